Background: an optimization exercise with open tools, aiming at small area. Do not read the settings as production practice.
RTL that was checked went through simulation tests only; none was proved equivalent to the original.
Runs are listed by start time; runs that overlapped did not see each other's results, and the first one shown may already differ from the original design.
Not every run is shown, and edits may drop behaviour that the tests do not exercise.
The RTL of runs 2 to 4 was laid out without a check of its function.

`flow/config.mk`:
```
export PLATFORM = sky130hd
export DESIGN_NAME = top_module
export DESIGN_NICKNAME = top_module
export VERILOG_FILES = /design/flow/design.v
export SDC_FILE = /design/flow/constraint.sdc
export NUM_CORES = 4
export LEC_CHECK = 0
export CAP_MARGIN = 20
export CORE_MARGIN = 2
export CORE_UTILIZATION = 40
export SLEW_MARGIN = 20
```
`flow/constraint.sdc`:
```
create_clock -name core_clock -period 10.0 [get_ports {clk}]
set_input_delay 2.0000 -clock core_clock [delete_from_list [all_inputs] [get_ports {clk}]]
set_output_delay 2.0000 -clock core_clock [all_outputs]
set_load 0.01 [all_outputs]
```
`flow/design.v`:
```
`timescale 1ns / 1ps
module clk_divider(
	input clk_in,
	input rst,
	output reg divided_clk,
	output tick
    );
parameter toggle_value = 24;  
reg [24:0] cnt; 
assign tick = (cnt==toggle_value) && !divided_clk;
always@(posedge clk_in)
begin
	if (rst) begin
		cnt <= 0;
		divided_clk <= 0;
	end
	else begin
		if (cnt==toggle_value) begin
			cnt <= 0;
			divided_clk <= ~divided_clk;
		end
		else begin
			cnt <= cnt +1;
			divided_clk <= divided_clk;		
		end
	end
end
endmodule
`timescale 1ns / 1ps
module debouncer(
	input 		clk,
	input 		en,  
	input 		rst,
	input 		noisy_in,  
	output reg 	clean_out  
    );
reg noisy_in_reg;
reg clean_out_tmp1;  
reg clean_out_tmp2;  
always@(posedge clk)
begin
	if (rst==1'b1) begin
		noisy_in_reg <= 0;
		clean_out_tmp1 <= 0;
		clean_out_tmp2 <= 0;
		clean_out <= 0;
	end
	else if (en) begin
		noisy_in_reg <= noisy_in; 
		clean_out_tmp1 <= noisy_in_reg;
		clean_out_tmp2 <= clean_out_tmp1;
		clean_out <= ~clean_out_tmp2 & clean_out_tmp1;  
	end
end
endmodule
`timescale 1ns / 1ps
module ssd(clk,reset,a,b,c,d,e,f,g,p,
		a_out,b_out,c_out,d_out,e_out,f_out,g_out,p_out,
		an
          );
input clk, reset; 
input [7:0] a,b,c,d,e,f,g,p;
output reg a_out,b_out,c_out,d_out,e_out,f_out,g_out,p_out;
output reg [7:0] an;
reg [3:0] state; 
reg [19:0] counter; 
parameter scan_count = 20'd999;  
always @ (posedge clk) begin  
	if(reset) begin	 
		state <= 0;  
		counter <= 0;
	end 
	else begin  
		if(counter == scan_count) begin	  
			if (state == 4'b1000) 
				state <= 1;
			else
				state <= state + 1;
			counter <= 0;
		end
		else
			counter <= counter + 1;  
	end
end
always@(posedge clk)
begin
	if(reset) 
	begin
		an[7:0] <= 8'b11111111;
		a_out <= 1;
		b_out  <= 1;
		c_out  <= 1;
		d_out  <= 1;
		e_out  <= 1;
		f_out  <= 1;
		g_out  <= 1;
		p_out  <= 1;
	end
	else if(state == 4'b0001) 
	begin
		an[7:0] <= 8'b11111110;
		a_out  <= a[0];
		b_out  <= b[0];
		c_out  <= c[0];
		d_out  <= d[0];
		e_out  <= e[0];
		f_out  <= f[0];
		g_out  <= g[0];
		p_out  <= p[0];
	end
	else if(state == 4'b0010) 
	begin
		an[7:0] <= 8'b11111101;
		a_out  <= a[1];
		b_out  <= b[1];
		c_out  <= c[1];
		d_out  <= d[1];
		e_out  <= e[1];
		f_out  <= f[1];
		g_out  <= g[1];
		p_out  <= p[1];
	end
	else if(state == 4'b0011) 
	begin
		an[7:0] <= 8'b11111011;
		a_out  <= a[2];
		b_out  <= b[2];
		c_out  <= c[2];
		d_out  <= d[2];
		e_out  <= e[2];
		f_out  <= f[2];
		g_out  <= g[2];
		p_out  <= p[2];
	end
	else if(state == 4'b0100)	
	begin
		an[7:0] <= 8'b11110111;
		a_out  <= a[3];
		b_out  <= b[3];
		c_out  <= c[3];
		d_out  <= d[3];
		e_out  <= e[3];
		f_out  <= f[3];
		g_out  <= g[3];
		p_out  <= p[3];
	end
	else if(state == 4'b0101)	
	begin
		an[7:0] <= 8'b11101111;
		a_out  <= a[4];
		b_out  <= b[4];
		c_out  <= c[4];
		d_out  <= d[4];
		e_out  <= e[4];
		f_out  <= f[4];
		g_out  <= g[4];
		p_out  <= p[4];
	end
	else if(state == 4'b0110)	
	begin
		an[7:0] <= 8'b11011111;
		a_out  <= a[5];
		b_out  <= b[5];
		c_out  <= c[5];
		d_out  <= d[5];
		e_out  <= e[5];
		f_out  <= f[5];
		g_out  <= g[5];
		p_out  <= p[5];
	end
	else if(state == 4'b0111)	
	begin
		an[7:0] <= 8'b10111111;
		a_out  <= a[6];
		b_out  <= b[6];
		c_out  <= c[6];
		d_out  <= d[6];
		e_out  <= e[6];
		f_out  <= f[6];
		g_out  <= g[6];
		p_out  <= p[6];
	end
	else if(state == 4'b1000)	
	begin
		an[7:0] <= 8'b01111111;
		a_out  <= a[7];
		b_out  <= b[7];
		c_out  <= c[7];
		d_out  <= d[7];
		e_out  <= e[7];
		f_out  <= f[7];
		g_out  <= g[7];
		p_out  <= p[7];
	end
	else  
	begin
		an[7:0] <= 8'b11111111;
		a_out  <= 1;
		b_out  <= 1;
		c_out  <= 1;
		d_out  <= 1;
		e_out  <= 1;
		f_out  <= 1;
		g_out  <= 1;
		p_out  <= 1;
	end
end
endmodule
`timescale 1ns / 1ps
module elevator(
input clk, en, rst,
floor_0_p,
floor_1_p,
floor_2_p,
floor_3_p,
floor_4_p,
direction_1,
direction_2,
direction_3,
floor_0_d,
floor_1_d,
floor_2_d,
floor_3_d,
floor_4_d,
output led_inside_0,
led_inside_1,
led_inside_2,
led_inside_3,
led_inside_4,
led_outside_0,
led_outside_1,
led_outside_2,
led_outside_3,
led_outside_4,
led_busy,
output reg [7:0] a,b,c,d,e,f,g,p
);
    reg Cleared;
    reg Pathway,PathwayAnalyzed,ConcurrentP;
    reg kat0,kat1,kat2,kat3,kat4;
    reg [2:0] kat;
    reg [4:0]inreg;
    assign led_inside_0 =inreg[0]; 
    assign led_inside_1 =inreg[1]; 
    assign led_inside_2 =inreg[2]; 
    assign led_inside_3 =inreg[3]; 
    assign led_inside_4 =inreg[4]; 
    reg [9:0] decelerate;
    reg [2:0] pressed,sevenD,somewhere_in_M,Last_Point;
    reg [4:0]oreg;
    assign led_busy = ~Cleared;
    assign led_outside_0 = oreg[0]; 
    assign led_outside_1 = oreg[1]; 
    assign led_outside_2 = oreg[2]; 
    assign led_outside_3 = oreg[3]; 
    assign led_outside_4 = oreg[4]; 
    always @ (posedge clk)
        begin
            if(rst==0)
                begin
                    kat0<=0;
                    kat1<=0;
                    kat2<=0;
                    kat3<=0;
                    kat4<=0;
                    inreg<=0;
                    oreg<=0;
                    p<=8'b11111111;
                    a<=8'b11110110;
                    b<=8'b11001110;
                    c<=8'b11001110;
                    d<=8'b11101010;
                    e<=8'b11100010;
                    f<=8'b11110010;
                    g<=8'b00100101;
                    ConcurrentP<=0;
                    sevenD<=7;
                    kat<=0;
                    PathwayAnalyzed<=0;
                    decelerate<=1;
                    pressed<=7;
                    Cleared<=1;
                    Pathway<=0;
                    somewhere_in_M<=7;
                    Last_Point<=7;
                end
            else if(en)
                begin
                    kat0<=floor_0_d;
                    kat1<=floor_1_d;
                    kat2<=floor_2_d;
                    kat3<=floor_3_d;
                    kat4<=floor_4_d;
					p<=8'b11111111;
					a[7]<=1;
					b[7]<=1;
					c[7]<=1;
					d[7]<=1;
					e[7]<=1;
					f[7]<=1;
					g[7]<=0;
					a[6]<=1;
					b[6]<=1;
					c[6]<=1;
					d[6]<=1;
					e[6]<=1;
					f[6]<=1;
					g[6]<=0;
					if(Cleared)
					   begin
                            a[5]<=1;
                            b[5]<=0;
                            c[5]<=0;
                            d[5]<=1;
                            e[5]<=1;
                            f[5]<=1;
                            g[5]<=1;					   
					   end
					else if(Pathway)
					   begin
                            a[5]<=1;
                            b[5]<=0;
                            c[5]<=0;
                            d[5]<=0;
                            e[5]<=0;
                            f[5]<=1;
                            g[5]<=0;					   
					   end	
					else
					   begin
                            a[5]<=1;
							b[5]<=0;
							c[5]<=0;
							d[5]<=0;
							e[5]<=0;
							f[5]<=0;
							g[5]<=1;					   
					   end						   
					 if(Cleared)
					   begin
                            a[4]<=1;
							b[4]<=0;
							c[4]<=0;
							d[4]<=0;
							e[4]<=0;
							f[4]<=1;
							g[4]<=0;					   
					   end							
					 else if(Pathway)
					   begin
                            a[4]<=0;
							b[4]<=0;
							c[4]<=0;
							d[4]<=0;
							e[4]<=0;
							f[4]<=0;
							g[4]<=1;					   
					   end									
				    else 
					   begin
                            a[4]<=0;
							b[4]<=0;
							c[4]<=1;
							d[4]<=1;
							e[4]<=0;
							f[4]<=0;
							g[4]<=0;					   
					   end
					a[3]<=0;
					b[3]<=1;
					c[3]<=1;
					d[3]<=1;
					e[3]<=0;
					f[3]<=0;
					g[3]<=0;
					a[2]<=1;
					b[2]<=1;
					c[2]<=1;
					d[2]<=0;
					e[2]<=0;
					f[2]<=0;
					g[2]<=1;					
					a[1]<=1;
					b[1]<=1;
					c[1]<=1;
					d[1]<=1;
					e[1]<=1;
					f[1]<=1;
					g[1]<=0;					
					if(kat==0)
					   begin
							a[0]<=0;
							b[0]<=0;
							c[0]<=0;
							d[0]<=0;
							e[0]<=0;
							f[0]<=0;
							g[0]<=1;						   
					   end
					else if(kat==1)
					   begin
                            a[0]<=1;
							b[0]<=0;
							c[0]<=0;
							d[0]<=1;
							e[0]<=1;
							f[0]<=1;
							g[0]<=1;						   
					   end
					else if(kat==2)
					   begin
                            a[0]<=0;
							b[0]<=0;
							c[0]<=1;
							d[0]<=0;
							e[0]<=0;
							f[0]<=1;
							g[0]<=0;						   
					   end
					else if(kat==3)
					   begin
                            a[0]<=0;
							b[0]<=0;
							c[0]<=0;
							d[0]<=0;
							e[0]<=1;
							f[0]<=1;
							g[0]<=0;						   
					   end
					else
					   begin
                            a[0]<=1;
							b[0]<=1;
							c[0]<=0;
							d[0]<=1;
							e[0]<=1;
							f[0]<=0;
							g[0]<=0;						   
					   end					   					   					   					   
                    if(floor_0_p)
                        begin
                            pressed<=0;
							PathwayAnalyzed<=0;
                        end
                    else if(floor_1_p)
                        begin
                            pressed<=1;
							PathwayAnalyzed<=direction_1;
                        end                
                    else if(floor_2_p)
                        begin
                            pressed<=2;
							PathwayAnalyzed<=direction_2;
                        end
                    else if(floor_3_p)
                        begin
                            pressed<=3;
							PathwayAnalyzed<=direction_3;
                        end 
                    else if(floor_4_p)
                        begin
                            pressed<=4;
							PathwayAnalyzed<=1;
                        end    
                    if(floor_0_d==1 && kat0==0 ) 
                        begin
                            sevenD<=0;
							ConcurrentP<=1;
                        end 
                    else if(floor_1_d==1 && kat1==0 ) 
                        begin
                            sevenD<=1;
							ConcurrentP<=1;
                        end
                    else if(floor_2_d==1 && kat2==0 ) 
                        begin
                            sevenD<=2;
							ConcurrentP<=1;
                        end
                    else if(floor_3_d==1 && kat3==0 ) 
                        begin
                            sevenD<=3;
							ConcurrentP<=1;
                        end
                    else if(floor_4_d==1 && kat4==0 ) 
                        begin
                            sevenD<=4;
							ConcurrentP<=1;
                        end                                                                        
                    case(kat)
                        3'd0:
                            begin                  
                                if(decelerate<250)
                                    begin
                                        decelerate<=decelerate+1;
                                    end
                                else
                                    begin
                                        pressed<=7;
										decelerate<=1;
										ConcurrentP<=0;
										somewhere_in_M<=7;
										if(pressed!=7 && pressed!=0)
                                            begin
                                                oreg[pressed]<=1;
												Cleared<=0;
												Last_Point<=pressed;   
												kat<=kat+1;
												Pathway<=0;
                                            end     
                                        else if(ConcurrentP && sevenD!=0)
                                            begin
                                                inreg[sevenD]<=1;
												Cleared<=0;
												Last_Point<=sevenD;  
												kat<=kat+1;
												Pathway<=0;
                                            end
										else
										  begin
										      inreg[0]<=0;
											Cleared<=1;
											oreg[0]<=0;
                                          end
                                    end
                            end
                        3'd1:
                            begin
                                if(decelerate<250)
                                    begin
                                        decelerate<=decelerate+1;
                                    end
                                else
                                    begin       
                                        ConcurrentP<=0;
										pressed<=7;
										decelerate<=1;
                                        if(Last_Point==1 && Cleared==0)    
                                            begin
												Cleared<=1;
												inreg[1]<=0;
												oreg[1]<=0;
												Last_Point<=7;
                                            end
                                        else if(somewhere_in_M==1 && Cleared==0)    
                                            begin
                                                somewhere_in_M<=7;
												inreg[1]<=0;
												oreg[1]<=0;
                                            end											
                                        else 
											begin
												if(Cleared==0)
													begin
														if(Pathway==0)
															kat<=kat+1;
														else
															kat<=kat-1;
													end
												if(pressed!=7 &&  pressed!=1)
													begin
														if(Cleared==1)
															begin
															    oreg[pressed]<=1;
																somewhere_in_M<=7;
																Last_Point<=pressed;
																Cleared<=0;
																if(pressed>1)
																	Pathway<=0;
																else
																	Pathway<=1;
															end
														else if(Pathway==0)
															begin
																if(pressed<2)
																    begin
																    end
																else if(pressed<Last_Point && PathwayAnalyzed ==Pathway)
																	begin
																	   oreg[pressed]<=1;
																		somewhere_in_M<=pressed;
																	end
															end
														else
															begin
															end                                                    
													end
												else if(ConcurrentP && sevenD!=1)
													begin
														if(Cleared==1)
															begin
															    inreg[sevenD]<=1;
																somewhere_in_M<=7;
																Last_Point<=sevenD;
																Cleared<=0;
																if(sevenD>1)
																	Pathway<=0;
																else
																	Pathway<=1;
															end													
														else if(Pathway==0)
															begin
																if(sevenD<2)
																    begin
																    end
																else if(sevenD<Last_Point)
																    begin
																	   inreg[sevenD]<=1;
																	   somewhere_in_M<=sevenD;
																	end
															end
														else
															begin
															end
													end
											end
                                    end
                            end
                        3'd2:
                            begin
                                if(decelerate<250)
                                    begin
                                        decelerate<=decelerate+1;
                                    end
                                else
                                    begin   
                                        ConcurrentP<=0;
										pressed<=7;    
										decelerate<=1;
                                        if(Last_Point==2 && Cleared==0)    
                                            begin
                                                inreg[2]<=0;
												Cleared<=1;
												oreg[2]<=0;
												Last_Point<=7;
                                            end
                                        else if(somewhere_in_M==2 && Cleared==0)    
                                            begin
                                                inreg[2]<=0;
												oreg[2]<=0;
												somewhere_in_M<=7;
                                            end											
                                        else 
											begin
												if(Cleared==0)
													begin
														if(Pathway==0)
															kat<=kat+1;
														else
															kat<=kat-1;
													end
												if(pressed!=7 &&  pressed!=2)
													begin
														if(Cleared==1)
															begin
															    oreg[pressed]<=1;
																somewhere_in_M<=7;
																Last_Point<=pressed;
																Cleared<=0;
																if(pressed>2)
																	Pathway<=0;
																else
																	Pathway<=1;
															end
														else if(Pathway==0)
															begin
																if(pressed<3)
																    begin
																    end
																else if(pressed<Last_Point && PathwayAnalyzed ==Pathway) 
																	begin
																	    oreg[pressed]<=1;
																		somewhere_in_M<=pressed;
																	end
															end
														else
															begin
																if(pressed>=2) 
																    begin
																    end
																else if(pressed>Last_Point && PathwayAnalyzed ==Pathway)
																	begin
																	   oreg[pressed]<=1;
																		somewhere_in_M<=pressed;
																	end
															end                                                    
													end
												else if(ConcurrentP && sevenD!=2)
													begin
														if(Cleared==1)
															begin
															    inreg[sevenD]<=1;
																somewhere_in_M<=7;
																Last_Point<=sevenD;
																Cleared<=0;
																if(sevenD>2)
																	Pathway<=0;
																else
																	Pathway<=1;
															end													
														else if(Pathway==0) 
															begin
																if(sevenD<3)
																    begin
																    end
																else if(sevenD<Last_Point)
																    begin
																	   inreg[sevenD]<=1;
																	   somewhere_in_M<=sevenD;
															         end		
															end
														else
															begin
																if(sevenD>=2) 
																    begin
																    end
																else if(sevenD>Last_Point)
																	begin
																		somewhere_in_M<=sevenD;
																		inreg[sevenD]<=1;
																	end
															end
													end
											end
                                    end
                            end				
                        3'd3:
                            begin
                                if(decelerate<250)
                                    begin
                                        decelerate<=decelerate+1;
                                    end
                                else
                                    begin  
                                        ConcurrentP<=0; 
                                        pressed<=7;   
										decelerate<=1;
                                        if(Last_Point==3 && Cleared==0)    
                                            begin
												Cleared<=1;
												inreg[3]<=0;
												oreg[3]<=0;
												Last_Point<=7;
                                            end
                                        else if(somewhere_in_M==3 && Cleared==0)    
                                            begin
                                                inreg[3]<=0;
                                                oreg[3]<=0;
                                                somewhere_in_M<=7;
                                            end											
                                        else 
											begin
												if(Cleared==0)
													begin
														if(Pathway==0)
															kat<=kat+1;
														else
															kat<=kat-1;
													end
												if(pressed!=7 &&  pressed!=3)
													begin
														if(Cleared==1)
															begin
															    oreg[pressed]<=1;
																somewhere_in_M<=7;
																Last_Point<=pressed;
																Cleared<=0;
																if(pressed>3)
																	Pathway<=0;
																else
																	Pathway<=1;
															end
														else if(Pathway==0)
															begin
															end
														else
															begin
																if(pressed>=3)
																    begin
																    end
																else if(pressed>Last_Point && PathwayAnalyzed ==Pathway)
																	begin
																	    oreg[pressed]<=1;
																		somewhere_in_M<=pressed;
																	end
															end                                                    
													end
												else if(ConcurrentP && sevenD!=3)
													begin
														if(Cleared==1)
															begin
															    inreg[sevenD]<=1;
																somewhere_in_M<=7;
																Last_Point<=sevenD;
																Cleared<=0;
																if(sevenD>3)
																	Pathway<=0;
																else
																	Pathway<=1;
															end													
														else if(Pathway==0)
															begin
															end
														else
															begin
																if(sevenD>=3)
																    begin
																    end
																else if(sevenD>Last_Point)
																	begin
																	   inreg[sevenD]<=1;
																		somewhere_in_M<=sevenD;
																	end
															end
													end
											end
                                    end
                            end				
                        3'd4:
                            begin
                                if(decelerate<250)
                                    begin
                                        decelerate<=decelerate+1;
                                    end
                                else
                                    begin   
                                        ConcurrentP<=0; 
                                        pressed<=7;   
										decelerate<=1;
                                        if(Last_Point==4 && Cleared==0)    
                                            begin
                                                Last_Point<=7;
												Cleared<=1;
												inreg[4]<=0;
												oreg[4]<=0;
                                            end
                                        else if(somewhere_in_M==3 && Cleared==0)    
                                            begin
                                                inreg[4]<=0;
                                                oreg[4]<=0;
                                                somewhere_in_M<=7;
                                            end											
                                        else 
											begin
												if(Cleared==0)
													begin
														kat<=kat-1;
													end
												if(pressed!=7 &&  pressed!=4)
													begin
														if(Cleared==1)
															begin
															    oreg[pressed]<=1;
																somewhere_in_M<=7;
																Last_Point<=pressed;
																Cleared<=0;
																Pathway<=1;
															end
														else if(Pathway==0)
															begin
															end
														else
															begin
																if(pressed>Last_Point && PathwayAnalyzed ==Pathway)
																	begin
																	    oreg[pressed]<=1;
																		somewhere_in_M<=pressed;
																	end
															end                                                    
													end
												else if(ConcurrentP && sevenD!=4)
													begin
														if(Cleared==1)
															begin
															   inreg[sevenD]<=1;
																somewhere_in_M<=7;
																Last_Point<=sevenD;
																Cleared<=0;
																Pathway<=1;
															end													
														else if(Pathway==0)
															begin
															end
														else
															begin
																if(sevenD>Last_Point)
																	begin
																		somewhere_in_M<=sevenD;
																		inreg[sevenD]<=1;
																	end
															end
													end
											end
                                    end
                            end				
                endcase
                end
        end
endmodule
`timescale 1ns / 1ps
module top_module(
    input clk,
    rst,
    floor_0_p,
    floor_1_p,
    floor_2_p,
    floor_3_p,
    floor_4_p,
    direction_1,
    direction_2,
    direction_3,
    floor_0_d,
    floor_1_d,
    floor_2_d,
    floor_3_d,
    floor_4_d,
    output led_inside_0,
    led_inside_1,
    led_inside_2,
    led_inside_3,
    led_inside_4,
    led_outside_0,
    led_outside_1,
    led_outside_2,
    led_outside_3,
    led_outside_4,
    led_busy,
    a_out,b_out,c_out,d_out,e_out,f_out,g_out,p_out,
    output [7:0] an
);
 wire [7:0] a,b,c,d,e,f,g,p;
    wire clk50hz, tick50hz;
    wire floor_0_p_clean,floor_1_p_clean,floor_2_p_clean,floor_3_p_clean,floor_4_p_clean;
    clk_divider divider(.clk_in(clk), .rst(!rst), .divided_clk(clk50hz), .tick(tick50hz));
    debouncer pb0(.clk(clk), .en(tick50hz), .rst(!rst), .noisy_in(floor_0_p), .clean_out(floor_0_p_clean));
    debouncer pb1(.clk(clk), .en(tick50hz), .rst(!rst), .noisy_in(floor_1_p), .clean_out(floor_1_p_clean));
    debouncer pb2(.clk(clk), .en(tick50hz), .rst(!rst), .noisy_in(floor_2_p), .clean_out(floor_2_p_clean));
    debouncer pb3(.clk(clk), .en(tick50hz), .rst(!rst), .noisy_in(floor_3_p), .clean_out(floor_3_p_clean));
    debouncer pb4(.clk(clk), .en(tick50hz), .rst(!rst), .noisy_in(floor_4_p), .clean_out(floor_4_p_clean));
    ssd seven_segment_display(clk,!rst,a,b,c,d,e,f,g,p,
		a_out,b_out,c_out,d_out,e_out,f_out,g_out,p_out,
		an);
	elevator elev(
	clk,tick50hz,rst,
	floor_0_p_clean,floor_1_p_clean,floor_2_p_clean,floor_3_p_clean,floor_4_p_clean,
	direction_1,direction_2,direction_3,
	floor_0_d,floor_1_d,floor_2_d,floor_3_d,floor_4_d,
	led_inside_0,led_inside_1,led_inside_2,led_inside_3,led_inside_4,
	led_outside_0,led_outside_1,led_outside_2,led_outside_3,led_outside_4, led_busy,
	a,b,c,d,e,f,g,p);
endmodule
```
`flow/run.sh`:
```
#!/bin/bash
# synth_recipe.tcl (not shown) runs the flow's synth.tcl, then flattens the netlist and writes it again
# the make line also repeats each setting of config.mk as NAME=value (left out here)
make -C /OpenROAD-flow-scripts/flow DESIGN_CONFIG=/design/flow/config.mk WORK_HOME=/design/flow/orfs CLKGATE_MAP_FILE= SYNTH_SCRIPT=/design/flow/synth_recipe.tcl finish
```
==> run summary, run 1 <==
* DIE AREA at 22,400 sq um
* First-pass GRT wire length at 42.0 mm
* Max_cap viols at 0
* Ports at 42
* Hold-fix buffers at CTS at 0
* Kind of critical path: register to primary output
* WP data arrival at 2070 ps
* R2R setup slack at 6300 ps
* # DRC at 0
* Largest net degree at the start of global routing at 56
* Root Buffer Master: clkbuf_16
* Syn Area/Cell at 7.62 sq um
* Crit Path Max Fanout at 41
* Cell Area, Synth at 8470 sq um
* Nets at 1,163
* Tmin final at 4070 ps
* Clock sinks at 140
* Slack of the critical path at 5930 ps
* Area Growth Syn to Fin at 13.8%
* Slew HR at 30.9%
* Worst Skew at 10.2 ps
* Post-DRT Antenna Nets at 0
* Initial antenna violation count at 0
* Gr usage total at 23.7%
* Grt ovf at 0
* Unrepaired setup endpoints after global routing: no
* Biggest register: divider.cnt
* CTS tree: yes
* Critical Path End Type: primary output
* Detail-routed via count per cell at 6.00
* Most frequent cell after synthesis: nand2_1
* Slew @ Worst Pin at 1030 ps
* Routability cong. at 1.00
* Clock Path Buffers at 2
* Worst Min Path Start: pb3.clean_out_tmp2
* Ys Warns at 4
* Setup TNS at 0 ps
* # setup viols final at 0
* Final period utilization at 40.7%
* Vias in the first global route at 7,743
* Crit path required time at 8000 ps
* EDFF count, synth at 0
* Reg clk slew, reported paths at 60 ps
* Iteration-0 DRC Markers at 919
* Drt pass-1 iters at 8
* Ant diodes at 0
* Core area at 20,900 sq um
* Via count at 8,400
* Mux share of post-synthesis cell area at 2.19%
* Layout fillers at 2,114
* CTS Buf Count at 17
* Synth top area share at 33.1%
* Wire per inst at 18.9 um
* Critical path origin: elev.Cleared
* Post-Syn Instances at 1,112
* Fmax at 0.246 GHz
* Max FFs per register at 25
* Post CTS Setup Buffer Count at 0
* Async SR Flop Fraction at 0%
* Skew-Pair Late Insertion Delay at 430 ps
* Seq/Total Area, Yosys at 33.1%
* IO Port Bufs at 40
* Die width at 150 um
* Startpoint Class: register
* Synth Area in Simple Gates at 29.4%
* Flop and latch count out of synthesis at 140
* Post-synthesis adder-cell area fraction at 5.32%
* Post-DP HPWL at 18.3 mm
* Synth area leader: dfxtp_1
* Top FF cell, synth: dfxtp_1
* Yosys cell types at 75
* Endpoints failing hold at 0
* Compound-Gate Fraction of Synth Area at 20.7%
* Synth top cells by count: 143 x nand2_1, 140 x dfxtp_1, 124 x nor2_1
* Area contributors post-synth: dfxtp_1 33%, nand2_1 6.3%, a21oi_1 5.5%
* Worst slack, placed at 5650 ps
* Outcome: no timing/DRC/antenna violations
* Biggest regs: divider.cnt: 25 flops, seven_segment_display.counter: 20 flops, elev.decelerate: 10 flops
* Reg-to-reg startpoint: elev.pressed[1]
* Post-cts sizing count at 0
* Largest family of logic cells by synthesized area: simple AND/OR/NAND/NOR gates
* Starting density of the core at 40.6%
* Final wirelength at 26.5 mm
* Hold crit path type: register to register
* Cell Rows at 53
* Share of layout cells above drive strength 1 at 5.60%
* CTS H-tree depth at 4
* XOR/XNOR Fraction of Synth Area at 4.76%
* Post-synth net total at 1,163
* Max Slew Vio Count at 0
* Die height at 150 um
==> stage by stage <==
stage	util (%)	hold WS [ps]	area (sq um)	instances
CTS	46.1	448	9640	1399
global placement	43.2	429	9020	1368
global route	46.1	460	9640	1399
floorplan	-	418	8470	1112
finish	46.1	443	9640	1399
detailed placement	43.2	437	9020	1368
==> placed cells by master, fill, tap and decap left out, drive strengths merged, types with 31 or more instances in the layout <==
cell type and count:
nand2 143, ha 36, o21ai 47, nor3 31, nand3 54, nor2 124
a21oi 93, inv 36, dfxtp 140, clkdlybuf4s50 40
==> kinds of logic (layout without fill, tap and decap cells) <==
| group | Yosys count | in the layout |
|---|---|---|
| other | 1 | 1 |
| buffers and inverters | 101 | 113 |
| multiplexers | 18 | 18 |
| adder cells (fa/ha/maj) | 36 | 36 |
| AO/OA/AOI/OAI | 269 | 269 |
| flip-flops | 140 | 140 |
| AND/OR/NAND/NOR | 501 | 501 |
| XOR/XNOR | 46 | 46 |
==> metal layers <==
layer  part of all wire (%)  routed length, um  GRT usage (%)
met1                     43              11300           30.8
met4                    3.2                849           8.48
met3                    8.2               2180           5.64
met2                     46              12200           38.5
met5                      0                  0              0
==> path summary, 6_finish.rpt <==
path	endpoint	cells past startpoint
worst min-delay path	pb3.clean_out_tmp2	2
worst min register to register	pb3.clean_out_tmp2	2
worst max register to register	elev.inreg[4]	8
worst max-delay path	led_busy	3
==> critical path, cell delays in order (launching register included) <==
cell and delay (ps):
dfxtp_1 310, buf_4 380, inv_1 370, clkdlybuf4s50_1 580
==> final cells by class <==
class,count,area (sq um),share of cell area [%]
Clock buffer,19,453,4.70
Clock inverter,12,163,1.69
Inverter,34,128,1.32
Multi-Input combinational cell,871,5290,54.9
Sequential cell,140,2800,29.1
Tap cell,275,344,3.57
Timing Repair Buffer,48,460,4.78
Power of run 1 is not shown: the default activity estimate is doubtful for this run.
==> inputs of run 2 (changes only) <==
==> flow/design.v (replaced) <==
`timescale 1ns / 1ps
module top_module(
    input clk,
    rst,
    floor_0_p,
    floor_1_p,
    floor_2_p,
    floor_3_p,
    floor_4_p,
    direction_1,
    direction_2,
    direction_3,
    floor_0_d,
    floor_1_d,
    floor_2_d,
    floor_3_d,
    floor_4_d,
    output led_inside_0,
    led_inside_1,
    led_inside_2,
    led_inside_3,
    led_inside_4,
    led_outside_0,
    led_outside_1,
    led_outside_2,
    led_outside_3,
    led_outside_4,
    led_busy,
    a_out,b_out,c_out,d_out,e_out,f_out,g_out,p_out,
    output [7:0] an
);
    function [5:0] inc6(input [5:0] x);
        inc6 = x ^ {&x[4:0], &x[3:0], &x[2:0], &x[1:0], x[0], 1'b1};
    endfunction
    function [4:0] inc5(input [4:0] x);
        inc5 = x ^ {&x[3:0], &x[2:0], &x[1:0], x[0], 1'b1};
    endfunction
    reg [5:0] r;
    reg [4:0] b, a;
    wire r_wrap = (r == 6'd49);
    wire tick = (r == 6'd23);
    wire b_wrap = (b == 5'd19);
    wire t249 = (a == 5'd12 && b == 5'd9) || (a == 5'd24 && b == 5'd19);
    wire t1 = (a == 5'd0 && b == 5'd1) || (a == 5'd12 && b == 5'd11);
    wire step = tick && t249;
    always @(posedge clk) begin
        if (!rst) begin
            r <= 6'd63;
            b <= 5'd0;
            a <= 5'd0;
        end else begin
            r <= r_wrap ? 6'd0 : inc6(r);
            if (tick) begin
                b <= b_wrap ? 5'd0 : inc5(b);
                if (b_wrap)
                    a <= (a == 5'd24) ? 5'd0 : inc5(a);
            end
        end
    end
    reg [7:0] anr;
    wire an7 = &anr[6:0];
    wire anff = an7 & anr[7];
    always @(posedge clk) begin
        if (!rst)
            anr <= 8'hff;
        else if (r_wrap && b == 5'd0)
            anr <= {anr[6:0], ~an7};
    end
    assign an = anr;
    wire wend = (r == 6'd24) && t1 && !anff;
    wire early0 = anff && b == 5'd0;
    wire early3 = anff && b < 5'd3;
    wire early4 = anff && b < 5'd4;
    wire [4:0] fp = {floor_4_p, floor_3_p, floor_2_p, floor_1_p, floor_0_p};
    wire [4:0] fd = {floor_4_d, floor_3_d, floor_2_d, floor_1_d, floor_0_d};
    reg [4:0] s0, s1, s2, s3, fdl;
    always @(posedge clk)
        if (tick) begin
            s0 <= fp; s1 <= s0; s2 <= s1; s3 <= s2;
            fdl <= fd;
        end
    wire [4:0] hp = s2 & ~{5{early3}} & ~(s3 & ~{5{early4}});
    wire [4:0] cab = fd & ~(fdl & ~{5{early0}});
    reg [4:0] inr, outr;      
    reg busy;                 
    reg P;                    
    reg [2:0] kat;            
    reg [2:0] LP;             
    reg [1:0] SM;             
    reg [2:0] pr;             
    reg PA;                   
    reg [2:0] sd;             
    reg dk;                   
    reg Cd;                   
    wire k0 = (kat == 3'd0);
    wire hv = (pr != 3'd7) && (pr != kat);
    wire cv = (sd != 3'd7) && (sd != kat);
    wire tv = hv | cv;
    wire [2:0] t = hv ? pr : sd;
    wire arrive = busy && !k0 && (LP == kat);
    wire mid = busy && !k0 && !arrive && (SM == ((kat == 3'd4) ? 2'd3 : kat[1:0]));
    wire other = !k0 && !arrive && !mid;
    wire start = tv && (k0 || (other && !busy));
    wire between = P ? (t < kat && t > LP) : (t > kat && t < LP);
    wire accept = other && busy && tv && between && (!hv || PA == P);
    wire clr0 = k0 && !tv;
    wire move = other && busy;
    wire set = start || accept;
    wire [4:0] kat_oh = 5'b1 << kat;
    wire [4:0] t_oh = 5'b1 << t;
    wire [4:0] clr_m = (arrive || mid || clr0) ? kat_oh : 5'b0;
    wire [4:0] n_out = (outr & ~clr_m) | ((set && hv) ? t_oh : 5'b0);
    wire [4:0] n_in = (inr & ~clr_m) | ((set && !hv) ? t_oh : 5'b0);
    wire n_busy = start ? 1'b1 : (arrive || clr0) ? 1'b0 : busy;
    wire [2:0] hp_f = hp[0] ? 3'd0 : hp[1] ? 3'd1 : hp[2] ? 3'd2 : hp[3] ? 3'd3 : 3'd4;
    wire hp_dir = hp[0] ? 1'b0 : hp[1] ? direction_1 : hp[2] ? direction_2 : hp[3] ? direction_3 : 1'b1;
    wire [2:0] cab_f = cab[0] ? 3'd0 : cab[1] ? 3'd1 : cab[2] ? 3'd2 : cab[3] ? 3'd3 : 3'd4;
    always @(posedge clk) begin
        if (tick) begin
            if (|hp) PA <= hp_dir;
            if (step) begin
                if (start) begin
                    P <= (t < kat);
                    LP <= t;
                end
                if (start || k0 || mid)
                    SM <= 2'd0;
                else if (accept)
                    SM <= t[1:0];
                dk <= (k0 && start) || move;
            end
        end
        if (!rst) begin
            inr <= 0; outr <= 0; busy <= 0; kat <= 0; Cd <= 0;
            pr <= 3'd7; sd <= 3'd7;
        end else if (wend) begin
            if (dk)
                kat <= P ? kat - 3'd1 : kat + 3'd1;
            Cd <= busy;
        end else if (tick) begin
            if (step) begin
                busy <= n_busy;
                inr <= n_in; outr <= n_out;
                pr <= 3'd7; sd <= 3'd7;
            end else begin
                if (|hp) pr <= hp_f;
                if (|cab) sd <= cab_f;
            end
        end
    end
    assign {led_inside_4, led_inside_3, led_inside_2, led_inside_1, led_inside_0} = inr;
    assign {led_outside_4, led_outside_3, led_outside_2, led_outside_1, led_outside_0} = outr;
    assign led_busy = busy;
    wire busy_d = Cd;
    wire [2:0] kat_d = kat;
    wire P_d = P | k0;
    reg [6:0] d0, d4, d5;
    always @* begin
        case (kat_d)
            3'd0: d0 = 7'b0000001;
            3'd1: d0 = 7'b1001111;
            3'd2: d0 = 7'b0010010;
            3'd3: d0 = 7'b0000110;
            default: d0 = 7'b1101100;
        endcase
        if (!busy_d) begin
            d4 = 7'b1000010; d5 = 7'b1001111;
        end else if (P_d) begin
            d4 = 7'b0000001; d5 = 7'b1000010;
        end else begin
            d4 = 7'b0011000; d5 = 7'b1000001;
        end
    end
    wire [6:0] seg = ({7{anr[0]}} | d0) & ({7{anr[1]}} | 7'b1111110) &
                     ({7{anr[2]}} | 7'b1110001) & ({7{anr[3]}} | 7'b0111000) &
                     ({7{anr[4]}} | d4) & ({7{anr[5]}} | d5) &
                     ({7{anr[6]}} | 7'b1111110) & ({7{anr[7]}} | 7'b1111110);
    assign {a_out, b_out, c_out, d_out, e_out, f_out, g_out} = seg;
    assign p_out = 1'b1;
endmodule
==> run 2 against run 1 <==
Effect of this change: still clean; critical path depth is 5 higher; register-to-register slack lost 530 ps; first-iteration DRC count is 80% lower; final cell count fell by 54%; non-clock buffer count decreased by 6; worst setup slack lost 850 ps; global-route usage fell by 6.2 points; final area shrank 49%; synthesized cell count fell by 59%; clock-buffer cell count shrank 8; critical path type unchanged; largest cell class unchanged.
==> run summary, run 2 <==
* Endpoints failing hold at 0 (unchanged)
* Critical path origin: kat[0]
* Hold-fix buffers at CTS at 0 (unchanged)
* CTS tree: yes
* Fmax at 0.203 GHz (-17%)
* Tmin final at 4910 ps (+849 ps)
* Reg clk slew, reported paths at 90 ps (+30 ps)
* Unrepaired setup endpoints after global routing: no
* Max FFs per register at 8 (-68%)
* # DRC at 0 (unchanged)
* Crit path required time at 8000 ps (about the same)
* Most frequent cell after synthesis: nand2_1
* Top FF cell, synth: dfxtp_1
* Via count at 3,449 (-59%)
* Detail-routed via count per cell at 5.38 (-10%)
* Final wirelength at 9.38 mm (-65%)
* Setup TNS at 0 ps (unchanged)
* Clock sinks at 78 (-44%)
* Root Buffer Master: clkbuf_8
* Ant diodes at 0 (unchanged)
* Worst Skew at 14.2 ps (+4.05 ps)
* Initial antenna violation count at 0 (unchanged)
* Routability cong. at 0.937 (-6.3%)
* Kind of critical path: register to primary output
* Starting density of the core at 40.8% (+0.22 points)
* Cell Rows at 37 (-30%)
* R2R setup slack at 5770 ps (-530 ps)
* Grt ovf at 0 (unchanged)
* WP data arrival at 2910 ps (+840 ps)
* Worst Min Path Start: s1[4]
* First-pass GRT wire length at 15.6 mm (-63%)
* Slew @ Worst Pin at 758 ps (-272 ps)
* Async SR Flop Fraction at 0% (unchanged)
* Post-DRT Antenna Nets at 0 (unchanged)
* Max Slew Vio Count at 0 (unchanged)
* DIE AREA at 11,200 sq um (-50%)
* CTS H-tree depth at 3 (-1)
* Biggest regs: anr: 8 flops, r: 6 flops
* Iteration-0 DRC Markers at 186 (-80%)
* Crit Path Max Fanout at 15 (-63%)
* Max_cap viols at 0 (unchanged)
* Final period utilization at 49.1% (+8.5 points)
* Startpoint Class: register
* Yosys cell types at 67 (-11%)
* Post-DP HPWL at 6.81 mm (-63%)
* Skew-Pair Late Insertion Delay at 360 ps (-70 ps)
* Synth top area share at 23.9% (-9.2 points)
* Most frequent cells in the layout: 61 x nand2_1, 45 x dfxtp_1, 41 x nor2_1
* Nets at 538 (-54%)
* Ports at 42 (unchanged)
* Post-synth net total at 498 (-57%)
* Most common cell after layout, fill and taps aside: nand2_1
* Outcome: no timing/DRC/antenna violations
* Biggest register: anr
* Clock Path Buffers at 2 (unchanged)
* Post CTS Setup Buffer Count at 0 (unchanged)
* Drt pass-1 iters at 4 (-4)
* Seq/Total Area, Yosys at 45.6% (+12 points)
* IO Port Bufs at 40 (unchanged)
* Post-cts sizing count at 0 (unchanged)
* CTS Buf Count at 9 (-8)
* Vias in the first global route at 3,226 (-58%)
* Cell Area, Synth at 4150 sq um (-51%)
* Flop and latch count out of synthesis at 78 (-44%)
* Die height at 106 um (-29%)
* Share of layout cells above drive strength 1 at 6.14% (+0.53 points)
* EDFF count, synth at 33 (+33)
* Syn Area/Cell at 9.03 sq um (+19%)
* Critical Path End Type: primary output
* Synth area leader: edfxtp_1
* Area contributors post-synth: edfxtp_1 24%, dfxtp_1 22%, ha_1 6.9%
* Largest net degree at the start of global routing at 31 (-45%)
* Ys Warns at 1 (-3)
* Core area at 10,200 sq um (-51%)
* Wire per inst at 14.6 um (-23%)
* Area Growth Syn to Fin at 17.4%
* Synth top cells by count: 61 x nand2_1, 45 x dfxtp_1, 41 x nor2_1
* Gr usage total at 17.6% (-6.2 points)
* Reg-to-reg startpoint: kat[2]
* Slew HR at 49.4% (+19 points)
* Die width at 106 um (-29%)
* Hold crit path type: register to register
* # setup viols final at 0 (unchanged)
* Post-Syn Instances at 460 (-59%)
run 2: cells by family after synthesis:
kind of cell	Yosys count	share of synthesized area [%]
multiplexers	7	1.75
buffers and inverters	48	4.55
other	1	0.0903
flip-flops	78	45.6
adder cells (fa/ha/maj)	23	6.93
AO/OA/AOI/OAI	105	17.0
XOR/XNOR	14	2.95
AND/OR/NAND/NOR	184	21.2
run 2: layer usage:
layer | GRT usage (%) | vias up | part of all wire (%)
met1 | 22.6 | 1608 | 46
met4 | 8.55 | 0 | 2.1
met2 | 27.9 | 108 | 46
li1 | - | 1717 | -
met5 | 0 | - | 0
met3 | 3.99 | 16 | 5.8
run 2: cell type report:
type | count | area, sq um
flip-flops and latches | 78 | 1890
well taps | 136 | 170
fillers | 982 | 5310
clock inverters | 5 | 35.0
multi-input cells | 334 | 2070
clock buffers | 11 | 141
repair buffers | 42 | 435
inverters | 35 | 131
run 2: worst max-delay path, stage by stage (launching register included):
cell and delay (ps):
dfxtp_1 660, inv_1 250, ha_1 340, nor2b_1 190
nor2_1 190, nor2_1 70, mux2i_1 110, nor3_1 170
clkdlybuf4s50_1 570
run 2: final timing paths:
check	to	cells past startpoint
max	g_out	8
min	s2[4]	0
max reg2reg	SM[1]	13
min reg2reg	s2[4]	0
run 2: metrics by stage:
step	setup WS [ps]	hold slack, ps	instances	utilization (%)	instance area (sq um)
floorplan	6400	400	460	-	4150
global placement	5580	404	624	45.9	4670
detailed placement	5490	405	624	45.9	4670
CTS	5070	425	640	47.6	4850
global route	4890	433	641	47.9	4880
finish	5090	425	641	47.9	4880
Power of run 2 is not shown: the default activity estimate is doubtful for this run.
==> inputs of run 3 (changes only) <==
--- a/flow/design.v
+++ b/flow/design.v
@@ -70,16 +70,20 @@
     wire wend = (r == 6'd24) && t1 && !anff;
     wire early0 = anff && b == 5'd0;
     wire early3 = anff && b < 5'd3;
-    wire early4 = anff && b < 5'd4;
     wire [4:0] fp = {floor_4_p, floor_3_p, floor_2_p, floor_1_p, floor_0_p};
     wire [4:0] fd = {floor_4_d, floor_3_d, floor_2_d, floor_1_d, floor_0_d};
-    reg [4:0] s0, s1, s2, s3, fdl;
+    reg [4:0] s0, fdl;
+    reg [2:0] q1, q2, q3;
+    wire [4:0] rise = fp & ~(s0 & ~{5{early0}});
+    wire [2:0] rise_f = rise[0] ? 3'd0 : rise[1] ? 3'd1 : rise[2] ? 3'd2 :
+                        rise[3] ? 3'd3 : rise[4] ? 3'd4 : 3'd7;
     always @(posedge clk)
         if (tick) begin
-            s0 <= fp; s1 <= s0; s2 <= s1; s3 <= s2;
+            s0 <= fp; q1 <= rise_f; q2 <= q1; q3 <= q2;
             fdl <= fd;
         end
-    wire [4:0] hp = s2 & ~{5{early3}} & ~(s3 & ~{5{early4}});
+    wire [2:0] hq = early3 ? 3'd7 : q3;
+    wire hpv = (hq != 3'd7);
     wire [4:0] cab = fd & ~(fdl & ~{5{early0}});
     reg [4:0] inr, outr;      
     reg busy;                 
@@ -112,12 +116,12 @@
     wire [4:0] n_out = (outr & ~clr_m) | ((set && hv) ? t_oh : 5'b0);
     wire [4:0] n_in = (inr & ~clr_m) | ((set && !hv) ? t_oh : 5'b0);
     wire n_busy = start ? 1'b1 : (arrive || clr0) ? 1'b0 : busy;
-    wire [2:0] hp_f = hp[0] ? 3'd0 : hp[1] ? 3'd1 : hp[2] ? 3'd2 : hp[3] ? 3'd3 : 3'd4;
-    wire hp_dir = hp[0] ? 1'b0 : hp[1] ? direction_1 : hp[2] ? direction_2 : hp[3] ? direction_3 : 1'b1;
+    wire hp_dir = (hq == 3'd0) ? 1'b0 : (hq == 3'd1) ? direction_1 :
+                  (hq == 3'd2) ? direction_2 : (hq == 3'd3) ? direction_3 : 1'b1;
     wire [2:0] cab_f = cab[0] ? 3'd0 : cab[1] ? 3'd1 : cab[2] ? 3'd2 : cab[3] ? 3'd3 : 3'd4;
     always @(posedge clk) begin
         if (tick) begin
-            if (|hp) PA <= hp_dir;
+            if (hpv) PA <= hp_dir;
             if (step) begin
                 if (start) begin
                     P <= (t < kat);
@@ -143,7 +147,7 @@
                 inr <= n_in; outr <= n_out;
                 pr <= 3'd7; sd <= 3'd7;
             end else begin
-                if (|hp) pr <= hp_f;
+                if (hpv) pr <= hq;
                 if (|cab) sd <= cab_f;
             end
         end
==> flow/flow/run.sh (new file) <==
#!/bin/bash
# Standard ORFS layout, with the smallest buffer cell used for port buffering.
set -euo pipefail
cd "$(dirname "${BASH_SOURCE[0]}")/.."
echo 'export BUFFER_PORTS_ARGS = -buffer_cell sky130_fd_sc_hd__buf_1' >> config.mk
bash standard.sh > flow_standard.log 2>&1
==> flow/standard.sh (new file) <==
#!/bin/bash
# synth_recipe.tcl (not shown) runs the flow's synth.tcl, then flattens the netlist and writes it again
# the make line also repeats each setting of config.mk as NAME=value (left out here)
make -C /OpenROAD-flow-scripts/flow DESIGN_CONFIG=/design/flow/config.mk WORK_HOME=/design/flow/orfs CLKGATE_MAP_FILE= SYNTH_SCRIPT=/design/flow/synth_recipe.tcl "${@:-finish}"
--- a/flow/config.mk
+++ b/flow/config.mk
@@ -5,7 +5,8 @@
 export SDC_FILE = /design/flow/constraint.sdc
 export NUM_CORES = 4
 export LEC_CHECK = 0
-export CAP_MARGIN = 20
+export CAP_MARGIN = 0
 export CORE_MARGIN = 2
 export CORE_UTILIZATION = 40
-export SLEW_MARGIN = 20
+export SLEW_MARGIN = 0
+export BUFFER_PORTS_ARGS = -buffer_cell sky130_fd_sc_hd__buf_1
removed: flow/run.sh
==> run 3 against run 2 <==
Effect of this change: critical path depth stayed put; highest routed layer unchanged; synthesized cell count is 0.22% higher; die area is 2.6% lower; first-iteration DRC count is 8.1% lower; final cell count is 1.4% lower; still clean on timing, DRC and antenna; clock skew is 1.0 ps higher; via count is 0.87% lower; worst setup slack better by 330 ps; clock-buffer cell count is 2 lower.
==> run summary, run 3 <==
* WHS Path Cells at 0 (unchanged)
* Slew @ Worst Pin at 1230 ps (+474 ps)
* Crit path required time at 8000 ps (about the same)
* Largest net degree at the start of global routing at 44 (+42%)
* Final period utilization at 45.9% (-3.3 points)
* Synth top cells by count: 80 x nand2_1, 45 x dfxtp_1, 31 x nor2_1
* Routability cong. at 0.862 (-8.0%)
* Initial antenna violation count at 0 (unchanged)
* Vias in the first global route at 3,302 (+2.4%)
* Async SR Flop Fraction at 0% (unchanged)
* IO Port Bufs at 40 (unchanged)
* Max_cap viols at 0 (unchanged)
* Final wirelength at 9.37 mm (about the same)
* Hold-fix buffers at CTS at 0 (unchanged)
* Ports at 42 (unchanged)
* Unrepaired setup endpoints after global routing: no
* CTS Buf Count at 9 (unchanged)
* Worst Skew at 15.3 ps (+1.05 ps)
* Area Growth Syn to Fin at 10.7%
* Cell Area, Synth at 4040 sq um (-2.7%)
* WP data arrival at 2590 ps (-320 ps)
* FF-to-FF End: outr[4]
* Clock sinks at 72 (-7.7%)
* Gr usage total at 18.1% (+0.48 points)
* CTS tree: yes
* Outcome: no timing/DRC/antenna violations
* Ys Warns at 1 (unchanged)
* Syn Area/Cell at 8.76 sq um (-2.9%)
* Root Buffer Master: clkbuf_8
* Skew-Pair Late Insertion Delay at 370 ps (about the same)
* Share of layout cells above drive strength 1 at 6.21% (+0.074 points)
* Slowest stage cell, crit path: dfxtp_1
* Post-cts sizing count at 0 (unchanged)
* Biggest regs: anr: 8 flops, r: 6 flops
* Kind of critical path: register to primary output
* Flop and latch count out of synthesis at 72 (-7.7%)
* Biggest register: anr
* Clock Path Buffers at 2 (unchanged)
* Worst Min Path Start: q1[2]
* Most frequent CP cell: nor2_1
* Tmin final at 4590 ps (-326 ps)
* Wire per inst at 14.8 um (+1.3%)
* Die height at 105 um (-1.3%)
* Core area at 9770 sq um (-4.0%)
* Starting density of the core at 41.3% (+0.56 points)
* Yosys cell types at 67 (unchanged)
* Reg2reg path depth at 13 (unchanged)
* Most common cell after layout, fill and taps aside: nand2_1
* R2R setup slack at 5480 ps (-290 ps)
* EDFF count, synth at 27 (-18%)
* Synth area leader: dfxtp_1
* # DRC at 0 (unchanged)
* Slew HR at 17.1% (-32 points)
* Synth top area share at 22.3% (-1.6 points)
* Most frequent cells in the layout: 80 x nand2_1, 45 x dfxtp_1, 40 x buf_1
* Top FF cell, synth: dfxtp_1
* Endpoints failing hold at 0 (unchanged)
* Max Slew Vio Count at 0 (unchanged)
* Nets at 532 (-1.1%)
* Reg clk slew, reported paths at 100 ps (about the same)
* Worst hold endpoint: q2[2]
* # setup viols final at 0 (unchanged)
* Cell Rows at 36 (-2.7%)
* First-pass GRT wire length at 15.9 mm (+1.7%)
* Drt pass-1 iters at 4 (unchanged)
* Layout fillers at 978 (-0.41%)
* Seq/Total Area, Yosys at 42.4% (-3.2 points)
* Post-DRT Antenna Nets at 0 (unchanged)
* Hold crit path type: register to register
* Ant diodes at 0 (unchanged)
* Fmax at 0.218 GHz (+7.1%)
* Top delay family on crit path: flip-flops
* Die width at 105 um (-1.3%)
* Area contributors post-synth: dfxtp_1 22%, edfxtp_1 20%, nand2_1 7.4%
* Most frequent cell after synthesis: nand2_1
* Setup TNS at 0 ps (unchanged)
* Critical path buffers and inverters at 2 (unchanged)
* Max FFs per register at 8 (unchanged)
* Grt ovf at 0 (unchanged)
* DIE AREA at 10,900 sq um (-2.6%)
* Crit-path cells: inv_1, ha_1, nor2b_1, nor2_1, nor2_1, mux2i_1, nor3_1, buf_1
* Post CTS Setup Buffer Count at 0 (unchanged)
* Crit Path Max Fanout at 18 (+3)
* Post-DP HPWL at 6.77 mm (-0.50%)
* Post-synth net total at 499 (+0.20%)
* Startpoint Class: register
* Via count at 3,419 (-0.87%)
* Post-Syn Instances at 461 (+0.22%)
* Reg-to-reg startpoint: kat[2]
* CTS H-tree depth at 3 (unchanged)
* Critical Path End Type: primary output
* Detail-routed via count per cell at 5.41 (+0.54%)
* Slowest stage delay, CP at 770 ps (+110 ps)
* Iteration-0 DRC Markers at 171 (-8.1%)
==> run 3: cells by family (layout without fill, tap and decap cells) <==
| family | after synthesis | in the layout | share of synthesized area [%] |
|---|---|---|---|
| other cells | 1 | 1 | 0.0928 |
| buf+inv | 47 | 85 | 4.92 |
| flops | 72 | 72 | 42.4 |
| mux | 5 | 5 | 1.24 |
| compound gates | 105 | 105 | 18.2 |
| xor+xnor | 13 | 13 | 2.82 |
| simple gates | 195 | 195 | 23.2 |
| fa+ha+maj | 23 | 23 | 7.12 |
==> run 3: layout make-up <==
| class | count | area (sq um) | share of cell area (%) |
|---|---|---|---|
| clock buffers | 9 | 124 | 2.77 |
| clock inverters | 7 | 68.8 | 1.54 |
| inverters | 26 | 97.6 | 2.18 |
| multi-input cells | 342 | 2130 | 47.6 |
| flip-flops and latches | 72 | 1710 | 38.3 |
| well taps | 133 | 166 | 3.72 |
| repair buffers | 43 | 173 | 3.86 |
==> run 3: how the worst max path moves through the flow <==
stage / slack (ps) / endpoint / depth (start not counted) / startpoint
floorplan: 6150 / g_out / 9 / kat[1]
global placement: 5690 / SM[0] / 13 / kat[2]
detailed placement: 5520 / outr[4] / 13 / kat[2]
CTS: 5410 / g_out / 8 / kat[1]
global route: 5010 / outr[4] / 13 / kat[2]
finish: 5410 / g_out / 8 / kat[1]
==> run 3: stage by stage <==
| stage | hold WS (ps) | setup slack [ps] | area [sq um] | std cells | utilization, % |
|---|---|---|---|---|---|
| after global placement | 401 | 5690 | 4280 | 616 | 43.8 |
| after floorplan | 400 | 6150 | 4040 | 461 | - |
| after detailed placement | 407 | 5520 | 4280 | 616 | 43.8 |
| after CTS | 431 | 5410 | 4470 | 632 | 45.7 |
| final | 432 | 5410 | 4470 | 632 | 45.7 |
| after global routing | 455 | 5010 | 4470 | 632 | 45.7 |
==> run 3: routing by layer <==
metal | track usage, % | wire, um | vias up
li1 | - | - | 1725
met2 | 28.6 | 4410 | 89
met4 | 8.49 | 299 | 0
met5 | 0 | 0 | -
met3 | 4.89 | 505 | 19
met1 | 22.8 | 4160 | 1586
Power of run 3 is not shown: the default activity estimate is doubtful for this run.
==> inputs of run 4 (changes only) <==
==> flow/run.sh (new file) <==
#!/bin/bash
# synth_recipe.tcl (not shown) runs the flow's synth.tcl, then flattens the netlist and writes it again
# the make line also repeats each setting of config.mk as NAME=value (left out here)
make -C /OpenROAD-flow-scripts/flow DESIGN_CONFIG=/design/flow/config.mk WORK_HOME=/design/flow/orfs CLKGATE_MAP_FILE= SYNTH_SCRIPT=/design/flow/synth_recipe.tcl finish
--- a/flow/config.mk
+++ b/flow/config.mk
@@ -9,4 +9,3 @@
 export CORE_MARGIN = 2
 export CORE_UTILIZATION = 40
 export SLEW_MARGIN = 0
-export BUFFER_PORTS_ARGS = -buffer_cell sky130_fd_sc_hd__buf_1
removed: flow/flow/run.sh
removed: flow/standard.sh
==> run 4 against run 3 <==
Effect of this change: maximum frequency decreased by 7.7%; worst setup slack got worse by 380 ps; clock skew decreased by 6.4 ps; critical endpoint unchanged.
==> run summary, run 4 <==
* Syn Area/Cell at 8.76 sq um (unchanged)
* Slack of the critical path at 5030 ps (-381 ps)
* Wire per inst at 15.1 um (+2.2%)
* Share of layout cells above drive strength 1 at 6.02% (-0.19 points)
* # DRC at 0 (unchanged)
* Tmin final at 4970 ps (+381 ps)
* Die height at 105 um (unchanged)
* Hold crit path type: register to register
* Worst Skew at 8.88 ps (-6.38 ps)
* Slew @ Worst Pin at 1230 ps (+0.513 ps)
* Yosys cell types at 67 (unchanged)
* Final hold slack at 426 ps (-5.64 ps)
* Largest family of logic cells by synthesized area: simple AND/OR/NAND/NOR gates
* Async SR Flop Fraction at 0% (unchanged)
* Synth Area in Simple Gates at 23.2% (unchanged)
* Synth area leader: dfxtp_1
* Post-synthesis adder-cell area fraction at 7.12% (unchanged)
* WP data arrival at 2970 ps (+380 ps)
* CTS Buf Count at 9 (unchanged)
* Top FF cell, synth: dfxtp_1
* Grt ovf at 0 (unchanged)
* Hold-fix buffers at CTS at 0 (unchanged)
* Skew-Pair Late Insertion Delay at 360 ps (about the same)
* Max_cap viols at 0 (unchanged)
* Crit path required time at 8000 ps (about the same)
* Final wirelength at 9.56 mm (+2.0%)
* Detail-routed via count per cell at 5.38 (-0.60%)
* Reg2reg path depth at 13 (unchanged)
* Area Growth Syn to Fin at 16.7%
* Routability cong. at 0.853 (-1.1%)
* Cell Area, Synth at 4040 sq um (unchanged)
* Reg clk slew, reported paths at 90 ps (about the same)
* Unrepaired setup endpoints after global routing: no
* Post-Syn Instances at 461 (unchanged)
* Largest net degree at the start of global routing at 44 (unchanged)
* Kind of critical path: register to primary output
* Post-cts sizing count at 0 (unchanged)
* # setup viols final at 0 (unchanged)
* Flop and latch count out of synthesis at 72 (unchanged)
* Starting density of the core at 41.3% (unchanged)
* Vias in the first global route at 3,277 (-0.76%)
* Area contributors post-synth: dfxtp_1 22%, edfxtp_1 20%, nand2_1 7.4%
* Post-DP HPWL at 6.85 mm (+1.1%)
* CTS H-tree depth at 3 (unchanged)
* Core area at 9770 sq um (unchanged)
* Critical Path End Type: primary output
* XOR/XNOR Fraction of Synth Area at 2.82% (unchanged)
* Max Slew Vio Count at 0 (unchanged)
* Setup TNS at 0 ps (unchanged)
* Startpoint Class: register
* Iteration-0 DRC Markers at 135 (-21%)
* Ports at 42 (unchanged)
* Gr usage total at 18.0% (-0.025 points)
* Crit Path Max Fanout at 18 (unchanged)
* Nets at 531 (-0.19%)
* Clock sinks at 72 (unchanged)
* Biggest regs: anr: 8 flops, r: 6 flops
* IO Port Bufs at 40 (unchanged)
* Most common cell after layout, fill and taps aside: nand2_1
* Post-synth net total at 499 (unchanged)
* WHS Path Cells at 0 (unchanged)
* Slew HR at 17.0% (-0.035 points)
* Max FFs per register at 8 (unchanged)
* Mux share of post-synthesis cell area at 1.24% (unchanged)
* Ant diodes at 0 (unchanged)
* Root Buffer Master: clkbuf_8
* Via count at 3,393 (-0.76%)
* First-pass GRT wire length at 16.0 mm (+0.65%)
* Post CTS Setup Buffer Count at 0 (unchanged)
* Synth top area share at 22.3% (unchanged)
* CTS tree: yes
* DIE AREA at 10,900 sq um (unchanged)
* Compound-Gate Fraction of Synth Area at 18.2% (unchanged)
* Most frequent cell after synthesis: nand2_1
* Outcome: no timing/DRC/antenna violations
* Drt pass-1 iters at 4 (unchanged)
* Layout fillers at 961 (-1.7%)
* Final period utilization at 49.7% (+3.8 points)
* Worst slack, placed at 5460 ps (-55.9 ps)
* Clock Path Buffers at 2 (unchanged)
* Most frequent cells in the layout: 80 x nand2_1, 45 x dfxtp_1, 40 x clkdlybuf4s50_1
* Post-DRT Antenna Nets at 0 (unchanged)
* Fmax at 0.201 GHz (-7.7%)
* Initial antenna violation count at 0 (unchanged)
* Cell Rows at 36 (unchanged)
* Endpoints failing hold at 0 (unchanged)
* Seq/Total Area, Yosys at 42.4% (unchanged)
* EDFF count, synth at 27 (unchanged)
* Biggest register: anr
* Synth top cells by count: 80 x nand2_1, 45 x dfxtp_1, 31 x nor2_1
* Ys Warns at 1 (unchanged)
* Die width at 105 um (unchanged)
run 4: cell counts after synthesis:
No cell type changed its count.
run 4: worst paths after layout:
check / from / end / slack [ps]
worst max-delay path: kat[1] / g_out / 5030
worst min-delay path: q2[2] / q3[2] / 430
worst max register to register: kat[2] / inr[4] / 5430
worst min register to register: q2[2] / q3[2] / 430
run 4: final cells by class:
type,instances,area (sq um),share of cell area (%)
clock buffers,9,124,2.63
clock inverters,7,71.3,1.51
inverters,26,97.6,2.07
multi-input cells,342,2130,45.2
flip-flops and latches,72,1710,36.3
well taps,133,166,3.53
repair buffers,42,415,8.81
run 4: cell families (layout without fill, tap and decap cells):
logic type	after synthesis	count (layout)
simple gates	195	195
compound gates	105	105
flops	72	72
buf+inv	47	84
fa+ha+maj	23	23
xor+xnor	13	13
mux	5	5
other cells	1	1
run 4: per-layer routing:
layer	vias to the layer above	wire, um	global-route usage, %
met5	-	0	0
met4	0	135	7.05
met3	13	439	3.82
met2	78	4730	29.8
met1	1582	4260	22.9
li1	1720	-	-
run 4: critical path, stage by stage, from the launching register on:
cell	delay, ps
dfxtp_1	760
inv_1	250
ha_1	300
nor2b_1	220
nor2_1	190
nor2_1	70
mux2i_1	120
nor3_1	140
clkdlybuf4s50_1	560
run 4: through the flow:
stage	instances	utilization, %	area (sq um)
after floorplan	461	-	4040
after detailed placement	615	46.2	4520
final	631	48.2	4720
after global routing	631	48.2	4720
after global placement	615	46.2	4520
after CTS	631	48.2	4720
Power of run 4 is not shown: the default activity estimate is doubtful for this run.
==> inputs of run 5 (changes only) <==
--- a/flow/design.v
+++ b/flow/design.v
@@ -29,31 +29,34 @@
     a_out,b_out,c_out,d_out,e_out,f_out,g_out,p_out,
     output [7:0] an
 );
-    function [5:0] inc6(input [5:0] x);
-        inc6 = x ^ {&x[4:0], &x[3:0], &x[2:0], &x[1:0], x[0], 1'b1};
-    endfunction
-    function [4:0] inc5(input [4:0] x);
-        inc5 = x ^ {&x[3:0], &x[2:0], &x[1:0], x[0], 1'b1};
-    endfunction
     reg [5:0] r;
     reg [4:0] b, a;
-    wire r_wrap = (r == 6'd49);
-    wire tick = (r == 6'd23);
-    wire b_wrap = (b == 5'd19);
-    wire t249 = (a == 5'd12 && b == 5'd9) || (a == 5'd24 && b == 5'd19);
-    wire t1 = (a == 5'd0 && b == 5'd1) || (a == 5'd12 && b == 5'd11);
+    wire r_wrap = r[5] & r[2] & r[1] & r[0];              
+    wire tick = r[5] & r[3] & r[2] & r[0];                
+    wire r24 = r[4] & r[3] & r[1] & r[0];                 
+    wire b_wrap = b[4] & ~b[1] & ~b[0];                   
+    wire b0 = ~b[2] & ~b[1] & ~b[0];                      
+    wire b_lt3 = ~b[4] & ~b[3] & ~b[2];                   
+    wire b1 = ~b[3] & ~b[2] & ~b[1] & b[0];               
+    wire b9 = b[4] & ~b[3] & b[2] & b[1] & ~b[0];         
+    wire b11 = b[4] & ~b[2] & b[1] & b[0];                
+    wire a0 = ~a[3] & ~a[2] & ~a[1] & ~a[0];              
+    wire a12 = ~a[3] & a[2] & a[1] & a[0];                
+    wire a24 = ~a[4] & a[3] & ~a[2] & ~a[1] & a[0];       
+    wire t249 = (a12 & b9) | (a24 & b_wrap);
+    wire t1 = (a0 & b1) | (a12 & b11);
     wire step = tick && t249;
     always @(posedge clk) begin
         if (!rst) begin
-            r <= 6'd63;
+            r <= 6'd0;
             b <= 5'd0;
             a <= 5'd0;
         end else begin
-            r <= r_wrap ? 6'd0 : inc6(r);
+            r <= r_wrap ? 6'b000001 : {r[4:0], ~(r[5] ^ r[0])};
             if (tick) begin
-                b <= b_wrap ? 5'd0 : inc5(b);
+                b <= b_wrap ? 5'd0 : {b[3:0], ~(b[4] ^ b[1])};
                 if (b_wrap)
-                    a <= (a == 5'd24) ? 5'd0 : inc5(a);
+                    a <= a24 ? 5'd0 : {a[3:0], ~(a[4] ^ a[1])};
             end
         end
     end
@@ -63,13 +66,13 @@
     always @(posedge clk) begin
         if (!rst)
             anr <= 8'hff;
-        else if (r_wrap && b == 5'd0)
+        else if (r_wrap && b0)
             anr <= {anr[6:0], ~an7};
     end
     assign an = anr;
-    wire wend = (r == 6'd24) && t1 && !anff;
-    wire early0 = anff && b == 5'd0;
-    wire early3 = anff && b < 5'd3;
+    wire wend = r24 && t1 && !anff;
+    wire early0 = anff && b0;
+    wire early3 = anff && b_lt3;
     wire [4:0] fp = {floor_4_p, floor_3_p, floor_2_p, floor_1_p, floor_0_p};
     wire [4:0] fd = {floor_4_d, floor_3_d, floor_2_d, floor_1_d, floor_0_d};
     reg [4:0] s0, fdl;
==> flow/flow/run.sh (new file) <==
#!/bin/bash
# Standard ORFS layout, with the smallest buffer cell used for port buffering.
set -euo pipefail
cd "$(dirname "${BASH_SOURCE[0]}")/.."
echo 'export BUFFER_PORTS_ARGS = -buffer_cell sky130_fd_sc_hd__buf_1' >> config.mk
bash standard.sh > flow_standard.log 2>&1
==> flow/standard.sh (new file) <==
#!/bin/bash
# synth_recipe.tcl (not shown) runs the flow's synth.tcl, then flattens the netlist and writes it again
# the make line also repeats each setting of config.mk as NAME=value (left out here)
make -C /OpenROAD-flow-scripts/flow DESIGN_CONFIG=/design/flow/config.mk WORK_HOME=/design/flow/orfs CLKGATE_MAP_FILE= SYNTH_SCRIPT=/design/flow/synth_recipe.tcl "${@:-finish}"
--- a/flow/config.mk
+++ b/flow/config.mk
@@ -9,3 +9,4 @@
 export CORE_MARGIN = 2
 export CORE_UTILIZATION = 40
 export SLEW_MARGIN = 0
+export BUFFER_PORTS_ARGS = -buffer_cell sky130_fd_sc_hd__buf_1
removed: flow/run.sh
==> run 5 against run 4 <==
Effect of this change: critical path depth decreased by 1; critical endpoint is now d_out; via count down 5.0%; flip-flop and latch count unchanged; critical path type unchanged; final cell count shrank 5.2%; worst hold slack hardly changed.
==> run summary, run 5 <==
* XOR/XNOR Fraction of Synth Area at 2.05% (-0.77 points)
* Die height at 102 um (-2.3%)
* Gr usage total at 18.4% (+0.35 points)
* Met2 Wirelength at 3.92 mm (-17%)
* Max Used Layer: met4
* Root Buffer Master: clkbuf_8
* Reg-to-reg startpoint: kat[0]
* Vias in the first global route at 3,039 (-7.3%)
* Setup TNS at 0 ps (unchanged)
* Reg clk slew, reported paths at 90 ps (about the same)
* Post-synthesis adder-cell area fraction at 3.90% (-3.2 points)
* WHS Path Cells at 0 (unchanged)
* # DRC at 0 (unchanged)
* Die width at 102 um (-2.3%)
* Synth top cells by count: 76 x nand2_1, 45 x dfxtp_1, 34 x nor2_1
* CTS Buf Count at 9 (unchanged)
* Most frequent cell after synthesis: nand2_1
* Outcome: no timing/DRC/antenna violations
* Synth top area share at 23.4% (+1.1 points)
* Register Area at 1710 sq um (unchanged)
* Most common cell after layout, fill and taps aside: nand2_1
* Biggest register: anr
* Biggest regs: anr: 8 flops, r: 6 flops
* Via count at 3,222 (-5.0%)
* Max_cap viols at 0 (unchanged)
* Multi-input gate area at 1980 sq um (-6.9%)
* Crit Path Max Fanout at 17 (-1)
* Reg2reg path depth at 13 (unchanged)
* CTS tree: yes
* Area contributors post-synth: dfxtp_1 23%, edfxtp_1 21%, nand2_1 7.4%
* Initial antenna violation count at 0 (unchanged)
* EDFF count, synth at 27 (unchanged)
* Fmax at 0.207 GHz (+3.0%)
* Nets at 491 (-7.5%)
* Routability cong. at 0.839 (-1.6%)
* Grt ovf at 0 (unchanged)
* WP data arrival at 2830 ps (-140 ps)
* Drt pass-1 iters at 4 (unchanged)
* Core area at 9280 sq um (-5.0%)
* Seq/Total Area, Yosys at 44.4% (+2.1 points)
* Clock sinks at 72 (unchanged)
* # setup viols final at 0 (unchanged)
* Top FF cell, synth: dfxtp_1
* Kind of critical path: register to primary output
* Syn Area/Cell at 9.02 sq um (+2.9%)
* Max FFs per register at 8 (unchanged)
* Tmin final at 4830 ps (-143 ps)
* Wire per inst at 14.9 um (-1.3%)
* Area Growth Syn to Fin at 11.9%
* Async SR Flop Fraction at 0% (unchanged)
* Flop and latch count out of synthesis at 72 (unchanged)
* Largest family of logic cells by synthesized area: simple AND/OR/NAND/NOR gates
* Ports at 42 (unchanged)
* Detail-routed via count per cell at 5.39 (+0.20%)
* Final period utilization at 48.3% (-1.4 points)
* Synth Area in Simple Gates at 23.6% (+0.45 points)
* Startpoint Class: register
* Max Slew Vio Count at 0 (unchanged)
* Endpoints failing hold at 0 (unchanged)
* Met3 WL at 408 um (-7.1%)
* Synth area leader: dfxtp_1
* Compound-Gate Fraction of Synth Area at 18.2% (-0.086 points)
* FF-to-FF End: outr[0]
* Starting density of the core at 41.5% (+0.16 points)
* Final wirelength at 8.94 mm (-6.5%)
* Critical Path End Type: primary output
* Worst hold endpoint: q2[1]
* Post-cts sizing count at 0 (unchanged)
* Slew @ Worst Pin at 864 ps (-369 ps)
* Worst Skew at 7.56 ps (-1.32 ps)
* Ant diodes at 0 (unchanged)
* DRT met1 WL at 4.49 mm (+5.4%)
* Clock Path Buffers at 2 (unchanged)
* Layout fillers at 946 (-1.6%)
* Share of layout cells above drive strength 1 at 7.46% (+1.4 points)
* Slew HR at 42.3% (+25 points)
* Skew-Pair Late Insertion Delay at 360 ps (about the same)
* Ys Warns at 1 (unchanged)
* Cell Area, Synth at 3850 sq um (-4.6%)
* Worst Min Path Start: q1[1]
* IO Port Bufs at 40 (unchanged)
* Crit path required time at 8000 ps (about the same)
* Most frequent cells in the layout: 76 x nand2_1, 45 x dfxtp_1, 40 x buf_1
* R2R setup slack at 5560 ps (+130 ps)
* Unrepaired setup endpoints after global routing: no
* Post-DRT Antenna Nets at 0 (unchanged)
* Yosys cell types at 65 (-3.0%)
* DIE AREA at 10,400 sq um (-4.5%)
* CTS H-tree depth at 3 (unchanged)
* Hold crit path type: register to register
* Cell Rows at 35 (-2.8%)
* Iteration-0 DRC Markers at 182 (+35%)
* Hold-fix buffers at CTS at 0 (unchanged)
* Post-DP HPWL at 6.45 mm (-5.9%)
* Post-synth net total at 454 (-9.0%)
* Post-Syn Instances at 427 (-7.4%)
* Post CTS Setup Buffer Count at 0 (unchanged)
* Largest net degree at the start of global routing at 36 (-18%)
* Mux share of post-synthesis cell area at 3.64% (+2.4 points)
* First-pass GRT wire length at 15.1 mm (-5.5%)
## run 5: per-stage QoR
step           area, sq um  cells  worst slack [ps]  hold slack (ps)  util, %
2_1_floorplan         3850    427              6170              400        -
3_3_place_gp          4100    582              5660              403     44.2
3_5_place_dp          4100    582              5610              405     44.2
4_1_cts               4310    598              5200              428     46.4
5_1_grt               4310    598              4990              431     46.4
6_report              4310    598              5170              427     46.4
## run 5: cell type report
class	count	share of cell area [%]
repair buffers	43	4.00
well taps	129	3.74
clock inverters	7	2.03
multi-input cells	319	46.0
clock buffers	9	2.87
flip-flops and latches	72	39.7
inverters	19	1.65
## run 5: worst max path at each step
| stage | startpoint | end | slack, ps | cells after the start |
|---|---|---|---|---|
| final | kat[0] | d_out | 5170 | 7 |
| after global routing | kat[0] | d_out | 4990 | 7 |
| after CTS | kat[0] | d_out | 5200 | 7 |
| after detailed placement | kat[0] | outr[0] | 5610 | 13 |
| after global placement | kat[0] | d_out | 5660 | 7 |
| after floorplan | kat[1] | d_out | 6170 | 7 |
## run 5: metal layers
metal  GRT usage (%)  up-vias
met2            27.9       88
met4            7.08        0
li1                -     1612
met5               0        -
met1            26.3     1510
met3            3.08       12
## run 5: logic make-up after synthesis
| group | after synthesis |
|---|---|
| mux | 14 |
| other cells | 1 |
| xor+xnor | 9 |
| fa+ha+maj | 12 |
| compound gates | 94 |
| flops | 72 |
| buf+inv | 36 |
| simple gates | 189 |
## run 5: critical path, stage by stage (launching register included)
cell and delay, ps:
dfxtp_1 750, inv_1 300, ha_1 370, or3_1 390, a21oi_1 200, nor3b_1 90, nor3_1 190, buf_1 170
Power of run 5 is not shown: the default activity estimate is doubtful for this run.
==> inputs of run 6 (changes only) <==
==> flow/run.sh (new file) <==
#!/bin/bash
# synth_recipe.tcl (not shown) runs the flow's synth.tcl, then flattens the netlist and writes it again
# the make line also repeats each setting of config.mk as NAME=value (left out here)
make -C /OpenROAD-flow-scripts/flow DESIGN_CONFIG=/design/flow/config.mk WORK_HOME=/design/flow/orfs CLKGATE_MAP_FILE= SYNTH_SCRIPT=/design/flow/synth_recipe.tcl finish
--- a/flow/config.mk
+++ b/flow/config.mk
@@ -9,4 +9,3 @@
 export CORE_MARGIN = 2
 export CORE_UTILIZATION = 40
 export SLEW_MARGIN = 0
-export BUFFER_PORTS_ARGS = -buffer_cell sky130_fd_sc_hd__buf_1
removed: flow/flow/run.sh
removed: flow/standard.sh
==> run 6 against run 5 <==
Effect of this change: still clean on timing, DRC and antenna; critical endpoint unchanged; global-route usage is 0.27 points higher; wire length grew 0.40%; synthesized cell count did not move; clock skew is 10 ps higher; critical path type unchanged.
==> run summary, run 6 <==
* # DRC at 0 (unchanged)
* CTS tree: yes
* Endpoints failing hold at 0 (unchanged)
* Area contributors post-synth: dfxtp_1 23%, edfxtp_1 21%, nand2_1 7.4%
* Crit path required time at 8000 ps (about the same)
* Outcome: no timing/DRC/antenna violations
* Drt pass-1 iters at 4 (unchanged)
* Biggest register: anr
* Post-DP HPWL at 6.28 mm (-2.6%)
* Max_cap viols at 0 (unchanged)
* Area Growth Syn to Fin at 18.9%
* First-pass GRT wire length at 15.3 mm (+1.3%)
* Reg-to-reg startpoint: kat[0]
* Largest net degree at the start of global routing at 36 (unchanged)
* Cell Area, Synth at 3850 sq um (unchanged)
* Top FF cell, synth: dfxtp_1
* Yosys cell types at 65 (unchanged)
* CTS Buf Count at 9 (unchanged)
* Most frequent cell after synthesis: nand2_1
* Gr usage total at 18.7% (+0.27 points)
* Post-synth net total at 454 (unchanged)
* Kind of critical path: register to primary output
* Share of layout cells above drive strength 1 at 7.46% (unchanged)
* WP data arrival at 3180 ps (+350 ps)
* Async SR Flop Fraction at 0% (unchanged)
* # setup viols final at 0 (unchanged)
* Syn Area/Cell at 9.02 sq um (unchanged)
* Most frequent cells in the layout: 76 x nand2_1, 45 x dfxtp_1, 40 x clkdlybuf4s50_1
* Setup TNS at 0 ps (unchanged)
* Routability cong. at 0.862 (+2.7%)
* Core area at 9280 sq um (unchanged)
* Slew HR at 40.5% (-1.9 points)
* Seq/Total Area, Yosys at 44.4% (unchanged)
* Worst Min Path Start: q1[2]
* Initial antenna violation count at 0 (unchanged)
* Detail-routed via count per cell at 5.37 (-0.25%)
* Biggest regs: anr: 8 flops, r: 6 flops
* Ant diodes at 0 (unchanged)
* Critical Path End Type: primary output
* Starting density of the core at 41.5% (unchanged)
* WHS Path Cells at 0 (unchanged)
* Reg clk slew, reported paths at 90 ps (about the same)
* R2R setup slack at 5510 ps (-50 ps)
* Iteration-0 DRC Markers at 201 (+10%)
* Post CTS Setup Buffer Count at 0 (unchanged)
* Most common cell after layout, fill and taps aside: nand2_1
* Via count at 3,214 (-0.25%)
* EDFF count, synth at 27 (unchanged)
* Hold-fix buffers at CTS at 0 (unchanged)
* Cell Rows at 35 (unchanged)
* Final wirelength at 8.98 mm (+0.40%)
* Final hold slack at 426 ps (-1.10 ps)
* Multi-input gate area at 1980 sq um (unchanged)
* Synth top cells by count: 76 x nand2_1, 45 x dfxtp_1, 34 x nor2_1
* Fmax at 0.193 GHz (-6.9%)
* Register Area at 1710 sq um (unchanged)
* FF-to-FF End: outr[0]
* Util after Layout at 49.4% (+2.9 points)
* DIE AREA at 10,400 sq um (unchanged)
* Hold crit path type: register to register
* Vias in the first global route at 3,138 (+3.3%)
* Unrepaired setup endpoints after global routing: no
* Synth top area share at 23.4% (unchanged)
* Layout fillers at 909 (-3.9%)
* Startpoint Class: register
* Max Slew Vio Count at 0 (unchanged)
* Crit Path Max Fanout at 17 (unchanged)
* Post-cts sizing count at 0 (unchanged)
* IO Port Bufs at 40 (unchanged)
* Ports at 42 (unchanged)
* Post-DRT Antenna Nets at 0 (unchanged)
* Nets at 491 (unchanged)
* Grt ovf at 0 (unchanged)
* Skew-Pair Late Insertion Delay at 360 ps (about the same)
* Final period utilization at 51.8% (+3.6 points)
* Clock Path Buffers at 2 (unchanged)
* Area after DPL at 4350 sq um (+6.1%)
* Worst hold endpoint: q2[2]
* Max FFs per register at 8 (unchanged)
* Reg2reg path depth at 13 (unchanged)
* Tmin final at 5180 ps (+355 ps)
* Worst Skew at 17.9 ps (+10.3 ps)
* Synth area leader: dfxtp_1
* Slew @ Worst Pin at 892 ps (+27.7 ps)
* Root Buffer Master: clkbuf_8
* Final instance area at 4580 sq um (+6.3%)
* CTS H-tree depth at 3 (unchanged)
* Flop and latch count out of synthesis at 72 (unchanged)
* Die width at 102 um (unchanged)
* Clock sinks at 72 (unchanged)
* Wire per inst at 15.0 um (+0.40%)
* Die height at 102 um (unchanged)
* Ys Warns at 1 (unchanged)
* Post-Syn Instances at 427 (unchanged)
run 6: layout make-up:
type	count	share of cell area (%)
Tap cell	129	3.52
Timing Repair Buffer	43	9.23
Sequential cell	72	37.4
Inverter	19	1.56
Multi-Input combinational cell	319	43.3
Clock buffer	9	2.70
Clock inverter	7	2.35
run 6: layer usage:
metal / global-route usage, % / wire (um)
met5: 0 / 0
met4: 7.49 / 194
met3: 3.28 / 408
met2: 28.9 / 3830
met1: 25.9 / 4540
run 6: logic make-up after synthesis:
kind of cell / count (synthesis) / share of synthesized area [%]
and+or+nand+nor: 189 / 23.6
adders and majority gates: 12 / 3.90
other: 1 / 0.0973
muxes: 14 / 3.64
buffers and inverters: 36 / 4.09
xor gates and xnor gates: 9 / 2.05
AOI/OAI and AO/OA: 94 / 18.2
DFF: 72 / 44.4
run 6: worst max path at each step:
stage | depth (start not counted) | from | end
after detailed placement | 7 | kat[0] | d_out
final | 7 | kat[0] | d_out
after CTS | 7 | kat[0] | d_out
after global routing | 7 | kat[0] | d_out
after global placement | 7 | kat[0] | d_out
after floorplan | 7 | kat[1] | d_out
run 6: worst max-delay path, cell delays in order (launching register included):
cell and delay [ps]:
dfxtp_1 720, inv_1 280, ha_1 360, or3_1 390, a21oi_1 230, nor3b_1 90, nor3_1 190, clkdlybuf4s50_1 560
run 6: per-stage QoR:
step | std cells | worst slack, ps
global route | 598 | 4570
detailed placement | 582 | 5220
floorplan | 427 | 6170
global placement | 582 | 5270
finish | 598 | 4820
CTS | 598 | 4820
Power of run 6 is not shown: the default activity estimate is doubtful for this run.
==> inputs of run 7 (changes only) <==
==> flow/flow/run.sh (new file) <==
#!/bin/bash
# ORFS layout as standard.sh makes it, with two changes:
#  - ports are buffered with the smallest buffer cell (buf_1);
#  - after the standard synthesis, its combinational logic is re-mapped
#    with a longer ABC script (flow/resyn.tcl); registers are untouched.
# Each tool writes its full output to a log file in this folder.
set -euo pipefail
cd "$(dirname "${BASH_SOURCE[0]}")/.."
W=$(pwd)
echo 'export BUFFER_PORTS_ARGS = -buffer_cell sky130_fd_sc_hd__buf_1' >> config.mk

bash standard.sh synth > log_1_synth.log 2>&1

R=$W/orfs/results/${FLOW_PLATFORM}/top_module/base
cp "$R/1_2_yosys.v" "$W/std_1_2_yosys.v"
YOSYS=$(command -v yosys || echo "$FLOW_HOME/../tools/install/yosys/bin/yosys")
export RESYN_LIB="$FLOW_HOME/platforms/sky130hd/lib/sky130_fd_sc_hd__tt_025C_1v80.lib"
export RESYN_IN="$W/std_1_2_yosys.v"
export RESYN_OUT="$W/resyn_1_2_yosys.v"
export RESYN_TOP="$FLOW_TOP"
export RESYN_SCRIPT="$W/flow/resyn.abc"
export RESYN_DONT_USE="$(sed -n '/DONT_USE_CELLS/,/^$/p' "$FLOW_HOME/platforms/sky130hd/config.mk" | grep -o 'sky130_fd_sc_hd__[a-z0-9_]*' | tr '\n' ' ')"
ok=0
if "$YOSYS" -c "$W/flow/resyn.tcl" > log_2_resyn.log 2>&1; then
  # keep the result only if every register instance is still there
  n_std=$(grep -cE '^\s*sky130_fd_sc_hd__e?dfxtp_[0-9]+ ' "$RESYN_IN" || true)
  n_new=$(grep -cE '^\s*sky130_fd_sc_hd__e?dfxtp_[0-9]+ ' "$RESYN_OUT" || true)
  if [[ "$n_std" -gt 0 && "$n_std" == "$n_new" ]]; then ok=1; fi
fi
echo "resyn ok=$ok" >> log_2_resyn.log
if [[ $ok == 1 ]]; then
  cp "$RESYN_OUT" "$R/1_2_yosys.v"
  touch "$R/1_2_yosys.v"
fi

bash standard.sh > log_3_finish.log 2>&1
==> flow/flow/resyn.abc (new file) <==
strash
&get -n
&fraig -x
&put
scorr
dc2
dretime
strash
&get -n
&dch -f
&nf -R 1000
&put
strash
&get -n
&dch -f
&nf -R 1000
&put
strash
&get -n
&dch -f
&nf -R 1000
&put
strash
&get -n
&dch -f
&nf -R 1000
&put
==> flow/flow/resyn.tcl (new file) <==
# Re-map the combinational logic of the standard synthesis netlist with a
# longer ABC script.  Flip-flops (and tie cells) stay as they are: their
# library cells are read as black boxes, every other cell is read with its
# logic function and flattened into plain gates before ABC maps it again.
yosys -import
set lib $::env(RESYN_LIB)
read_liberty -ignore_miss_func $lib
blackbox sky130_fd_sc_hd__dfxtp_1 sky130_fd_sc_hd__dfxtp_2 sky130_fd_sc_hd__dfxtp_4 sky130_fd_sc_hd__edfxtp_1 sky130_fd_sc_hd__conb_1
read_verilog $::env(RESYN_IN)
hierarchy -top $::env(RESYN_TOP)
flatten
opt -purge
set dont_use {}
foreach c $::env(RESYN_DONT_USE) { lappend dont_use -dont_use $c }
abc -liberty $lib -script $::env(RESYN_SCRIPT) {*}$dont_use
opt_clean -purge
setundef -zero
splitnets
opt_clean -purge
hilomap -singleton -hicell sky130_fd_sc_hd__conb_1 HI -locell sky130_fd_sc_hd__conb_1 LO
insbuf -buf sky130_fd_sc_hd__buf_4 A X
opt_clean -purge
stat -liberty $lib
write_verilog -noattr -nohex -nodec $::env(RESYN_OUT)
==> flow/standard.sh (new file) <==
#!/bin/bash
# synth_recipe.tcl (not shown) runs the flow's synth.tcl, then flattens the netlist and writes it again
# the make line also repeats each setting of config.mk as NAME=value (left out here)
make -C /OpenROAD-flow-scripts/flow DESIGN_CONFIG=/design/flow/config.mk WORK_HOME=/design/flow/orfs CLKGATE_MAP_FILE= SYNTH_SCRIPT=/design/flow/synth_recipe.tcl "${@:-finish}"
--- a/flow/config.mk
+++ b/flow/config.mk
@@ -9,3 +9,4 @@
 export CORE_MARGIN = 2
 export CORE_UTILIZATION = 40
 export SLEW_MARGIN = 0
+export BUFFER_PORTS_ARGS = -buffer_cell sky130_fd_sc_hd__buf_1
removed: flow/run.sh
==> run 7 against run 6 <==
Effect of this change: still clean on timing, DRC and antenna; die area decreased by 12%; final cell count fell by 8.4%; utilization fell by 3.2 points; register-to-register slack lost 180 ps; via count is 7.3% lower; largest cell class is now flip-flops and latches.
==> run summary, run 7 <==
* Outcome: no timing/DRC/antenna violations
* Via count at 2,979 (-7.3%)
* Kind of critical path: register to register
* Hold-fix buffers at CTS at 0 (unchanged)
* Busiest grt layer: met2
* M2 GR Usage at 27.6% (-1.4 points)
* Biggest regs: anr: 8 flops, r: 6 flops
* Vias in the first global route at 2,690 (-14%)
* Grt ovf at 0 (unchanged)
* Final hold slack at 427 ps (+1.03 ps)
* WP data arrival at 4960 ps (+1780 ps)
* Root Buffer Master: clkbuf_8
* CTS tree: yes
* Crit path required time at 10,280 ps (+2280 ps)
* Final cell count without fillers at 548 (-8.4%)
* M1 GR Usage at 24.0% (-2.0 points)
* Slack of the critical path at 5330 ps (+508 ps)
* Drt pass-1 iters at 4 (unchanged)
* Post-DRT Antenna Nets at 0 (unchanged)
* Reg clk slew, reported paths at 80 ps (about the same)
* Fmax at 0.214 GHz (+11%)
* Core area at 8180 sq um (-12%)
* Share of layout cells above drive strength 1 at 3.61% (-3.9 points)
* Tmin final at 4670 ps (-508 ps)
* # setup viols final at 0 (unchanged)
* Routability cong. at 0.912 (+5.8%)
* Max FFs per register at 8 (unchanged)
* Post-DP HPWL at 5.45 mm (-13%)
* Post CTS Setup Buffer Count at 0 (unchanged)
* Layout fillers at 830 (-8.7%)
* Final wirelength at 7.75 mm (-14%)
* IO Port Bufs at 40 (unchanged)
* Startpoint Class: register
* Clock sinks at 72 (unchanged)
* Nets at 453 (-7.7%)
* # DRC at 0 (unchanged)
* Starting density of the core at 41.3% (-0.23 points)
* Endpoints failing hold at 0 (unchanged)
* Post-Syn Instances at 394 (-7.7%)
* Gr usage total at 17.8% (-0.85 points)
* Most frequent cells in the layout: 66 x nand2_1, 55 x nor2_1, 45 x dfxtp_1
* Clock Path Buffers at 2 (unchanged)
* Post-synth net total at 409 (-9.9%)
* Placed cells at 532 (-8.6%)
* Largest net degree at the start of global routing at 42 (+17%)
* Most common cell after layout, fill and taps aside: nand2_1
* Worst Skew at 6.37 ps (-11.5 ps)
* Slowest stage delay, CP at 680 ps (-40 ps)
* Biggest register: anr
* Crit-path cells: xnor2_1, nor2b_1, a21oi_1, a21o_1, nor2b_1, mux2i_1, o22ai_1, a21oi_1, nand2_1, a21oi_1, a21oi_1, nor2_1, o21ai_0, a21oi_1, clkinv_1, nand2_1, nand4_1, or4b_1, o21ai_0
* Top delay family on crit path: simple AND/OR/NAND/NOR gates
* First-pass GRT wire length at 12.6 mm (-17%)
* Hold crit path type: register to register
* Crit Path Max Fanout at 16 (-1)
* Post-cts sizing count at 0 (unchanged)
* Slew HR at 26.1% (-14 points)
* Slowest stage cell, crit path: dfxtp_1
* Worst slack, placed at 5430 ps (+216 ps)
* Die width at 95.8 um (-6.2%)
* Ys Warns at 1 (unchanged)
* Area Growth Syn to Fin at 11.9%
* Max Slew Vio Count at 0 (unchanged)
* Wire per inst at 14.1 um (-5.8%)
* CTS H-tree depth at 3 (unchanged)
* Ant diodes at 0 (unchanged)
* Detail-routed via count per cell at 5.44 (+1.1%)
* Cell Rows at 33 (-5.7%)
* Most frequent CP cell: a21oi_1
* Critical Path End Type: register
* Syn Area/Cell at 8.56 sq um (-5.1%)
* Met3 usage at 3.76% (+0.48 points)
* Critical path buffers and inverters at 1 (-1)
* Slew @ Worst Pin at 1100 ps (+206 ps)
* DIE AREA at 9180 sq um (-12%)
* Unrepaired setup endpoints after global routing: no
* Ports at 42 (unchanged)
* Setup TNS at 0 ps (unchanged)
* Max_cap viols at 0 (unchanged)
* Cell Area, Synth at 3370 sq um (-12%)
* CTS Buf Count at 9 (unchanged)
* Final period utilization at 46.7% (-5.1 points)
* Die height at 95.8 um (-6.2%)
* Initial antenna violation count at 0 (unchanged)
* Iteration-0 DRC Markers at 156 (-22%)
* Skew-Pair Late Insertion Delay at 350 ps (about the same)
run 7: metal layers:
metal	vias to the layer above	part of all wire, %
met5	-	0
met4	0	2.0
met1	1377	48
met2	77	46
li1	1510	-
met3	15	4.5
run 7: layout make-up:
| cell class | count | area, sq um | share of cell area [%] |
|---|---|---|---|
| clock inverters | 7 | 47.5 | 1.26 |
| clock buffers | 9 | 124 | 3.28 |
| inverters | 16 | 60.1 | 1.59 |
| multi-input cells | 298 | 1540 | 40.8 |
| flip-flops and latches | 72 | 1710 | 45.4 |
| repair buffers | 41 | 158 | 4.18 |
| well taps | 105 | 131 | 3.48 |
run 7: per-stage QoR:
stage	utilization (%)	instance area [sq um]
finish	46.2	3770
global route	46.2	3770
CTS	46.2	3770
detailed placement	44.1	3600
global placement	44.1	3600
floorplan	-	3370
run 7: final timing paths:
| check | startpoint | endpoint | slack (ps) | cells after the start |
|---|---|---|---|---|
| setup / recovery | kat[1] | inr[4] | 5330 | 19 |
| hold / removal | q2[2] | q3[2] | 430 | 0 |
| setup reg to reg | kat[1] | inr[4] | 5330 | 19 |
| hold reg to reg | q2[2] | q3[2] | 430 | 0 |
Power of run 7 is not shown: the default activity estimate is doubtful for this run.
==> inputs of run 8 (changes only) <==
--- a/flow/design.v
+++ b/flow/design.v
@@ -60,15 +60,19 @@
             end
         end
     end
-    reg [7:0] anr;
-    wire an7 = &anr[6:0];
-    wire anff = an7 & anr[7];
+    reg [2:0] dg;
+    reg blank;
+    wire anff = blank;
     always @(posedge clk) begin
-        if (!rst)
-            anr <= 8'hff;
-        else if (r_wrap && b0)
-            anr <= {anr[6:0], ~an7};
+        if (!rst) begin
+            dg <= 3'd7;
+            blank <= 1'b1;
+        end else if (r_wrap && b0) begin
+            dg <= {dg[2] ^ (dg[1] & dg[0]), dg[1] ^ dg[0], ~dg[0]};
+            blank <= 1'b0;
+        end
     end
+    wire [7:0] anr = {8{blank}} | ~(8'h01 << dg);
     assign an = anr;
     wire wend = r24 && t1 && !anff;
     wire early0 = anff && b0;
@@ -91,7 +95,8 @@
     reg [4:0] inr, outr;      
     reg busy;                 
     reg P;                    
-    reg [2:0] kat;            
+    reg [2:0] kj;             
+    wire [2:0] kat = {kj[2] & ~kj[0], kj[1] & (~kj[2] | kj[0]), kj[0] & (~kj[1] | kj[2])};
     reg [2:0] LP;             
     reg [1:0] SM;             
     reg [2:0] pr;             
@@ -138,11 +143,11 @@
             end
         end
         if (!rst) begin
-            inr <= 0; outr <= 0; busy <= 0; kat <= 0; Cd <= 0;
+            inr <= 0; outr <= 0; busy <= 0; kj <= 0; Cd <= 0;
             pr <= 3'd7; sd <= 3'd7;
         end else if (wend) begin
             if (dk)
-                kat <= P ? kat - 3'd1 : kat + 3'd1;
+                kj <= P ? {~kj[0], kj[2:1]} : {kj[1:0], ~kj[2]};
             Cd <= busy;
         end else if (tick) begin
             if (step) begin
--- a/flow/flow/run.sh
+++ b/flow/flow/run.sh
@@ -2,7 +2,10 @@
 # ORFS layout as standard.sh makes it, with two changes:
 #  - ports are buffered with the smallest buffer cell (buf_1);
 #  - after the standard synthesis, its combinational logic is re-mapped
-#    with a longer ABC script (flow/resyn.tcl); registers are untouched.
+#    with a longer ABC script (flow/resyn.tcl, flow/resyn.abc); registers
+#    are untouched.  The result is used only if it keeps every register,
+#    is fully mapped and Yosys proves it equivalent (flow/eqchk.tcl);
+#    otherwise the standard netlist is laid out.
 # Each tool writes its full output to a log file in this folder.
 set -euo pipefail
 cd "$(dirname "${BASH_SOURCE[0]}")/.."
@@ -22,12 +25,18 @@
 export RESYN_DONT_USE="$(sed -n '/DONT_USE_CELLS/,/^$/p' "$FLOW_HOME/platforms/sky130hd/config.mk" | grep -o 'sky130_fd_sc_hd__[a-z0-9_]*' | tr '\n' ' ')"
 ok=0
 if "$YOSYS" -c "$W/flow/resyn.tcl" > log_2_resyn.log 2>&1; then
-  # keep the result only if every register instance is still there
   n_std=$(grep -cE '^\s*sky130_fd_sc_hd__e?dfxtp_[0-9]+ ' "$RESYN_IN" || true)
   n_new=$(grep -cE '^\s*sky130_fd_sc_hd__e?dfxtp_[0-9]+ ' "$RESYN_OUT" || true)
-  if [[ "$n_std" -gt 0 && "$n_std" == "$n_new" ]]; then ok=1; fi
+  n_asg=$(grep -cE '^\s*assign ' "$RESYN_OUT" || true)
+  if [[ "$n_std" -gt 0 && "$n_std" == "$n_new" && "$n_asg" == 0 ]]; then
+    sed "s/^module $FLOW_TOP(/module eq_gold(/" "$RESYN_IN" > "$W/eq_gold.v"
+    sed "s/^module $FLOW_TOP(/module eq_gate(/" "$RESYN_OUT" > "$W/eq_gate.v"
+    if EQ_GOLD="$W/eq_gold.v" EQ_GATE="$W/eq_gate.v" "$YOSYS" -c "$W/flow/eqchk.tcl" > log_2_eqchk.log 2>&1; then
+      ok=1
+    fi
+  fi
 fi
-echo "resyn ok=$ok" >> log_2_resyn.log
+echo "resyn used: $ok" >> log_2_resyn.log
 if [[ $ok == 1 ]]; then
   cp "$RESYN_OUT" "$R/1_2_yosys.v"
   touch "$R/1_2_yosys.v"
==> flow/flow/eqchk.tcl (new file) <==
# Prove the re-mapped netlist equivalent to the standard synthesis netlist
# (same registers, so a combinational/inductive proof per register).
yosys -import
set lib $::env(RESYN_LIB)
read_liberty -ignore_miss_func $lib
read_verilog $::env(EQ_GOLD)
read_verilog $::env(EQ_GATE)
flatten eq_gold eq_gate
opt_clean
equiv_make eq_gold eq_gate eq
hierarchy -top eq
equiv_simple -seq 2
equiv_induct
equiv_status -assert
==> flow/flow/resyn.abc (replaced) <==
strash
&get -n
&fraig -x
&put
scorr
dc2
dretime
strash
&get -n
&dc2
&dch -f
&nf -R 1000
&put
strash
&get -n
&dc2
&dch -f
&nf -R 1000
&put
strash
&get -n
&dc2
&dch -f
&nf -R 1000
&put
strash
&get -n
&dc2
&dch -f
&nf -R 1000
&put
==> run 8 against run 7 <==
Effect of this change: flip-flop and latch count is 4 lower; non-clock buffer count stayed put; still clean on timing, DRC and antenna; critical path depth is 2 lower; highest routed layer unchanged; die area is 5.7% lower.
==> run summary, run 8 <==
* Slew HR at 46.4% (+20 points)
* Drt pass-1 iters at 4 (unchanged)
* Crit path required time at 10,270 ps (about the same)
* Starting density of the core at 41.1% (-0.18 points)
* Biggest register: r
* R2R setup slack at 5680 ps (+350 ps)
* Worst setup path end: inr[2]
* Syn Area/Cell at 8.74 sq um (+2.1%)
* Final period utilization at 43.2% (-3.5 points)
* Root Buffer Master: clkbuf_8
* Post-synth net total at 378 (-7.6%)
* Critical Path End Type: register
* Post-DP HPWL at 5.41 mm (-0.72%)
* CTS H-tree depth at 3 (unchanged)
* # setup viols final at 0 (unchanged)
* Routability cong. at 0.886 (-2.9%)
* Outcome: no timing/DRC/antenna violations
* Core area at 7730 sq um (-5.5%)
* Detail-routed via count per cell at 5.47 (+0.65%)
* Skew-Pair Late Insertion Delay at 350 ps (about the same)
* Endpoints failing hold at 0 (unchanged)
* Register Area at 1630 sq um (-4.7%)
* IO Port Bufs at 40 (unchanged)
* Die height at 93.1 um (-2.9%)
* Max FFs per register at 6 (-2)
* Hold crit path type: register to register
* Crit Path Max Fanout at 9 (-7)
* Largest net degree at the start of global routing at 38 (-9.5%)
* Iteration-0 DRC Markers at 152 (-2.6%)
* Ports at 42 (unchanged)
* Post CTS Setup Buffer Count at 0 (unchanged)
* Share of layout cells above drive strength 1 at 3.81% (+0.20 points)
* Setup TNS at 0 ps (unchanged)
* WP data arrival at 4600 ps (-360 ps)
* Worst Skew at 12.8 ps (+6.43 ps)
* Slew @ Worst Pin at 804 ps (-295 ps)
* CTS tree: yes
* Reg clk slew, reported paths at 80 ps (about the same)
* Max_cap viols at 0 (unchanged)
* Reg2reg path depth at 17 (-2)
* Most frequent cells in the layout: 58 x nand2_1, 50 x nor2_1, 41 x dfxtp_1
* Fmax at 0.231 GHz (+8.1%)
* Wire per inst at 14.3 um (+1.1%)
* Hold-fix buffers at CTS at 0 (unchanged)
* Die width at 93.1 um (-2.9%)
* WHS Path Cells at 0 (unchanged)
* DIE AREA at 8660 sq um (-5.7%)
* Via count at 2,856 (-4.1%)
* First-pass GRT wire length at 12.5 mm (-1.3%)
* Final wirelength at 7.46 mm (-3.7%)
* Layout fillers at 756 (-8.9%)
* Vias in the first global route at 2,678 (-0.45%)
* Worst Min Path Start: q2[0]
* Post-Syn Instances at 363 (-7.9%)
* Initial antenna violation count at 0 (unchanged)
* Gr usage total at 18.5% (+0.66 points)
* FF-to-FF End: inr[2]
* Grt ovf at 0 (unchanged)
* Clock Path Buffers at 2 (unchanged)
* Nets at 430 (-5.1%)
* Post-cts sizing count at 0 (unchanged)
* Clock sinks at 68 (-5.6%)
* Startpoint Class: register
* Cell Area, Synth at 3170 sq um (-5.9%)
* Kind of critical path: register to register
* CTS Buf Count at 9 (unchanged)
* Critical path origin: kj[2]
* Reg-to-reg startpoint: kj[2]
* Ys Warns at 1 (unchanged)
* Unrepaired setup endpoints after global routing: no
* Most common cell after layout, fill and taps aside: nand2_1
* Cell Rows at 32 (-3.0%)
* Max Slew Vio Count at 0 (unchanged)
* Area Growth Syn to Fin at 16.3%
* # DRC at 0 (unchanged)
* Tmin final at 4320 ps (-350 ps)
* Post-DRT Antenna Nets at 0 (unchanged)
* Ant diodes at 0 (unchanged)
* Multi-input gate area at 1490 sq um (-3.6%)
run 8: worst min path at each step:
stage / end / slack [ps]
floorplan: q2[0] / 400
global placement: q2[0] / 400
detailed placement: q3[0] / 410
CTS: q3[0] / 430
global route: q3[1] / 440
finish: q3[0] / 420
run 8: layout make-up:
class | count | share of cell area [%]
sequential | 68 | 44.2
clock inverter | 5 | 2.71
tap | 102 | 3.46
clock buffer | 11 | 3.56
timing repair buffer | 41 | 4.27
inverter | 15 | 1.53
multi-input combinational | 280 | 40.3
run 8: worst max-delay path: stages, from the launching register on:
cell and delay [ps]:
dfxtp_1 390, nor2_1 290, nor2_1 70, a2111oi_0 600, nor3_1 130, a21oi_1 410
nand2b_1 130, o21ai_0 300, clkinv_1 190, nor2_1 140, o31ai_1 100, clkinv_1 90
nor2_1 50, or4_1 490, and2_0 210, nor4b_1 390, nand2_1 110, o21ai_0 160
run 8: routing by layer:
layer | GRT usage, % | wire (um) | vias to the layer above
met5 | 0 | 0 | -
met4 | 9.19 | 189 | 0
met3 | 5.00 | 320 | 18
met2 | 30.5 | 3560 | 63
met1 | 22.2 | 3390 | 1345
li1 | - | - | 1430
run 8: stage by stage:
| step | cells | utilization (%) | hold WS [ps] | area [sq um] | worst slack [ps] |
|---|---|---|---|---|---|
| CTS | 522 | 47.8 | 425 | 3690 | 5700 |
| global placement | 506 | 44.8 | 403 | 3460 | 5840 |
| floorplan | 363 | - | 400 | 3170 | 6370 |
| global route | 522 | 47.8 | 437 | 3690 | 5120 |
| detailed placement | 506 | 44.8 | 407 | 3460 | 5720 |
| finish | 522 | 47.8 | 424 | 3690 | 5680 |
Power of run 8 is not shown: the default activity estimate is doubtful for this run.
==> inputs of run 9 (changes only) <==
--- a/flow/flow/run.sh
+++ b/flow/flow/run.sh
@@ -1,6 +1,7 @@
 #!/bin/bash
 # ORFS layout as standard.sh makes it, with two changes:
-#  - ports are buffered with the smallest buffer cell (buf_1);
+#  - ports are buffered with the smallest buffer cell (buf_1), and CTS
+#    options are set (flow/extra.mk);
 #  - after the standard synthesis, its combinational logic is re-mapped
 #    with a longer ABC script (flow/resyn.tcl, flow/resyn.abc); registers
 #    are untouched.  The result is used only if it keeps every register,
@@ -10,7 +11,7 @@
 set -euo pipefail
 cd "$(dirname "${BASH_SOURCE[0]}")/.."
 W=$(pwd)
-echo 'export BUFFER_PORTS_ARGS = -buffer_cell sky130_fd_sc_hd__buf_1' >> config.mk
+cat flow/extra.mk >> config.mk
 
 bash standard.sh synth > log_1_synth.log 2>&1
 
==> flow/flow/extra.mk (new file) <==
export BUFFER_PORTS_ARGS = -buffer_cell sky130_fd_sc_hd__buf_1
export CTS_ARGS = -sink_clustering_enable -repair_clock_nets -dont_use_dummy_load
--- a/flow/config.mk
+++ b/flow/config.mk
@@ -10,3 +10,4 @@
 export CORE_UTILIZATION = 40
 export SLEW_MARGIN = 0
 export BUFFER_PORTS_ARGS = -buffer_cell sky130_fd_sc_hd__buf_1
+export CTS_ARGS = -sink_clustering_enable -repair_clock_nets -dont_use_dummy_load
==> run 9 against run 8 <==
Effect of this change: worst setup slack better by 18 ps; synthesized cell count unchanged; clock-buffer cell count shrank 2; maximum frequency up 0.42%; critical endpoint unchanged; largest cell class unchanged.
==> run summary, run 9 <==
* Outcome: no timing/DRC/antenna violations
* Top delay family on crit path: simple AND/OR/NAND/NOR gates
* Cell Area, Synth at 3170 sq um (unchanged)
* # DRC at 0 (unchanged)
* Gr usage total at 18.3% (-0.13 points)
* WP data arrival at 4570 ps (-30 ps)
* Share of layout cells above drive strength 1 at 2.66% (-1.1 points)
* Root Buffer Master: clkbuf_8
* Layout fillers at 762 (+0.79%)
* Starting density of the core at 41.1% (unchanged)
* Slew HR at 47.9% (+1.5 points)
* Skew-Pair Late Insertion Delay at 340 ps (about the same)
* Via count at 2,840 (-0.56%)
* Clock sinks at 68 (unchanged)
* Most frequent CP cell: nor2_1
* Iteration-0 DRC Markers at 153 (+0.66%)
* Slowest stage delay, CP at 600 ps (about the same)
* Critical path buffers and inverters at 0 (-2)
* Worst Skew at 14.0 ps (+1.17 ps)
* Max Slew Vio Count at 0 (unchanged)
* Post-Syn Instances at 363 (unchanged)
* Startpoint Class: register
* Crit path required time at 10,270 ps (about the same)
* Fmax at 0.232 GHz (+0.42%)
* Crit Path Max Fanout at 9 (unchanged)
* Ports at 42 (unchanged)
* Final period utilization at 43.1% (-0.18 points)
* Die width at 93.1 um (unchanged)
* Final wirelength at 7.33 mm (-1.7%)
* Post-DP HPWL at 5.41 mm (unchanged)
* Unrepaired setup endpoints after global routing: no
* Post-cts sizing count at 0 (unchanged)
* Reg clk slew, reported paths at 70 ps (about the same)
* Tmin final at 4310 ps (-18.0 ps)
* First-pass GRT wire length at 12.4 mm (-0.89%)
* Cell Rows at 32 (unchanged)
* CTS Buf Count at 9 (unchanged)
* Core area at 7730 sq um (unchanged)
* Hold-fix buffers at CTS at 0 (unchanged)
* Post-DRT Antenna Nets at 0 (unchanged)
* Syn Area/Cell at 8.74 sq um (unchanged)
* Die height at 93.1 um (unchanged)
* Vias in the first global route at 2,658 (-0.75%)
* Ant diodes at 0 (unchanged)
* Setup TNS at 0 ps (unchanged)
* Most common cell after layout, fill and taps aside: nand2_1
* Critical Path End Type: register
* Area Growth Syn to Fin at 12.9%
* Slew @ Worst Pin at 781 ps (-22.7 ps)
* Biggest register: r
* CTS tree: yes
* Max_cap viols at 0 (unchanged)
* Largest net degree at the start of global routing at 38 (unchanged)
* Slack of the critical path at 5690 ps (+18.0 ps)
* Ys Warns at 1 (unchanged)
* Hold crit path type: register to register
* Grt ovf at 0 (unchanged)
* DIE AREA at 8660 sq um (unchanged)
* Detail-routed via count per cell at 5.51 (+0.79%)
* Kind of critical path: register to register
* Endpoints failing hold at 0 (unchanged)
* Slowest stage cell, crit path: a2111oi_0
* Clock Path Buffers at 2 (unchanged)
* # setup viols final at 0 (unchanged)
* Worst slack, placed at 5720 ps (unchanged)
* Max FFs per register at 6 (unchanged)
* Initial antenna violation count at 0 (unchanged)
* IO Port Bufs at 40 (unchanged)
* CTS H-tree depth at 3 (unchanged)
* Nets at 430 (unchanged)
* Post CTS Setup Buffer Count at 0 (unchanged)
* Drt pass-1 iters at 5 (+1)
* Most frequent cells in the layout: 58 x nand2_1, 50 x nor2_1, 41 x dfxtp_1
* Post-synth net total at 378 (unchanged)
* Wire per inst at 14.2 um (-0.37%)
* Crit-path cells: nor2_1, nor2_1, a2111oi_0, nor3_1, a21oi_1, mux2i_1, a22oi_1, a211oi_1, nor2_1, or4_1, and2_0, nor4b_1, nand2_1, o21ai_0
* Routability cong. at 0.886 (unchanged)
## run 9: layout make-up
type | instances | area, sq um | area share [%]
clock buffer | 9 | 124 | 3.46
sequential | 68 | 1630 | 45.5
timing repair buffer | 41 | 158 | 4.40
multi-input combinational | 280 | 1490 | 41.5
inverter | 15 | 56.3 | 1.57
tap | 102 | 128 | 3.56
## run 9: per-layer routing
layer | GRT usage (%) | share of wire, % | up-vias
met5 | 0 | 0 | -
li1 | - | - | 1427
met3 | 5.16 | 5.2 | 24
met2 | 30.0 | 47 | 76
met4 | 9.68 | 3.3 | 0
met1 | 22.0 | 45 | 1313
## run 9: path summary, 6_finish.rpt
kind,startpoint,end,slack [ps],depth (start not counted)
min reg2reg,q2[0],q3[0],420,0
min,q2[0],q3[0],420,0
max,kj[2],inr[2],5690,14
max reg2reg,kj[2],inr[2],5690,14
## run 9: stage by stage
step	std cells	instance area, sq um	utilization (%)	hold slack (ps)
global placement	506	3460	44.8	403
global route	515	3580	46.4	437
finish	515	3580	46.4	423
floorplan	363	3170	-	400
CTS	515	3580	46.4	424
detailed placement	506	3460	44.8	407
## run 9: worst reg2reg max path, stage by stage, from the launching register on
cell       delay, ps
dfxtp_1          380
nor2_1           300
nor2_1            70
a2111oi_0        600
nor3_1           130
a21oi_1          410
mux2i_1          490
a22oi_1          190
a211oi_1         240
nor2_1            60
or4_1            490
and2_0           210
nor4b_1          390
nand2_1          120
o21ai_0          160
Power of run 9 is not shown: the default activity estimate is doubtful for this run.
==> inputs of run 10 (changes only) <==
==> flow/flow/extra.mk (replaced) <==
export BUFFER_PORTS_ARGS = -buffer_cell sky130_fd_sc_hd__buf_1
export CTS_ARGS = -sink_clustering_enable -repair_clock_nets -dont_use_dummy_load -sink_clustering_size 25 -sink_clustering_max_diameter 200
--- a/flow/config.mk
+++ b/flow/config.mk
@@ -10,4 +10,4 @@
 export CORE_UTILIZATION = 40
 export SLEW_MARGIN = 0
 export BUFFER_PORTS_ARGS = -buffer_cell sky130_fd_sc_hd__buf_1
-export CTS_ARGS = -sink_clustering_enable -repair_clock_nets -dont_use_dummy_load
+export CTS_ARGS = -sink_clustering_enable -repair_clock_nets -dont_use_dummy_load -sink_clustering_size 25 -sink_clustering_max_diameter 200
==> run 10 against run 9 <==
Effect of this change: maximum frequency unchanged; clock-buffer cell count unchanged; critical path depth unchanged; clock skew unchanged; flip-flop and latch count unchanged; worst setup slack unchanged; sequential share of layout area unchanged; via count unchanged; area after synthesis unchanged; non-clock buffer count unchanged; critical path type unchanged; die area unchanged; utilization unchanged.
==> run summary, run 10 <==
* Hold-fix buffers at CTS at 0 (unchanged)
* Setup TNS at 0 ps (unchanged)
* Crit Path Max Fanout at 9 (unchanged)
* Register Area at 1630 sq um (unchanged)
* Routability cong. at 0.886 (unchanged)
* Max FFs per register at 6 (unchanged)
* Outcome: no timing/DRC/antenna violations
* Root Buffer Master: clkbuf_8
* CTS tree: yes
* Die width at 93.1 um (unchanged)
* Post-synth net total at 378 (unchanged)
* Vias in the first global route at 2,658 (unchanged)
* Final period utilization at 43.1% (unchanged)
* Post-cts sizing count at 0 (unchanged)
* Skew-Pair Late Insertion Delay at 340 ps (about the same)
* Reg clk slew, reported paths at 70 ps (about the same)
* Critical Path End Type: register
* Initial antenna violation count at 0 (unchanged)
* Fmax at 0.232 GHz (unchanged)
* Slew @ Worst Pin at 781 ps (unchanged)
* WP data arrival at 4570 ps (about the same)
* Cell Rows at 32 (unchanged)
* Most frequent cells in the layout: 58 x nand2_1, 50 x nor2_1, 41 x dfxtp_1
* Hold crit path type: register to register
* # setup viols final at 0 (unchanged)
* Cell Area, Synth at 3170 sq um (unchanged)
* Share of layout cells above drive strength 1 at 2.66% (unchanged)
* Area Growth Syn to Fin at 12.9% (unchanged)
* Max_cap viols at 0 (unchanged)
* Most common cell after layout, fill and taps aside: nand2_1
* Post-Syn Instances at 363 (unchanged)
* Kind of critical path: register to register
* Ant diodes at 0 (unchanged)
* Final wirelength at 7.33 mm (unchanged)
* Worst Skew at 14.0 ps (unchanged)
* CTS Buf Count at 9 (unchanged)
* Endpoints failing hold at 0 (unchanged)
* Clock sinks at 68 (unchanged)
* Clock Path Buffers at 2 (unchanged)
* # DRC at 0 (unchanged)
* Ys Warns at 1 (unchanged)
* Drt pass-1 iters at 5 (unchanged)
* Post-DP HPWL at 5.41 mm (unchanged)
* Post-DRT Antenna Nets at 0 (unchanged)
* DIE AREA at 8660 sq um (unchanged)
* Crit path required time at 10,270 ps (about the same)
* Slack of the critical path at 5690 ps (unchanged)
* Largest net degree at the start of global routing at 38 (unchanged)
* Biggest register: r
* First-pass GRT wire length at 12.4 mm (unchanged)
* Max Slew Vio Count at 0 (unchanged)
* Layout fillers at 762 (unchanged)
* Syn Area/Cell at 8.74 sq um (unchanged)
* Multi-input gate area at 1490 sq um (unchanged)
* Post CTS Setup Buffer Count at 0 (unchanged)
* Wire per inst at 14.2 um (unchanged)
* Gr usage total at 18.3% (unchanged)
* Unrepaired setup endpoints after global routing: no
* Grt ovf at 0 (unchanged)
* Via count at 2,840 (unchanged)
* Iteration-0 DRC Markers at 153 (unchanged)
* Detail-routed via count per cell at 5.51 (unchanged)
* Slew HR at 47.9% (unchanged)
* Core area at 7730 sq um (unchanged)
* Startpoint Class: register
* Nets at 430 (unchanged)
* Starting density of the core at 41.1% (unchanged)
* Tmin final at 4310 ps (unchanged)
* Worst slack, placed at 5720 ps (unchanged)
* IO Port Bufs at 40 (unchanged)
* Die height at 93.1 um (unchanged)
* CTS H-tree depth at 3 (unchanged)
* Ports at 42 (unchanged)
run 10: layout make-up:
class	count	area share [%]
Sequential cell	68	45.5
Multi-Input combinational cell	280	41.5
Timing Repair Buffer	41	4.40
Tap cell	102	3.56
Clock buffer	9	3.46
Inverter	15	1.57
run 10: final timing paths:
| check | cells past startpoint | endpoint | slack (ps) | start |
|---|---|---|---|---|
| setup / recovery | 14 | inr[2] | 5690 | kj[2] |
| hold / removal | 0 | q3[0] | 420 | q2[0] |
| setup reg to reg | 14 | inr[2] | 5690 | kj[2] |
| hold reg to reg | 0 | q3[0] | 420 | q2[0] |
run 10: worst max-delay path: stages, from the launching register on:
cell,delay (ps)
dfxtp_1,380
nor2_1,290
nor2_1,70
a2111oi_0,600
nor3_1,130
a21oi_1,410
mux2i_1,490
a22oi_1,190
a211oi_1,240
nor2_1,60
or4_1,490
and2_0,210
nor4b_1,390
nand2_1,120
o21ai_0,160
run 10: metrics by stage:
stage	hold WS, ps	util (%)	area, sq um	instances
finish	423	46.4	3580	515
global route	437	46.4	3580	515
CTS	424	46.4	3580	515
detailed placement	407	44.8	3460	506
global placement	403	44.8	3460	506
floorplan	400	-	3170	363
run 10: routing by layer:
metal | track usage (%) | part of all wire (%) | vias up
met2 | 30.0 | 47 | 76
met5 | 0 | 0 | -
met1 | 22.0 | 45 | 1313
met3 | 5.16 | 5.2 | 24
li1 | - | - | 1427
met4 | 9.68 | 3.3 | 0
Power of run 10 is not shown: the default activity estimate is doubtful for this run.
==> inputs of run 11 (changes only) <==
==> flow/flow/extra.mk (replaced) <==
export BUFFER_PORTS_ARGS = -buffer_cell sky130_fd_sc_hd__buf_1
export CTS_ARGS = -sink_clustering_enable -repair_clock_nets -dont_use_dummy_load -buf_list sky130_fd_sc_hd__clkbuf_4 -root_buf sky130_fd_sc_hd__clkbuf_4
--- a/flow/config.mk
+++ b/flow/config.mk
@@ -10,4 +10,4 @@
 export CORE_UTILIZATION = 40
 export SLEW_MARGIN = 0
 export BUFFER_PORTS_ARGS = -buffer_cell sky130_fd_sc_hd__buf_1
-export CTS_ARGS = -sink_clustering_enable -repair_clock_nets -dont_use_dummy_load -sink_clustering_size 25 -sink_clustering_max_diameter 200
+export CTS_ARGS = -sink_clustering_enable -repair_clock_nets -dont_use_dummy_load -buf_list sky130_fd_sc_hd__clkbuf_4 -root_buf sky130_fd_sc_hd__clkbuf_4
==> run 11 against run 10 <==
Effect of this change: still clean on timing, DRC and antenna; flip-flop and latch count stayed put; clock skew increased by 9.7 ps; largest cell class unchanged; utilization down 0.73 points; via count grew 0.63%; first-iteration DRC count decreased by 15%; sequential share of layout area grew 0.73 points; critical path depth unchanged.
==> run summary, run 11 <==
* Outcome: no timing/DRC/antenna violations
* First-pass GRT wire length at 12.4 mm (-0.11%)
* Grt ovf at 0 (unchanged)
* Cell Area, Synth at 3170 sq um (unchanged)
* CTS Buf Count at 9 (unchanged)
* Post-synth net total at 378 (unchanged)
* Reg-to-reg startpoint: kj[2]
* Iteration-0 DRC Markers at 130 (-15%)
* Slack of the critical path at 5680 ps (-8.52 ps)
* Critical path origin: kj[2]
* Root Buffer Master: clkbuf_4
* CTS H-tree depth at 3 (unchanged)
* Ant diodes at 0 (unchanged)
* Ports at 42 (unchanged)
* Kind of critical path: register to register
* Fmax at 0.232 GHz (-0.20%)
* Slew HR at 47.2% (-0.70 points)
* Setup TNS at 0 ps (unchanged)
* Die width at 93.1 um (unchanged)
* Ys Warns at 1 (unchanged)
* Core area at 7730 sq um (unchanged)
* Hold crit path type: register to register
* Crit Path Max Fanout at 9 (unchanged)
* Post-Syn Instances at 363 (unchanged)
* Max FFs per register at 6 (unchanged)
* Worst setup path end: inr[2]
* WP data arrival at 4650 ps (+80 ps)
* Most common cell after layout, fill and taps aside: nand2_1
* Gr usage total at 18.2% (-0.089 points)
* Endpoints failing hold at 0 (unchanged)
* # setup viols final at 0 (unchanged)
* Crit path required time at 10,330 ps (+60 ps)
* Routability cong. at 0.886 (unchanged)
* Share of layout cells above drive strength 1 at 2.66% (unchanged)
* Post-DP HPWL at 5.41 mm (unchanged)
* Final period utilization at 43.2% (+0.085 points)
* Hold-fix buffers at CTS at 0 (unchanged)
* Post-cts sizing count at 0 (unchanged)
* IO Port Bufs at 40 (unchanged)
* # DRC at 0 (unchanged)
* Drt pass-1 iters at 4 (-1)
* Nets at 430 (unchanged)
* Max_cap viols at 0 (unchanged)
* Tmin final at 4320 ps (+8.52 ps)
* DIE AREA at 8660 sq um (unchanged)
* Worst Skew at 23.6 ps (+9.66 ps)
* Die height at 93.1 um (unchanged)
* Via count at 2,858 (+0.63%)
* Layout fillers at 763 (+0.13%)
* Initial antenna violation count at 0 (unchanged)
* Cell Rows at 32 (unchanged)
* FF-to-FF End: inr[2]
* Final wirelength at 7.37 mm (+0.55%)
* Largest net degree at the start of global routing at 38 (unchanged)
* Unrepaired setup endpoints after global routing: no
* Starting density of the core at 41.1% (unchanged)
* Clock Path Buffers at 2 (unchanged)
* CTS tree: yes
* Startpoint Class: register
* Worst slack, placed at 5720 ps (unchanged)
* Syn Area/Cell at 8.74 sq um (unchanged)
* R2R setup slack at 5680 ps (about the same)
* Vias in the first global route at 2,694 (+1.4%)
* Post-DRT Antenna Nets at 0 (unchanged)
* Area Growth Syn to Fin at 11.1%
* Wire per inst at 14.3 um (+0.55%)
* Reg2reg path depth at 14 (unchanged)
* Detail-routed via count per cell at 5.55 (+0.63%)
* Critical Path End Type: register
* Max Slew Vio Count at 0 (unchanged)
* Final hold slack at 431 ps (+8.11 ps)
* Clock sinks at 68 (unchanged)
* Most frequent cells in the layout: 58 x nand2_1, 50 x nor2_1, 41 x dfxtp_1
* Biggest register: r
* Reg clk slew, reported paths at 110 ps (+40 ps)
* Post CTS Setup Buffer Count at 0 (unchanged)
* Skew-Pair Late Insertion Delay at 400 ps (+60 ps)
* Slew @ Worst Pin at 791 ps (+10.5 ps)
[run 11: how the worst min path moves through the flow]
stage	cells after the start	end	start	slack (ps)
after floorplan	0	q2[0]	q1[0]	400
after global placement	0	q2[0]	q1[0]	400
after detailed placement	0	q3[0]	q2[0]	410
after CTS	0	q3[0]	q2[0]	430
after global routing	0	q3[1]	q2[1]	450
final	0	q3[0]	q2[0]	430
[run 11: area by class of cell]
type	instances	area (sq um)	share of cell area [%]
tap	102	128	3.62
multi-input combinational	280	1490	42.1
timing repair buffer	41	158	4.47
clock buffer	9	67.6	1.92
inverter	15	56.3	1.60
sequential	68	1630	46.3
[run 11: per-layer routing]
metal	part of all wire, %	wire (um)	GRT usage [%]	vias to the layer above
met5	0	0	0	-
met4	2.0	144	7.48	0
met3	4.6	340	5.64	14
met2	49	3580	30.6	73
met1	45	3310	21.7	1343
li1	-	-	-	1428
[run 11: worst max-delay path: stages, from the launching register on]
cell and delay, ps:
dfxtp_1 400, nor2_1 290, nor2_1 70, a2111oi_0 600, nor3_1 130, a21oi_1 420
mux2i_1 490, a22oi_1 190, a211oi_1 240, nor2_1 60, or4_1 490, and2_0 210
nor4b_1 390, nand2_1 110, o21ai_0 160
[run 11: through the flow]
| step | cell area, sq um | cells | utilization [%] |
|---|---|---|---|
| floorplan | 3170 | 363 | - |
| global placement | 3460 | 506 | 44.8 |
| detailed placement | 3460 | 506 | 44.8 |
| CTS | 3530 | 515 | 45.6 |
| global route | 3530 | 515 | 45.6 |
| finish | 3530 | 515 | 45.6 |
Power of run 11 is not shown: the default activity estimate is doubtful for this run.
==> inputs of run 12 (changes only) <==
==> flow/flow/run.sh (replaced) <==
#!/bin/bash
# ORFS layout as standard.sh makes it, with two changes:
#  - ports are buffered with the smallest buffer cell (buf_1), and CTS
#    options are set (flow/extra.mk);
#  - after the standard synthesis, its combinational logic is re-mapped
#    with longer ABC scripts (flow/resyn.tcl with flow/resyn_*.abc, each
#    also run a second time on its own result); registers are untouched.
#    The smallest result that keeps every register, is fully mapped and
#    that Yosys proves equivalent to the standard netlist (flow/eqchk.tcl)
#    is laid out; if none qualifies, the standard netlist is.
# Each tool writes its full output to a log file in this folder.
set -euo pipefail
cd "$(dirname "${BASH_SOURCE[0]}")/.."
W=$(pwd)
cat flow/extra.mk >> config.mk

bash standard.sh synth > log_1_synth.log 2>&1

R=$W/orfs/results/${FLOW_PLATFORM}/top_module/base
cp "$R/1_2_yosys.v" "$W/std_1_2_yosys.v"
YOSYS=$(command -v yosys || echo "$FLOW_HOME/../tools/install/yosys/bin/yosys")
export RESYN_LIB="$FLOW_HOME/platforms/sky130hd/lib/sky130_fd_sc_hd__tt_025C_1v80.lib"
export RESYN_TOP="$FLOW_TOP"
export RESYN_DONT_USE="$(sed -n '/DONT_USE_CELLS/,/^$/p' "$FLOW_HOME/platforms/sky130hd/config.mk" | grep -o 'sky130_fd_sc_hd__[a-z0-9_]*' | tr '\n' ' ')"
STD="$W/std_1_2_yosys.v"
n_std=$(grep -cE '^\s*sky130_fd_sc_hd__e?dfxtp_[0-9]+ ' "$STD" || true)

# try: run one re-mapping; print "area file" if the result is usable
try() {  # in out script log
  if RESYN_IN="$1" RESYN_OUT="$2" RESYN_SCRIPT="$3" "$YOSYS" -c "$W/flow/resyn.tcl" > "$4" 2>&1; then
    local n_new n_asg area
    n_new=$(grep -cE '^\s*sky130_fd_sc_hd__e?dfxtp_[0-9]+ ' "$2" || true)
    n_asg=$(grep -cE '^\s*assign ' "$2" || true)
    area=$(grep "Chip area for module" "$4" | tail -1 | awk '{print $NF}')
    if [[ "$n_std" -gt 0 && "$n_std" == "$n_new" && "$n_asg" == 0 && -n "$area" ]]; then
      echo "$area $2"
    fi
  fi
}
: > resyn_candidates.txt
for s in flow/resyn_*.abc; do
  k=$(basename "$s" .abc)
  try "$STD" "$W/${k}_1.v" "$W/$s" "log_2_${k}_1.log" >> resyn_candidates.txt || true
  if [[ -f "$W/${k}_1.v" ]]; then
    try "$W/${k}_1.v" "$W/${k}_2.v" "$W/$s" "log_2_${k}_2.log" >> resyn_candidates.txt || true
  fi
done
sort -g resyn_candidates.txt > resyn_sorted.txt
chosen=""
sed "s/^module $FLOW_TOP(/module eq_gold(/" "$STD" > "$W/eq_gold.v"
while read -r area f; do
  sed "s/^module $FLOW_TOP(/module eq_gate(/" "$f" > "$W/eq_gate.v"
  if EQ_GOLD="$W/eq_gold.v" EQ_GATE="$W/eq_gate.v" "$YOSYS" -c "$W/flow/eqchk.tcl" > "log_2_eqchk_$(basename "$f" .v).log" 2>&1; then
    chosen="$f"; break
  fi
done < resyn_sorted.txt
echo "chosen: ${chosen:-standard netlist}" > log_2_resyn_choice.log
cat resyn_sorted.txt >> log_2_resyn_choice.log
if [[ -n "$chosen" ]]; then
  cp "$chosen" "$R/1_2_yosys.v"
  touch "$R/1_2_yosys.v"
fi

bash standard.sh > log_3_finish.log 2>&1
==> flow/flow/resyn_a.abc (new file) <==
strash
&get -n
&fraig -x
&put
scorr
dc2
dretime
strash
&get -n
&dc2
&dch -f
&nf -R 1000
&put
strash
&get -n
&dc2
&dch -f
&nf -R 1000
&put
strash
&get -n
&dc2
&dch -f
&nf -R 1000
&put
strash
&get -n
&dc2
&dch -f
&nf -R 1000
&put
==> flow/flow/resyn_b.abc (new file) <==
strash
&get -n
&fraig -x
&put
scorr
dc2
dretime
strash
dc2
dch -f
map -a
strash
&get -n
&dc2
&dch -f
&nf -R 1000
&put
strash
&get -n
&dc2
&dch -f
&nf -R 1000
&put
==> flow/flow/resyn_c.abc (new file) <==
strash
&get -n
&fraig -x
&put
scorr
dc2
dretime
strash
&get -n
&dch -f
&nf -R 1000
&put
strash
&get -n
&dch -f
&nf -R 1000
&put
strash
&get -n
&dch -f
&nf -R 1000
&put
strash
&get -n
&dch -f
&nf -R 1000
&put
strash
&get -n
&dch -f
&nf -R 1000
&put
strash
&get -n
&dch -f
&nf -R 1000
&put
==> flow/flow/resyn_d.abc (new file) <==
strash
&get -n
&fraig -x
&put
scorr
dc2
dretime
strash
&get -n
&dch -f
&nf -R 1000
&put
strash
&get -n
&dch -f
&nf -R 1000
&put
strash
&get -n
&dch -f
&nf -R 1000
&put
strash
&get -n
&dch -f
&nf -R 1000
&put
removed: flow/flow/resyn.abc
==> run 12 against run 11 <==
Effect of this change: utilization increased by 0.17 points; die area decreased by 0.38%; sequential share of layout area increased by 0.066 points; worst hold slack improved by 3.8 ps; clock-buffer cell count unchanged; flip-flop and latch count unchanged; synthesized cell count increased by 0.55%; critical path type is now register to primary output; highest routed layer unchanged.
==> run summary, run 12 <==
* Share of layout cells above drive strength 1 at 2.88% (+0.22 points)
* Biggest register: r
* Outcome: no timing/DRC/antenna violations
* Crit Path Max Fanout at 10 (+1)
* Reg-to-reg startpoint: kj[2]
* Reg clk slew, reported paths at 100 ps (about the same)
* Critical path buffers and inverters at 1 (+1)
* Most common cell after layout, fill and taps aside: nand2_1
* First-pass GRT wire length at 12.1 mm (-1.8%)
* Via count at 2,830 (-0.98%)
* DIE AREA at 8630 sq um (-0.38%)
* Post-cts sizing count at 0 (unchanged)
* WP data arrival at 2140 ps (-2510 ps)
* Post-synth net total at 380 (+0.53%)
* Clock sinks at 68 (unchanged)
* Skew-Pair Late Insertion Delay at 410 ps (about the same)
* Final wirelength at 7.14 mm (-3.1%)
* Hold crit path type: register to register
* Wire per inst at 13.8 um (-3.7%)
* Detail-routed via count per cell at 5.46 (-1.6%)
* # DRC at 0 (unchanged)
* Post-DP HPWL at 5.22 mm (-3.6%)
* Ant diodes at 0 (unchanged)
* Ports at 42 (unchanged)
* Layout fillers at 772 (+1.2%)
* CTS Buf Count at 9 (unchanged)
* Initial antenna violation count at 0 (unchanged)
* # setup viols final at 0 (unchanged)
* Max_cap viols at 0 (unchanged)
* Die height at 92.9 um (-0.19%)
* Setup TNS at 0 ps (unchanged)
* Top delay family on crit path: simple AND/OR/NAND/NOR gates
* Startpoint Class: register
* Slew @ Worst Pin at 798 ps (+6.95 ps)
* Met2 Wirelength at 3.27 mm (-8.6%)
* Syn Area/Cell at 8.66 sq um (-0.94%)
* Crit path required time at 8000 ps (-2330 ps)
* Ys Warns at 1 (unchanged)
* Worst Min Path Start: q2[1]
* Vias in the first global route at 2,541 (-5.7%)
* Fmax at 0.242 GHz (+4.2%)
* Cell Area, Synth at 3160 sq um (-0.39%)
* Die width at 92.9 um (-0.19%)
* Kind of critical path: register to primary output
* Grt ovf at 0 (unchanged)
* Final period utilization at 41.4% (-1.8 points)
* Clock Path Buffers at 2 (unchanged)
* Routability cong. at 0.887 (+0.14%)
* IO Port Bufs at 40 (unchanged)
* CTS tree: yes
* CTS H-tree depth at 3 (unchanged)
* Nets at 433 (+0.70%)
* Slowest stage delay, CP at 680 ps (+80 ps)
* Post-Syn Instances at 365 (+0.55%)
* Cell Rows at 32 (unchanged)
* Most frequent cells in the layout: 68 x nand2_1, 42 x nor2_1, 41 x dfxtp_1
* Iteration-0 DRC Markers at 161 (+24%)
* Unrepaired setup endpoints after global routing: no
* Met3 WL at 287 um (-16%)
* Crit-path cells: nor3_1, nor2_1, nor2b_1, o211ai_1, nor2_1, buf_1
* Max Used Layer: met4
* Core area at 7690 sq um (-0.52%)
* Gr usage total at 17.6% (-0.65 points)
* Root Buffer Master: clkbuf_4
* Most frequent CP cell: nor2_1
* Worst Skew at 39.5 ps (+15.9 ps)
* Drt pass-1 iters at 4 (unchanged)
* Post CTS Setup Buffer Count at 0 (unchanged)
* Max FFs per register at 6 (unchanged)
* Tmin final at 4140 ps (-176 ps)
* Slowest stage cell, crit path: nor3_1
* DRT met1 WL at 3.49 mm (+5.6%)
* Starting density of the core at 41.1% (+0.051 points)
* Hold-fix buffers at CTS at 0 (unchanged)
* Endpoints failing hold at 0 (unchanged)
* Critical path origin: kj[2]
* Critical Path End Type: primary output
* Area Growth Syn to Fin at 11.4%
* Max Slew Vio Count at 0 (unchanged)
* Largest net degree at the start of global routing at 31 (-18%)
* Post-DRT Antenna Nets at 0 (unchanged)
* Slew HR at 46.4% (-0.79 points)
run 12: worst paths after layout:
| kind | slack [ps] | endpoint | cells past startpoint |
|---|---|---|---|
| worst max-delay path | 5860 | g_out | 6 |
| worst min register to register | 430 | q3[1] | 0 |
| worst min-delay path | 430 | q3[1] | 0 |
| worst max register to register | 6440 | inr[1] | 17 |
run 12: final cells by class:
type	count	area, sq um	share of cell area (%)
clock buffers	9	67.6	1.92
multi-input cells	279	1460	41.5
inverters	18	67.6	1.92
well taps	102	128	3.62
flip-flops and latches	68	1630	46.3
repair buffers	42	165	4.69
run 12: per-layer routing:
metal  track usage, %  vias to the layer above
li1                 -                     1433
met1             23.3                     1326
met2             28.3                       58
met3             5.53                       13
met4             3.92                        0
met5                0                        -
run 12: per-stage QoR:
step	setup WS [ps]	util, %	hold WS (ps)	std cells	area [sq um]
floorplan	6560	-	400	365	3160
global placement	6320	44.9	403	509	3450
detailed placement	6270	44.9	406	509	3450
CTS	5840	45.8	438	518	3520
global route	5590	45.8	453	518	3520
finish	5860	45.8	435	518	3520
Power of run 12 is not shown: the default activity estimate is doubtful for this run.
==> inputs of run 13 (changes only) <==
==> flow/flow/extra.mk (replaced) <==
export BUFFER_PORTS_ARGS = -buffer_cell sky130_fd_sc_hd__buf_1
export CTS_ARGS = -sink_clustering_enable -repair_clock_nets -dont_use_dummy_load -buf_list sky130_fd_sc_hd__clkbuf_4 -root_buf sky130_fd_sc_hd__clkbuf_4 -sink_clustering_size 6
--- a/flow/config.mk
+++ b/flow/config.mk
@@ -10,4 +10,4 @@
 export CORE_UTILIZATION = 40
 export SLEW_MARGIN = 0
 export BUFFER_PORTS_ARGS = -buffer_cell sky130_fd_sc_hd__buf_1
-export CTS_ARGS = -sink_clustering_enable -repair_clock_nets -dont_use_dummy_load -buf_list sky130_fd_sc_hd__clkbuf_4 -root_buf sky130_fd_sc_hd__clkbuf_4
+export CTS_ARGS = -sink_clustering_enable -repair_clock_nets -dont_use_dummy_load -buf_list sky130_fd_sc_hd__clkbuf_4 -root_buf sky130_fd_sc_hd__clkbuf_4 -sink_clustering_size 6
==> run 13 against run 12 <==
Effect of this change: worst hold slack unchanged; final area is the same; sequential share of layout area is the same; wire length unchanged; global-route usage unchanged; critical path type unchanged; critical endpoint unchanged; highest routed layer unchanged.
==> run summary, run 13 <==
* # DRC at 0 (unchanged)
* Final wirelength at 7.14 mm (unchanged)
* Area Growth Syn to Fin at 11.4% (unchanged)
* Worst Min Path Start: q2[1]
* Unrepaired setup endpoints after global routing: no
* Drt pass-1 iters at 4 (unchanged)
* Ys Warns at 1 (unchanged)
* First-pass GRT wire length at 12.1 mm (unchanged)
* Util after Layout at 45.8% (unchanged)
* Final period utilization at 41.4% (unchanged)
* IO Port Bufs at 40 (unchanged)
* Final instance area at 3520 sq um (unchanged)
* DIE AREA at 8630 sq um (unchanged)
* CTS tree: yes
* Kind of critical path: register to primary output
* Syn Area/Cell at 8.66 sq um (unchanged)
* Ports at 42 (unchanged)
* Post-cts sizing count at 0 (unchanged)
* Wire per inst at 13.8 um (unchanged)
* Die height at 92.9 um (unchanged)
* Fmax at 0.242 GHz (unchanged)
* Max_cap viols at 0 (unchanged)
* WP data arrival at 2140 ps (about the same)
* Detail-routed via count per cell at 5.46 (unchanged)
* Initial antenna violation count at 0 (unchanged)
* Clock Path Buffers at 2 (unchanged)
* Slowest stage delay, CP at 680 ps (about the same)
* Post-synth net total at 380 (unchanged)
* Area after DPL at 3450 sq um (unchanged)
* Iteration-0 DRC Markers at 161 (unchanged)
* Crit Path Max Fanout at 10 (unchanged)
* Endpoints failing hold at 0 (unchanged)
* Routability cong. at 0.887 (unchanged)
* Crit path required time at 8000 ps (about the same)
* Reg clk slew, reported paths at 100 ps (about the same)
* Post-DRT Antenna Nets at 0 (unchanged)
* Hold crit path type: register to register
* Post-Syn Instances at 365 (unchanged)
* Setup TNS at 0 ps (unchanged)
* Grt ovf at 0 (unchanged)
* Slew HR at 46.4% (unchanged)
* Startpoint Class: register
* Outcome: no timing/DRC/antenna violations
* CTS H-tree depth at 3 (unchanged)
* Tmin final at 4140 ps (unchanged)
* Gr usage total at 17.6% (unchanged)
* Max Slew Vio Count at 0 (unchanged)
* Top delay family on crit path: simple AND/OR/NAND/NOR gates
* Placed cells at 509 (unchanged)
* Slowest stage cell, crit path: nor3_1
* Cell Rows at 32 (unchanged)
* Crit-path cells: nor3_1, nor2_1, nor2b_1, o211ai_1, nor2_1, buf_1
* Nets at 433 (unchanged)
* Via count at 2,830 (unchanged)
* Worst Skew at 39.5 ps (unchanged)
* Most frequent CP cell: nor2_1
* Starting density of the core at 41.1% (unchanged)
* Slew @ Worst Pin at 798 ps (unchanged)
* Largest net degree at the start of global routing at 31 (unchanged)
* Post-DP HPWL at 5.22 mm (unchanged)
* Reg-to-reg startpoint: kj[2]
* Final cell count without fillers at 518 (unchanged)
* CTS Buf Count at 9 (unchanged)
* Ant diodes at 0 (unchanged)
* Skew-Pair Late Insertion Delay at 410 ps (about the same)
* Share of layout cells above drive strength 1 at 2.88% (unchanged)
* Hold-fix buffers at CTS at 0 (unchanged)
* Die width at 92.9 um (unchanged)
* Post CTS Setup Buffer Count at 0 (unchanged)
* Most frequent cells in the layout: 68 x nand2_1, 42 x nor2_1, 41 x dfxtp_1
* Biggest register: r
* Root Buffer Master: clkbuf_4
* Critical Path End Type: primary output
* Most common cell after layout, fill and taps aside: nand2_1
* Vias in the first global route at 2,541 (unchanged)
* Max FFs per register at 6 (unchanged)
* Critical path buffers and inverters at 1 (unchanged)
* Cell Area, Synth at 3160 sq um (unchanged)
* Core area at 7690 sq um (unchanged)
* Critical path origin: kj[2]
* # setup viols final at 0 (unchanged)
* Clock sinks at 68 (unchanged)
run 13: cell counts in the layout (fill, tap and decap cells not counted):
No cell type changed its count.
run 13: stage by stage:
stage	hold slack, ps	setup WS (ps)
5_1_grt	453	5590
2_1_floorplan	400	6560
4_1_cts	438	5840
3_5_place_dp	406	6270
6_report	435	5860
3_3_place_gp	403	6320
run 13: worst paths after layout:
kind / cells past startpoint / end / slack, ps
max: 6 / g_out / 5860
min: 0 / q3[1] / 430
max reg2reg: 17 / inr[1] / 6440
min reg2reg: 0 / q3[1] / 430
run 13: worst reg2reg max path: cells and delay by family (launching register included):
family                 cells  cell delay (ps)
AOI/OAI and AO/OA          9             1420
buffers and inverters      1              180
DFF                        1              520
and+or+nand+nor            7             1340
run 13: final cells by class:
class / instances / area (sq um)
well taps: 102 / 128
inverters: 18 / 67.6
repair buffers: 42 / 165
multi-input cells: 279 / 1460
flip-flops and latches: 68 / 1630
clock buffers: 9 / 67.6
fillers: 772 / 4170
run 13: routing by layer:
layer	GRT usage [%]	routed length, um
met5	0	0
met4	3.92	92
met3	5.53	287
met2	28.3	3270
met1	23.3	3490
Power of run 13 is not shown: the default activity estimate is doubtful for this run.
==> inputs of run 14 (changes only) <==
==> flow/flow/extra.mk (replaced) <==
export BUFFER_PORTS_ARGS = -buffer_cell sky130_fd_sc_hd__buf_1
export CTS_ARGS = -sink_clustering_enable -repair_clock_nets -dont_use_dummy_load -buf_list "sky130_fd_sc_hd__clkbuf_4 sky130_fd_sc_hd__clkbuf_8" -root_buf sky130_fd_sc_hd__clkbuf_4
--- a/flow/config.mk
+++ b/flow/config.mk
@@ -10,4 +10,4 @@
 export CORE_UTILIZATION = 40
 export SLEW_MARGIN = 0
 export BUFFER_PORTS_ARGS = -buffer_cell sky130_fd_sc_hd__buf_1
-export CTS_ARGS = -sink_clustering_enable -repair_clock_nets -dont_use_dummy_load -buf_list sky130_fd_sc_hd__clkbuf_4 -root_buf sky130_fd_sc_hd__clkbuf_4 -sink_clustering_size 6
+export CTS_ARGS = -sink_clustering_enable -repair_clock_nets -dont_use_dummy_load -buf_list "sky130_fd_sc_hd__clkbuf_4 sky130_fd_sc_hd__clkbuf_8" -root_buf sky130_fd_sc_hd__clkbuf_4
==> run 14 against run 13 <==
Effect of this change: sequential share of layout area unchanged; die area unchanged; first-iteration DRC count unchanged; utilization unchanged; synthesized cell count unchanged; register-to-register slack about the same; via count unchanged; flip-flop and latch count unchanged; area after synthesis unchanged; clock-buffer cell count unchanged; final cell count unchanged; critical path depth unchanged; critical endpoint unchanged; highest routed layer unchanged.
==> run summary, run 14 <==
* Worst slack, placed at 6270 ps (unchanged)
* Gr usage total at 17.6% (unchanged)
* Slowest stage cell, crit path: nor3_1
* Reg2reg path depth at 17 (unchanged)
* Setup TNS at 0 ps (unchanged)
* Util after Layout at 45.8% (unchanged)
* Clock Path Buffers at 2 (unchanged)
* Startpoint Class: register
* Core area at 7690 sq um (unchanged)
* Share of layout cells above drive strength 1 at 2.88% (unchanged)
* FF-to-FF End: inr[1]
* Skew-Pair Late Insertion Delay at 410 ps (about the same)
* Most frequent cells in the layout: 68 x nand2_1, 42 x nor2_1, 41 x dfxtp_1
* Met3 usage at 5.53% (unchanged)
* # DRC at 0 (unchanged)
* Crit Path Max Fanout at 10 (unchanged)
* # setup viols final at 0 (unchanged)
* Layout fillers at 772 (unchanged)
* Hold-fix buffers at CTS at 0 (unchanged)
* First-pass GRT wire length at 12.1 mm (unchanged)
* DIE AREA at 8630 sq um (unchanged)
* Max FFs per register at 6 (unchanged)
* Critical path buffers and inverters at 1 (unchanged)
* Grt ovf at 0 (unchanged)
* CTS Buf Count at 9 (unchanged)
* CTS tree: yes
* Post-DRT Antenna Nets at 0 (unchanged)
* Max Slew Vio Count at 0 (unchanged)
* Fmax at 0.242 GHz (unchanged)
* Worst Min Path Start: q2[1]
* Most frequent CP cell: nor2_1
* Vias in the first global route at 2,541 (unchanged)
* Post-cts sizing count at 0 (unchanged)
* Unrepaired setup endpoints after global routing: no
* Final period utilization at 41.4% (unchanged)
* Max_cap viols at 0 (unchanged)
* Ys Warns at 1 (unchanged)
* Crit-path cells: nor3_1, nor2_1, nor2b_1, o211ai_1, nor2_1, buf_1
* Slew HR at 46.4% (unchanged)
* Syn Area/Cell at 8.66 sq um (unchanged)
* Worst hold endpoint: q3[1]
* Top delay family on crit path: simple AND/OR/NAND/NOR gates
* Detail-routed via count per cell at 5.46 (unchanged)
* IO Port Bufs at 40 (unchanged)
* Biggest register: r
* WHS Path Cells at 0 (unchanged)
* Critical path origin: kj[2]
* Wire per inst at 13.8 um (unchanged)
* Placed cells at 509 (unchanged)
* Busiest grt layer: met2
* Post-Syn Instances at 365 (unchanged)
* Root Buffer Master: clkbuf_4
* Slew @ Worst Pin at 798 ps (unchanged)
* Ports at 42 (unchanged)
* Cell Rows at 32 (unchanged)
* Post-synth net total at 380 (unchanged)
* M2 GR Usage at 28.3% (unchanged)
* Initial antenna violation count at 0 (unchanged)
* Crit path required time at 8000 ps (about the same)
* Die width at 92.9 um (unchanged)
* Reg clk slew, reported paths at 100 ps (about the same)
* Area Growth Syn to Fin at 11.4% (unchanged)
* Hold crit path type: register to register
* Drt pass-1 iters at 4 (unchanged)
* Kind of critical path: register to primary output
* M1 GR Usage at 23.3% (unchanged)
* Clock sinks at 68 (unchanged)
* Reg-to-reg startpoint: kj[2]
* Tmin final at 4140 ps (unchanged)
* Critical Path End Type: primary output
* Ant diodes at 0 (unchanged)
* Worst Skew at 39.5 ps (unchanged)
* Slowest stage delay, CP at 680 ps (about the same)
* CTS H-tree depth at 3 (unchanged)
* Slack of the critical path at 5860 ps (unchanged)
* Largest net degree at the start of global routing at 31 (unchanged)
* WP data arrival at 2140 ps (about the same)
* Most common cell after layout, fill and taps aside: nand2_1
* Endpoints failing hold at 0 (unchanged)
* Cell Area, Synth at 3160 sq um (unchanged)
* Post-DP HPWL at 5.22 mm (unchanged)
* Nets at 433 (unchanged)
* Final wirelength at 7.14 mm (unchanged)
* R2R setup slack at 6440 ps (about the same)
* Iteration-0 DRC Markers at 161 (unchanged)
* Routability cong. at 0.887 (unchanged)
* Starting density of the core at 41.1% (unchanged)
* Via count at 2,830 (unchanged)
* Post CTS Setup Buffer Count at 0 (unchanged)
* Die height at 92.9 um (unchanged)
* Outcome: no timing/DRC/antenna violations
* Final cell count without fillers at 518 (unchanged)
-- run 14: through the flow --
| stage | hold WS (ps) | cell area (sq um) |
|---|---|---|
| 2_1_floorplan | 400 | 3160 |
| 3_3_place_gp | 403 | 3450 |
| 3_5_place_dp | 406 | 3450 |
| 4_1_cts | 438 | 3520 |
| 5_1_grt | 453 | 3520 |
| 6_report | 435 | 3520 |
-- run 14: cell type report --
class / count / area (sq um) / share of cell area (%)
Inverter: 18 / 67.6 / 1.92
Multi-Input combinational cell: 279 / 1460 / 41.5
Timing Repair Buffer: 42 / 165 / 4.69
Clock buffer: 9 / 67.6 / 1.92
Sequential cell: 68 / 1630 / 46.3
Tap cell: 102 / 128 / 3.62
-- run 14: how the worst max path moves through the flow --
stage	end	slack [ps]	cells after the start
global placement	g_out	6320	6
floorplan	f_out	6560	3
finish	g_out	5860	6
CTS	g_out	5840	6
global route	g_out	5590	6
detailed placement	g_out	6270	6
-- run 14: layer usage --
| layer | vias to the layer above | routed length, um |
|---|---|---|
| met5 | - | 0 |
| met4 | 0 | 92 |
| met3 | 13 | 287 |
| met2 | 58 | 3270 |
| met1 | 1326 | 3490 |
| li1 | 1433 | - |
Power of run 14 is not shown: the default activity estimate is doubtful for this run.
==> inputs of run 15 (changes only) <==
==> flow/flow/extra.mk (replaced) <==
export BUFFER_PORTS_ARGS = -buffer_cell sky130_fd_sc_hd__buf_1
export CTS_ARGS = -sink_clustering_enable -repair_clock_nets -dont_use_dummy_load -buf_list sky130_fd_sc_hd__clkbuf_4 -root_buf sky130_fd_sc_hd__clkbuf_4 -sink_buffer_max_cap_derate 0.6
--- a/flow/config.mk
+++ b/flow/config.mk
@@ -10,4 +10,4 @@
 export CORE_UTILIZATION = 40
 export SLEW_MARGIN = 0
 export BUFFER_PORTS_ARGS = -buffer_cell sky130_fd_sc_hd__buf_1
-export CTS_ARGS = -sink_clustering_enable -repair_clock_nets -dont_use_dummy_load -buf_list "sky130_fd_sc_hd__clkbuf_4 sky130_fd_sc_hd__clkbuf_8" -root_buf sky130_fd_sc_hd__clkbuf_4
+export CTS_ARGS = -sink_clustering_enable -repair_clock_nets -dont_use_dummy_load -buf_list sky130_fd_sc_hd__clkbuf_4 -root_buf sky130_fd_sc_hd__clkbuf_4 -sink_buffer_max_cap_derate 0.6
==> run 15 against run 14 <==
Effect of this change: wire length did not move; via count did not move; die area did not move; utilization did not move; worst hold slack did not move; final area did not move; critical path depth did not move; sequential share of layout area did not move; synthesized cell count did not move; highest routed layer unchanged.
==> run summary, run 15 <==
* Placed cells at 509 (unchanged)
* Post-Syn Instances at 365 (unchanged)
* WP data arrival at 2140 ps (about the same)
* Startpoint Class: register
* Clock Path Buffers at 2 (unchanged)
* Core area at 7690 sq um (unchanged)
* Tmin final at 4140 ps (unchanged)
* Slowest stage cell, crit path: nor3_1
* CTS tree: yes
* Hold crit path type: register to register
* Reg-to-reg startpoint: kj[2]
* Endpoints failing hold at 0 (unchanged)
* Max FFs per register at 6 (unchanged)
* # DRC at 0 (unchanged)
* Hold-fix buffers at CTS at 0 (unchanged)
* Max Slew Vio Count at 0 (unchanged)
* Nets at 433 (unchanged)
* Post-synth net total at 380 (unchanged)
* Starting density of the core at 41.1% (unchanged)
* Cell Area, Synth at 3160 sq um (unchanged)
* Slack of the critical path at 5860 ps (unchanged)
* Final period utilization at 41.4% (unchanged)
* Grt ovf at 0 (unchanged)
* Routability cong. at 0.887 (unchanged)
* Biggest register: r
* FF-to-FF End: inr[1]
* Post-cts sizing count at 0 (unchanged)
* Vias in the first global route at 2,541 (unchanged)
* Most frequent cells in the layout: 68 x nand2_1, 42 x nor2_1, 41 x dfxtp_1
* Syn Area/Cell at 8.66 sq um (unchanged)
* Worst hold endpoint: q3[1]
* Clock sinks at 68 (unchanged)
* Drt pass-1 iters at 4 (unchanged)
* Area Growth Syn to Fin at 11.4% (unchanged)
* Via count at 2,830 (unchanged)
* Most common cell after layout, fill and taps aside: nand2_1
* Post CTS Setup Buffer Count at 0 (unchanged)
* CTS H-tree depth at 3 (unchanged)
* Fmax at 0.242 GHz (unchanged)
* Outcome: no timing/DRC/antenna violations
* Slew @ Worst Pin at 798 ps (unchanged)
* Ant diodes at 0 (unchanged)
* Wire per inst at 13.8 um (unchanged)
* Gr usage total at 17.6% (unchanged)
* Skew-Pair Late Insertion Delay at 410 ps (about the same)
* Post-DRT Antenna Nets at 0 (unchanged)
* Final cell count without fillers at 518 (unchanged)
* Post-DP HPWL at 5.22 mm (unchanged)
* Kind of critical path: register to primary output
* Detail-routed via count per cell at 5.46 (unchanged)
* Unrepaired setup endpoints after global routing: no
* Reg clk slew, reported paths at 100 ps (about the same)
* Die height at 92.9 um (unchanged)
* Max_cap viols at 0 (unchanged)
* Iteration-0 DRC Markers at 161 (unchanged)
* Slowest stage delay, CP at 680 ps (about the same)
* Crit Path Max Fanout at 10 (unchanged)
* Die width at 92.9 um (unchanged)
* Share of layout cells above drive strength 1 at 2.88% (unchanged)
* Crit path required time at 8000 ps (about the same)
* Layout fillers at 772 (unchanged)
* Worst Min Path Start: q2[1]
* # setup viols final at 0 (unchanged)
* Ports at 42 (unchanged)
* Worst Skew at 39.5 ps (unchanged)
* Setup TNS at 0 ps (unchanged)
* Worst slack, placed at 6270 ps (unchanged)
* WHS Path Cells at 0 (unchanged)
* Initial antenna violation count at 0 (unchanged)
* First-pass GRT wire length at 12.1 mm (unchanged)
* Reg2reg path depth at 17 (unchanged)
* DIE AREA at 8630 sq um (unchanged)
* CTS Buf Count at 9 (unchanged)
* Ys Warns at 1 (unchanged)
* Largest net degree at the start of global routing at 31 (unchanged)
* Final wirelength at 7.14 mm (unchanged)
* Crit-path cells: nor3_1, nor2_1, nor2b_1, o211ai_1, nor2_1, buf_1
* Slew HR at 46.4% (unchanged)
* R2R setup slack at 6440 ps (about the same)
* Cell Rows at 32 (unchanged)
* Critical Path End Type: primary output
* IO Port Bufs at 40 (unchanged)
* Most frequent CP cell: nor2_1
* Register Area at 1630 sq um (unchanged)
* Root Buffer Master: clkbuf_4
* Multi-input gate area at 1460 sq um (unchanged)
-- run 15: worst max path at each step --
stage,slack (ps),end,depth (start not counted),start
after global placement,6320,g_out,6,kj[2]
after global routing,5590,g_out,6,kj[2]
after CTS,5840,g_out,6,kj[2]
after floorplan,6560,f_out,3,kj[2]
final,5860,g_out,6,kj[2]
after detailed placement,6270,g_out,6,kj[2]
-- run 15: final cells by class --
class	count	share of cell area [%]
inverter	18	1.92
tap	102	3.62
multi-input combinational	279	41.5
clock buffer	9	1.92
timing repair buffer	42	4.69
sequential	68	46.3
-- run 15: routing by layer --
layer | GRT usage (%) | share of wire, % | vias to the layer above
met5 | 0 | 0 | -
met4 | 3.92 | 1.3 | 0
met3 | 5.53 | 4.0 | 13
met2 | 28.3 | 46 | 58
met1 | 23.3 | 49 | 1326
li1 | - | - | 1433
-- run 15: per-stage QoR --
stage | instance area (sq um) | hold slack [ps] | util, %
2_1_floorplan | 3160 | 400 | -
3_3_place_gp | 3450 | 403 | 44.9
3_5_place_dp | 3450 | 406 | 44.9
4_1_cts | 3520 | 438 | 45.8
5_1_grt | 3520 | 453 | 45.8
6_report | 3520 | 435 | 45.8
-- run 15: critical path: cells and delay by family, from the launching register on --
kind	cells	cell delay, ps
AO/OA/AOI/OAI	1	90
buffers and inverters	1	150
flip-flops	1	420
AND/OR/NAND/NOR	4	1080
Power of run 15 is not shown: the default activity estimate is doubtful for this run.
==> inputs of run 16 (changes only) <==
==> flow/flow/extra.mk (replaced) <==
export BUFFER_PORTS_ARGS = -buffer_cell sky130_fd_sc_hd__buf_1
export CTS_ARGS = -sink_clustering_enable -repair_clock_nets -dont_use_dummy_load -buf_list sky130_fd_sc_hd__clkbuf_4 -root_buf sky130_fd_sc_hd__clkbuf_4 -sink_clustering_max_diameter 40
--- a/flow/config.mk
+++ b/flow/config.mk
@@ -10,4 +10,4 @@
 export CORE_UTILIZATION = 40
 export SLEW_MARGIN = 0
 export BUFFER_PORTS_ARGS = -buffer_cell sky130_fd_sc_hd__buf_1
-export CTS_ARGS = -sink_clustering_enable -repair_clock_nets -dont_use_dummy_load -buf_list sky130_fd_sc_hd__clkbuf_4 -root_buf sky130_fd_sc_hd__clkbuf_4 -sink_buffer_max_cap_derate 0.6
+export CTS_ARGS = -sink_clustering_enable -repair_clock_nets -dont_use_dummy_load -buf_list sky130_fd_sc_hd__clkbuf_4 -root_buf sky130_fd_sc_hd__clkbuf_4 -sink_clustering_max_diameter 40
==> run 16 against run 15 <==
Effect of this change: maximum frequency stayed put; critical path depth stayed put; non-clock buffer count stayed put; worst hold slack stayed put; die area stayed put.
==> run summary, run 16 <==
* Outcome: no timing/DRC/antenna violations
* DIE AREA at 8630 sq um (unchanged)
* Clock sinks at 68 (unchanged)
* Max FFs per register at 6 (unchanged)
* Drt pass-1 iters at 4 (unchanged)
* Util after Layout at 45.8% (unchanged)
* Syn Area/Cell at 8.66 sq um (unchanged)
* Crit Path Max Fanout at 10 (unchanged)
* # setup viols final at 0 (unchanged)
* Iteration-0 DRC Markers at 161 (unchanged)
* Starting density of the core at 41.1% (unchanged)
* Most frequent cells in the layout: 68 x nand2_1, 42 x nor2_1, 41 x dfxtp_1
* Most frequent CP cell: nor2_1
* Routability cong. at 0.887 (unchanged)
* IO Port Bufs at 40 (unchanged)
* Ant diodes at 0 (unchanged)
* Via count at 2,830 (unchanged)
* Crit-path cells: nor3_1, nor2_1, nor2b_1, o211ai_1, nor2_1, buf_1
* Max_cap viols at 0 (unchanged)
* Post-DRT Antenna Nets at 0 (unchanged)
* First-pass GRT wire length at 12.1 mm (unchanged)
* Reg clk slew, reported paths at 100 ps (about the same)
* Biggest register: r
* Clock Path Buffers at 2 (unchanged)
* Top delay family on crit path: simple AND/OR/NAND/NOR gates
* Skew-Pair Late Insertion Delay at 410 ps (about the same)
* Die width at 92.9 um (unchanged)
* Core area at 7690 sq um (unchanged)
* Gr usage total at 17.6% (unchanged)
* Max Slew Vio Count at 0 (unchanged)
* Slew HR at 46.4% (unchanged)
* Area Growth Syn to Fin at 11.4% (unchanged)
* Post-Syn Instances at 365 (unchanged)
* Kind of critical path: register to primary output
* Setup TNS at 0 ps (unchanged)
* Hold crit path type: register to register
* Reg-to-reg startpoint: kj[2]
* Tmin final at 4140 ps (unchanged)
* Fmax at 0.242 GHz (unchanged)
* Detail-routed via count per cell at 5.46 (unchanged)
* CTS H-tree depth at 3 (unchanged)
* CTS Buf Count at 9 (unchanged)
* Wire per inst at 13.8 um (unchanged)
* Slowest stage delay, CP at 680 ps (about the same)
* Hold-fix buffers at CTS at 0 (unchanged)
* Startpoint Class: register
* Post-synth net total at 380 (unchanged)
* Post-DP HPWL at 5.22 mm (unchanged)
* Unrepaired setup endpoints after global routing: no
* Ys Warns at 1 (unchanged)
* Final period utilization at 41.4% (unchanged)
* WP data arrival at 2140 ps (about the same)
* Slowest stage cell, crit path: nor3_1
* Vias in the first global route at 2,541 (unchanged)
* Nets at 433 (unchanged)
* Crit path required time at 8000 ps (about the same)
* Worst Min Path Start: q2[1]
* Post CTS Setup Buffer Count at 0 (unchanged)
* Largest net degree at the start of global routing at 31 (unchanged)
* Critical path buffers and inverters at 1 (unchanged)
* CTS tree: yes
* Grt ovf at 0 (unchanged)
* Share of layout cells above drive strength 1 at 2.88% (unchanged)
* Most common cell after layout, fill and taps aside: nand2_1
* Root Buffer Master: clkbuf_4
* Cell Rows at 32 (unchanged)
* Die height at 92.9 um (unchanged)
* Layout fillers at 772 (unchanged)
* Ports at 42 (unchanged)
* Endpoints failing hold at 0 (unchanged)
* # DRC at 0 (unchanged)
* Critical Path End Type: primary output
* Slew @ Worst Pin at 798 ps (unchanged)
* Final wirelength at 7.14 mm (unchanged)
* Critical path origin: kj[2]
* Worst Skew at 39.5 ps (unchanged)
* Post-cts sizing count at 0 (unchanged)
* Cell Area, Synth at 3160 sq um (unchanged)
* Initial antenna violation count at 0 (unchanged)
==> run 16: path summary, 6_finish.rpt <==
| path | endpoint | slack [ps] | cells after the start |
|---|---|---|---|
| worst max-delay path | g_out | 5860 | 6 |
| worst min-delay path | q3[1] | 430 | 0 |
| worst max register to register | inr[1] | 6440 | 17 |
| worst min register to register | q3[1] | 430 | 0 |
==> run 16: final cells by class <==
class	count	area, sq um	area share [%]
Timing Repair Buffer	42	165	4.69
Tap cell	102	128	3.62
Clock buffer	9	67.6	1.92
Multi-Input combinational cell	279	1460	41.5
Inverter	18	67.6	1.92
Sequential cell	68	1630	46.3
==> run 16: worst register-to-register path, cell delays in order (launching register included) <==
cell and delay, ps:
dfxtp_1 520, nand2_1 310, o21bai_1 220, nor2_1 70
o21a_1 120, a21oi_1 320, o21ai_0 120, buf_4 180
a21oi_1 120, o221ai_1 150, nand2_1 130, a31oi_1 60
nor3_1 190, o21ai_0 160, nand2_1 120, nand3_1 150
or3_1 370, o21ai_0 150
==> run 16: layer usage <==
metal  wire [um]  GRT usage [%]  vias to the layer above
met3         287           5.53                       13
li1            -              -                     1433
met4          92           3.92                        0
met5           0              0                        -
met2        3270           28.3                       58
met1        3490           23.3                     1326
==> run 16: through the flow <==
step                      worst slack, ps  area (sq um)  hold slack, ps  instances
final                                5860          3520             435        518
after global routing                 5590          3520             453        518
after CTS                            5840          3520             438        518
after detailed placement             6270          3450             406        509
after global placement               6320          3450             403        509
after floorplan                      6560          3160             400        365
Power of run 16 is not shown: the default activity estimate is doubtful for this run.
==> inputs of run 17 (changes only) <==
==> flow/flow/extra.mk (replaced) <==
export BUFFER_PORTS_ARGS = -buffer_cell sky130_fd_sc_hd__buf_1
export CTS_ARGS = -sink_clustering_enable -repair_clock_nets -dont_use_dummy_load -buf_list sky130_fd_sc_hd__clkbuf_4 -root_buf sky130_fd_sc_hd__clkbuf_4
==> flow/config.mk (replaced) <==
export PLATFORM = sky130hd
export DESIGN_NAME = top_module
export DESIGN_NICKNAME = top_module
export VERILOG_FILES = /design/flow/design.v
export SDC_FILE = /design/flow/constraint.sdc
export NUM_CORES = 4
export LEC_CHECK = 0
export CAP_MARGIN = 0
export CORE_MARGIN = 2
export CORE_UTILIZATION = 55
export SLEW_MARGIN = 0
export BUFFER_PORTS_ARGS = -buffer_cell sky130_fd_sc_hd__buf_1
export CTS_ARGS = -sink_clustering_enable -repair_clock_nets -dont_use_dummy_load -buf_list sky130_fd_sc_hd__clkbuf_4 -root_buf sky130_fd_sc_hd__clkbuf_4
==> run 17 against run 16 <==
Effect of this change: still clean on timing, DRC and antenna; utilization rose by 17 points; global-route usage rose by 6.0 points; final cell count fell by 5.8%; sequential share of layout area rose by 0.50 points; worst hold slack got worse by 7.7 ps; clock skew fell by 12 ps; die area fell by 26%; register-to-register slack got worse by 60 ps; highest routed layer unchanged.
==> run summary, run 17 <==
* Outcome: no timing/DRC/antenna violations
* Most common cell after layout, fill and taps aside: nand2_1
* CTS Buf Count at 9 (unchanged)
* Reg2reg path depth at 17 (unchanged)
* Max_cap viols at 0 (unchanged)
* Max FFs per register at 6 (unchanged)
* Initial antenna violation count at 0 (unchanged)
* Post-DP HPWL at 5.12 mm (-1.9%)
* Ys Warns at 1 (unchanged)
* Ant diodes at 0 (unchanged)
* WP data arrival at 2190 ps (+50 ps)
* Slew @ Worst Pin at 810 ps (+11.5 ps)
* Biggest register: r
* Hold-fix buffers at CTS at 0 (unchanged)
* Critical Path End Type: primary output
* Post-DRT Antenna Nets at 0 (unchanged)
* Gr usage total at 23.6% (+6.0 points)
* Post CTS Setup Buffer Count at 0 (unchanged)
* Die width at 79.8 um (-14%)
* Hold crit path type: register to register
* Cell Rows at 27 (-16%)
* WHS Path Cells at 0 (unchanged)
* Worst hold endpoint: q2[2]
* Worst Skew at 28.0 ps (-11.5 ps)
* Worst Min Path Start: q1[2]
* IO Port Bufs at 40 (unchanged)
* Share of layout cells above drive strength 1 at 2.88% (unchanged)
* Crit Path Max Fanout at 10 (unchanged)
* Die height at 79.8 um (-14%)
* R2R setup slack at 6380 ps (-60 ps)
* CTS tree: yes
* Max Slew Vio Count at 0 (unchanged)
* Final period utilization at 41.9% (+0.49 points)
* Post-cts sizing count at 0 (unchanged)
* Reg-to-reg startpoint: kj[2]
* Syn Area/Cell at 8.66 sq um (unchanged)
* Fmax at 0.239 GHz (-1.2%)
* Post-Syn Instances at 365 (unchanged)
* DIE AREA at 6370 sq um (-26%)
* Starting density of the core at 57.1% (+16 points)
* First-pass GRT wire length at 11.8 mm (-3.1%)
* # DRC at 0 (unchanged)
* Area Growth Syn to Fin at 10.2%
* Routability cong. at 0.894 (+0.78%)
* Detail-routed via count per cell at 5.81 (+6.4%)
* Via count at 2,836 (+0.21%)
* Clock sinks at 68 (unchanged)
* CTS H-tree depth at 3 (unchanged)
* Ports at 42 (unchanged)
* Most frequent cells in the layout: 68 x nand2_1, 42 x nor2_1, 41 x dfxtp_1
* Reg clk slew, reported paths at 90 ps (about the same)
* Iteration-0 DRC Markers at 197 (+22%)
* Kind of critical path: register to primary output
* Tmin final at 4190 ps (+49.1 ps)
* Vias in the first global route at 2,538 (-0.12%)
* Final wirelength at 7.17 mm (+0.35%)
* FF-to-FF End: inr[1]
* # setup viols final at 0 (unchanged)
* Startpoint Class: register
* Clock Path Buffers at 2 (unchanged)
* Skew-Pair Late Insertion Delay at 410 ps (about the same)
* Root Buffer Master: clkbuf_4
* Grt ovf at 0 (unchanged)
* Wire per inst at 14.7 um (+6.5%)
* Setup TNS at 0 ps (unchanged)
* Crit path required time at 8000 ps (about the same)
* Nets at 433 (unchanged)
* Endpoints failing hold at 0 (unchanged)
* Core area at 5540 sq um (-28%)
* Drt pass-1 iters at 4 (unchanged)
* Unrepaired setup endpoints after global routing: no
* Cell Area, Synth at 3160 sq um (unchanged)
* Largest net degree at the start of global routing at 31 (unchanged)
* Post-synth net total at 380 (unchanged)
* Slew HR at 45.7% (-0.77 points)
==> run 17: cell counts in the layout (fill, tap and decap cells not counted) <==
Identical to the previous run, type by type.
==> run 17: per-layer routing <==
metal / global-route usage, % / vias up / routed length [um]
li1: - / 1430 / -
met3: 3.51 / 10 / 246
met4: 9.49 / 0 / 102
met2: 38.7 / 68 / 3400
met1: 31.4 / 1328 / 3420
met5: 0 / - / 0
==> run 17: worst max path at each step <==
stage	end	from	slack, ps
4_1_cts	g_out	kj[2]	5800
3_3_place_gp	g_out	kj[2]	6330
6_report	g_out	kj[2]	5810
3_5_place_dp	g_out	kj[2]	6250
2_1_floorplan	f_out	kj[2]	6560
5_1_grt	g_out	kj[2]	5560
==> run 17: layout make-up <==
type,instances,area (sq um)
inverter,18,67.6
sequential,68,1630
tap,72,90.1
clock buffer,9,67.6
fill,511,2060
timing repair buffer,42,165
multi-input combinational,279,1460
==> run 17: stage by stage <==
| stage | hold slack [ps] | util (%) | worst slack (ps) | cells | instance area, sq um |
|---|---|---|---|---|---|
| floorplan | 400 | - | 6560 | 365 | 3160 |
| global placement | 400 | 61.7 | 6330 | 479 | 3420 |
| finish | 427 | 62.9 | 5810 | 488 | 3480 |
| detailed placement | 405 | 61.7 | 6250 | 479 | 3420 |
| CTS | 427 | 62.9 | 5800 | 488 | 3480 |
| global route | 432 | 62.9 | 5560 | 488 | 3480 |
==> run 17: worst max-delay path, stage by stage, from the launching register on <==
cell and delay (ps):
dfxtp_1 420, nor3_1 690, nor2_1 160, nor2b_1 170, o211ai_1 100, nor2_1 110
buf_1 160
Power of run 17 is not shown: the default activity estimate is doubtful for this run.
==> inputs of run 18 (changes only) <==
==> flow/run.sh (new file) <==
#!/bin/bash
# synth_recipe.tcl (not shown) runs the flow's synth.tcl, then flattens the netlist and writes it again
# the make line also repeats each setting of config.mk as NAME=value (left out here)
make -C /OpenROAD-flow-scripts/flow DESIGN_CONFIG=/design/flow/config.mk WORK_HOME=/design/flow/orfs CLKGATE_MAP_FILE= SYNTH_SCRIPT=/design/flow/synth_recipe.tcl finish
==> flow/config.mk (replaced) <==
export PLATFORM = sky130hd
export DESIGN_NAME = top_module
export DESIGN_NICKNAME = top_module
export VERILOG_FILES = /design/flow/design.v
export SDC_FILE = /design/flow/constraint.sdc
export NUM_CORES = 4
export LEC_CHECK = 0
export CAP_MARGIN = 0
export CORE_MARGIN = 2
export CORE_UTILIZATION = 40
export SLEW_MARGIN = 0
removed: flow/flow/run.sh
removed: flow/flow/eqchk.tcl
removed: flow/flow/extra.mk
removed: flow/flow/resyn.tcl
removed: flow/flow/resyn_a.abc
removed: flow/flow/resyn_b.abc
removed: flow/flow/resyn_c.abc
removed: flow/flow/resyn_d.abc
removed: flow/standard.sh
==> run 18 against run 17 <==
Effect of this change: still clean; via count up 8.1%; worst setup slack worse by 340 ps; maximum frequency down 7.5%; die area up 56%; non-clock buffer count down 2; sequential share of layout area down 9.6 points; critical path depth down 1; synthesized cell count up 12%; utilization down 13 points; clock-buffer cell count unchanged.
==> run summary, run 18 <==
* Outcome: no timing/DRC/antenna violations
* Top FF cell, synth: dfxtp_1
* Via count at 3,067 (+8.1%)
* Fmax at 0.221 GHz (-7.5%)
* Layout fillers at 835 (+63%)
* Slew HR at 31.4% (-14 points)
* Post-DP HPWL at 5.95 mm (+16%)
* Skew-Pair Late Insertion Delay at 350 ps (-60 ps)
* Worst Skew at 12.4 ps (-15.6 ps)
* Wire per inst at 14.9 um (+1.8%)
* Final period utilization at 45.3% (+3.4 points)
* Clock sinks at 68 (unchanged)
* Met3 usage at 3.87% (+0.36 points)
* Area contributors post-synth: dfxtp_1 22%, edfxtp_1 22%, nand2_1 6.3%
* Endpoints failing hold at 0 (unchanged)
* Register Area at 1630 sq um (unchanged)
* Seq/Total Area, Yosys at 44.5%
* # DRC at 0 (unchanged)
* Crit path required time at 8000 ps (about the same)
* Max_cap viols at 0 (unchanged)
* Reg clk slew, reported paths at 80 ps (about the same)
* Critical Path End Type: primary output
* WP data arrival at 2530 ps (+340 ps)
* EDFF count, synth at 27
* Post-DRT Antenna Nets at 0 (unchanged)
* Core area at 8810 sq um (+59%)
* Worst Min Path Start: q2[0]
* Hold-fix buffers at CTS at 0 (unchanged)
* Cell Rows at 34 (+26%)
* # setup viols final at 0 (unchanged)
* IO Port Bufs at 40 (unchanged)
* Max FFs per register at 6 (unchanged)
* Cell Area, Synth at 3670 sq um (+16%)
* Die width at 99.8 um (+25%)
* Syn Area/Cell at 8.99 sq um (+3.8%)
* Ant diodes at 0 (unchanged)
* Slowest stage cell, crit path: dfxtp_1
* Root Buffer Master: clkbuf_8
* Largest net degree at the start of global routing at 33 (+6.5%)
* Share of layout cells above drive strength 1 at 6.95% (+4.1 points)
* Clock Path Buffers at 2 (unchanged)
* Synth area leader: dfxtp_1
* Hold crit path type: register to register
* CTS H-tree depth at 3 (unchanged)
* Grt ovf at 0 (unchanged)
* Critical path origin: kj[2]
* Routability cong. at 0.864 (-3.3%)
* Starting density of the core at 41.6% (-15 points)
* Synth top cells by count: 62 x nand2_1, 41 x dfxtp_1, 27 x edfxtp_1
* Top delay family on crit path: flip-flops
* M2 GR Usage at 28.6% (-10 points)
* Slowest stage delay, CP at 770 ps (+80 ps)
* CTS tree: yes
* Multi-input gate area at 1860 sq um (+27%)
* Flop and latch count out of synthesis at 68
* DIE AREA at 9950 sq um (+56%)
* Tmin final at 4530 ps (+341 ps)
* Drt pass-1 iters at 4 (unchanged)
* Most common cell after layout, fill and taps aside: nand2_1
* Kind of critical path: register to primary output
* Most frequent cells in the layout: 62 x nand2_1, 41 x dfxtp_1, 40 x clkdlybuf4s50_1
* Post-synth net total at 435 (+14%)
* Unrepaired setup endpoints after global routing: no
* Final wirelength at 8.28 mm (+16%)
* Nets at 468 (+8.1%)
* Critical path buffers and inverters at 1 (unchanged)
* First-pass GRT wire length at 13.8 mm (+17%)
* Reg-to-reg startpoint: kj[2]
* M1 GR Usage at 22.8% (-8.7 points)
* Iteration-0 DRC Markers at 122 (-38%)
* Crit-path cells: nand2b_1, and2_1, o311ai_0, a21oi_1, clkdlybuf4s50_1
* Worst hold endpoint: q3[0]
* Post CTS Setup Buffer Count at 0 (unchanged)
* Max Slew Vio Count at 0 (unchanged)
* Vias in the first global route at 2,893 (+14%)
* Slew @ Worst Pin at 1030 ps (+215 ps)
* Gr usage total at 17.5% (-6.1 points)
* Setup TNS at 0 ps (unchanged)
* Die height at 99.8 um (+25%)
* Biggest register: r
* CTS Buf Count at 9 (unchanged)
* WHS Path Cells at 0 (unchanged)
* Reg2reg path depth at 12 (-5)
* Detail-routed via count per cell at 5.54 (-4.7%)
* Async SR Flop Fraction at 0%
* FF-to-FF End: SM[0]
* Area Growth Syn to Fin at 19.5%
* Ys Warns at 1 (unchanged)
* Initial antenna violation count at 0 (unchanged)
* Yosys cell types at 62
* R2R setup slack at 5930 ps (-450 ps)
* Most frequent cell after synthesis: nand2_1
* Ports at 42 (unchanged)
* Busiest grt layer: met2
* Startpoint Class: register
* Post-Syn Instances at 408 (+12%)
* Post-cts sizing count at 0 (unchanged)
* Synth top area share at 22.4%
* Crit Path Max Fanout at 20 (+10)
-- run 18: cell count changes in the layout (fill, tap and decap cells not counted), sizes merged, moves of 6 or more --
cell,previous run,this run
clkinv,18,2
inv,0,24
and2,2,9
ha,0,12
buf,42,0
o22ai,9,2
nor2,42,20
clkdlybuf4s50,0,40
o21ai,32,25
nand2,68,62
nand2b,4,10
a211oi,4,10
-- run 18: through the flow --
step                util [%]  cells  hold slack, ps  area, sq um  worst slack [ps]
floorplan                  -    408             400         3670              6500
global placement        46.7    538             402         4110              5350
detailed placement      46.7    538             405         4110              5270
CTS                     49.8    554             422         4380              5480
global route            49.8    554             427         4380              5340
finish                  49.8    554             423         4380              5470
-- run 18: cell families after synthesis --
logic type | share of synthesized area, %
AO/OA/AOI/OAI | 19.1
XOR/XNOR | 0.955
adder cells (fa/ha/maj) | 4.09
buffers and inverters | 4.81
flip-flops | 44.5
multiplexers | 1.67
other | 0.102
AND/OR/NAND/NOR | 24.8
-- run 18: how the worst max path moves through the flow --
stage,cells after the start,slack [ps],endpoint
after floorplan,6,6500,g_out
after global placement,6,5350,outr[3]
after detailed placement,6,5270,outr[3]
after CTS,5,5480,f_out
after global routing,5,5340,f_out
final,5,5470,f_out
-- run 18: layout make-up --
type	instances	share of cell area [%]
multi-input cells	299	42.4
flip-flops and latches	68	37.2
inverters	23	1.97
clock buffers	9	2.83
well taps	108	3.08
clock inverters	7	3.34
repair buffers	40	9.14
-- run 18: per-layer routing --
layer	wire, um	vias up
li1	-	1555
met2	3980	53
met1	3900	1450
met4	108	0
met3	295	9
met5	0	-
-- run 18: worst register-to-register path: stages, from the launching register on --
cell and delay, ps:
dfxtp_1 770, nand2b_1 390, o31a_1 270, a21oi_4 120, o21ai_0 740, ha_1 280, nand2_1 50, o21a_1 200
nor4_1 260, a31oi_1 80, o22ai_2 230, nand3_1 110, a21oi_1 270
Power of run 18 is not shown: the default activity estimate is doubtful for this run.
==> inputs of run 19 (changes only) <==
==> flow/flow/run.sh: back to that of run 12 <==
==> flow/flow/eqchk.tcl (new file) <==
# Prove the re-mapped netlist equivalent to the standard synthesis netlist
# (same registers, so a combinational/inductive proof per register).
yosys -import
set lib $::env(RESYN_LIB)
read_liberty -ignore_miss_func $lib
read_verilog $::env(EQ_GOLD)
read_verilog $::env(EQ_GATE)
flatten eq_gold eq_gate
opt_clean
equiv_make eq_gold eq_gate eq
hierarchy -top eq
equiv_simple -seq 2
equiv_induct
equiv_status -assert
==> flow/flow/extra.mk (new file) <==
export BUFFER_PORTS_ARGS = -buffer_cell sky130_fd_sc_hd__buf_1
export CTS_ARGS = -repair_clock_nets -dont_use_dummy_load -buf_list sky130_fd_sc_hd__clkbuf_4 -root_buf sky130_fd_sc_hd__clkbuf_4
==> flow/flow/resyn.tcl (new file) <==
# Re-map the combinational logic of the standard synthesis netlist with a
# longer ABC script.  Flip-flops (and tie cells) stay as they are: their
# library cells are read as black boxes, every other cell is read with its
# logic function and flattened into plain gates before ABC maps it again.
yosys -import
set lib $::env(RESYN_LIB)
read_liberty -ignore_miss_func $lib
blackbox sky130_fd_sc_hd__dfxtp_1 sky130_fd_sc_hd__dfxtp_2 sky130_fd_sc_hd__dfxtp_4 sky130_fd_sc_hd__edfxtp_1 sky130_fd_sc_hd__conb_1
read_verilog $::env(RESYN_IN)
hierarchy -top $::env(RESYN_TOP)
flatten
opt -purge
set dont_use {}
foreach c $::env(RESYN_DONT_USE) { lappend dont_use -dont_use $c }
abc -liberty $lib -script $::env(RESYN_SCRIPT) {*}$dont_use
opt_clean -purge
setundef -zero
splitnets
opt_clean -purge
hilomap -singleton -hicell sky130_fd_sc_hd__conb_1 HI -locell sky130_fd_sc_hd__conb_1 LO
insbuf -buf sky130_fd_sc_hd__buf_4 A X
opt_clean -purge
stat -liberty $lib
write_verilog -noattr -nohex -nodec $::env(RESYN_OUT)
==> flow/flow/resyn_a.abc (new file) <==
strash
&get -n
&fraig -x
&put
scorr
dc2
dretime
strash
&get -n
&dc2
&dch -f
&nf -R 1000
&put
strash
&get -n
&dc2
&dch -f
&nf -R 1000
&put
strash
&get -n
&dc2
&dch -f
&nf -R 1000
&put
strash
&get -n
&dc2
&dch -f
&nf -R 1000
&put
==> flow/flow/resyn_b.abc (new file) <==
strash
&get -n
&fraig -x
&put
scorr
dc2
dretime
strash
dc2
dch -f
map -a
strash
&get -n
&dc2
&dch -f
&nf -R 1000
&put
strash
&get -n
&dc2
&dch -f
&nf -R 1000
&put
==> flow/flow/resyn_c.abc (new file) <==
strash
&get -n
&fraig -x
&put
scorr
dc2
dretime
strash
&get -n
&dch -f
&nf -R 1000
&put
strash
&get -n
&dch -f
&nf -R 1000
&put
strash
&get -n
&dch -f
&nf -R 1000
&put
strash
&get -n
&dch -f
&nf -R 1000
&put
strash
&get -n
&dch -f
&nf -R 1000
&put
strash
&get -n
&dch -f
&nf -R 1000
&put
==> flow/flow/resyn_d.abc (new file) <==
strash
&get -n
&fraig -x
&put
scorr
dc2
dretime
strash
&get -n
&dch -f
&nf -R 1000
&put
strash
&get -n
&dch -f
&nf -R 1000
&put
strash
&get -n
&dch -f
&nf -R 1000
&put
strash
&get -n
&dch -f
&nf -R 1000
&put
==> flow/standard.sh (new file) <==
#!/bin/bash
# synth_recipe.tcl (not shown) runs the flow's synth.tcl, then flattens the netlist and writes it again
# the make line also repeats each setting of config.mk as NAME=value (left out here)
make -C /OpenROAD-flow-scripts/flow DESIGN_CONFIG=/design/flow/config.mk WORK_HOME=/design/flow/orfs CLKGATE_MAP_FILE= SYNTH_SCRIPT=/design/flow/synth_recipe.tcl "${@:-finish}"
--- a/flow/config.mk
+++ b/flow/config.mk
@@ -7,5 +7,7 @@
 export LEC_CHECK = 0
 export CAP_MARGIN = 0
 export CORE_MARGIN = 2
-export CORE_UTILIZATION = 40
+export CORE_UTILIZATION = 55
 export SLEW_MARGIN = 0
+export BUFFER_PORTS_ARGS = -buffer_cell sky130_fd_sc_hd__buf_1
+export CTS_ARGS = -repair_clock_nets -dont_use_dummy_load -buf_list sky130_fd_sc_hd__clkbuf_4 -root_buf sky130_fd_sc_hd__clkbuf_4
removed: flow/run.sh
==> run 19 against run 18 <==
Effect of this change: die area down 36%; sequential share of layout area up 9.6 points; flip-flop and latch count unchanged; final cell count down 12%; clock skew up 16 ps; wire length down 13%; register-to-register slack better by 450 ps; critical path depth up 1; maximum frequency up 8.1%; first-iteration DRC count up 61%; highest routed layer unchanged.
==> run summary, run 19 <==
* Slowest stage delay, CP at 690 ps (-80 ps)
* Final cell count without fillers at 488 (-12%)
* Ports at 42 (unchanged)
* WP data arrival at 2190 ps (-340 ps)
* Clock Path Buffers at 2 (unchanged)
* Multi-input gate area at 1460 sq um (-21%)
* Max FFs per register at 6 (unchanged)
* CTS tree: yes
* Hold crit path type: register to register
* R2R setup slack at 6380 ps (+450 ps)
* M1 GR Usage at 31.4% (+8.7 points)
* CTS H-tree depth at 3 (unchanged)
* Post-DP HPWL at 5.12 mm (-14%)
* Starting density of the core at 57.1% (+15 points)
* # DRC at 0 (unchanged)
* Crit-path cells: nor3_1, nor2_1, nor2b_1, o211ai_1, nor2_1, buf_1
* Area Growth Syn to Fin at 10.2%
* Slew HR at 45.7% (+14 points)
* Crit Path Max Fanout at 10 (-50%)
* Final wirelength at 7.17 mm (-13%)
* Slowest stage cell, crit path: nor3_1
* Share of layout cells above drive strength 1 at 2.88% (-4.1 points)
* Placed cells at 479 (-11%)
* Vias in the first global route at 2,538 (-12%)
* Fmax at 0.239 GHz (+8.1%)
* DIE AREA at 6370 sq um (-36%)
* Cell Area, Synth at 3160 sq um (-14%)
* Met3 usage at 3.51% (-0.36 points)
* Biggest register: r
* Initial antenna violation count at 0 (unchanged)
* Detail-routed via count per cell at 5.81 (+5.0%)
* Ant diodes at 0 (unchanged)
* Reg clk slew, reported paths at 90 ps (about the same)
* Cell Rows at 27 (-21%)
* Post-DRT Antenna Nets at 0 (unchanged)
* Kind of critical path: register to primary output
* FF-to-FF End: inr[1]
* Worst Skew at 28.0 ps (+15.6 ps)
* Skew-Pair Late Insertion Delay at 410 ps (+60 ps)
* Final hold slack at 427 ps (+4.52 ps)
* # setup viols final at 0 (unchanged)
* WHS Path Cells at 0 (unchanged)
* Wire per inst at 14.7 um (-1.7%)
* Crit path required time at 8000 ps (about the same)
* Max Slew Vio Count at 0 (unchanged)
* CTS Buf Count at 9 (unchanged)
* Most frequent cells in the layout: 68 x nand2_1, 42 x nor2_1, 41 x dfxtp_1
* Largest net degree at the start of global routing at 31 (-6.1%)
* Busiest grt layer: met2
* Root Buffer Master: clkbuf_4
* Most common cell after layout, fill and taps aside: nand2_1
* Register Area at 1630 sq um (unchanged)
* Routability cong. at 0.894 (+3.5%)
* Tmin final at 4190 ps (-341 ps)
* Nets at 433 (-7.5%)
* First-pass GRT wire length at 11.8 mm (-15%)
* Util after Layout at 62.9% (+13 points)
* Gr usage total at 23.6% (+6.1 points)
* Grt ovf at 0 (unchanged)
* Post-synth net total at 380 (-13%)
* IO Port Bufs at 40 (unchanged)
* Clock sinks at 68 (unchanged)
* Most frequent CP cell: nor2_1
* Outcome: no timing/DRC/antenna violations
* Slew @ Worst Pin at 810 ps (-215 ps)
* Critical Path End Type: primary output
* M2 GR Usage at 38.7% (+10 points)
* Ys Warns at 1 (unchanged)
* Post CTS Setup Buffer Count at 0 (unchanged)
* Reg-to-reg startpoint: kj[2]
* Startpoint Class: register
* Via count at 2,836 (-7.5%)
* Hold-fix buffers at CTS at 0 (unchanged)
* Post-Syn Instances at 365 (-11%)
* Core area at 5540 sq um (-37%)
* Max_cap viols at 0 (unchanged)
* Layout fillers at 511 (-39%)
* Reg2reg path depth at 17 (+5)
* Final period utilization at 41.9% (-3.4 points)
* Die height at 79.8 um (-20%)
* Setup TNS at 0 ps (unchanged)
* Drt pass-1 iters at 4 (unchanged)
* Unrepaired setup endpoints after global routing: no
* Endpoints failing hold at 0 (unchanged)
* Syn Area/Cell at 8.66 sq um (-3.6%)
* Worst Min Path Start: q1[2]
* Worst hold endpoint: q2[2]
* Iteration-0 DRC Markers at 197 (+61%)
* Die width at 79.8 um (-20%)
* Post-cts sizing count at 0 (unchanged)
run 19: cell types whose count changed in the layout (fill, tap and decap cells not counted), sizes merged, moves of 6 or more:
| cell | previous run | this run |
|---|---|---|
| nand2b | 10 | 4 |
| nor2 | 20 | 42 |
| buf | 0 | 42 |
| o22ai | 2 | 9 |
| ha | 12 | 0 |
| and2 | 9 | 2 |
| clkinv | 2 | 18 |
| o21ai | 25 | 32 |
| clkdlybuf4s50 | 40 | 0 |
| nand2 | 62 | 68 |
| inv | 24 | 0 |
| a211oi | 10 | 4 |
run 19: critical path: cells and delay by family (launching register included):
| family | cells | cell delay, ps |
|---|---|---|
| buffers and inverters | 1 | 160 |
| flip-flops | 1 | 420 |
| AO/OA/AOI/OAI | 1 | 100 |
| AND/OR/NAND/NOR | 4 | 1130 |
run 19: worst max-delay path by stage:
stage,start,to,slack [ps],cells after the start
floorplan,kj[2],f_out,6560,3
global placement,kj[2],g_out,6330,6
detailed placement,kj[2],g_out,6250,6
CTS,kj[2],g_out,5800,6
global route,kj[2],g_out,5560,6
finish,kj[2],g_out,5810,6
run 19: final cells by class:
class	instances	area share [%]
sequential	68	46.8
clock buffer	9	1.94
multi-input combinational	279	42.0
inverter	18	1.94
timing repair buffer	42	4.74
tap	72	2.59
run 19: through the flow:
stage	area, sq um	setup WS, ps
after global placement	3420	6330
after detailed placement	3420	6250
after global routing	3480	5560
after CTS	3480	5800
final	3480	5810
after floorplan	3160	6560
run 19: per-layer routing:
layer | up-vias | share of wire (%) | wire length [um]
li1 | 1430 | - | -
met1 | 1328 | 48 | 3420
met2 | 68 | 47 | 3400
met3 | 10 | 3.4 | 246
met4 | 0 | 1.4 | 102
met5 | - | 0 | 0
Power of run 19 is not shown: the default activity estimate is doubtful for this run.
==> inputs of run 20 (changes only) <==
==> flow/flow/extra.mk (replaced) <==
export BUFFER_PORTS_ARGS = -buffer_cell sky130_fd_sc_hd__buf_1
export CTS_ARGS = -sink_clustering_enable -repair_clock_nets -dont_use_dummy_load -buf_list sky130_fd_sc_hd__clkbuf_4 -root_buf sky130_fd_sc_hd__clkbuf_4
==> flow/config.mk (replaced) <==
export PLATFORM = sky130hd
export DESIGN_NAME = top_module
export DESIGN_NICKNAME = top_module
export VERILOG_FILES = /design/flow/design.v
export SDC_FILE = /design/flow/constraint.sdc
export NUM_CORES = 4
export LEC_CHECK = 0
export CAP_MARGIN = 0
export CORE_MARGIN = 2
export CORE_UTILIZATION = 70
export SLEW_MARGIN = 0
export BUFFER_PORTS_ARGS = -buffer_cell sky130_fd_sc_hd__buf_1
export CTS_ARGS = -sink_clustering_enable -repair_clock_nets -dont_use_dummy_load -buf_list sky130_fd_sc_hd__clkbuf_4 -root_buf sky130_fd_sc_hd__clkbuf_4
==> run 20 against run 19 <==
Effect of this change: final area decreased by 0.72%; still clean on timing, DRC and antenna; worst hold slack got worse by 1.3 ps; clock skew increased by 14 ps; sequential share of layout area increased by 0.34 points; utilization increased by 17 points.
==> run summary, run 20 <==
* Outcome: no timing/DRC/antenna violations
* Share of layout cells above drive strength 1 at 2.88% (unchanged)
* Via count at 2,956 (+4.2%)
* Root Buffer Master: clkbuf_4
* Final wirelength at 7.10 mm (-0.89%)
* WHS Path Cells at 0 (unchanged)
* Ant diodes at 0 (unchanged)
* Hold crit path type: register to register
* Post-DRT Antenna Nets at 0 (unchanged)
* Worst Skew at 41.5 ps (+13.5 ps)
* Endpoints failing hold at 0 (unchanged)
* Max FFs per register at 6 (unchanged)
* Slew HR at 48.5% (+2.8 points)
* Ports at 42 (unchanged)
* Slew @ Worst Pin at 768 ps (-42.3 ps)
* Critical Path End Type: primary output
* First-pass GRT wire length at 11.9 mm (+1.0%)
* Unrepaired setup endpoints after global routing: no
* Max_cap viols at 0 (unchanged)
* DRT met1 WL at 2.98 mm (-13%)
* Nets at 433 (unchanged)
* Core area at 4350 sq um (-21%)
* Wire per inst at 15.2 um (+3.3%)
* Cell Area, Synth at 3160 sq um (unchanged)
* Fmax at 0.242 GHz (+1.2%)
* WP data arrival at 2140 ps (-50 ps)
* Reg2reg path depth at 17 (unchanged)
* Clock sinks at 68 (unchanged)
* Ys Warns at 1 (unchanged)
* Post-DP HPWL at 5.16 mm (+0.68%)
* # DRC at 0 (unchanged)
* Die width at 71.2 um (-11%)
* Skew-Pair Late Insertion Delay at 410 ps (about the same)
* Most common cell after layout, fill and taps aside: nand2_1
* CTS tree: yes
* Starting density of the core at 72.6% (+16 points)
* Crit Path Max Fanout at 10 (unchanged)
* Setup TNS at 0 ps (unchanged)
* CTS Buf Count at 9 (unchanged)
* Area Growth Syn to Fin at 9.42%
* Iteration-0 DRC Markers at 370 (+88%)
* Clock Path Buffers at 2 (unchanged)
* Largest net degree at the start of global routing at 31 (unchanged)
* Most frequent cells in the layout: 68 x nand2_1, 42 x nor2_1, 41 x dfxtp_1
* Die height at 71.2 um (-11%)
* Max Slew Vio Count at 0 (unchanged)
* CTS H-tree depth at 3 (unchanged)
* Startpoint Class: register
* Met3 WL at 593 um (+140%)
* Drt pass-1 iters at 5 (+1)
* Hold-fix buffers at CTS at 0 (unchanged)
* Vias in the first global route at 2,614 (+3.0%)
* IO Port Bufs at 40 (unchanged)
* Routability cong. at 0.891 (-0.29%)
* Final period utilization at 41.4% (-0.49 points)
* Detail-routed via count per cell at 6.32 (+8.7%)
* Max Used Layer: met4
* Cell Rows at 24 (-11%)
* Gr usage total at 30.1% (+6.5 points)
* Grt ovf at 0 (unchanged)
* Kind of critical path: register to primary output
* Crit path required time at 8000 ps (about the same)
* Tmin final at 4140 ps (-49.3 ps)
* Layout fillers at 322 (-37%)
* Biggest register: r
* Post CTS Setup Buffer Count at 0 (unchanged)
* Post-cts sizing count at 0 (unchanged)
* Met2 Wirelength at 3.40 mm (+0.12%)
* Syn Area/Cell at 8.66 sq um (unchanged)
* DIE AREA at 5070 sq um (-20%)
* Post-synth net total at 380 (unchanged)
* Post-Syn Instances at 365 (unchanged)
* Initial antenna violation count at 0 (unchanged)
* Reg clk slew, reported paths at 80 ps (about the same)
* # setup viols final at 0 (unchanged)
## run 20: metal layers
metal	vias to the layer above	GRT usage (%)
li1	1425	-
met1	1341	38.6
met2	173	47.6
met3	17	8.69
met4	0	13.0
met5	-	0
## run 20: metrics by stage
step / worst slack (ps) / cells / hold slack, ps / cell area, sq um / utilization (%)
after floorplan: 6560 / 365 / 400 / 3160 / -
after detailed placement: 6270 / 459 / 405 / 3390 / 77.9
after global placement: 6340 / 459 / 401 / 3390 / 77.9
final: 5860 / 468 / 426 / 3460 / 79.5
after global routing: 5620 / 468 / 433 / 3460 / 79.5
after CTS: 5850 / 468 / 426 / 3460 / 79.5
## run 20: worst paths after layout
path | start | endpoint | slack, ps
setup / recovery | kj[2] | g_out | 5860
hold / removal | q1[0] | q2[0] | 430
setup reg to reg | kj[2] | inr[2] | 6490
hold reg to reg | q1[0] | q2[0] | 430
## run 20: layout make-up
type	instances	area, sq um	share of cell area, %
Multi-Input combinational cell	279	1460	42.3
Clock buffer	9	67.6	1.95
Sequential cell	68	1630	47.2
Inverter	18	67.6	1.95
Tap cell	52	65.1	1.88
Timing Repair Buffer	42	165	4.77
## run 20: worst max-delay path: stages, from the launching register on
cell and delay, ps:
dfxtp_1 410, nor3_1 660, nor2_1 160, nor2b_1 160, o211ai_1 100, nor2_1 110, buf_1 150
Power of run 20 is not shown: the default activity estimate is doubtful for this run.
==> inputs of run 21 (changes only) <==
==> flow/flow/extra.mk (replaced) <==
export BUFFER_PORTS_ARGS = -buffer_cell sky130_fd_sc_hd__buf_1
export CTS_ARGS = -sink_clustering_enable -repair_clock_nets -dont_use_dummy_load -buf_list sky130_fd_sc_hd__clkbuf_4 -root_buf sky130_fd_sc_hd__clkbuf_4 -sink_clustering_levels 1
==> flow/config.mk (replaced) <==
export PLATFORM = sky130hd
export DESIGN_NAME = top_module
export DESIGN_NICKNAME = top_module
export VERILOG_FILES = /design/flow/design.v
export SDC_FILE = /design/flow/constraint.sdc
export NUM_CORES = 4
export LEC_CHECK = 0
export CAP_MARGIN = 0
export CORE_MARGIN = 2
export CORE_UTILIZATION = 55
export SLEW_MARGIN = 0
export BUFFER_PORTS_ARGS = -buffer_cell sky130_fd_sc_hd__buf_1
export CTS_ARGS = -sink_clustering_enable -repair_clock_nets -dont_use_dummy_load -buf_list sky130_fd_sc_hd__clkbuf_4 -root_buf sky130_fd_sc_hd__clkbuf_4 -sink_clustering_levels 1
==> run 21 against run 20 <==
Effect of this change: first-iteration DRC count is 47% lower; via count is 4.1% lower; utilization is 17 points lower; highest routed layer unchanged; wire length is 0.90% higher; final cell count is 4.3% higher; still clean on timing, DRC and antenna; largest cell class unchanged; worst hold slack better by 1.3 ps; sequential share of layout area is 0.34 points lower; register-to-register slack worse by 110 ps; flip-flop and latch count stayed put; critical path depth stayed put; area after synthesis stayed put.
==> run summary, run 21 <==
* Ant diodes at 0 (unchanged)
* Grt ovf at 0 (unchanged)
* # setup viols final at 0 (unchanged)
* IO Port Bufs at 40 (unchanged)
* Wire per inst at 14.7 um (-3.2%)
* Slew @ Worst Pin at 810 ps (+42.3 ps)
* Crit Path Max Fanout at 10 (unchanged)
* Max FFs per register at 6 (unchanged)
* DIE AREA at 6370 sq um (+26%)
* Final cell count without fillers at 488 (+4.3%)
* Iteration-0 DRC Markers at 197 (-47%)
* Ys Warns at 1 (unchanged)
* CTS tree: yes
* Hold-fix buffers at CTS at 0 (unchanged)
* Final period utilization at 41.9% (+0.49 points)
* Initial antenna violation count at 0 (unchanged)
* Nets at 433 (unchanged)
* CTS Buf Count at 9 (unchanged)
* First-pass GRT wire length at 11.8 mm (-0.99%)
* Post-DRT Antenna Nets at 0 (unchanged)
* Fmax at 0.239 GHz (-1.2%)
* Post-cts sizing count at 0 (unchanged)
* Ports at 42 (unchanged)
* Largest net degree at the start of global routing at 31 (unchanged)
* Die width at 79.8 um (+12%)
* Post CTS Setup Buffer Count at 0 (unchanged)
* Area Growth Syn to Fin at 10.2%
* Routability cong. at 0.894 (+0.29%)
* Clock sinks at 68 (unchanged)
* Final hold slack at 427 ps (+1.29 ps)
* Util after Layout at 62.9% (-17 points)
* Reg clk slew, reported paths at 90 ps (about the same)
* Post-synth net total at 380 (unchanged)
* Unrepaired setup endpoints after global routing: no
* Starting density of the core at 57.1% (-16 points)
* Crit path required time at 8000 ps (about the same)
* Cell Area, Synth at 3160 sq um (unchanged)
* Slew HR at 45.7% (-2.8 points)
* Post-DP HPWL at 5.12 mm (-0.68%)
* Hold crit path type: register to register
* WP data arrival at 2190 ps (+50 ps)
* Root Buffer Master: clkbuf_4
* Drt pass-1 iters at 4 (-1)
* Skew-Pair Late Insertion Delay at 410 ps (about the same)
* R2R setup slack at 6380 ps (-110 ps)
* Placed cells at 479 (+4.4%)
* Share of layout cells above drive strength 1 at 2.88% (unchanged)
* Syn Area/Cell at 8.66 sq um (unchanged)
* Vias in the first global route at 2,538 (-2.9%)
* Via count at 2,836 (-4.1%)
* Core area at 5540 sq um (+27%)
* CTS H-tree depth at 3 (unchanged)
* Worst Skew at 28.0 ps (-13.5 ps)
* Max Slew Vio Count at 0 (unchanged)
* Kind of critical path: register to primary output
* Tmin final at 4190 ps (+49.3 ps)
* Biggest register: r
* Final wirelength at 7.17 mm (+0.90%)
* Critical Path End Type: primary output
* Die height at 79.8 um (+12%)
* Max_cap viols at 0 (unchanged)
* Post-Syn Instances at 365 (unchanged)
* Most common cell after layout, fill and taps aside: nand2_1
* Most frequent cells in the layout: 68 x nand2_1, 42 x nor2_1, 41 x dfxtp_1
* Clock Path Buffers at 2 (unchanged)
* Cell Rows at 27 (+13%)
* Setup TNS at 0 ps (unchanged)
* Startpoint Class: register
* Gr usage total at 23.6% (-6.5 points)
* Endpoints failing hold at 0 (unchanged)
* # DRC at 0 (unchanged)
* Outcome: no timing/DRC/antenna violations
* Detail-routed via count per cell at 5.81 (-8.0%)
## run 21: per-stage QoR
step           cell area [sq um]  setup WS [ps]
3_5_place_dp                3420           6250
6_report                    3480           5810
2_1_floorplan               3160           6560
3_3_place_gp                3420           6330
4_1_cts                     3480           5800
5_1_grt                     3480           5560
## run 21: path summary, 6_finish.rpt
| path | start | endpoint | cells past startpoint |
|---|---|---|---|
| setup / recovery | kj[2] | g_out | 6 |
| hold / removal | q1[2] | q2[2] | 0 |
| setup reg to reg | kj[2] | inr[1] | 17 |
| hold reg to reg | q1[2] | q2[2] | 0 |
## run 21: final cells by class
class / count / area (sq um)
fillers: 511 / 2060
flip-flops and latches: 68 / 1630
multi-input cells: 279 / 1460
repair buffers: 42 / 165
well taps: 72 / 90.1
clock buffers: 9 / 67.6
inverters: 18 / 67.6
## run 21: worst max-delay path: stages (launching register included)
cell and delay [ps]:
dfxtp_1 420, nor3_1 690, nor2_1 160, nor2b_1 170, o211ai_1 100, nor2_1 110
buf_1 160
## run 21: routing by layer
| layer | wire length, um | vias to the layer above | track usage [%] | share of wire, % |
|---|---|---|---|---|
| met5 | 0 | - | 0 | 0 |
| met4 | 102 | 0 | 9.49 | 1.4 |
| met3 | 246 | 10 | 3.51 | 3.4 |
| met2 | 3400 | 68 | 38.7 | 47 |
| met1 | 3420 | 1328 | 31.4 | 48 |
| li1 | - | 1430 | - | - |
Power of run 21 is not shown: the default activity estimate is doubtful for this run.
==> inputs of run 22 (changes only) <==
==> flow/flow/extra.mk (replaced) <==
export BUFFER_PORTS_ARGS = -buffer_cell sky130_fd_sc_hd__buf_1
export CTS_ARGS = -sink_clustering_enable -repair_clock_nets -dont_use_dummy_load -buf_list sky130_fd_sc_hd__clkbuf_2 -root_buf sky130_fd_sc_hd__clkbuf_4
--- a/flow/config.mk
+++ b/flow/config.mk
@@ -10,4 +10,4 @@
 export CORE_UTILIZATION = 55
 export SLEW_MARGIN = 0
 export BUFFER_PORTS_ARGS = -buffer_cell sky130_fd_sc_hd__buf_1
-export CTS_ARGS = -sink_clustering_enable -repair_clock_nets -dont_use_dummy_load -buf_list sky130_fd_sc_hd__clkbuf_4 -root_buf sky130_fd_sc_hd__clkbuf_4 -sink_clustering_levels 1
+export CTS_ARGS = -sink_clustering_enable -repair_clock_nets -dont_use_dummy_load -buf_list sky130_fd_sc_hd__clkbuf_2 -root_buf sky130_fd_sc_hd__clkbuf_4
==> run 22 against run 21 <==
Effect of this change: largest cell class unchanged; critical path depth stayed put; global-route usage stayed put; first-iteration DRC count stayed put; sequential share of layout area stayed put; register-to-register slack hardly changed; final area stayed put; final cell count stayed put.
==> run summary, run 22 <==
* Outcome: no timing/DRC/antenna violations
* Slew HR at 45.7% (unchanged)
* Reg-to-reg startpoint: kj[2]
* Post-DP HPWL at 5.12 mm (unchanged)
* Top delay family on crit path: simple AND/OR/NAND/NOR gates
* R2R setup slack at 6380 ps (about the same)
* Critical path buffers and inverters at 1 (unchanged)
* Final hold slack at 427 ps (unchanged)
* Area Growth Syn to Fin at 10.2% (unchanged)
* Worst setup path end: g_out
* FF-to-FF End: inr[1]
* Reg2reg path depth at 17 (unchanged)
* Die height at 79.8 um (unchanged)
* Max_cap viols at 0 (unchanged)
* Post-DRT Antenna Nets at 0 (unchanged)
* Final period utilization at 41.9% (unchanged)
* Detail-routed via count per cell at 5.81 (unchanged)
* Max Slew Vio Count at 0 (unchanged)
* IO Port Bufs at 40 (unchanged)
* Wire per inst at 14.7 um (unchanged)
* # DRC at 0 (unchanged)
* CTS tree: yes
* Skew-Pair Late Insertion Delay at 410 ps (about the same)
* WP data arrival at 2190 ps (about the same)
* Worst Skew at 28.0 ps (unchanged)
* First-pass GRT wire length at 11.8 mm (unchanged)
* Hold-fix buffers at CTS at 0 (unchanged)
* Critical path origin: kj[2]
* Hold crit path type: register to register
* Clock sinks at 68 (unchanged)
* Core area at 5540 sq um (unchanged)
* Biggest register: r
* Routability cong. at 0.894 (unchanged)
* Ys Warns at 1 (unchanged)
* Cell Rows at 27 (unchanged)
* Share of layout cells above drive strength 1 at 2.88% (unchanged)
* Area after DPL at 3420 sq um (unchanged)
* Ant diodes at 0 (unchanged)
* Syn Area/Cell at 8.66 sq um (unchanged)
* Starting density of the core at 57.1% (unchanged)
* Critical path depth at 6 (unchanged)
* Post CTS Setup Buffer Count at 0 (unchanged)
* Nets at 433 (unchanged)
* Final instance area at 3480 sq um (unchanged)
* Kind of critical path: register to primary output
* Slowest stage delay, CP at 690 ps (about the same)
* DIE AREA at 6370 sq um (unchanged)
* Most frequent CP cell: nor2_1
* Grt ovf at 0 (unchanged)
* Post-cts sizing count at 0 (unchanged)
* Setup TNS at 0 ps (unchanged)
* Final wirelength at 7.17 mm (unchanged)
* Gr usage total at 23.6% (unchanged)
* Via count at 2,836 (unchanged)
* Reg clk slew, reported paths at 90 ps (about the same)
* Max FFs per register at 6 (unchanged)
* Die width at 79.8 um (unchanged)
* Most common cell after layout, fill and taps aside: nand2_1
* Unrepaired setup endpoints after global routing: no
* Iteration-0 DRC Markers at 197 (unchanged)
* Cell Area, Synth at 3160 sq um (unchanged)
* Post-Syn Instances at 365 (unchanged)
* Critical Path End Type: primary output
* Most frequent cells in the layout: 68 x nand2_1, 42 x nor2_1, 41 x dfxtp_1
* Tmin final at 4190 ps (unchanged)
* Initial antenna violation count at 0 (unchanged)
* Drt pass-1 iters at 4 (unchanged)
* CTS Buf Count at 9 (unchanged)
* # setup viols final at 0 (unchanged)
* Vias in the first global route at 2,538 (unchanged)
* Root Buffer Master: clkbuf_4
* Post-synth net total at 380 (unchanged)
* Crit Path Max Fanout at 10 (unchanged)
* Slowest stage cell, crit path: nor3_1
* Startpoint Class: register
* Endpoints failing hold at 0 (unchanged)
* Fmax at 0.239 GHz (unchanged)
* Slew @ Worst Pin at 810 ps (unchanged)
* Crit-path cells: nor3_1, nor2_1, nor2b_1, o211ai_1, nor2_1, buf_1
* Crit path required time at 8000 ps (about the same)
* Ports at 42 (unchanged)
* Clock Path Buffers at 2 (unchanged)
* CTS H-tree depth at 3 (unchanged)
* Largest net degree at the start of global routing at 31 (unchanged)
[run 22: area by class of cell]
class,count,area (sq um)
flip-flops and latches,68,1630
clock buffers,9,67.6
well taps,72,90.1
repair buffers,42,165
multi-input cells,279,1460
inverters,18,67.6
fillers,511,2060
[run 22: layer usage]
layer / wire length, um / vias to the layer above / share of wire [%] / global-route usage [%]
met1: 3420 / 1328 / 48 / 31.4
met4: 102 / 0 / 1.4 / 9.49
met2: 3400 / 68 / 47 / 38.7
met5: 0 / - / 0 / 0
met3: 246 / 10 / 3.4 / 3.51
li1: - / 1430 / - / -
[run 22: worst min path at each step]
stage / from / slack [ps] / cells past startpoint / end
after floorplan: q1[0] / 400 / 0 / q2[0]
after global placement: q2[1] / 400 / 0 / q3[1]
after detailed placement: q1[2] / 410 / 0 / q2[2]
after CTS: q1[2] / 430 / 0 / q2[2]
after global routing: q1[2] / 430 / 0 / q2[2]
final: q1[2] / 430 / 0 / q2[2]
[run 22: per-stage QoR]
stage | std cells | worst slack, ps | utilization (%)
after floorplan | 365 | 6560 | -
after global placement | 479 | 6330 | 61.7
after detailed placement | 479 | 6250 | 61.7
after CTS | 488 | 5800 | 62.9
after global routing | 488 | 5560 | 62.9
final | 488 | 5810 | 62.9
[run 22: worst register-to-register path, stage by stage, from the launching register on]
cell	delay, ps
dfxtp_1	530
nand2_1	330
o21bai_1	250
nor2_1	80
o21a_1	110
a21oi_1	340
o21ai_0	140
buf_4	190
a21oi_1	120
o221ai_1	130
nand2_1	120
a31oi_1	50
nor3_1	200
o21ai_0	180
nand2_1	130
nand3_1	150
or3_1	370
o21ai_0	160
Power of run 22 is not shown: the default activity estimate is doubtful for this run.
==> inputs of run 23 (changes only) <==
==> flow/flow/extra.mk (replaced) <==
export BUFFER_PORTS_ARGS = -buffer_cell sky130_fd_sc_hd__buf_1
export CTS_ARGS = -sink_clustering_enable -repair_clock_nets -dont_use_dummy_load -buf_list sky130_fd_sc_hd__clkbuf_4 -root_buf sky130_fd_sc_hd__clkbuf_4
==> flow/config.mk (replaced) <==
export PLATFORM = sky130hd
export DESIGN_NAME = top_module
export DESIGN_NICKNAME = top_module
export VERILOG_FILES = /design/flow/design.v
export SDC_FILE = /design/flow/constraint.sdc
export NUM_CORES = 4
export LEC_CHECK = 0
export ABC_AREA = 1
export CAP_MARGIN = 0
export CORE_MARGIN = 2
export CORE_UTILIZATION = 55
export SLEW_MARGIN = 0
export BUFFER_PORTS_ARGS = -buffer_cell sky130_fd_sc_hd__buf_1
export CTS_ARGS = -sink_clustering_enable -repair_clock_nets -dont_use_dummy_load -buf_list sky130_fd_sc_hd__clkbuf_4 -root_buf sky130_fd_sc_hd__clkbuf_4
==> run 23 against run 22 <==
Effect of this change: still clean on timing, DRC and antenna; maximum frequency decreased by 14%; register-to-register slack got worse by 1200 ps; worst setup slack got worse by 680 ps; highest routed layer unchanged.
==> run summary, run 23 <==
* Outcome: no timing/DRC/antenna violations
* Syn Area/Cell at 8.78 sq um (+1.3%)
* Post-DP HPWL at 4.95 mm (-3.3%)
* WP data arrival at 5210 ps (+3020 ps)
* Post-synth net total at 374 (-1.6%)
* # DRC at 0 (unchanged)
* Wire per inst at 14.2 um (-3.6%)
* Startpoint Class: register
* Layout fillers at 480 (-6.1%)
* Nets at 426 (-1.6%)
* Drt pass-1 iters at 5 (+1)
* Most frequent cells in the layout: 55 x nand2_1, 51 x nor2_1, 41 x dfxtp_1
* Cell Rows at 27 (unchanged)
* Slowest stage delay, CP at 940 ps (+250 ps)
* Ys Warns at 1 (unchanged)
* WHS Path Cells at 0 (unchanged)
* Crit-path cells: clkinv_1, nor2_1, xor2_1, a2111oi_0, a31oi_1, o22ai_1, clkinv_1, o21a_1, o31ai_1, o2111ai_1, a21oi_1, o21a_1, nor2_1, nor2_1, a22oi_1, nor2b_1
* Skew-Pair Late Insertion Delay at 390 ps (-20 ps)
* Share of layout cells above drive strength 1 at 2.44% (-0.44 points)
* Worst Skew at 32.0 ps (+3.98 ps)
* Reg2reg path depth at 16 (-1)
* Endpoints failing hold at 0 (unchanged)
* Core area at 5510 sq um (-0.61%)
* Kind of critical path: register to register
* Tmin final at 4870 ps (+681 ps)
* Worst slack, placed at 5250 ps (-999 ps)
* Hold-fix buffers at CTS at 0 (unchanged)
* Multi-input gate area at 1470 sq um (+0.26%)
* Setup TNS at 0 ps (unchanged)
* Starting density of the core at 57.2% (+0.15 points)
* Crit path required time at 10,340 ps (+2340 ps)
* Clock Path Buffers at 2 (unchanged)
* DIE AREA at 6350 sq um (-0.34%)
* CTS tree: yes
* Routability cong. at 0.955 (+6.8%)
* Area Growth Syn to Fin at 10.0%
* Final wirelength at 6.81 mm (-5.0%)
* Slew HR at 23.5% (-22 points)
* Max Slew Vio Count at 0 (unchanged)
* Initial antenna violation count at 0 (unchanged)
* Via count at 2,793 (-1.5%)
* Post-DRT Antenna Nets at 0 (unchanged)
* Final hold slack at 411 ps (-16.0 ps)
* Detail-routed via count per cell at 5.81 (about the same)
* Crit Path Max Fanout at 7 (-3)
* Reg clk slew, reported paths at 110 ps (+20 ps)
* Gr usage total at 22.7% (-0.89 points)
* Cell Area, Synth at 3150 sq um (-0.36%)
* Max FFs per register at 6 (unchanged)
* Most frequent CP cell: nor2_1
* Register Area at 1630 sq um (unchanged)
* Grt ovf at 0 (unchanged)
* Post-Syn Instances at 359 (-1.6%)
* Clock sinks at 68 (unchanged)
* Slack of the critical path at 5130 ps (-681 ps)
* CTS H-tree depth at 3 (unchanged)
* Final period utilization at 48.7% (+6.8 points)
* Unrepaired setup endpoints after global routing: no
* Iteration-0 DRC Markers at 190 (-3.6%)
* Die height at 79.7 um (-0.17%)
* Fmax at 0.205 GHz (-14%)
* # setup viols final at 0 (unchanged)
* Ports at 42 (unchanged)
* Post CTS Setup Buffer Count at 0 (unchanged)
* Max_cap viols at 0 (unchanged)
* First-pass GRT wire length at 11.1 mm (-5.9%)
* Die width at 79.7 um (-0.17%)
* Ant diodes at 0 (unchanged)
* Biggest register: r
* Slowest stage cell, crit path: a2111oi_0
* Critical Path End Type: register
* IO Port Bufs at 40 (unchanged)
* Post-cts sizing count at 0 (unchanged)
* Root Buffer Master: clkbuf_4
* CTS Buf Count at 9 (unchanged)
* Slew @ Worst Pin at 1120 ps (+309 ps)
* Largest net degree at the start of global routing at 29 (-6.5%)
* Hold crit path type: register to register
* Most common cell after layout, fill and taps aside: nand2_1
* Vias in the first global route at 2,416 (-4.8%)
## run 23: final cells by class
| class | count | share of cell area, % |
|---|---|---|
| sequential | 68 | 47.1 |
| tap | 72 | 2.60 |
| clock buffer | 9 | 1.95 |
| multi-input combinational | 277 | 42.3 |
| timing repair buffer | 41 | 4.55 |
| inverter | 14 | 1.52 |
## run 23: through the flow
step | std cells | util, % | instance area [sq um]
final | 481 | 62.9 | 3470
after CTS | 481 | 62.9 | 3470
after global placement | 472 | 61.7 | 3400
after floorplan | 359 | - | 3150
after detailed placement | 472 | 61.7 | 3400
after global routing | 481 | 62.9 | 3470
## run 23: layer usage
layer,global-route usage (%),share of wire [%],vias up
met4,9.14,1.7,0
met3,4.86,4.5,12
met2,35.7,47,88
li1,-,-,1419
met1,30.4,47,1274
met5,0,0,-
## run 23: worst paths after layout
kind / from / end / slack [ps]
hold reg to reg: q1[2] / q2[2] / 410
setup / recovery: kj[2] / outr[1] / 5130
setup reg to reg: kj[2] / outr[1] / 5130
hold / removal: q1[2] / q2[2] / 410
## run 23: worst max-delay path, delay by kind of cell (launching register included)
family,cells,cell delay [ps]
and+or+nand+nor,4,920
DFF,1,430
AOI/OAI and AO/OA,9,2980
xor gates and xnor gates,1,120
buffers and inverters,2,400
Power of run 23 is not shown: the default activity estimate is doubtful for this run.

[re-timing with driven ports]
No port has a modelled driver above. Below, the same layouts with a new extraction and two added sets of constraints.
Step 1 assumes that a clkbuf_16 drives the clock port and a buf_2 every other input.
Step 2 moves the port delays by t, midway between the first and last clock arrival at a register: inputs arrive t later, outputs are due t later. That takes back most of the time a late clock gives input paths.
Slacks: no drivers / after step 1 / after step 2; pairs: no drivers / after step 1.
run | shift t [ns] | setup WS [ns] | clock arrival spread, ns | worst register clock-pin slew, ns | pins driven straight from the clock port
run 1 | 0.464 | 5.934 / 5.892 / 5.597 | 0.010 / 0.010 | 0.07 / 0.07 | 1
run 2 | 0.388 | 5.085 / 5.054 / 5.442 | 0.014 / 0.014 | 0.09 / 0.09 | 1
run 3 | 0.393 | 5.411 / 5.378 / 5.476 | 0.015 / 0.016 | 0.10 / 0.10 | 1
run 4 | 0.392 | 5.030 / 4.997 / 5.389 | 0.010 / 0.009 | 0.09 / 0.09 | 1
run 5 | 0.383 | 5.173 / 5.142 / 5.525 | 0.008 / 0.008 | 0.09 / 0.09 | 1
run 6 | 0.382 | 4.818 / 4.785 / 5.167 | 0.018 / 0.018 | 0.09 / 0.09 | 1
run 7 | 0.377 | 5.326 / 5.326 / 5.326 | 0.006 / 0.007 | 0.08 / 0.08 | 1
run 8 | 0.373 | 5.676 / 5.676 / 5.676 | 0.013 / 0.013 | 0.08 / 0.08 | 1
run 9 | 0.366 | 5.693 / 5.693 / 5.693 | 0.014 / 0.014 | 0.07 / 0.07 | 1
run 10 | 0.366 | 5.693 / 5.693 / 5.693 | 0.014 / 0.014 | 0.07 / 0.07 | 1
run 11 | 0.419 | 5.685 / 5.685 / 5.685 | 0.023 / 0.024 | 0.11 / 0.11 | 1
run 12 | 0.418 | 5.861 / 5.834 / 6.252 | 0.040 / 0.040 | 0.12 / 0.12 | 1
run 13 | 0.418 | 5.861 / 5.834 / 6.252 | 0.040 / 0.040 | 0.12 / 0.12 | 1
run 14 | 0.418 | 5.861 / 5.834 / 6.252 | 0.040 / 0.040 | 0.12 / 0.12 | 1
run 15 | 0.418 | 5.861 / 5.834 / 6.252 | 0.040 / 0.040 | 0.12 / 0.12 | 1
run 16 | 0.418 | 5.861 / 5.834 / 6.252 | 0.040 / 0.040 | 0.12 / 0.12 | 1
run 17 | 0.418 | 5.812 / 5.785 / 6.203 | 0.028 / 0.028 | 0.11 / 0.11 | 1
run 18 | 0.379 | 5.471 / 5.440 / 5.341 | 0.013 / 0.013 | 0.08 / 0.08 | 1
run 19 | 0.418 | 5.812 / 5.785 / 6.203 | 0.028 / 0.028 | 0.11 / 0.11 | 1
run 20 | 0.420 | 5.861 / 5.835 / 6.255 | 0.041 / 0.042 | 0.11 / 0.11 | 1
run 21 | 0.418 | 5.812 / 5.785 / 6.203 | 0.028 / 0.028 | 0.11 / 0.11 | 1
run 22 | 0.418 | 5.812 / 5.785 / 6.203 | 0.028 / 0.028 | 0.11 / 0.11 | 1
run 23 | 0.403 | 5.130 / 5.130 / 5.130 | 0.032 / 0.032 | 0.11 / 0.11 | 1
After both steps setup and hold are still met in every run listed. For run 1, which loses most, drivers alone change the setup slack by -0.042 ns; drivers and shift together by -0.337 ns.
